Background: an optimization exercise with open tools, aiming at small area, a short achievable clock period and few clock cycles per item. Do not read the settings as production practice.
At most, simulation tests tie the RTL to the original design; equivalence was not proved.
Order is by start time. A run may have started before the one above it ended, and the first run may already hold edits.
The series may have gaps, and a smaller design here may also do less where the tests do not look.
Only the layout flow was run in run 24; the RTL was not checked for function there.
No driver is modelled on the clock port, so clock power and skew are understated where the tree is cut down; a real chip needs a root buffer or a tree.
No activity file was given, so power comes from the tool's default toggle rates.

File: flow/config.mk
export PLATFORM = sky130hd
export DESIGN_NAME = topModule
export DESIGN_NICKNAME = topModule
export VERILOG_FILES = /design/flow/design.v
export SDC_FILE = /design/flow/constraint.sdc
export NUM_CORES = 4
export LEC_CHECK = 0
export CAP_MARGIN = 20
export CORE_MARGIN = 2
export CORE_UTILIZATION = 40
export SLEW_MARGIN = 20
File: flow/constraint.sdc
create_clock -name core_clock -period 10.0 [get_ports {clock}]
set_input_delay 2.0000 -clock core_clock [delete_from_list [all_inputs] [get_ports {clock}]]
set_output_delay 2.0000 -clock core_clock [all_outputs]
set_load 0.01 [all_outputs]
File: flow/design.v
`timescale 1ns / 1ps
module sqrt(
    input clock,
    input reset,
    input start_in,
    input wire [7:0] input_x,
    output reg done,
    output reg [7:0] output_x
);
localparam IDLE = 1'b0;
localparam WORK = 1'b1;
reg [7:0] x_buffer;
reg [7:0] m;
reg [7:0] b;
reg [7:0] y_buffer;
reg state;
always @(posedge clock) begin
    if (reset) begin
        state <= IDLE;
        x_buffer <= 0;
        m <= 1 << 6;
        y_buffer <= 0;
        done <= 0;
    end else begin
    case (state)
        IDLE: begin
            done <= 0;
            if (start_in) begin
                state <= WORK;
                x_buffer <= input_x;
                m <= 1 << 6;
                output_x <= 0;
                y_buffer <= 0;
            end
        end
        WORK: begin
            if (m != 0) begin
            b = y_buffer | m;
            y_buffer = y_buffer >> 1;
            if (x_buffer >= b) begin
                x_buffer = x_buffer - b;
                y_buffer = y_buffer | m;
            end
            m = m >> 2;
            end else begin
                state <= IDLE;
                output_x <= y_buffer;
                done <=1;
            end
        end
    endcase
    end
end
endmodule
`timescale 1ns / 1ps
module topModule(
    input clock,
    input reset,
    input start,
    input [7:0] input_a,
    input [7:0] input_b,
    output done,
    output [7:0] result
);
wire sqrt1_done;
wire [7:0] sqrt1_result;
wire [7:0] sqrt_plus_result;
wire sqrt_plus_done;
reg [7:0] input_a_reg;
always @(posedge clock) begin
    if (start) begin
        input_a_reg <= input_a;
    end
end 
sqrt sqrt1(
    .clock(clock),
    .reset(reset),
    .start_in(start),
    .input_x(input_b),
    .done(sqrt1_done),
    .output_x(sqrt1_result)
);
assign sqrt_plus_result = sqrt1_result+input_a_reg;
sqrt sqrt2(
    .clock(clock),
    .reset(reset),
    .start_in(sqrt1_done),
    .input_x(sqrt_plus_result),
    .done(done),
    .output_x(result)
);
endmodule
File: flow/run.sh
#!/bin/bash
# synth_recipe.tcl (not shown) runs the flow's synth.tcl, then flattens the netlist and writes it again
# the make line also repeats each setting of config.mk as NAME=value (left out here)
make -C /OpenROAD-flow-scripts/flow DESIGN_CONFIG=/design/flow/config.mk WORK_HOME=/design/flow/orfs CLKGATE_MAP_FILE= SYNTH_SCRIPT=/design/flow/synth_recipe.tcl finish
==> qor.yml, run 1 <==
sta:
  finalHoldViolCount: 0
  finalSetupTns_ps: 0
  finalCriticalPeriod_ps: 3810
  worst_slack_ps: 6190
  setup-violations-final: 0
  maxSlewViolCount: 0
  clock_skew_ps: 7.36
  rsz0062_at_grt: "false"
  timing.slew.headroom_pct: 50.8
  period_share_pct: 38.1
  whs_ps: 477
  fmax_ghz: 0.262
  tightest_slew_ps: 736
setup_path:
  endpoint_kind: "flop"
  critPathKind: "primary input to flop"
  crit_buf_inv: 1
  cpLargestDelayFamily: "simple AND/OR/NAND/NOR gates"
  path_cells: "clkdlybuf4s50_1 -> nor2b_1 -> or2_1 -> nor2_1 -> a311oi_2"
  critical_path_peak_fanout: 16
  arrival_ps: 4060
  critPathMaxStageDelay_ps: 830
  slowest_stage: "clkdlybuf4s50_1"
  start_kind: "primary input"
  required_ps: 10250
routing:
  first_pass_iters: 5
  routed_wl_mm: 7.32
  drt.antenna.violating_nets: 0
  remaining_drc_errors: 0
  drt-initial-drc-count: 109
  wl_per_cell_um: 13.8
  viasPerCell: 5.32
  vias: 2831
cells_and_area:
  layout.nets: 462
  drive_gt1_share_pct: 7.55
  finalCoreUtilization_pct: 47.1
  multi_input_area_um2: 1920
  seqCellArea_um2: 1500
  fillers: 818
  area.growth.synth_to_final_pct: 14.2
  n_antenna_cell: 0
  postLayoutCellArea_um2: 4110
  stdcell_count: 532
synthesis:
  seq_area_frac_synth_pct: 41.8
  synth_area_leaders: "dfxtp_1 23%, edfxtp_1 18%, ha_1 7.3%"
  yosysMostFrequentCell: "nor2_1"
  synth.avg_cell_area_um2: 9.06
  synth_top_area_share_pct: 23.4
  synth_seq_cells: 64
  synth_area_um2: 3600
  synth_cell_types: 59
  synth_common_cells: "50 x nor2_1, 42 x dfxtp_1, 36 x a21oi_1"
  synth_edf_count: 22
  async_flop_share_pct: 0
  yosysWarnings: 2
  synthFlopType: "dfxtp_1"
  synthCells: 397
  synth_top_area_cell: "dfxtp_1"
run:
  maxCapViolCount: 0
placed_design:
  gp_congestion: 0.795
  placed_area_um2: 3920
  io_buffers: 26
  dp_hpwl_mm: 5.27
  placed_cells: 516
  place_ws_ps: 5830
cts:
  clock_latency_ps: 330
  cts-root-buf: "clkbuf_8"
  cts_hold_buf: 0
  cts_max_path_buffers: 2
  ctsResizeCount: 0
  cts_setup_buffers: 0
  htreeDepth: 3
  clock-sinks: 64
  numCtsBuffers: 9
  tritoncts: "done"
  clkTransAtPathRegs_ps: 70
grt:
  antenna_found_initial: 0
  grt_start_max_net_pins: 41
  grtUsageMet3_pct: 3.83
  grtUsageMet2_pct: 27.8
  grt.busiest_layer: "met2"
  gr-usage-all-layers_pct: 16.5
  grt_overflow_total: 0
  grt_pass1_wl_mm: 13.1
  use_met1_pct: 21.2
  grt_pass1_vias: 2825
floorplan:
  core_um2: 8720
  die_width_um: 98.8
  ioPinCount: 28
  initial_core_util_pct: 41.2
  num_rows: 34
  dieArea_um2: 9760
  dieHeight_um: 98.8
power_and_ir_drop:
  p_leak_nw: 1.49
  max-vdd-ir-drop_uv: 85.8
  total_power_uw: 618
  cellPowerDensity_nw_per_um2: 150
run_status:
  status: "no timing/DRC/antenna violations"
worst_hold_path:
  worst_hold_path_type: "flop to flop"
[report_power, final]
group / internal, mW / switching (mW) / leakage [nW]
Clock: 0.121 / 0.0943 / 0.0978
Combinational: 0.0491 / 0.0643 / 0.836
Sequential: 0.280 / 0.00967 / 0.551
[layer usage]
layer  routed length [um]  part of all wire [%]
met5                    0                     0
met4                   80                   1.1
met3                  193                   2.6
met1                 3430                    47
met2                 3610                    49
[worst register-to-register path: cells and delay by family (launching register included)]
kind            cells  cell delay [ps]
compound gates      2              490
flops               1              800
buf+inv             1              690
simple gates        3             1120
[path summary, 6_finish.rpt]
check                          from           endpoint  slack (ps)  cells after the start
hold reg to reg   sqrt1.x_buffer[7]  sqrt1.x_buffer[7]         480                      2
hold / removal    sqrt1.x_buffer[7]  sqrt1.x_buffer[7]         480                      2
setup reg to reg        sqrt1.state  sqrt1.x_buffer[2]        6830                      6
setup / recovery              start  sqrt1.x_buffer[2]        6190                      5
[cell usage in the layout (no fill, tap or decap), types with 3 or more instances in the layout]
cell type / Yosys / final
nand2b_1: 10 / 10
a31oi_1: 5 / 5
clkdlybuf4s50_1: 0 / 26
inv_1: 22 / 22
nor3b_1: 6 / 6
mux2i_1: 4 / 4
a311oi_1: 3 / 3
ha_1: 21 / 21
a21oi_1: 36 / 36
clkbuf_8: 0 / 10
a211oi_1: 9 / 9
o211ai_1: 3 / 3
dfxtp_1: 42 / 42
nand2_1: 29 / 29
fa_1: 3 / 3
nand3b_1: 4 / 4
o21a_1: 4 / 4
o21ai_0: 15 / 15
nand3_1: 16 / 16
nor2_1: 50 / 50
xnor2_1: 3 / 3
edfxtp_1: 22 / 22
and2_1: 13 / 13
a211oi_2: 5 / 5
nor3_1: 8 / 8
a21o_1: 3 / 3
nor2b_1: 7 / 7
[area by class of cell]
type / instances / area share [%]
clock buffer: 12 / 3.53
clock inverter: 4 / 1.07
inverter: 23 / 2.10
multi-input combinational: 293 / 46.8
sequential: 64 / 36.6
tap: 108 / 3.29
timing repair buffer: 28 / 6.70
[kinds of logic after synthesis]
kind of cell,after synthesis,synth area share (%)
other,1,0.104
adder cells (fa/ha/maj),24,8.98
multiplexers,6,1.74
buffers and inverters,40,4.84
AO/OA/AOI/OAI,102,19.3
XOR/XNOR,5,1.22
flip-flops,64,41.8
AND/OR/NAND/NOR,155,22.1
Testbench counts, summed over its fixed seeds: cycles 144,000, items 12,000.
==> run 2, diff against run 1 <==
==> flow/design.v (replaced) <==
`timescale 1ns / 1ps
module blk_sqrt (
    input wire [7:0] x,
    output wire [3:0] y
);
  wire new_n13, new_n14, new_n15, new_n17, new_n18, new_n19, new_n20,
    new_n21, new_n22, new_n23, new_n24, new_n25, new_n26, new_n27, new_n28,
    new_n29, new_n30, new_n31, new_n32, new_n33, new_n34, new_n35, new_n36,
    new_n37, new_n38, new_n39, new_n41, new_n42, new_n43, new_n44, new_n45,
    new_n47;
  assign new_n13 = ~x[0]  & ~x[1] ;
  assign new_n14 = ~x[2]  & new_n13;
  assign new_n15 = ~x[3]  & new_n14;
  assign y[3]  = x[6]  | x[7] ;
  assign new_n17 = ~x[2]  & ~x[3] ;
  assign new_n18 = ~x[4]  & new_n17;
  assign new_n19 = ~y[3]  & new_n18;
  assign new_n20 = x[3]  & ~new_n14;
  assign new_n21 = x[6]  & x[7] ;
  assign new_n22 = ~new_n20 & ~new_n21;
  assign new_n23 = ~new_n19 & new_n22;
  assign new_n24 = ~new_n15 & ~new_n23;
  assign new_n25 = x[4]  & y[3] ;
  assign new_n26 = x[5]  & ~x[7] ;
  assign new_n27 = ~x[5]  & x[7] ;
  assign new_n28 = ~new_n26 & ~new_n27;
  assign new_n29 = ~new_n25 & ~new_n28;
  assign new_n30 = new_n25 & new_n28;
  assign new_n31 = ~new_n29 & ~new_n30;
  assign new_n32 = ~new_n24 & new_n31;
  assign new_n33 = x[4]  & ~new_n15;
  assign new_n34 = ~x[7]  & ~new_n33;
  assign new_n35 = ~new_n27 & ~new_n34;
  assign new_n36 = ~x[4]  & ~x[5] ;
  assign new_n37 = ~x[6]  & new_n36;
  assign new_n38 = ~new_n18 & ~new_n37;
  assign new_n39 = ~new_n35 & new_n38;
  assign y[0]  = ~new_n32 & ~new_n39;
  assign new_n41 = ~new_n26 & ~new_n37;
  assign new_n42 = ~x[7]  & new_n18;
  assign new_n43 = ~new_n41 & ~new_n42;
  assign new_n44 = ~x[5]  & new_n18;
  assign new_n45 = new_n21 & ~new_n44;
  assign y[1]  = new_n43 | new_n45;
  assign new_n47 = ~x[6]  & ~new_n36;
  assign y[2]  = new_n21 | new_n47;
endmodule
`timescale 1ns / 1ps
module topModule(
    input clock,
    input reset,
    input start,
    input [7:0] input_a,
    input [7:0] input_b,
    output reg done,
    output [7:0] result
);
wire [3:0] r;
wire [4:0] lo;
wire [3:0] hi_inc;
wire [3:0] y;
reg  [7:0] sum_reg;
blk_sqrt u_sqrt1(.x(input_b), .y(r));
assign lo = {1'b0, input_a[3:0]} + {1'b0, r};
assign hi_inc = input_a[7:4] + 4'd1;
always @(posedge clock) begin
    done <= start & ~reset;
    sum_reg <= {lo[4] ? hi_inc : input_a[7:4], lo[3:0]};
end
blk_sqrt u_sqrt2(.x(sum_reg), .y(y));
assign result = {4'd0, y};
endmodule
==> flow/flow/run.sh (new file) <==
#!/bin/bash
# The standard layout with these changes:
#  - synthesis maps the logic with our own ABC script (flow/abc.script, area-oriented
#    mapping) instead of ORFS's, and leaves adders to ABC rather than mapping them to
#    full/half-adder cells first (MY_NO_FA). my_synth.tcl is synth_recipe.tcl with an abc
#    wrapper that swaps the script, so the rest of the synthesis (registers and their
#    names) is unchanged;
#  - the port buffers are sky130_fd_sc_hd__buf_1 instead of the slow clkdlybuf4s50_1 that
#    OpenROAD picks by default.
set -euo pipefail
here=$(pwd)
export MY_ABC_SCRIPT=$here/flow/abc.script
export MY_NO_FA=1
bash standard.sh finish \
  "SYNTH_SCRIPT=$here/flow/my_synth.tcl" \
  "BUFFER_PORTS_ARGS=-buffer_cell sky130_fd_sc_hd__buf_1" > standard.log 2>&1
==> flow/flow/abc.script (new file) <==
strash
dc2
dch -f
map -a
topo
==> flow/flow/my_synth.tcl (new file) <==
proc synth {args} { yosys synth -nofsm -noshare {*}$args }
# Technology mapping with our own ABC script and delay target (MY_ABC_SCRIPT, MY_ABC_D)
# instead of ORFS's; everything else in ORFS's synthesis is unchanged.
proc abc {args} {
  if {[info exists ::env(MY_ABC_SCRIPT)]} {
    set i [lsearch -exact $args -script]
    if {$i >= 0} { lset args [expr {$i + 1}] $::env(MY_ABC_SCRIPT) }
  }
  if {[info exists ::env(MY_ABC_D)]} {
    set i [lsearch -exact $args -D]
    if {$i >= 0} { lset args [expr {$i + 1}] $::env(MY_ABC_D) }
  }
  yosys abc {*}$args
}
# MY_NO_FA: leave adders to ABC instead of mapping them to full/half-adder cells first
if {[info exists ::env(MY_NO_FA)] && $::env(MY_NO_FA)} { set ::env(ADDER_MAP_FILE) "" }
source $::env(SCRIPTS_DIR)/synth.tcl
# left out here: clear keep_hierarchy, flatten, clean up, hide names made inside functions, write 1_2_yosys.v
==> flow/standard.sh (new file) <==
#!/bin/bash
# synth_recipe.tcl (not shown) runs the flow's synth.tcl, then flattens the netlist and writes it again
# the make line also repeats each setting of config.mk as NAME=value (left out here)
make -C /OpenROAD-flow-scripts/flow DESIGN_CONFIG=/design/flow/config.mk WORK_HOME=/design/flow/orfs CLKGATE_MAP_FILE= SYNTH_SCRIPT=/design/flow/synth_recipe.tcl "${@:-finish}"
--- a/flow/config.mk
+++ b/flow/config.mk
@@ -5,7 +5,9 @@
 export SDC_FILE = /design/flow/constraint.sdc
 export NUM_CORES = 4
 export LEC_CHECK = 0
+export ABC_AREA = 1
 export CAP_MARGIN = 20
 export CORE_MARGIN = 2
 export CORE_UTILIZATION = 40
+export CTS_BUF_LIST = sky130_fd_sc_hd__clkbuf_2
 export SLEW_MARGIN = 20
removed: flow/run.sh
==> qor.yml, run 2 <==
cts:
  cts_max_path_buffers: 2  # unchanged
  clkTransAtPathRegs_ps: 80  # about the same
  clock-sinks: 9  # -86%
  cts-root-buf: "clkbuf_2"
  cts_setup_buffers: 0  # unchanged
  numCtsBuffers: 3  # -6
  ctsResizeCount: 0  # unchanged
  cts_hold_buf: 0  # unchanged
  htreeDepth: 1  # -2
  tritoncts: "done"
setup_path:
  cp_common_cell: "nor2_1"
  endpoint_kind: "flop"
  required_ps: 10120  # -130 ps
  critical_path_peak_fanout: 5  # -11
  start_kind: "primary input"
  critPathMaxStageDelay_ps: 210  # -620 ps
  critPathKind: "primary input to flop"
  path_cells: "buf_1 -> clkinv_1 -> nor2_1 -> nor2_1 -> xor2_1 -> a32oi_1 -> nand2_1 -> nor2_1 -> a21oi_1 -> nor2_1 -> a21oi_1 -> nand2_1 -> and3_2 -> and3_2 -> xor2_1"
  slowest_stage: "and3_2"
  arrival_ps: 4040  # -20 ps
synthesis:
  yosysWarnings: 1  # -1
  yosysMostFrequentCell: "nor2_1"
  synth_common_cells: "21 x nor2_1, 11 x clkinv_1, 11 x nand2_1"
  synthCells: 94  # -76%
  async_flop_share_pct: 0  # unchanged
  synth_seq_cells: 9  # -86%
  synth_top_area_cell: "dfxtp_1"
  seq_area_frac_synth_pct: 29.1  # -13 points
  synth_edf_count: 0  # -100%
  synthFlopType: "dfxtp_1"
  synth_area_um2: 619  # -83%
  synth.avg_cell_area_um2: 6.59  # -27%
  synth_top_area_share_pct: 29.1  # +5.7 points
  synth_cell_types: 19  # -68%
  synth_area_leaders: "dfxtp_1 29%, nor2_1 13%, xor2_1 11%"
run_status:
  status: "no timing/DRC/antenna violations"
routing:
  remaining_drc_errors: 0  # unchanged
  wl_per_cell_um: 7.84  # -43%
  viasPerCell: 4.74  # -11%
  drt-initial-drc-count: 3  # -97%
  first_pass_iters: 2  # -3
  vias: 645  # -77%
  routed_wl_mm: 1.07  # -85%
  drt.antenna.violating_nets: 0  # unchanged
grt:
  grt_pass1_wl_mm: 1.81  # -86%
  gr-usage-all-layers_pct: 12.6  # -3.9 points
  grtUsageMet3_pct: 1.25  # -2.6 points
  grtUsageMet2_pct: 25.7  # -2.1 points
  grt_overflow_total: 0  # unchanged
  grt_pass1_vias: 533  # -81%
  antenna_found_initial: 0  # unchanged
  use_met1_pct: 11.7  # -9.5 points
  grt.busiest_layer: "met2"
  grt_start_max_net_pins: 7  # -83%
cells_and_area:
  fillers: 168  # -79%
  layout.nets: 140  # -70%
  drive_gt1_share_pct: 5.83  # -1.7 points
  stdcell_count: 136  # -74%
  largest_reg_flops: 8
  area.growth.synth_to_final_pct: 17.4
  n_antenna_cell: 0  # unchanged
  postLayoutCellArea_um2: 727  # -82%
  most-common-layout-cells: "23 x buf_1, 21 x nor2_1, 11 x clkinv_1, 11 x nand2_1, 9 x dfxtp_1"
  final_common_cell: "buf_1"
floorplan:
  ioPinCount: 28  # unchanged
  num_rows: 14  # -59%
  initial_core_util_pct: 42.1  # +0.86 points
  die_width_um: 43.4  # -56%
  core_um2: 1470  # -83%
  dieHeight_um: 43.4  # -56%
  dieArea_um2: 1880  # -81%
placed_design:
  placed_area_um2: 707  # -82%
  dp_hpwl_um: 963  # -82%
  placed_cells: 132  # -74%
  gp_congestion: 0.845  # +6.4%
  io_buffers: 23  # -12%
worst_hold_path:
  worst_hold_path_type: "primary input to flop"
run:
  maxCapViolCount: 0  # unchanged
sta:
  finalCriticalPeriod_ps: 3920  # +106 ps
  fmax_ghz: 0.255  # -2.7%
  maxSlewViolCount: 0  # unchanged
  finalHoldViolCount: 0  # unchanged
  setup-violations-final: 0  # unchanged
  finalSetupTns_ps: 0  # unchanged
  rsz0062_at_grt: "false"
  period_share_pct: 39.2  # +1.1 points
power_and_ir_drop:
  max-vdd-ir-drop_uv: 41.4  # -52%
  p_leak_nw: 0.297  # -80%
  total_power_uw: 100  # -84%
  cellPowerDensity_nw_per_um2: 138  # -8.5%
run 2: cell count changes in the layout (fill, tap and decap cells not counted), sizes merged, moves of 11 or more:
cell / delta
nor2: -30
buf: +21
a211oi: -14
nand2: -18
nand2b: -11
nand3: -15
edfxtp: -22
and2: -13
clkdlybuf4s50: -26
a21oi: -31
ha: -21
dfxtp: -33
inv: -22
run 2: path summary, 6_finish.rpt:
path | from | endpoint | slack, ps | cells after the start
worst max-delay path | input_b[7] | sum_reg[7] | 6080 | 15
worst min-delay path | reset | done | 1910 | 2
run 2: worst max-delay path, delay by kind of cell:
kind,cells,cell delay (ps)
simple gates,8,960
compound gates,3,460
buf+inv,2,340
xor+xnor,2,260
run 2: power breakdown:
group	leakage (nW)	switching, mW	internal, mW	total, mW
clock	0.0166	0.0106	0.0106	0.0213
sequential	0.0758	0.00412	0.0418	0.0459
combinational	0.205	0.0186	0.0142	0.0329
run 2: cells by family (layout without fill, tap and decap cells):
family | Yosys count | in the layout | synth area share [%]
buffers and inverters | 15 | 38 | 11.5
and+or+nand+nor | 41 | 41 | 27.9
xor gates and xnor gates | 10 | 10 | 14.1
DFF | 9 | 9 | 29.1
other | 1 | 4 | 0.605
AOI/OAI and AO/OA | 18 | 18 | 16.8
run 2: layer usage:
layer | routed length (um) | vias up
li1 | - | 355
met3 | 51 | 0
met1 | 416 | 271
met2 | 598 | 19
met4 | 0 | 0
met5 | 0 | -
run 2: area by class of cell:
| type | instances | area (um^2) | share of cell area (%) |
|---|---|---|---|
| Timing Repair Buffer | 23 | 86.3 | 11.9 |
| Multi-Input combinational cell | 73 | 379 | 52.2 |
| Inverter | 11 | 41.3 | 5.68 |
| Clock buffer | 4 | 20.0 | 2.75 |
| Tap cell | 16 | 20.0 | 2.75 |
| Sequential cell | 9 | 180 | 24.8 |
run 2: through the flow:
step | hold WS (ps) | worst slack (ps) | utilization [%]
3_5_place_dp | 2150 | 5840 | 48.0
6_report | 1910 | 6080 | 49.4
4_1_cts | 1890 | 6090 | 49.4
3_3_place_gp | 2150 | 5900 | 48.0
5_1_grt | 1880 | 5890 | 49.4
2_1_floorplan | 2070 | 6200 | -
Testbench counts for the RTL of run 2, summed over its fixed seeds: cycles 12,000, items 12,000.
==> run 3, diff against run 2 <==
==> flow/flow/abc.script (replaced) <==
strash
dch -f
map -a
strash
dch -f
map -a
topo
==> qor.yml, run 3 <==
run_status:
  status: "no timing/DRC/antenna violations"
cts:
  cts_max_path_buffers: 2  # unchanged
  numCtsBuffers: 3  # unchanged
  clkTransAtPathRegs_ps: 80  # about the same
  tritoncts: "done"
  cts_hold_buf: 0  # unchanged
  ctsResizeCount: 0  # unchanged
  cts-root-buf: "clkbuf_2"
  clock-sinks: 9  # unchanged
  htreeDepth: 1  # unchanged
  cts_setup_buffers: 0  # unchanged
routing:
  drt-initial-drc-count: 11  # +8
  routed_wl_mm: 1.12  # +5.1%
  wl_met2_um: 599  # +0.17%
  wl_met1_um: 446  # +7.2%
  drt.antenna.violating_nets: 0  # unchanged
  remaining_drc_errors: 0  # unchanged
  viasPerCell: 4.81  # +1.3%
  first_pass_iters: 4  # +2
  highest_layer: "met4"
  wl_per_cell_um: 7.78  # -0.77%
  vias: 692  # +7.3%
  met3_length_um: 57  # +12%
sta:
  rsz0062_at_grt: "false"
  finalSetupTns_ps: 0  # unchanged
  maxSlewViolCount: 0  # unchanged
  fmax_ghz: 0.270  # +5.9%
  finalCriticalPeriod_ps: 3700  # -217 ps
  setup-violations-final: 0  # unchanged
  finalHoldViolCount: 0  # unchanged
  period_share_pct: 37.0  # -2.2 points
synthesis:
  synth_compound_area_share_pct: 17.2  # +0.48 points
  synth_cell_types: 22  # +3
  yosysWarnings: 1  # unchanged
  synth_seq_cells: 9  # unchanged
  async_flop_share_pct: 0  # unchanged
  synth.avg_cell_area_um2: 6.33  # -3.9%
  synth_top_family_by_area: "simple AND/OR/NAND/NOR gates"
  synthSimpleGateAreaFrac_pct: 31.4  # +3.5 points
  seq_area_frac_synth_pct: 27.9  # -1.2 points
  synth_area_leaders: "dfxtp_1 28%, nor2_1 12%, clkinv_1 8.7%"
  yosysMostFrequentCell: "nor2_1"
  synthFlopType: "dfxtp_1"
  synth_common_cells: "20 x nor2_1, 15 x clkinv_1, 14 x nand2_1"
  synthMuxAreaShare_pct: 0  # unchanged
  synthCells: 102  # +8.5%
  synth_fa_ha_area_share_pct: 0  # unchanged
  synth-xor-area-share_pct: 9.50  # -4.6 points
  synth_edf_count: 0  # unchanged
  synth_top_area_cell: "dfxtp_1"
  synth_area_um2: 646  # +4.2%
  synth_top_area_share_pct: 27.9  # -1.2 points
setup_path:
  endpoint_kind: "flop"
  cpLargestDelayFamily: "simple AND/OR/NAND/NOR gates"
  cp_common_cell: "nand2_1"
  start_kind: "primary input"
  arrival_ps: 3820  # -220 ps
  crit_buf_inv: 1  # -1
  slowest_stage: "nor3_1"
  path_cells: "buf_1 -> nor3_1 -> nand2_1 -> o211ai_1 -> nand2_1 -> nand2_1 -> and3_2 -> nand2_1 -> a21oi_1 -> nand3_1 -> nand2_1 -> nand4_1 -> xnor2_1"
  critPathMaxStageDelay_ps: 380  # +170 ps
  critical_path_peak_fanout: 4  # -1
  required_ps: 10120  # about the same
  critPathKind: "primary input to flop"
cells_and_area:
  finalCoreUtilization_pct: 50.0  # +0.60 points
  n_antenna_cell: 0  # unchanged
  largest_reg_flops: 8  # unchanged
  fillers: 183  # +8.9%
  final_common_cell: "buf_1"
  layout.nets: 148  # +5.7%
  postLayoutCellArea_um2: 753  # +3.6%
  most-common-layout-cells: "23 x buf_1, 20 x nor2_1, 15 x clkinv_1"
  area.growth.synth_to_final_pct: 16.7
  drive_gt1_share_pct: 5.47  # -0.36 points
floorplan:
  dieArea_um2: 1950  # +3.8%
  initial_core_util_pct: 42.9  # +0.77 points
  core_um2: 1510  # +2.4%
  die_width_um: 44.2  # +1.9%
  dieHeight_um: 44.2  # +1.9%
  num_rows: 14  # unchanged
  ioPinCount: 28  # unchanged
run:
  maxCapViolCount: 0  # unchanged
worst_hold_path:
  worst_hold_path_type: "primary input to flop"
power_and_ir_drop:
  p_leak_nw: 0.300  # +1.1%
  max-vdd-ir-drop_uv: 41.4  # about the same
  total_power_uw: 99.6  # -0.46%
  cellPowerDensity_nw_per_um2: 132  # -3.9%
placed_design:
  io_buffers: 23  # unchanged
  dp_hpwl_mm: 1.02  # +6.3%
  gp_congestion: 0.767  # -9.2%
  placed_area_um2: 733  # +3.7%
grt:
  antenna_found_initial: 0  # unchanged
  grt_overflow_total: 0  # unchanged
  grt_pass1_wl_mm: 2.13  # +18%
  grt_start_max_net_pins: 7  # unchanged
  grt_pass1_vias: 592  # +11%
  gr-usage-all-layers_pct: 14.3  # +1.7 points
[run 3: cell types whose count changed in the layout (fill, tap and decap cells not counted), sizes merged, moves of 2 or more]
cell and change:
o21ai -3, o21a +2, nor3 +2, nand2 +3, clkinv +4, o22ai -2
a21oi +3, xor2 -4
[run 3: per-layer routing]
metal / global-route usage [%] / up-vias
li1: - / 378
met3: 2.45 / 2
met5: 0 / -
met1: 15.0 / 292
met4: 5.45 / 0
met2: 27.6 / 20
[run 3: stage by stage]
stage                     cells  hold WS [ps]  setup slack, ps
after floorplan             105          2070             6370
after global placement      140          2150             6090
after detailed placement    140          2160             6060
after CTS                   144          1910             6300
after global routing        144          1920             5960
final                       144          1920             6300
[run 3: cell type report]
cell class | count | area (um^2) | area share (%)
well taps | 16 | 20.0 | 2.66
clock buffers | 4 | 20.0 | 2.66
repair buffers | 23 | 86.3 | 11.5
multi-input cells | 77 | 390 | 51.8
flip-flops and latches | 9 | 180 | 23.9
inverters | 15 | 56.3 | 7.48
[run 3: kinds of logic after synthesis]
group | Yosys count
simple gates | 47
compound gates | 19
buf+inv | 19
flops | 9
xor+xnor | 7
other cells | 1
[run 3: final timing paths]
kind	start	to	slack, ps	depth (start not counted)
worst min-delay path	reset	done	1920	2
worst max-delay path	input_b[2]	sum_reg[7]	6300	13
[run 3: report_power, final]
part	switching [mW]	leakage [nW]	internal [mW]
clock	0.0106	0.0166	0.0107
sequential	0.00372	0.0758	0.0412
combinational	0.0192	0.208	0.0142
==> run 4, diff against run 3 <==
--- a/flow/config.mk
+++ b/flow/config.mk
@@ -7,7 +7,7 @@
 export LEC_CHECK = 0
 export ABC_AREA = 1
 export CAP_MARGIN = 20
-export CORE_MARGIN = 2
-export CORE_UTILIZATION = 40
+export CORE_AREA = 2 2 60 60
 export CTS_BUF_LIST = sky130_fd_sc_hd__clkbuf_2
+export DIE_AREA = 0 0 62 62
 export SLEW_MARGIN = 20
==> qor.yml, run 4 <==
synthesis:
  yosysWarnings: 1  # unchanged
  synth_compound_area_share_pct: 17.2  # unchanged
  synth_common_cells: "20 x nor2_1, 15 x clkinv_1, 14 x nand2_1"
  synth_top_area_cell: "dfxtp_1"
  synth_top_family_by_area: "simple AND/OR/NAND/NOR gates"
  seq_area_frac_synth_pct: 27.9  # unchanged
  synth_area_leaders: "dfxtp_1 28%, nor2_1 12%, clkinv_1 8.7%"
  synth_top_area_share_pct: 27.9  # unchanged
  synth.avg_cell_area_um2: 6.33  # unchanged
  synth_area_um2: 646  # unchanged
  synth_fa_ha_area_share_pct: 0  # unchanged
  synth-xor-area-share_pct: 9.50  # unchanged
  synthMuxAreaShare_pct: 0  # unchanged
  synthCells: 102  # unchanged
  synthFlopType: "dfxtp_1"
  synth_cell_types: 22  # unchanged
  synthSimpleGateAreaFrac_pct: 31.4  # unchanged
  synth_edf_count: 0  # unchanged
  synth_seq_cells: 9  # unchanged
  async_flop_share_pct: 0  # unchanged
  yosysMostFrequentCell: "nor2_1"
worst_hold_path:
  hold_depth: 2  # unchanged
  worst_hold_path_type: "primary input to flop"
setup_path:
  critPathLaunch: "input_b[2]"
  required_ps: 10130  # about the same
  cp_common_cell: "nand2_1"
  cpLargestDelayFamily: "simple AND/OR/NAND/NOR gates"
  slowest_stage: "nor3_1"
  crit_buf_inv: 1  # unchanged
  arrival_ps: 3830  # about the same
  critical_path_peak_fanout: 4  # unchanged
  critPathKind: "primary input to flop"
  endpoint: "sum_reg[7]"
  path_depth: 13  # unchanged
  endpoint_kind: "flop"
  path_cells: "buf_1 -> nor3_1 -> nand2_1 -> o211ai_1 -> nand2_1 -> nand2_1 -> and3_2 -> nand2_1 -> a21oi_1 -> nand3_1 -> nand2_1 -> nand4_1 -> xnor2_1"
  start_kind: "primary input"
  critPathMaxStageDelay_ps: 370  # about the same
sta:
  fmax_ghz: 0.270  # about the same
  finalSetupTns_ps: 0  # unchanged
  setup-violations-final: 0  # unchanged
  finalCriticalPeriod_ps: 3700  # +2.79 ps
  maxSlewViolCount: 0  # unchanged
  finalHoldViolCount: 0  # unchanged
  period_share_pct: 37.0  # about the same
  rsz0062_at_grt: "false"
power_and_ir_drop:
  cellPowerDensity_nw_per_um2: 127  # -4.0%
  seqPwrFrac_pct: 44.7  # -0.4 points
  switchingPower_uw: 34.3  # +2.2%
  pwr-share-comb_pct: 33.7  # +0.2 points
  p_clk_share_pct: 21.6  # +0.2 points
  p_leak_nw: 0.300  # unchanged
  swShare_pct: 34.2  # +0.50 points
  intPower_uw: 66.0  # about the same
  max-vdd-ir-drop_uv: 24.8  # -40%
  total_power_uw: 100  # +0.74%
cts:
  tritoncts: "done"
  ctsResizeCount: 0  # unchanged
  clock-sinks: 9  # unchanged
  clkTransAtPathRegs_ps: 80  # about the same
  cts_max_path_buffers: 2  # unchanged
  numCtsBuffers: 3  # unchanged
  cts_setup_buffers: 0  # unchanged
  htreeDepth: 1  # unchanged
  cts-root-buf: "clkbuf_2"
  cts_hold_buf: 0  # unchanged
floorplan:
  ioPinCount: 28  # unchanged
  initial_core_util_pct: 19.7  # -23 points
  num_rows: 21  # +7
  dieArea_um2: 3840  # +97%
  die_width_um: 62  # +40%
  dieHeight_um: 62  # +40%
  core_um2: 3280  # +120%
routing:
  remaining_drc_errors: 0  # unchanged
  drt.antenna.violating_nets: 0  # unchanged
  drt-initial-drc-count: 18  # +7
  vias: 649  # -6.2%
  first_pass_iters: 4  # unchanged
  routed_wl_mm: 1.19  # +5.8%
  wl_per_cell_um: 6.81  # -12%
  viasPerCell: 3.73  # -22%
placed_design:
  gp_congestion: 0.823  # +7.2%
  io_buffers: 23  # unchanged
  placed_cells: 170  # +21%
  dp_hpwl_mm: 1.03  # +0.79%
cells_and_area:
  most-common-layout-cells: "23 x buf_1, 20 x nor2_1, 15 x clkinv_1"
  largest_reg_flops: 8  # unchanged
  stdcell_count: 174  # +21%
  layout.nets: 148  # unchanged
  n_antenna_cell: 0  # unchanged
  drive_gt1_share_pct: 5.47  # unchanged
  area.growth.synth_to_final_pct: 22.5
  final_common_cell: "buf_1"
grt:
  grt_pass1_wl_mm: 1.89  # -11%
  grt_overflow_total: 0  # unchanged
  grt_start_max_net_pins: 7  # unchanged
  grt_pass1_vias: 502  # -15%
  gr-usage-all-layers_pct: 6.57  # -7.7 points
  antenna_found_initial: 0  # unchanged
run_status:
  status: "no timing/DRC/antenna violations"
run:
  maxCapViolCount: 0  # unchanged
-- run 4: cell counts in the layout (fill, tap and decap cells not counted) --
No cell type changed its count.
-- run 4: routing by layer --
layer,routed length [um],up-vias,track usage (%),part of all wire [%]
li1,-,377,-,-
met1,587,254,8.71,50
met2,529,18,9.97,45
met3,68,0,1.24,5.7
met4,0,0,3.65,0
met5,0,-,0,0
-- run 4: area by class of cell --
cell class	count	area [um^2]
multi-input cells	77	390
flip-flops and latches	9	180
repair buffers	23	86.3
inverters	15	56.3
fillers	379	2490
clock buffers	4	20.0
well taps	46	57.6
-- run 4: cells by family after synthesis --
logic type                count (synthesis)
xor gates and xnor gates                  7
other                                     1
and+or+nand+nor                          47
AOI/OAI and AO/OA                        19
buffers and inverters                    19
DFF                                       9
-- run 4: worst min-delay path by stage --
stage	start	end	slack (ps)
2_1_floorplan	reset	done	2070
3_3_place_gp	reset	done	2150
3_5_place_dp	reset	done	2150
4_1_cts	reset	done	1890
5_1_grt	reset	done	1900
6_report	reset	done	1910
-- run 4: power by group through the flow --
| stage | registers (mW) | logic [mW] | clock network (mW) |
|---|---|---|---|
| 2_1_floorplan | 0.0451 | 0.0258 | 0 |
| 3_3_place_gp | 0.0458 | 0.0336 | 0 |
| 3_5_place_dp | 0.0458 | 0.0340 | 0 |
| 4_1_cts | 0.0449 | 0.0341 | 0.0230 |
| 5_1_grt | 0.0454 | 0.0391 | 0.0247 |
| 6_report | 0.0448 | 0.0338 | 0.0217 |
-- run 4: per-stage QoR --
step                worst slack, ps  area (um^2)  util, %  hold WS [ps]
floorplan                      6370          657        -          2070
global placement               6100          771     23.5          2150
detailed placement             6050          771     23.5          2150
CTS                            6310          791     24.1          1890
global route                   6030          791     24.1          1900
finish                         6300          791     24.1          1910
==> run 5, diff against run 4 <==
--- a/flow/config.mk
+++ b/flow/config.mk
@@ -7,7 +7,7 @@
 export LEC_CHECK = 0
 export ABC_AREA = 1
 export CAP_MARGIN = 20
-export CORE_AREA = 2 2 60 60
+export CORE_AREA = 2 2 68 68
 export CTS_BUF_LIST = sky130_fd_sc_hd__clkbuf_2
-export DIE_AREA = 0 0 62 62
+export DIE_AREA = 0 0 70 70
 export SLEW_MARGIN = 20
==> qor.yml, run 5 <==
cts:
  cts-root-buf: "clkbuf_2"
  ctsResizeCount: 0  # unchanged
  clkTransAtPathRegs_ps: 80  # about the same
  clock-sinks: 9  # unchanged
  numCtsBuffers: 3  # unchanged
  htreeDepth: 1  # unchanged
  cts_setup_buffers: 0  # unchanged
  cts_hold_buf: 0  # unchanged
  tritoncts: "done"
  cts_max_path_buffers: 2  # unchanged
power_and_ir_drop:
  cellPowerDensity_nw_per_um2: 126  # -0.82%
  total_power_uw: 100  # +0.12%
  max-vdd-ir-drop_uv: 25.3  # +2.0%
  p_leak_nw: 0.300  # unchanged
synthesis:
  seq_area_frac_synth_pct: 27.9  # unchanged
  synth-xor-area-share_pct: 9.50  # unchanged
  synth_cell_types: 22  # unchanged
  synthFlopType: "dfxtp_1"
  synth_seq_cells: 9  # unchanged
  synth_common_cells: "20 x nor2_1, 15 x clkinv_1, 14 x nand2_1"
  async_flop_share_pct: 0  # unchanged
  synthSimpleGateAreaFrac_pct: 31.4  # unchanged
  synth_edf_count: 0  # unchanged
  synth_fa_ha_area_share_pct: 0  # unchanged
  synthMuxAreaShare_pct: 0  # unchanged
  synth.avg_cell_area_um2: 6.33  # unchanged
  synth_top_area_share_pct: 27.9  # unchanged
  yosysWarnings: 1  # unchanged
  synth_top_area_cell: "dfxtp_1"
  yosysMostFrequentCell: "nor2_1"
  synth_compound_area_share_pct: 17.2  # unchanged
  synthCells: 102  # unchanged
  synth_top_family_by_area: "simple AND/OR/NAND/NOR gates"
  synth_area_leaders: "dfxtp_1 28%, nor2_1 12%, clkinv_1 8.7%"
  synth_area_um2: 646  # unchanged
routing:
  viasPerCell: 3.72  # -0.21%
  drt.antenna.violating_nets: 0  # unchanged
  first_pass_iters: 4  # unchanged
  remaining_drc_errors: 0  # unchanged
  wl_per_cell_um: 7.25  # +6.5%
  drt-initial-drc-count: 14  # -4
  vias: 670  # +3.2%
  routed_wl_mm: 1.31  # +10%
setup_path:
  critical_path_peak_fanout: 4  # unchanged
  critPathKind: "primary input to flop"
  required_ps: 10130  # about the same
  arrival_ps: 3790  # -40 ps
  start_kind: "primary input"
  endpoint_kind: "flop"
placed_design:
  placed_area_um2: 778  # +0.97%
  io_buffers: 23  # unchanged
  gp_congestion: 0.824  # +0.18%
  dp_hpwl_mm: 1.16  # +12%
floorplan:
  ioPinCount: 28  # unchanged
  core_um2: 4260  # +30%
  dieArea_um2: 4900  # +27%
  die_width_um: 70  # +13%
  num_rows: 24  # +14%
  dieHeight_um: 70  # +13%
  initial_core_util_pct: 15.1  # -4.5 points
sta:
  finalCriticalPeriod_ps: 3660  # -44.2 ps
  setup-violations-final: 0  # unchanged
  maxSlewViolCount: 0  # unchanged
  finalSetupTns_ps: 0  # unchanged
  fmax_ghz: 0.273  # +1.2%
  finalHoldViolCount: 0  # unchanged
  rsz0062_at_grt: "false"
  period_share_pct: 36.6  # -0.44 points
grt:
  grt_pass1_vias: 545  # +8.6%
  antenna_found_initial: 0  # unchanged
  grt_start_max_net_pins: 7  # unchanged
  gr-usage-all-layers_pct: 5.39  # -1.2 points
  grt_overflow_total: 0  # unchanged
  grt_pass1_wl_mm: 2.16  # +14%
cells_and_area:
  postLayoutCellArea_um2: 798  # +0.95%
  most-common-layout-cells: "23 x buf_1, 20 x nor2_1, 15 x clkinv_1"
  area.growth.synth_to_final_pct: 23.6
  layout.nets: 148  # unchanged
  drive_gt1_share_pct: 5.47  # unchanged
  n_antenna_cell: 0  # unchanged
  largest_reg_flops: 8  # unchanged
  final_common_cell: "buf_1"
worst_hold_path:
  worst_hold_path_type: "primary input to flop"
run:
  maxCapViolCount: 0  # unchanged
run_status:
  status: "no timing/DRC/antenna violations"
-- run 5: cells by family after synthesis --
| group | Yosys count |
|---|---|
| and+or+nand+nor | 47 |
| AOI/OAI and AO/OA | 19 |
| xor gates and xnor gates | 7 |
| DFF | 9 |
| buffers and inverters | 19 |
| other | 1 |
-- run 5: routing by layer --
metal | GRT usage, % | routed length (um)
met1 | 7.09 | 614
met2 | 8.04 | 632
met3 | 0.289 | 58
met4 | 4.49 | 0
met5 | 0 | 0
-- run 5: path summary, 6_finish.rpt --
kind,start,to,slack [ps],depth (start not counted)
hold / removal,reset,done,1910,2
setup / recovery,input_b[2],sum_reg[7],6340,13
-- run 5: critical path: stages --
cell,delay [ps]
buf_1,90
nor3_1,370
nand2_1,90
o211ai_1,90
nand2_1,70
nand2_1,70
and3_2,190
nand2_1,60
a21oi_1,230
nand3_1,100
nand2_1,140
nand4_1,140
xnor2_1,150
-- run 5: power by group --
part | internal [mW] | switching (mW)
combinational | 0.0142 | 0.0195
sequential | 0.0412 | 0.00377
clock | 0.0106 | 0.0111
total | 0.0660 | 0.0344
-- run 5: area by class of cell --
type / count / area [um^2]
fillers: 510 / 3470
multi-input cells: 77 / 390
inverters: 15 / 56.3
clock buffers: 4 / 20.0
flip-flops and latches: 9 / 180
well taps: 52 / 65.1
repair buffers: 23 / 86.3
-- run 5: per-stage QoR --
step           utilization (%)  std cells  setup WS (ps)  hold slack (ps)
2_1_floorplan                -        105           6370             2070
3_3_place_gp              18.3        176           6100             2150
3_5_place_dp              18.3        176           6050             2160
4_1_cts                   18.7        180           6330             1890
5_1_grt                   18.7        180           6040             1900
6_report                  18.7        180           6340             1910
==> run 6, diff against run 5 <==
--- a/flow/flow/run.sh
+++ b/flow/flow/run.sh
@@ -13,4 +13,5 @@
 export MY_NO_FA=1
 bash standard.sh finish \
   "SYNTH_SCRIPT=$here/flow/my_synth.tcl" \
-  "BUFFER_PORTS_ARGS=-buffer_cell sky130_fd_sc_hd__buf_1" > standard.log 2>&1
+  "BUFFER_PORTS_ARGS=-buffer_cell sky130_fd_sc_hd__buf_1" \
+  "SETUP_SLACK_MARGIN=6.5" > standard.log 2>&1
==> qor.yml, run 6 <==
sta:
  setup-violations-final: 0  # unchanged
  period_share_pct: 34.3  # -2.3 points
  finalSetupTns_ps: 0  # unchanged
  finalCriticalPeriod_ps: 3430  # -226 ps
  maxSlewViolCount: 0  # unchanged
  finalHoldViolCount: 0  # unchanged
  rsz0062_at_grt: "true"
  fmax_ghz: 0.291  # +6.6%
grt:
  grt_start_max_net_pins: 7  # unchanged
  grt_overflow_total: 0  # unchanged
  grt_pass1_wl_mm: 2.16  # unchanged
  antenna_found_initial: 0  # unchanged
  grt_pass1_vias: 570  # +4.6%
  gr-usage-all-layers_pct: 5.45  # +0.057 points
routing:
  vias: 720  # +7.5%
  drt.antenna.violating_nets: 0  # unchanged
  wl_per_cell_um: 8.01  # +10%
  remaining_drc_errors: 0  # unchanged
  first_pass_iters: 4  # unchanged
  viasPerCell: 3.91  # +5.1%
  drt-initial-drc-count: 13  # -1
  routed_wl_mm: 1.47  # +13%
synthesis:
  synth.avg_cell_area_um2: 6.33  # unchanged
  synth_top_area_share_pct: 27.9  # unchanged
  async_flop_share_pct: 0  # unchanged
  synthFlopType: "dfxtp_1"
  seq_area_frac_synth_pct: 27.9  # unchanged
  yosysMostFrequentCell: "nor2_1"
  synth_area_um2: 646  # unchanged
  synth_cell_types: 22  # unchanged
  synth_top_area_cell: "dfxtp_1"
  yosysWarnings: 1  # unchanged
  synth_seq_cells: 9  # unchanged
  synth_common_cells: "20 x nor2_1, 15 x clkinv_1, 14 x nand2_1"
  synthCells: 102  # unchanged
  synth_edf_count: 0  # unchanged
  synth_area_leaders: "dfxtp_1 28%, nor2_1 12%, clkinv_1 8.7%"
worst_hold_path:
  worst_hold_path_type: "primary input to flop"
  whs_endpoint: "done"
  worstHoldStart: "reset"
  hold_depth: 2  # unchanged
cts:
  tritoncts: "done"
  cts_hold_buf: 0  # unchanged
  cts-root-buf: "clkbuf_2"
  numCtsBuffers: 3  # unchanged
  clock-sinks: 9  # unchanged
  cts_max_path_buffers: 2  # unchanged
  htreeDepth: 1  # unchanged
  clkTransAtPathRegs_ps: 80  # about the same
placed_design:
  io_buffers: 23  # unchanged
  gp_congestion: 0.804  # -2.5%
  placed_area_um2: 790  # +1.4%
  dp_hpwl_mm: 1.10  # -5.0%
  placed_cells: 176  # unchanged
run:
  maxCapViolCount: 0  # unchanged
cells_and_area:
  area.growth.synth_to_final_pct: 45.2
  most-common-layout-cells: "17 x nor2_1, 17 x buf_1, 12 x nand2_1"
  postLayoutCellArea_um2: 937  # +17%
  drive_gt1_share_pct: 27.3  # +22 points
  layout.nets: 152  # +2.7%
  n_antenna_cell: 0  # unchanged
  fillers: 493  # -3.3%
  largest_reg_flops: 8  # unchanged
  stdcell_count: 184  # +2.2%
  finalCoreUtilization_pct: 22.0  # +3.3 points
floorplan:
  dieArea_um2: 4900  # unchanged
  ioPinCount: 28  # unchanged
  dieHeight_um: 70  # unchanged
  core_um2: 4260  # unchanged
  num_rows: 24  # unchanged
  die_width_um: 70  # unchanged
  initial_core_util_pct: 15.1  # unchanged
power_and_ir_drop:
  max-vdd-ir-drop_uv: 28.5  # +13%
  p_leak_nw: 0.368  # +23%
  p_clk_share_pct: 19.3  # -2.3 points
  total_power_uw: 113  # +13%
  intPower_uw: 72.5  # +9.9%
  pwr-share-comb_pct: 39.0  # +5.4 points
  switchingPower_uw: 40.7  # +18%
  seqPwrFrac_pct: 41.6  # -3.2 points
  cellPowerDensity_nw_per_um2: 121  # -3.9%
  swShare_pct: 35.9  # +1.7 points
run_status:
  status: "no timing/DRC/antenna violations"
setup_path:
  arrival_ps: 1430  # -2360 ps
  start_kind: "flop"
  endpoint_kind: "output pin"
  required_ps: 8000  # -2130 ps
  critPathKind: "flop to output pin"
  critical_path_peak_fanout: 3  # -1
run 6: cell types whose count changed in the layout (fill, tap and decap cells not counted), sizes merged:
cell,before,now
clkinv,15,12
inv,0,3
clkbuf,4,6
buf,23,25
run 6: worst max path at each step:
stage / from / end / slack, ps
6_report: sum_reg[4] / result[0] / 6570
3_5_place_dp: input_b[7] / sum_reg[7] / 6160
4_1_cts: sum_reg[2] / result[0] / 6510
2_1_floorplan: input_b[2] / sum_reg[7] / 6500
5_1_grt: sum_reg[4] / result[0] / 6460
3_3_place_gp: input_b[7] / sum_reg[7] / 6190
run 6: timing repair:
action,4_1_cts,5_1_grt
buffers inserted,3,1
setup endpoints to repair,4,4
pin swaps,2,9
resized for setup,6,29
endpoints found under the hold margin,0,0
run 6: cell families (layout without fill, tap and decap cells):
group | after synthesis | count (layout) | share of synthesized area (%)
compound gates | 19 | 19 | 17.2
xor+xnor | 7 | 7 | 9.50
buf+inv | 19 | 46 | 13.4
flops | 9 | 9 | 27.9
other cells | 1 | 4 | 0.581
simple gates | 47 | 47 | 31.4
run 6: stage by stage:
| step | worst slack [ps] | hold WS (ps) |
|---|---|---|
| final | 6570 | 1910 |
| after global routing | 6460 | 1880 |
| after CTS | 6510 | 1890 |
| after detailed placement | 6160 | 2160 |
| after global placement | 6190 | 2160 |
| after floorplan | 6500 | 2070 |
run 6: cell type report:
cell class	count	area [um^2]	area share, %
multi-input cells	77	472	50.3
flip-flops and latches	9	184	19.6
repair buffers	27	136	14.6
well taps	52	65.1	6.94
inverters	15	60.1	6.41
clock buffers	4	20.0	2.14
run 6: power groups by stage:
stage | combinational [mW] | clock [mW] | sequential (mW)
floorplan | 0.0264 | 0 | 0.0451
global placement | 0.0342 | 0 | 0.0458
detailed placement | 0.0345 | 0 | 0.0459
CTS | 0.0377 | 0.0236 | 0.0452
global route | 0.0493 | 0.0258 | 0.0477
finish | 0.0442 | 0.0219 | 0.0471
run 6: critical path: stages (launching register included):
cell and delay, ps:
dfxtp_2 340, buf_4 140, nor3_1 310, nor2_1 90, a22oi_2 180, buf_2 150
run 6: metal layers:
layer	track usage, %	share of wire (%)	vias up
li1	-	-	384
met1	6.56	41	311
met2	8.15	50	23
met3	1.30	7.2	2
met4	4.49	2.0	0
met5	0	0	-
==> run 7, diff against run 6 <==
--- a/flow/flow/run.sh
+++ b/flow/flow/run.sh
@@ -14,4 +14,4 @@
 bash standard.sh finish \
   "SYNTH_SCRIPT=$here/flow/my_synth.tcl" \
   "BUFFER_PORTS_ARGS=-buffer_cell sky130_fd_sc_hd__buf_1" \
-  "SETUP_SLACK_MARGIN=6.5" > standard.log 2>&1
+  "SETUP_SLACK_MARGIN=6.9" > standard.log 2>&1
==> qor.yml, run 7 <==
cells_and_area:
  most-common-layout-cells: "16 x nor2_1, 15 x buf_1, 11 x nand2_1, 11 x buf_4, 9 x clkinv_1"
  fillers: 491  # -0.41%
  drive_gt1_share_pct: 39.6  # +12 points
  layout.nets: 159  # +4.6%
  postLayoutCellArea_um2: 1100  # +17%
  area.growth.synth_to_final_pct: 70.2
  final_common_cell: "nor2_1"
  largest_reg_flops: 8  # unchanged
  n_antenna_cell: 0  # unchanged
routing:
  remaining_drc_errors: 0  # unchanged
  drt.antenna.violating_nets: 0  # unchanged
  vias: 747  # +3.8%
  viasPerCell: 3.91  # about the same
  routed_wl_mm: 1.55  # +4.9%
  wl_per_cell_um: 8.09  # +1.0%
  drt-initial-drc-count: 7  # -6
  first_pass_iters: 4  # unchanged
synthesis:
  synth_common_cells: "20 x nor2_1, 15 x clkinv_1, 14 x nand2_1"
  synth_area_um2: 646  # unchanged
  seq_area_frac_synth_pct: 27.9  # unchanged
  synth_top_area_share_pct: 27.9  # unchanged
  synth_top_area_cell: "dfxtp_1"
  synth_cell_types: 22  # unchanged
  synthCells: 102  # unchanged
  synth_area_leaders: "dfxtp_1 28%, nor2_1 12%, clkinv_1 8.7%"
  synth_seq_cells: 9  # unchanged
  yosysMostFrequentCell: "nor2_1"
  yosysWarnings: 1  # unchanged
  async_flop_share_pct: 0  # unchanged
  synthFlopType: "dfxtp_1"
  synth_edf_count: 0  # unchanged
  synth.avg_cell_area_um2: 6.33  # unchanged
grt:
  grt_pass1_wl_mm: 2.53  # +17%
  gr-usage-all-layers_pct: 6.44  # +0.99 points
  grt_overflow_total: 0  # unchanged
  grt_start_max_net_pins: 7  # unchanged
  grt_pass1_vias: 688  # +21%
  antenna_found_initial: 0  # unchanged
cts:
  cts_max_path_buffers: 2  # unchanged
  cts_hold_buf: 0  # unchanged
  clkTransAtPathRegs_ps: 80  # about the same
  htreeDepth: 1  # unchanged
  tritoncts: "done"
  numCtsBuffers: 3  # unchanged
  clock-sinks: 9  # unchanged
  cts-root-buf: "clkbuf_2"
floorplan:
  num_rows: 24  # unchanged
  core_um2: 4260  # unchanged
  initial_core_util_pct: 15.1  # unchanged
  dieHeight_um: 70  # unchanged
  dieArea_um2: 4900  # unchanged
  die_width_um: 70  # unchanged
  ioPinCount: 28  # unchanged
setup_path:
  slowest_stage: "dfxtp_4"
  path_cells: "nor3_4 -> inv_2 -> nor2_1 -> nor2_1 -> o21a_1 -> a22oi_2 -> buf_2"
  required_ps: 8000  # about the same
  critPathKind: "flop to output pin"
  endpoint_kind: "output pin"
  critical_path_peak_fanout: 3  # unchanged
  critPathMaxStageDelay_ps: 360  # +20 ps
  cp_common_cell: "nor2_1"
  start_kind: "flop"
  arrival_ps: 1370  # -60 ps
placed_design:
  io_buffers: 23  # unchanged
  gp_congestion: 0.828  # +2.9%
  placed_area_um2: 835  # +5.7%
  dp_hpwl_mm: 1.19  # +8.5%
sta:
  rsz0062_at_grt: "true"
  finalSetupTns_ps: 0  # unchanged
  finalCriticalPeriod_ps: 3370  # -60.4 ps
  setup-violations-final: 0  # unchanged
  maxSlewViolCount: 0  # unchanged
  finalHoldViolCount: 0  # unchanged
  period_share_pct: 33.7  # -0.60 points
  fmax_ghz: 0.296  # +1.8%
power_and_ir_drop:
  p_leak_nw: 0.433  # +18%
  max-vdd-ir-drop_uv: 26.1  # -8.6%
  cellPowerDensity_nw_per_um2: 113  # -6.2%
run_status:
  status: "no timing/DRC/antenna violations"
run:
  maxCapViolCount: 0  # unchanged
worst_hold_path:
  worst_hold_path_type: "primary input to flop"
## run 7: final cells by class
| type | instances | area [um^2] | share of cell area (%) |
|---|---|---|---|
| inverter | 15 | 66.3 | 6.04 |
| timing repair buffer | 34 | 214 | 19.5 |
| sequential | 9 | 191 | 17.4 |
| clock buffer | 4 | 20.0 | 1.82 |
| tap | 52 | 65.1 | 5.92 |
| multi-input combinational | 77 | 542 | 49.3 |
## run 7: what timing repair did
| action | CTS | global route |
|---|---|---|
| pin swaps | 13 | 8 |
| resized for setup | 34 | 18 |
| buffers inserted | 7 | 4 |
| endpoints found under the setup margin | 10 | 10 |
## run 7: metrics by stage
stage | total power [mW] | util [%] | cells | setup WS, ps | hold slack [ps]
finish | 0.125 | 25.8 | 191 | 6630 | 1910
global route | 0.134 | 25.8 | 191 | 6500 | 1900
CTS | 0.117 | 23.7 | 187 | 6550 | 1900
detailed placement | 0.0849 | 19.6 | 176 | 6220 | 2170
global placement | 0.0844 | 19.6 | 176 | 6270 | 2170
floorplan | 0.0754 | - | 105 | 6580 | 2070
## run 7: final timing paths
check,startpoint,end,slack (ps),cells past startpoint
setup / recovery,sum_reg[2],result[0],6630,7
hold / removal,reset,done,1910,2
## run 7: power by group
part / internal [mW] / switching (mW) / leakage (nW)
clock: 0.0106 / 0.0113 / 0.0166
combinational: 0.0270 / 0.0277 / 0.340
sequential: 0.0420 / 0.00604 / 0.0764
total: 0.0796 / 0.0450 / 0.433
## run 7: cell families (layout without fill, tap and decap cells)
group | after synthesis | count (layout) | share of synthesized area [%]
buf+inv | 19 | 53 | 13.4
other cells | 1 | 4 | 0.581
flops | 9 | 9 | 27.9
xor+xnor | 7 | 7 | 9.50
simple gates | 47 | 47 | 31.4
compound gates | 19 | 19 | 17.2
## run 7: per-layer routing
metal / GRT usage, % / up-vias / share of wire [%]
li1: - / 401 / -
met5: 0 / - / 0
met4: 5.13 / 0 / 3.2
met2: 11.1 / 23 / 52
met1: 7.01 / 318 / 41
met3: 0.866 / 5 / 3.9
## run 7: worst max-delay path, delay by kind of cell, from the launching register on
| kind | cells | cell delay, ps |
|---|---|---|
| compound gates | 2 | 270 |
| flops | 1 | 360 |
| simple gates | 3 | 300 |
| buf+inv | 2 | 200 |
==> run 8, diff against run 7 <==
--- a/flow/flow/run.sh
+++ b/flow/flow/run.sh
@@ -14,4 +14,4 @@
 bash standard.sh finish \
   "SYNTH_SCRIPT=$here/flow/my_synth.tcl" \
   "BUFFER_PORTS_ARGS=-buffer_cell sky130_fd_sc_hd__buf_1" \
-  "SETUP_SLACK_MARGIN=6.9" > standard.log 2>&1
+  "CTS_ARGS=-repair_clock_nets -buf_list sky130_fd_sc_hd__clkbuf_2 -dont_use_dummy_load" > standard.log 2>&1
==> qor.yml, run 8 <==
cells_and_area:
  final_common_cell: "buf_1"
  layout.nets: 148  # -6.9%
  stdcell_count: 179  # -6.3%
  largest_reg_flops: 8  # unchanged
  fillers: 509  # +3.7%
  multi_input_area_um2: 390  # -28%
  n_antenna_cell: 0  # unchanged
  area.growth.synth_to_final_pct: 22.9
  postLayoutCellArea_um2: 793  # -28%
  drive_gt1_share_pct: 4.72  # -35 points
  seqCellArea_um2: 180  # -5.9%
  most-common-layout-cells: "23 x buf_1, 20 x nor2_1, 15 x clkinv_1"
floorplan:
  core_um2: 4260  # unchanged
  dieHeight_um: 70  # unchanged
  num_rows: 24  # unchanged
  die_width_um: 70  # unchanged
  dieArea_um2: 4900  # unchanged
  initial_core_util_pct: 15.1  # unchanged
  ioPinCount: 28  # unchanged
synthesis:
  synth_area_leaders: "dfxtp_1 28%, nor2_1 12%, clkinv_1 8.7%"
  synth_edf_count: 0  # unchanged
  synth_top_area_share_pct: 27.9  # unchanged
  synth_top_area_cell: "dfxtp_1"
  synthFlopType: "dfxtp_1"
  synth_common_cells: "20 x nor2_1, 15 x clkinv_1, 14 x nand2_1"
  seq_area_frac_synth_pct: 27.9  # unchanged
  synth.avg_cell_area_um2: 6.33  # unchanged
  async_flop_share_pct: 0  # unchanged
  yosysWarnings: 1  # unchanged
  synthCells: 102  # unchanged
  synth_area_um2: 646  # unchanged
  synth_seq_cells: 9  # unchanged
  synth_cell_types: 22  # unchanged
  yosysMostFrequentCell: "nor2_1"
cts:
  cts_hold_buf: 0  # unchanged
  ctsResizeCount: 0  # -100%
  cts_max_path_buffers: 2  # unchanged
  numCtsBuffers: 3  # unchanged
  tritoncts: "done"
  clock-sinks: 9  # unchanged
  htreeDepth: 1  # unchanged
  cts_setup_buffers: 0  # -7
  clkTransAtPathRegs_ps: 80  # about the same
  cts-root-buf: "clkbuf_2"
power_and_ir_drop:
  p_clk_share_pct: 18.9  # +1.3 points
  intPower_uw: 63.6  # -20%
  swShare_pct: 34.5  # -1.6 points
  max-vdd-ir-drop_uv: 25.2  # -3.2%
  p_leak_nw: 0.296  # -32%
  pwr-share-comb_pct: 34.8  # -9.1 points
  seqPwrFrac_pct: 46.3  # +7.8 points
  cellPowerDensity_nw_per_um2: 122  # +7.9%
  switchingPower_uw: 33.5  # -25%
routing:
  routed_wl_mm: 1.30  # -16%
  drt.antenna.violating_nets: 0  # unchanged
  remaining_drc_errors: 0  # unchanged
  drt-initial-drc-count: 15  # +8
  wl_per_cell_um: 7.27  # -10%
  viasPerCell: 3.73  # -4.6%
  vias: 668  # -11%
  first_pass_iters: 4  # unchanged
worst_hold_path:
  worst_hold_path_type: "primary input to flop"
grt:
  grt_pass1_wl_mm: 2.15  # -15%
  grt_start_max_net_pins: 7  # unchanged
  grtUsageMet3_pct: 0.289  # -0.58 points
  grtUsageMet2_pct: 7.94  # -3.2 points
  use_met1_pct: 7.09  # +0.081 points
  grt_pass1_vias: 543  # -21%
  grt_overflow_total: 0  # unchanged
  gr-usage-all-layers_pct: 5.36  # -1.1 points
  antenna_found_initial: 0  # unchanged
  grt.busiest_layer: "met2"
setup_path:
  critical_path_peak_fanout: 4  # +1
  critPathKind: "primary input to flop"
  start_kind: "primary input"
  required_ps: 10130  # +2130 ps
  endpoint_kind: "flop"
  arrival_ps: 3790  # +2420 ps
sta:
  rsz0062_at_grt: "false"
  maxSlewViolCount: 0  # unchanged
  finalSetupTns_ps: 0  # unchanged
  finalCriticalPeriod_ps: 3660  # +286 ps
  period_share_pct: 36.6  # +2.9 points
  setup-violations-final: 0  # unchanged
  fmax_ghz: 0.273  # -7.8%
  finalHoldViolCount: 0  # unchanged
run_status:
  status: "no timing/DRC/antenna violations"
placed_design:
  placed_area_um2: 778  # -6.7%
  placed_cells: 176  # unchanged
  gp_congestion: 0.824  # -0.40%
  dp_hpwl_mm: 1.16  # -2.9%
  io_buffers: 23  # unchanged
run:
  maxCapViolCount: 0  # unchanged
[run 8: cell types whose count changed in the layout (fill, tap and decap cells not counted), sizes merged]
cell	delta
clkinv	+1
inv	-1
buf	-10
clkbuf	-2
[run 8: worst max-delay path: stages]
cell	delay, ps
buf_1	90
nor3_1	370
nand2_1	90
o211ai_1	90
nand2_1	70
nand2_1	70
and3_2	190
nand2_1	60
a21oi_1	230
nand3_1	100
nand2_1	140
nand4_1	140
xnor2_1	150
[run 8: power by group through the flow]
stage / registers [mW] / logic, mW / clock network, mW
2_1_floorplan: 0.0451 / 0.0258 / 0
4_1_cts: 0.0450 / 0.0341 / 0.0198
3_5_place_dp: 0.0459 / 0.0340 / 0
5_1_grt: 0.0455 / 0.0387 / 0.0202
6_report: 0.0450 / 0.0338 / 0.0184
3_3_place_gp: 0.0458 / 0.0335 / 0
[run 8: path summary, 6_finish.rpt]
check / start / to / cells past startpoint
min: reset / done / 2
max: input_b[2] / sum_reg[7] / 13
[run 8: cells by family after synthesis]
group           after synthesis  synth area share, %
buf+inv                      19                 13.4
other cells                   1                0.581
xor+xnor                      7                 9.50
compound gates               19                 17.2
simple gates                 47                 31.4
flops                         9                 27.9
[run 8: through the flow]
stage | power (mW) | util [%] | hold slack (ps) | worst slack (ps)
after floorplan | 0.0710 | - | 2070 | 6370
after global placement | 0.0793 | 18.3 | 2150 | 6100
after detailed placement | 0.0799 | 18.3 | 2160 | 6050
after CTS | 0.0989 | 18.6 | 1890 | 6330
after global routing | 0.104 | 18.6 | 1900 | 6040
final | 0.0971 | 18.6 | 1910 | 6340
[run 8: routing by layer]
| layer | up-vias | part of all wire, % |
|---|---|---|
| met5 | - | 0 |
| met4 | 0 | 0 |
| met3 | 0 | 4.5 |
| met2 | 16 | 48 |
| met1 | 274 | 47 |
| li1 | 378 | - |
[run 8: layout make-up]
type                            count  area share [%]
Clock buffer                        3            1.89
Inverter                           15            7.10
Timing Repair Buffer               23            10.9
Sequential cell                     9            22.7
Tap cell                           52            8.20
Multi-Input combinational cell     77            49.2
==> run 9, diff against run 8 <==
--- a/flow/flow/run.sh
+++ b/flow/flow/run.sh
@@ -14,4 +14,4 @@
 bash standard.sh finish \
   "SYNTH_SCRIPT=$here/flow/my_synth.tcl" \
   "BUFFER_PORTS_ARGS=-buffer_cell sky130_fd_sc_hd__buf_1" \
-  "CTS_ARGS=-repair_clock_nets -buf_list sky130_fd_sc_hd__clkbuf_2 -dont_use_dummy_load" > standard.log 2>&1
+  "CTS_ARGS=-sink_clustering_enable -sink_clustering_size 20 -sink_clustering_max_diameter 200 -repair_clock_nets -buf_list sky130_fd_sc_hd__clkbuf_2 -dont_use_dummy_load" > standard.log 2>&1
==> qor.yml, run 9 <==
grt:
  grtUsageMet2_pct: 7.94  # unchanged
  grt_pass1_vias: 543  # unchanged
  grt_start_max_net_pins: 7  # unchanged
  antenna_found_initial: 0  # unchanged
  gr-usage-all-layers_pct: 5.36  # unchanged
  grtUsageMet3_pct: 0.289  # unchanged
  use_met1_pct: 7.09  # unchanged
  grt_overflow_total: 0  # unchanged
  grt.busiest_layer: "met2"
  grt_pass1_wl_mm: 2.15  # unchanged
routing:
  wl_per_cell_um: 7.27  # unchanged
  viasPerCell: 3.73  # unchanged
  remaining_drc_errors: 0  # unchanged
  vias: 668  # unchanged
  routed_wl_mm: 1.30  # unchanged
  first_pass_iters: 4  # unchanged
  drt-initial-drc-count: 15  # unchanged
  drt.antenna.violating_nets: 0  # unchanged
floorplan:
  initial_core_util_pct: 15.1  # unchanged
  ioPinCount: 28  # unchanged
  die_width_um: 70  # unchanged
  num_rows: 24  # unchanged
  core_um2: 4260  # unchanged
  dieHeight_um: 70  # unchanged
  dieArea_um2: 4900  # unchanged
placed_design:
  gp_congestion: 0.824  # unchanged
  place_ws_ps: 6050  # unchanged
  io_buffers: 23  # unchanged
  dp_hpwl_mm: 1.16  # unchanged
setup_path:
  required_ps: 10130  # about the same
  start_kind: "primary input"
  critical_path_peak_fanout: 4  # unchanged
  arrival_ps: 3790  # about the same
  critPathKind: "primary input to flop"
  endpoint_kind: "flop"
cts:
  tritoncts: "done"
  cts_setup_buffers: 0  # unchanged
  clkTransAtPathRegs_ps: 80  # about the same
  ctsResizeCount: 0  # unchanged
  cts-root-buf: "clkbuf_2"
  numCtsBuffers: 3  # unchanged
  htreeDepth: 1  # unchanged
  cts_hold_buf: 0  # unchanged
  cts_max_path_buffers: 2  # unchanged
  clock-sinks: 9  # unchanged
synthesis:
  synth_top_area_cell: "dfxtp_1"
  synth_top_family_by_area: "simple AND/OR/NAND/NOR gates"
  synthSimpleGateAreaFrac_pct: 31.4  # unchanged
  synthCells: 102  # unchanged
  synth_fa_ha_area_share_pct: 0  # unchanged
  synth_common_cells: "20 x nor2_1, 15 x clkinv_1, 14 x nand2_1"
  synth_seq_cells: 9  # unchanged
  synth_cell_types: 22  # unchanged
  synth-xor-area-share_pct: 9.50  # unchanged
  synth.avg_cell_area_um2: 6.33  # unchanged
  synth_area_leaders: "dfxtp_1 28%, nor2_1 12%, clkinv_1 8.7%"
  synth_compound_area_share_pct: 17.2  # unchanged
  synth_edf_count: 0  # unchanged
  synth_top_area_share_pct: 27.9  # unchanged
  synth_area_um2: 646  # unchanged
  yosysWarnings: 1  # unchanged
  synthFlopType: "dfxtp_1"
  synthMuxAreaShare_pct: 0  # unchanged
  async_flop_share_pct: 0  # unchanged
  yosysMostFrequentCell: "nor2_1"
  seq_area_frac_synth_pct: 27.9  # unchanged
sta:
  finalCriticalPeriod_ps: 3660  # unchanged
  finalHoldViolCount: 0  # unchanged
  fmax_ghz: 0.273  # unchanged
  maxSlewViolCount: 0  # unchanged
  rsz0062_at_grt: "false"
  setup-violations-final: 0  # unchanged
  worst_slack_ps: 6340  # unchanged
  period_share_pct: 36.6  # unchanged
  finalSetupTns_ps: 0  # unchanged
cells_and_area:
  drive_gt1_share_pct: 4.72  # unchanged
  area.growth.synth_to_final_pct: 22.9  # unchanged
  layout.nets: 148  # unchanged
  final_common_cell: "buf_1"
  n_antenna_cell: 0  # unchanged
  most-common-layout-cells: "23 x buf_1, 20 x nor2_1, 15 x clkinv_1"
  largest_reg_flops: 8  # unchanged
power_and_ir_drop:
  max-vdd-ir-drop_uv: 25.2  # unchanged
  total_power_uw: 97.1  # unchanged
  cellPowerDensity_nw_per_um2: 122  # unchanged
  p_leak_nw: 0.296  # unchanged
run_status:
  status: "no timing/DRC/antenna violations"
run:
  maxCapViolCount: 0  # unchanged
worst_hold_path:
  worst_hold_path_type: "primary input to flop"
-- run 9: cell counts in the layout (fill, tap and decap cells not counted) --
No cell type changed its count.
-- run 9: metal layers --
layer / share of wire, % / up-vias
met5: 0 / -
met4: 0 / 0
met3: 4.5 / 0
met2: 48 / 16
met1: 47 / 274
li1: - / 378
-- run 9: report_power, final --
group / switching, mW / internal [mW] / leakage, nW
registers: 0.00377 / 0.0412 / 0.0758
logic: 0.0195 / 0.0142 / 0.208
clock network: 0.0102 / 0.00816 / 0.0125
total: 0.0335 / 0.0636 / 0.296
-- run 9: stage by stage --
step / cells / instance area, um^2 / utilization, % / hold slack (ps)
floorplan: 105 / 657 / - / 2070
global placement: 176 / 778 / 18.3 / 2150
detailed placement: 176 / 778 / 18.3 / 2160
CTS: 179 / 793 / 18.6 / 1890
global route: 179 / 793 / 18.6 / 1900
finish: 179 / 793 / 18.6 / 1910
-- run 9: cells by family after synthesis --
| group | count (synthesis) |
|---|---|
| XOR/XNOR | 7 |
| buffers and inverters | 19 |
| AND/OR/NAND/NOR | 47 |
| other | 1 |
| AO/OA/AOI/OAI | 19 |
| flip-flops | 9 |
-- run 9: final cells by class --
class,count,area [um^2]
Fill cell,509,3470
Multi-Input combinational cell,77,390
Sequential cell,9,180
Timing Repair Buffer,23,86.3
Tap cell,52,65.1
Inverter,15,56.3
Clock buffer,3,15.0
-- run 9: final timing paths --
check | endpoint | from | depth (start not counted) | slack, ps
hold / removal | done | reset | 2 | 1910
setup / recovery | sum_reg[7] | input_b[2] | 13 | 6340
-- run 9: worst max-delay path, cell delays in order --
cell	delay, ps
buf_1	90
nor3_1	370
nand2_1	90
o211ai_1	90
nand2_1	70
nand2_1	70
and3_2	190
nand2_1	60
a21oi_1	230
nand3_1	100
nand2_1	140
nand4_1	140
xnor2_1	150
==> run 10, diff against run 9 <==
--- a/flow/flow/run.sh
+++ b/flow/flow/run.sh
@@ -14,4 +14,5 @@
 bash standard.sh finish \
   "SYNTH_SCRIPT=$here/flow/my_synth.tcl" \
   "BUFFER_PORTS_ARGS=-buffer_cell sky130_fd_sc_hd__buf_1" \
-  "CTS_ARGS=-sink_clustering_enable -sink_clustering_size 20 -sink_clustering_max_diameter 200 -repair_clock_nets -buf_list sky130_fd_sc_hd__clkbuf_2 -dont_use_dummy_load" > standard.log 2>&1
+  "SKIP_REPAIR_TIE_FANOUT=1" \
+  "CTS_ARGS=-repair_clock_nets -buf_list sky130_fd_sc_hd__clkbuf_2 -dont_use_dummy_load" > standard.log 2>&1
==> qor.yml, run 10 <==
grt:
  grt_pass1_wl_mm: 2.13  # -0.61%
  grt_pass1_vias: 522  # -3.9%
  grt_overflow_total: 0  # unchanged
  gr-usage-all-layers_pct: 5.18  # -0.18 points
  grt_start_max_net_pins: 7  # unchanged
  antenna_found_initial: 0  # unchanged
placed_design:
  dp_hpwl_mm: 1.15  # -0.82%
  placed_area_um2: 767  # -1.4%
  io_buffers: 23  # unchanged
  place_ws_ps: 6030  # -12.8 ps
  gp_congestion: 0.891  # +8.1%
synthesis:
  synth_area_leaders: "dfxtp_1 28%, nor2_1 12%, clkinv_1 8.7%"
  synth_top_area_cell: "dfxtp_1"
  synth_common_cells: "20 x nor2_1, 15 x clkinv_1, 14 x nand2_1"
  synth_top_area_share_pct: 27.9  # unchanged
  synth.avg_cell_area_um2: 6.33  # unchanged
  async_flop_share_pct: 0  # unchanged
  synth_seq_cells: 9  # unchanged
  yosysMostFrequentCell: "nor2_1"
  synth_area_um2: 646  # unchanged
  synthFlopType: "dfxtp_1"
  yosysWarnings: 1  # unchanged
  synthCells: 102  # unchanged
  synth_cell_types: 22  # unchanged
  synth_edf_count: 0  # unchanged
  seq_area_frac_synth_pct: 27.9  # unchanged
cells_and_area:
  drive_gt1_share_pct: 4.84  # +0.11 points
  multi_input_area_um2: 379  # -2.9%
  fillers: 485  # -4.7%
  largest_reg_flops: 8  # unchanged
  final_common_cell: "buf_1"
  seqCellArea_um2: 180  # unchanged
  area.growth.synth_to_final_pct: 21.1
  most-common-layout-cells: "23 x buf_1, 20 x nor2_1, 15 x clkinv_1"
  n_antenna_cell: 0  # unchanged
  postLayoutCellArea_um2: 782  # -1.4%
  layout.nets: 145  # -2.0%
sta:
  setup-violations-final: 0  # unchanged
  maxSlewViolCount: 0  # unchanged
  rsz0062_at_grt: "false"
  finalSetupTns_ps: 0  # unchanged
  period_share_pct: 37.1  # +0.49 points
  whs_ps: 1940  # +29.7 ps
  finalCriticalPeriod_ps: 3710  # +49.5 ps
  worst_slack_ps: 6290  # -49.5 ps
  finalHoldViolCount: 0  # unchanged
  fmax_ghz: 0.270  # -1.3%
cts:
  clock-sinks: 9  # unchanged
  cts-root-buf: "clkbuf_2"
  cts_hold_buf: 0  # unchanged
  clkTransAtPathRegs_ps: 60  # -20 ps
  cts_setup_buffers: 0  # unchanged
  numCtsBuffers: 3  # unchanged
  htreeDepth: 1  # unchanged
  ctsResizeCount: 0  # unchanged
  cts_max_path_buffers: 2  # unchanged
  tritoncts: "done"
setup_path:
  endpoint_kind: "flop"
  start_kind: "primary input"
  arrival_ps: 3810  # +20 ps
  required_ps: 10100  # -30 ps
  critical_path_peak_fanout: 5  # +1
  critPathKind: "primary input to flop"
floorplan:
  core_um2: 4260  # unchanged
  initial_core_util_pct: 15.1  # unchanged
  num_rows: 24  # unchanged
  dieHeight_um: 70  # unchanged
  dieArea_um2: 4900  # unchanged
  ioPinCount: 28  # unchanged
  die_width_um: 70  # unchanged
routing:
  routed_wl_mm: 1.29  # -1.2%
  met3_length_um: 52  # -10%
  drt-initial-drc-count: 20  # +5
  wl_met2_um: 621  # -1.3%
  vias: 645  # -3.4%
  wl_per_cell_um: 7.31  # +0.53%
  remaining_drc_errors: 0  # unchanged
  viasPerCell: 3.66  # -1.8%
  first_pass_iters: 2  # -2
  highest_layer: "met3"
  wl_met1_um: 614  # +0.16%
  drt.antenna.violating_nets: 0  # unchanged
run_status:
  status: "no timing/DRC/antenna violations"
run:
  maxCapViolCount: 0  # unchanged
power_and_ir_drop:
  p_leak_nw: 0.287  # -3.3%
  cellPowerDensity_nw_per_um2: 123  # +0.62%
  max-vdd-ir-drop_uv: 25.0  # -1.1%
worst_hold_path:
  worst_hold_path_type: "primary input to flop"
==> run 10: cell type report <==
type,count,area share [%]
multi-input cells,74,48.5
well taps,52,8.32
inverters,15,7.20
flip-flops and latches,9,23.0
clock buffers,3,1.92
repair buffers,23,11.0
==> run 10: worst max-delay path, stage by stage <==
cell and delay [ps]:
buf_1 180, clkinv_1 170, nor2_1 170, nor2_1 70, xor2_1 130, nand2_1 70
and3_2 180, nand2_1 60, a21oi_1 240, nand3_1 110, nand2_1 140, nand4_1 140
xnor2_1 150
==> run 10: stage by stage <==
step                util, %  instances  power, mW
CTS                    18.3        176     0.0976
floorplan                 -        102     0.0710
finish                 18.3        176     0.0963
detailed placement     18.0        173     0.0798
global placement       18.0        173     0.0795
global route           18.3        176      0.105
==> run 10: report_power, final <==
group	internal [mW]	switching, mW
sequential	0.0412	0.00374
clock	0.00818	0.00935
combinational	0.0142	0.0196
==> run 10: path summary, 6_finish.rpt <==
kind,startpoint,endpoint,slack (ps),cells past startpoint
worst max-delay path,input_b[7],sum_reg[7],6290,13
worst min-delay path,reset,done,1940,2
==> run 10: cell families (layout without fill, tap and decap cells) <==
| kind of cell | Yosys count | count (layout) | share of synthesized area (%) |
|---|---|---|---|
| simple gates | 47 | 47 | 31.4 |
| xor+xnor | 7 | 7 | 9.50 |
| compound gates | 19 | 19 | 17.2 |
| buf+inv | 19 | 41 | 13.4 |
| flops | 9 | 9 | 27.9 |
| other cells | 1 | 1 | 0.581 |
==> run 10: per-layer routing <==
layer / up-vias / GRT usage (%)
met5: - / 0
li1: 371 / -
met2: 11 / 8.25
met4: 0 / 3.21
met1: 263 / 6.83
met3: 0 / 0.289
==> run 11, diff against run 10 <==
==> flow/flow/run.sh (replaced) <==
#!/bin/bash
# The standard layout with these changes:
#  - synthesis maps the logic with our own ABC script (flow/abc.script, area-oriented
#    mapping) instead of ORFS's, and leaves adders to ABC rather than mapping them to
#    full/half-adder cells first (MY_NO_FA). my_synth.tcl is synth_recipe.tcl with an abc
#    wrapper that swaps the script, so the rest of the synthesis (registers and their
#    names) is unchanged;
#  - the port buffers are sky130_fd_sc_hd__buf_1 instead of the slow clkdlybuf4s50_1 that
#    OpenROAD picks by default;
#  - the constant outputs share one tie cell, and the clock tree is a single buffer:
#    after CTS, flow/one_clkbuf.tcl connects all clock sinks to the root buffer and
#    removes the leaf buffers and the dummy load.
set -euo pipefail
here=$(pwd)
export MY_ABC_SCRIPT=$here/flow/abc.script
export MY_NO_FA=1
args=("SYNTH_SCRIPT=$here/flow/my_synth.tcl"
      "BUFFER_PORTS_ARGS=-buffer_cell sky130_fd_sc_hd__buf_1"
      "SKIP_REPAIR_TIE_FANOUT=1")
bash standard.sh cts "${args[@]}" > standard_cts.log 2>&1
ROOT_CLKBUF=sky130_fd_sc_hd__clkbuf_4 CTS_ODB=$here/orfs/results/sky130hd/topModule/base/4_cts.odb \
  openroad -no_init -exit $here/flow/one_clkbuf.tcl > one_clkbuf.log 2>&1
bash standard.sh finish "${args[@]}" > standard.log 2>&1
==> flow/flow/one_clkbuf.tcl (new file) <==
# After CTS: drive every clock sink from the root clock buffer and remove the leaf buffers
# that TritonCTS put between them (one buffer is enough for this handful of flip-flops).
# The root buffer becomes ROOT_CLKBUF.
read_db $::env(CTS_ODB)
set block [ord::get_db_block]
set root ""
foreach inst [$block getInsts] {
  if {[string match "clkbuf_0_*" [$inst getName]]} { set root $inst }
}
if {$root eq ""} { puts "no root clock buffer"; exit 1 }
set rootnet [[$root findITerm X] getNet]
set removed 0
foreach inst [$block getInsts] {
  if {[string match "clkbuf_1_*" [$inst getName]] || [string match "clkload*" [$inst getName]]} {
    set in [[$inst findITerm A] getNet]
    if {$in ne $rootnet} { puts "unexpected clock tree shape at [$inst getName]"; exit 1 }
    set xt [$inst findITerm X]
    set outnet [$xt getNet]
    if {$outnet ne "NULL"} {
      foreach it [$outnet getITerms] {
        if {[$it getInst] ne $inst} { $it disconnect; $it connect $rootnet }
      }
    }
    [$inst findITerm A] disconnect
    if {$outnet ne "NULL"} { $xt disconnect; odb::dbNet_destroy $outnet }
    odb::dbInst_destroy $inst
    incr removed
  }
}
# one buffer now drives every sink: make it strong enough for the flip-flops' clock slew
$root swapMaster [[ord::get_db] findMaster $::env(ROOT_CLKBUF)]
detailed_placement
check_placement -verbose
puts "removed $removed clock buffers; root [$root getName] drives [llength [$rootnet getITerms]] pins"
write_db $::env(CTS_ODB)
==> qor.yml, run 11 <==
run_status:
  status: "no timing/DRC/antenna violations"
sta:
  maxSlewViolCount: 0  # unchanged
  setup-violations-final: 0  # unchanged
  finalHoldViolCount: 0  # unchanged
  period_share_pct: 37.7  # +0.60 points
  rsz0062_at_grt: "false"
  finalCriticalPeriod_ps: 3770  # +60.5 ps
  finalSetupTns_ps: 0  # unchanged
  fmax_ghz: 0.265  # -1.6%
  whs_ps: 2000  # +63.7 ps
placed_design:
  dp_hpwl_mm: 1.15  # unchanged
  placed_cells: 173  # unchanged
  io_buffers: 23  # unchanged
  gp_congestion: 0.891  # unchanged
run:
  maxCapViolCount: 0  # unchanged
cells_and_area:
  n_antenna_cell: 0  # unchanged
  most-common-layout-cells: "23 x buf_1, 20 x nor2_1, 15 x clkinv_1"
  stdcell_count: 174  # -1.1%
  layout.nets: 143  # -1.4%
  fillers: 482  # -0.62%
  drive_gt1_share_pct: 3.28  # -1.6 points
  final_common_cell: "buf_1"
  finalCoreUtilization_pct: 18.2  # -0.18 points
  seqCellArea_um2: 180  # unchanged
  area.growth.synth_to_final_pct: 20.0
  multi_input_area_um2: 379  # unchanged
  largest_reg_flops: 8  # unchanged
grt:
  grt_overflow_total: 0  # unchanged
  grt_pass1_wl_mm: 2.13  # -0.33%
  grt_pass1_vias: 511  # -2.1%
  antenna_found_initial: 0  # unchanged
  gr-usage-all-layers_pct: 5.39  # +0.21 points
  grt_start_max_net_pins: 10  # +3
synthesis:
  synth_seq_cells: 9  # unchanged
  yosysWarnings: 1  # unchanged
  synth_top_area_share_pct: 27.9  # unchanged
  seq_area_frac_synth_pct: 27.9  # unchanged
  synth_edf_count: 0  # unchanged
  synthFlopType: "dfxtp_1"
  async_flop_share_pct: 0  # unchanged
  synth_common_cells: "20 x nor2_1, 15 x clkinv_1, 14 x nand2_1"
  synthCells: 102  # unchanged
  synth_area_leaders: "dfxtp_1 28%, nor2_1 12%, clkinv_1 8.7%"
  synth_top_area_cell: "dfxtp_1"
  synth_cell_types: 22  # unchanged
  synth.avg_cell_area_um2: 6.33  # unchanged
  synth_area_um2: 646  # unchanged
  yosysMostFrequentCell: "nor2_1"
routing:
  viasPerCell: 3.71  # +1.1%
  remaining_drc_errors: 0  # unchanged
  vias: 645  # unchanged
  wl_per_cell_um: 7.39  # +0.99%
  drt-initial-drc-count: 19  # -5.0%
  first_pass_iters: 4  # +2
  drt.antenna.violating_nets: 0  # unchanged
  routed_wl_mm: 1.29  # -0.16%
power_and_ir_drop:
  p_leak_nw: 0.279  # -2.7%
  cellPowerDensity_nw_per_um2: 117  # -4.8%
  max-vdd-ir-drop_uv: 25.0  # +0.15%
floorplan:
  ioPinCount: 28  # unchanged
  num_rows: 24  # unchanged
  dieHeight_um: 70  # unchanged
  die_width_um: 70  # unchanged
  dieArea_um2: 4900  # unchanged
  initial_core_util_pct: 15.1  # unchanged
  core_um2: 4260  # unchanged
worst_hold_path:
  worst_hold_path_type: "primary input to flop"
setup_path:
  arrival_ps: 3810  # about the same
  critical_path_peak_fanout: 5  # unchanged
  critPathKind: "primary input to flop"
  path_cells: "buf_1 -> clkinv_1 -> nor2_1 -> nor2_1 -> xor2_1 -> nand2_1 -> and3_2 -> nand2_1 -> a21oi_1 -> nand3_1 -> nand2_1 -> nand4_1 -> xnor2_1"
  critPathMaxStageDelay_ps: 230  # about the same
  cp_common_cell: "nand2_1"
  endpoint_kind: "flop"
  start_kind: "primary input"
  required_ps: 10040  # -60 ps
  slowest_stage: "a21oi_1"
  crit_buf_inv: 2  # unchanged
  cpLargestDelayFamily: "simple AND/OR/NAND/NOR gates"
cts:
  clock-sinks: 9  # unchanged
  cts_setup_buffers: 0  # unchanged
  cts_hold_buf: 0  # unchanged
  ctsResizeCount: 0  # unchanged
  clkTransAtPathRegs_ps: 80  # +20 ps
-- run 11: metal layers --
metal	vias up	routed length (um)	share of wire, %	global-route usage, %
met5	-	0	0	0
met4	0	0	0	1.92
met3	0	52	4.0	0.289
met2	11	615	48	9.42
met1	266	618	48	7.01
li1	368	-	-	-
-- run 11: logic make-up (layout without fill, tap and decap cells) --
logic type / Yosys count / count (layout) / synth area share (%)
DFF: 9 / 9 / 27.9
buffers and inverters: 19 / 39 / 13.4
xor gates and xnor gates: 7 / 7 / 9.50
other: 1 / 1 / 0.581
AOI/OAI and AO/OA: 19 / 19 / 17.2
and+or+nand+nor: 47 / 47 / 31.4
-- run 11: final cells by class --
type	instances	area share (%)
sequential	9	23.3
multi-input combinational	74	48.9
inverter	15	7.27
clock buffer	1	0.969
tap	52	8.40
timing repair buffer	23	11.1
-- run 11: power breakdown --
group / total, mW / internal, mW / switching, mW
logic: 0.0339 / 0.0142 / 0.0197
clock network: 0.0120 / 0.00477 / 0.00722
registers: 0.0449 / 0.0412 / 0.00375
-- run 11: final timing paths --
path / slack [ps] / depth (start not counted) / start / to
max: 6230 / 13 / input_b[7] / sum_reg[7]
min: 2000 / 2 / reset / done
-- run 11: metrics by stage --
stage | setup slack [ps] | power (mW) | area (um^2)
after floorplan | 6370 | 0.0710 | 646
final | 6230 | 0.0908 | 774
after global routing | 5940 | 0.0983 | 774
after global placement | 6090 | 0.0795 | 767
after detailed placement | 6030 | 0.0798 | 767
after CTS | 6280 | 0.101 | 787
==> run 12, diff against run 11 <==
==> flow/design.v (replaced) <==
`timescale 1ns / 1ps
module blk_sum (
    input wire [7:0] a,
    input wire [7:0] b,
    output wire [7:0] s
);
  wire new_n25, new_n26, new_n27, new_n28, new_n29, new_n30, new_n31,
    new_n32, new_n33, new_n34, new_n35, new_n36, new_n37, new_n38, new_n39,
    new_n40, new_n41, new_n42, new_n43, new_n44, new_n45, new_n46, new_n47,
    new_n48, new_n49, new_n50, new_n51, new_n52, new_n53, new_n54, new_n56,
    new_n57, new_n58, new_n59, new_n60, new_n61, new_n62, new_n63, new_n64,
    new_n65, new_n66, new_n68, new_n69, new_n70, new_n71, new_n72, new_n73,
    new_n74, new_n76, new_n77, new_n78, new_n79, new_n80, new_n81, new_n82,
    new_n84, new_n85, new_n86, new_n88, new_n89, new_n91, new_n92, new_n94,
    new_n95;
  assign new_n25 = ~b[0]  & ~b[1] ;
  assign new_n26 = ~b[2]  & new_n25;
  assign new_n27 = b[3]  & ~new_n26;
  assign new_n28 = ~b[2]  & ~b[3] ;
  assign new_n29 = ~b[4]  & new_n28;
  assign new_n30 = ~b[6]  & ~b[7] ;
  assign new_n31 = ~new_n29 & new_n30;
  assign new_n32 = ~b[5]  & ~new_n31;
  assign new_n33 = b[6]  & ~b[7] ;
  assign new_n34 = ~b[4]  & ~b[6] ;
  assign new_n35 = b[5]  & ~new_n34;
  assign new_n36 = ~new_n33 & new_n35;
  assign new_n37 = ~new_n32 & ~new_n36;
  assign new_n38 = b[4]  & b[7] ;
  assign new_n39 = new_n25 & new_n28;
  assign new_n40 = ~new_n38 & new_n39;
  assign new_n41 = ~new_n37 & ~new_n40;
  assign new_n42 = ~new_n27 & ~new_n41;
  assign new_n43 = ~b[5]  & new_n34;
  assign new_n44 = b[5]  & b[7] ;
  assign new_n45 = b[4]  & ~b[7] ;
  assign new_n46 = ~new_n44 & ~new_n45;
  assign new_n47 = ~new_n43 & new_n46;
  assign new_n48 = ~new_n42 & ~new_n47;
  assign new_n49 = ~b[5]  & ~b[7] ;
  assign new_n50 = ~new_n44 & ~new_n49;
  assign new_n51 = new_n29 & new_n50;
  assign new_n52 = ~new_n48 & ~new_n51;
  assign new_n53 = a[0]  & ~new_n52;
  assign new_n54 = ~a[0]  & new_n52;
  assign s[0]  = ~new_n53 & ~new_n54;
  assign new_n56 = ~b[6]  & b[7] ;
  assign new_n57 = ~new_n49 & ~new_n56;
  assign new_n58 = ~new_n43 & ~new_n57;
  assign new_n59 = new_n29 & ~new_n56;
  assign new_n60 = ~new_n36 & new_n59;
  assign new_n61 = ~new_n58 & ~new_n60;
  assign new_n62 = a[1]  & new_n61;
  assign new_n63 = ~a[1]  & ~new_n61;
  assign new_n64 = ~new_n62 & ~new_n63;
  assign new_n65 = ~new_n53 & new_n64;
  assign new_n66 = new_n53 & ~new_n64;
  assign s[1]  = new_n65 | new_n66;
  assign new_n68 = ~new_n33 & ~new_n43;
  assign new_n69 = a[2]  & new_n68;
  assign new_n70 = ~a[2]  & ~new_n68;
  assign new_n71 = ~new_n69 & ~new_n70;
  assign new_n72 = ~new_n63 & ~new_n65;
  assign new_n73 = ~new_n71 & new_n72;
  assign new_n74 = new_n71 & ~new_n72;
  assign s[2]  = new_n73 | new_n74;
  assign new_n76 = ~new_n69 & ~new_n72;
  assign new_n77 = ~new_n70 & ~new_n76;
  assign new_n78 = ~a[3]  & new_n30;
  assign new_n79 = a[3]  & ~new_n30;
  assign new_n80 = ~new_n78 & ~new_n79;
  assign new_n81 = new_n77 & new_n80;
  assign new_n82 = ~new_n77 & ~new_n80;
  assign s[3]  = ~new_n81 & ~new_n82;
  assign new_n84 = ~new_n79 & ~new_n81;
  assign new_n85 = a[4]  & ~new_n84;
  assign new_n86 = ~a[4]  & new_n84;
  assign s[4]  = ~new_n85 & ~new_n86;
  assign new_n88 = a[5]  & new_n85;
  assign new_n89 = ~a[5]  & ~new_n85;
  assign s[5]  = ~new_n88 & ~new_n89;
  assign new_n91 = a[6]  & new_n88;
  assign new_n92 = ~a[6]  & ~new_n88;
  assign s[6]  = ~new_n91 & ~new_n92;
  assign new_n94 = ~a[7]  & ~new_n91;
  assign new_n95 = a[7]  & new_n91;
  assign s[7]  = ~new_n94 & ~new_n95;
endmodule
module blk_sqrt (
    input wire [7:0] x,
    output wire [3:0] y
);
  wire new_n13, new_n14, new_n15, new_n16, new_n17, new_n18, new_n19,
    new_n20, new_n21, new_n22, new_n23, new_n24, new_n25, new_n26, new_n27,
    new_n28, new_n29, new_n30, new_n31, new_n32, new_n34, new_n35, new_n36,
    new_n37, new_n38, new_n39, new_n41, new_n42, new_n43, new_n44, new_n45;
  assign new_n13 = ~x[0]  & ~x[1] ;
  assign new_n14 = ~x[2]  & new_n13;
  assign new_n15 = ~x[3]  & ~x[7] ;
  assign new_n16 = ~x[2]  & ~x[4] ;
  assign new_n17 = ~x[3]  & new_n16;
  assign new_n18 = ~new_n15 & ~new_n17;
  assign new_n19 = new_n14 & ~new_n18;
  assign new_n20 = x[3]  & ~new_n14;
  assign new_n21 = x[6]  & ~x[7] ;
  assign new_n22 = ~x[4]  & ~x[6] ;
  assign new_n23 = ~new_n21 & ~new_n22;
  assign new_n24 = x[5]  & ~new_n23;
  assign new_n25 = ~new_n20 & new_n24;
  assign new_n26 = ~x[4]  & ~x[7] ;
  assign new_n27 = ~x[5]  & new_n23;
  assign new_n28 = ~new_n26 & ~new_n27;
  assign new_n29 = ~new_n25 & new_n28;
  assign new_n30 = ~new_n19 & new_n29;
  assign new_n31 = ~x[5]  & ~x[7] ;
  assign new_n32 = ~x[3]  & ~new_n31;
  assign y[3]  = x[6]  | x[7] ;
  assign new_n34 = ~new_n14 & ~y[3] ;
  assign new_n35 = ~new_n32 & ~new_n34;
  assign new_n36 = x[5]  & ~new_n15;
  assign new_n37 = ~x[3]  & ~new_n16;
  assign new_n38 = ~new_n36 & ~new_n37;
  assign new_n39 = ~new_n35 & new_n38;
  assign y[0]  = new_n30 | new_n39;
  assign new_n41 = ~x[5]  & new_n22;
  assign new_n42 = ~x[6]  & x[7] ;
  assign new_n43 = ~new_n31 & ~new_n42;
  assign new_n44 = ~new_n41 & ~new_n43;
  assign new_n45 = new_n17 & ~new_n28;
  assign y[1]  = ~new_n44 & ~new_n45;
  assign y[2]  = ~new_n21 & ~new_n41;
endmodule
`timescale 1ns / 1ps
module topModule(
    input clock,
    input reset,
    input start,
    input [7:0] input_a,
    input [7:0] input_b,
    output reg done,
    output [7:0] result
);
wire [7:0] s;
wire [3:0] y;
reg  [7:0] sum_reg;
blk_sum u_sum(.a(input_a), .b(input_b), .s(s));
always @(posedge clock) begin
    done <= start & ~reset;
    sum_reg <= s;
end
blk_sqrt u_sqrt(.x(sum_reg), .y(y));
assign result = {4'd0, y};
endmodule
==> qor.yml, run 12 <==
routing:
  routed_wl_mm: 1.33  # +3.7%
  wl_per_cell_um: 8.23  # +11%
  drt-initial-drc-count: 38  # +19
  vias: 639  # -0.93%
  viasPerCell: 3.94  # +6.4%
  remaining_drc_errors: 0  # unchanged
  drt.antenna.violating_nets: 0  # unchanged
  first_pass_iters: 4  # unchanged
floorplan:
  initial_core_util_pct: 14.3  # -0.88 points
  dieHeight_um: 70  # unchanged
  dieArea_um2: 4900  # unchanged
  die_width_um: 70  # unchanged
  ioPinCount: 28  # unchanged
  core_um2: 4260  # unchanged
  num_rows: 24  # unchanged
synthesis:
  synth_area_leaders: "dfxtp_1 30%, nand2_1 9.9%, o21ai_0 7.4%"
  yosysMostFrequentCell: "nand2_1"
  synth_common_cells: "16 x nand2_1, 11 x clkinv_1, 10 x nor2_1"
  synth_area_um2: 608  # -5.8%
  synthCells: 90  # -12%
  synth_top_area_cell: "dfxtp_1"
  synth_top_area_share_pct: 29.6  # +1.7 points
  synthFlopType: "dfxtp_1"
  synth.avg_cell_area_um2: 6.76  # +6.7%
  yosysWarnings: 1  # unchanged
  async_flop_share_pct: 0  # unchanged
  synth_seq_cells: 9  # unchanged
  synth_cell_types: 22  # unchanged
  synth_edf_count: 0  # unchanged
  seq_area_frac_synth_pct: 29.6  # +1.7 points
setup_path:
  critPathMaxStageDelay_ps: 280  # +50 ps
  cp_common_cell: "nand2_1"
  arrival_ps: 4010  # +200 ps
  required_ps: 10080  # +40 ps
  path_cells: "buf_1 -> nor2_1 -> clkinv_1 -> o21ai_0 -> o221ai_1 -> a22oi_1 -> nor2_1 -> o21ai_0 -> nand2_1 -> nand3_1 -> nand2_1 -> and3_2 -> nand2_1 -> xnor2_1"
  start_kind: "primary input"
  critical_path_peak_fanout: 6  # +1
  endpoint_kind: "flop"
  critPathKind: "primary input to flop"
  slowest_stage: "o21ai_0"
power_and_ir_drop:
  cellPowerDensity_nw_per_um2: 123  # +5.2%
  max-vdd-ir-drop_uv: 32.7  # +31%
  p_leak_nw: 0.280  # +0.61%
placed_design:
  placed_area_um2: 729  # -4.9%
  dp_hpwl_mm: 1.21  # +5.9%
  gp_congestion: 0.792  # -11%
  io_buffers: 23  # unchanged
cells_and_area:
  most-common-layout-cells: "23 x buf_1, 16 x nand2_1, 11 x clkinv_1"
  drive_gt1_share_pct: 2.73  # -0.55 points
  fillers: 518  # +7.5%
  area.growth.synth_to_final_pct: 21.2
  largest_reg_flops: 8  # unchanged
  n_antenna_cell: 0  # unchanged
  postLayoutCellArea_um2: 737  # -4.8%
  final_common_cell: "buf_1"
  layout.nets: 131  # -8.4%
cts:
  cts_setup_buffers: 0  # unchanged
  clkTransAtPathRegs_ps: 80  # about the same
  ctsResizeCount: 0  # unchanged
  cts_hold_buf: 0  # unchanged
  clock-sinks: 9  # unchanged
sta:
  finalSetupTns_ps: 0  # unchanged
  rsz0062_at_grt: "false"
  finalCriticalPeriod_ps: 3930  # +158 ps
  period_share_pct: 39.3  # +1.6 points
  maxSlewViolCount: 0  # unchanged
  whs_ps: 2000  # -2.53 ps
  setup-violations-final: 0  # unchanged
  finalHoldViolCount: 0  # unchanged
  fmax_ghz: 0.255  # -4.0%
grt:
  grt_overflow_total: 0  # unchanged
  grt_pass1_vias: 553  # +8.2%
  gr-usage-all-layers_pct: 5.42  # +0.032 points
  grt_pass1_wl_mm: 2.06  # -2.9%
  antenna_found_initial: 0  # unchanged
  grt_start_max_net_pins: 10  # unchanged
worst_hold_path:
  worst_hold_path_type: "primary input to flop"
run_status:
  status: "no timing/DRC/antenna violations"
run:
  maxCapViolCount: 0  # unchanged
## run 12: critical path, delay by kind of cell
| kind | cells | cell delay [ps] |
|---|---|---|
| buffers and inverters | 2 | 240 |
| AND/OR/NAND/NOR | 7 | 870 |
| AO/OA/AOI/OAI | 4 | 790 |
| XOR/XNOR | 1 | 110 |
## run 12: through the flow
stage	instances	total power [mW]	worst slack [ps]	utilization (%)
4_1_cts	165	0.101	6150	17.6
2_1_floorplan	90	0.0699	6290	-
3_5_place_dp	161	0.0795	5910	17.1
3_3_place_gp	161	0.0789	5930	17.1
6_report	162	0.0909	6070	17.3
5_1_grt	162	0.0979	5880	17.3
## run 12: layout make-up
cell class                 count  area (um^2)  share of cell area [%]
clock buffer                   1         7.51                    1.02
sequential                     9          180                    24.4
multi-input combinational     66          357                    48.4
tap                           52         65.1                    8.83
timing repair buffer          23         86.3                    11.7
inverter                      11         41.3                    5.60
## run 12: where the power goes
part	total [mW]	internal, mW	switching [mW]
logic	0.0329	0.0133	0.0195
registers	0.0456	0.0416	0.00400
clock network	0.0124	0.00478	0.00767
## run 12: kinds of logic (layout without fill, tap and decap cells)
group | after synthesis | in the layout | synth area share [%]
AO/OA/AOI/OAI | 23 | 23 | 23.5
XOR/XNOR | 8 | 8 | 11.5
buffers and inverters | 15 | 35 | 11.7
flip-flops | 9 | 9 | 29.6
other | 1 | 1 | 0.617
AND/OR/NAND/NOR | 34 | 34 | 23.0
## run 12: path summary, 6_finish.rpt
check	start	to	slack, ps	depth (start not counted)
worst min-delay path	reset	done	2000	2
worst max-delay path	input_b[7]	sum_reg[7]	6070	14
## run 12: per-layer routing
layer	GRT usage, %	share of wire [%]	up-vias
met5	0	0	-
met3	0.577	5.4	2
met1	6.13	43	279
met4	2.56	2.0	0
met2	10.1	49	17
li1	-	-	341
Testbench counts for the RTL of run 12, summed over its fixed seeds: cycles 12,000, items 12,000.
==> run 13, diff against run 12 <==
==> flow/flow/run.sh (replaced) <==
#!/bin/bash
# The standard layout with these changes:
#  - synthesis maps the logic with our own ABC script (flow/abc.script, area-oriented
#    mapping) instead of ORFS's, and leaves adders to ABC rather than mapping them to
#    full/half-adder cells first (MY_NO_FA). my_synth.tcl is synth_recipe.tcl with an abc
#    wrapper that swaps the script, so the rest of the synthesis (registers and their
#    names) is unchanged;
#  - the port buffers are sky130_fd_sc_hd__buf_1 instead of the slow clkdlybuf4s50_1 that
#    OpenROAD picks by default;
#  - the constant outputs share one tie cell, and CTS inserts no dummy load.
set -euo pipefail
here=$(pwd)
export MY_ABC_SCRIPT=$here/flow/abc.script
export MY_NO_FA=1
bash standard.sh finish \
  "SYNTH_SCRIPT=$here/flow/my_synth.tcl" \
  "BUFFER_PORTS_ARGS=-buffer_cell sky130_fd_sc_hd__buf_1" \
  "SKIP_REPAIR_TIE_FANOUT=1" \
  "CTS_ARGS=-sink_clustering_enable -repair_clock_nets -buf_list sky130_fd_sc_hd__clkbuf_2 -dont_use_dummy_load" > standard.log 2>&1
removed: flow/flow/one_clkbuf.tcl
==> qor.yml, run 13 <==
run_status:
  status: "no timing/DRC/antenna violations"
cts:
  ctsResizeCount: 0  # unchanged
  cts_setup_buffers: 0  # unchanged
  clock-sinks: 9  # unchanged
  cts_hold_buf: 0  # unchanged
  htreeDepth: 1
  clkTransAtPathRegs_ps: 80  # about the same
  numCtsBuffers: 3
  tritoncts: "done"
  cts-root-buf: "clkbuf_2"
  cts_max_path_buffers: 2
cells_and_area:
  final_common_cell: "buf_1"
  area.growth.synth_to_final_pct: 22.4
  layout.nets: 133  # +1.5%
  largest_reg_flops: 8  # unchanged
  n_antenna_cell: 0  # unchanged
  most-common-layout-cells: "23 x buf_1, 16 x nand2_1, 11 x clkinv_1"
  drive_gt1_share_pct: 4.46  # +1.7 points
floorplan:
  die_width_um: 70  # unchanged
  ioPinCount: 28  # unchanged
  initial_core_util_pct: 14.3  # unchanged
  dieHeight_um: 70  # unchanged
  core_um2: 4260  # unchanged
  dieArea_um2: 4900  # unchanged
  num_rows: 24  # unchanged
grt:
  grt_start_max_net_pins: 7  # -3
  grt_overflow_total: 0  # unchanged
  grt_pass1_wl_mm: 2.10  # +1.6%
  grt_pass1_vias: 577  # +4.3%
  antenna_found_initial: 0  # unchanged
  gr-usage-all-layers_pct: 5.33  # -0.090 points
routing:
  first_pass_iters: 4  # unchanged
  remaining_drc_errors: 0  # unchanged
  drt.antenna.violating_nets: 0  # unchanged
  viasPerCell: 3.91  # -0.76%
  wl_per_cell_um: 8.22  # -0.11%
  vias: 642  # +0.47%
  routed_wl_mm: 1.35  # +1.1%
  drt-initial-drc-count: 27  # -29%
synthesis:
  synth_edf_count: 0  # unchanged
  synth_common_cells: "16 x nand2_1, 11 x clkinv_1, 10 x nor2_1"
  seq_area_frac_synth_pct: 29.6  # unchanged
  synth_top_area_share_pct: 29.6  # unchanged
  synthCells: 90  # unchanged
  yosysWarnings: 1  # unchanged
  synth_area_leaders: "dfxtp_1 30%, nand2_1 9.9%, o21ai_0 7.4%"
  synth_area_um2: 608  # unchanged
  yosysMostFrequentCell: "nand2_1"
  synth_cell_types: 22  # unchanged
  synth_seq_cells: 9  # unchanged
  synth.avg_cell_area_um2: 6.76  # unchanged
  synth_top_area_cell: "dfxtp_1"
  async_flop_share_pct: 0  # unchanged
  synthFlopType: "dfxtp_1"
setup_path:
  required_ps: 10150  # +70 ps
  endpoint_kind: "flop"
  start_kind: "primary input"
  critical_path_peak_fanout: 6  # unchanged
  arrival_ps: 4010  # about the same
  critPathKind: "primary input to flop"
  critPathLaunch: "input_b[7]"
sta:
  finalHoldViolCount: 0  # unchanged
  setup-violations-final: 0  # unchanged
  fmax_ghz: 0.259  # +1.8%
  period_share_pct: 38.6  # -0.69 points
  whs_ps: 1920  # -74.7 ps
  rsz0062_at_grt: "false"
  finalCriticalPeriod_ps: 3860  # -69.0 ps
  finalSetupTns_ps: 0  # unchanged
  maxSlewViolCount: 0  # unchanged
power_and_ir_drop:
  pwr-share-comb_pct: 33.9  # -2.3 points
  cellPowerDensity_nw_per_um2: 130  # +5.3%
  p_leak_nw: 0.288  # +2.8%
  switchingPower_uw: 33.6  # +7.7%
  seqPwrFrac_pct: 47.1  # -3.0 points
  p_clk_share_pct: 18.9  # +5.2 points
  intPower_uw: 63.1  # +5.7%
  max-vdd-ir-drop_uv: 27.5  # -16%
  swShare_pct: 34.7  # +0.41 points
worst_hold_path:
  worst_hold_path_type: "primary input to flop"
  worstHoldStart: "reset"
run:
  maxCapViolCount: 0  # unchanged
placed_design:
  gp_congestion: 0.792  # unchanged
  dp_hpwl_mm: 1.21  # unchanged
  io_buffers: 23  # unchanged
==> run 13: changes by cell type in the layout (fill, tap and decap cells not counted), sizes merged <==
cell,previous run,this run
clkbuf,1,3
==> run 13: cells by family (layout without fill, tap and decap cells) <==
logic type / after synthesis / in the layout / share of synthesized area (%)
buffers and inverters: 15 / 37 / 11.7
AND/OR/NAND/NOR: 34 / 34 / 23.0
flip-flops: 9 / 9 / 29.6
XOR/XNOR: 8 / 8 / 11.5
AO/OA/AOI/OAI: 23 / 23 / 23.5
other: 1 / 1 / 0.617
==> run 13: critical path, stage by stage <==
cell	delay, ps
buf_1	140
nor2_1	210
clkinv_1	100
o21ai_0	150
o221ai_1	120
a22oi_1	240
nor2_1	100
o21ai_0	270
nand2_1	120
nand3_1	80
nand2_1	80
and3_2	200
nand2_1	70
xnor2_1	110
==> run 13: metrics by stage <==
| stage | instances | cell area, um^2 | utilization (%) | worst slack (ps) | power (mW) |
|---|---|---|---|---|---|
| after floorplan | 90 | 608 | - | 6290 | 0.0699 |
| after global placement | 161 | 729 | 17.1 | 5930 | 0.0789 |
| after detailed placement | 161 | 729 | 17.1 | 5910 | 0.0795 |
| after CTS | 164 | 744 | 17.5 | 6150 | 0.0982 |
| after global routing | 164 | 744 | 17.5 | 5970 | 0.105 |
| final | 164 | 744 | 17.5 | 6140 | 0.0967 |
==> run 13: cell type report <==
class | count | area, um^2
tap | 52 | 65.1
clock buffer | 3 | 15.0
sequential | 9 | 180
fill | 517 | 3520
inverter | 11 | 41.3
multi-input combinational | 66 | 357
timing repair buffer | 23 | 86.3
==> run 13: final timing paths <==
kind	to	slack [ps]	cells past startpoint
max	sum_reg[7]	6140	14
min	done	1920	2
==> run 13: metal layers <==
layer  global-route usage [%]  wire length [um]  vias up
met3                     1.01                71        2
li1                         -                 -      345
met2                     9.21               664       17
met5                        0                 0        -
met1                     5.52               585      278
met4                     4.49                27        0
==> run 13: power groups by stage <==
| stage | Sequential (mW) | Combinational [mW] | Clock, mW |
|---|---|---|---|
| 4_1_cts | 0.0456 | 0.0331 | 0.0194 |
| 3_5_place_dp | 0.0464 | 0.0330 | 0 |
| 5_1_grt | 0.0463 | 0.0373 | 0.0209 |
| 3_3_place_gp | 0.0463 | 0.0327 | 0 |
| 6_report | 0.0456 | 0.0328 | 0.0183 |
| 2_1_floorplan | 0.0455 | 0.0244 | 0 |
==> run 14, diff against run 13 <==
==> flow/flow/abc.script (replaced) <==
strash
dch -f
map -a
strash
dch -f
map -D 1200
topo
==> qor.yml, run 14 <==
routing:
  drt-initial-drc-count: 33  # +22%
  drt.antenna.violating_nets: 0  # unchanged
  remaining_drc_errors: 0  # unchanged
  vias: 675  # +5.1%
  first_pass_iters: 2  # -2
  wl_per_cell_um: 7.14  # -13%
  viasPerCell: 3.90  # -0.33%
  routed_wl_mm: 1.24  # -8.4%
sta:
  worst_slack_ps: 6390  # +253 ps
  fmax_ghz: 0.277  # +7.0%
  finalHoldViolCount: 0  # unchanged
  finalCriticalPeriod_ps: 3610  # -253 ps
  maxSlewViolCount: 0  # unchanged
  period_share_pct: 36.1  # -2.5 points
  rsz0062_at_grt: "false"
  whs_ps: 1920  # +0.160 ps
  setup-violations-final: 0  # unchanged
  finalSetupTns_ps: 0  # unchanged
grt:
  grt_overflow_total: 0  # unchanged
  grt_pass1_wl_mm: 2.13  # +1.3%
  gr-usage-all-layers_pct: 5.19  # -0.15 points
  antenna_found_initial: 0  # unchanged
  grt_pass1_vias: 615  # +6.6%
  grt_start_max_net_pins: 7  # unchanged
synthesis:
  async_flop_share_pct: 0  # unchanged
  seq_area_frac_synth_pct: 28.2  # -1.4 points
  synth_top_area_share_pct: 28.2  # -1.4 points
  yosysMostFrequentCell: "nand2_1"
  synth_area_um2: 639  # +5.1%
  synthFlopType: "dfxtp_1"
  synth_top_area_cell: "dfxtp_1"
  synth_edf_count: 0  # unchanged
  synth_common_cells: "19 x nand2_1, 14 x clkinv_1, 12 x nor2_1"
  synth_cell_types: 23  # +4.5%
  synth_seq_cells: 9  # unchanged
  synth.avg_cell_area_um2: 6.46  # -4.4%
  synth_area_leaders: "dfxtp_1 28%, nand2_1 11%, clkinv_1 8.2%"
  yosysWarnings: 1  # unchanged
  synthCells: 99  # +10%
placed_design:
  place_ws_ps: 6140  # +234 ps
  io_buffers: 23  # unchanged
  gp_congestion: 0.759  # -4.2%
  placed_area_um2: 761  # +4.3%
  dp_hpwl_mm: 1.16  # -4.4%
  placed_cells: 170  # +5.6%
floorplan:
  dieArea_um2: 4900  # unchanged
  initial_core_util_pct: 15.0  # +0.73 points
  num_rows: 24  # unchanged
  ioPinCount: 28  # unchanged
  core_um2: 4260  # unchanged
  dieHeight_um: 70  # unchanged
  die_width_um: 70  # unchanged
cells_and_area:
  multi_input_area_um2: 377  # +5.6%
  most-common-layout-cells: "23 x buf_1, 19 x nand2_1, 14 x clkinv_1"
  stdcell_count: 173  # +5.5%
  final_common_cell: "buf_1"
  drive_gt1_share_pct: 3.31  # -1.2 points
  n_antenna_cell: 0  # unchanged
  layout.nets: 142  # +6.8%
  fillers: 507  # -1.9%
  finalCoreUtilization_pct: 18.2  # +0.73 points
  postLayoutCellArea_um2: 776  # +4.2%
  area.growth.synth_to_final_pct: 21.3
  seqCellArea_um2: 180  # unchanged
  largest_reg_flops: 8  # unchanged
run:
  maxCapViolCount: 0  # unchanged
setup_path:
  critPathMaxStageDelay_ps: 270  # about the same
  critPathKind: "primary input to flop"
  critical_path_peak_fanout: 5  # -1
  arrival_ps: 3770  # -240 ps
  critPathLaunch: "input_b[7]"
  cp_common_cell: "nand2_1"
  start_kind: "primary input"
  slowest_stage: "a21oi_1"
  endpoint_kind: "flop"
  path_cells: "buf_1 -> clkinv_1 -> nand2_1 -> nand2_1 -> o221ai_1 -> a22oi_1 -> nor2_1 -> o21ai_0 -> nand2_1 -> nand3_1 -> a21oi_1 -> nand4_1 -> nand2_1"
  required_ps: 10170  # +20 ps
cts:
  clock-sinks: 9  # unchanged
  cts_hold_buf: 0  # unchanged
  ctsResizeCount: 0  # unchanged
  numCtsBuffers: 3  # unchanged
  cts-root-buf: "clkbuf_2"
  cts_max_path_buffers: 2  # unchanged
  htreeDepth: 1  # unchanged
  tritoncts: "done"
  clkTransAtPathRegs_ps: 70  # about the same
  cts_setup_buffers: 0  # unchanged
power_and_ir_drop:
  total_power_uw: 94.6  # -2.2%
  p_leak_nw: 0.299  # +3.8%
  max-vdd-ir-drop_uv: 30.3  # +10%
  cellPowerDensity_nw_per_um2: 122  # -6.1%
worst_hold_path:
  worst_hold_path_type: "primary input to flop"
  whs_endpoint: "done"
  hold_depth: 2  # unchanged
  worstHoldStart: "reset"
run_status:
  status: "no timing/DRC/antenna violations"
==> run 14: cell types whose count changed after synthesis <==
cell and change:
and3_2 -1, a211oi_1 +1, o211ai_1 +1, clkinv_1 +3, nor2_1 +2, xor2_1 -1
nand4_1 +2, xnor2_1 -2, nand3b_1 +1, nand2_1 +3
==> run 14: worst max path at each step <==
stage | to | slack, ps | depth (start not counted)
2_1_floorplan | sum_reg[5] | 6520 | 12
3_3_place_gp | sum_reg[7] | 6180 | 13
3_5_place_dp | sum_reg[7] | 6140 | 13
4_1_cts | sum_reg[7] | 6380 | 13
5_1_grt | sum_reg[7] | 6020 | 13
6_report | sum_reg[7] | 6390 | 13
==> run 14: final cells by class <==
| cell class | count | share of cell area [%] |
|---|---|---|
| well taps | 52 | 8.39 |
| inverters | 14 | 6.77 |
| flip-flops and latches | 9 | 23.2 |
| clock buffers | 3 | 1.94 |
| repair buffers | 23 | 11.1 |
| multi-input cells | 72 | 48.5 |
==> run 14: kinds of logic after synthesis <==
family,after synthesis,synth area share [%]
xor gates and xnor gates,5,6.85
DFF,9,28.2
other,1,0.587
buffers and inverters,18,12.9
AOI/OAI and AO/OA,25,24.7
and+or+nand+nor,41,26.8
==> run 14: report_power, final <==
group          switching, mW  internal (mW)
Clock                0.00967        0.00818
Sequential           0.00366         0.0413
Combinational         0.0191         0.0127
Total                 0.0324         0.0622
==> run 14: metal layers <==
metal	up-vias	wire [um]	GRT usage [%]
li1	380	-	-
met4	0	21	4.49
met2	10	629	9.31
met3	2	64	1.01
met5	-	0	0
met1	283	519	5.00
==> run 14: worst max-delay path, delay by kind of cell <==
kind	cells	cell delay [ps]
compound gates	4	690
simple gates	7	800
buf+inv	2	300
==> run 15, diff against run 14 <==
==> flow/flow/abc.script (replaced) <==
strash
dch -f
map -a
strash
dch -f
map -D 1650
topo
==> qor.yml, run 15 <==
run_status:
  status: "no timing/DRC/antenna violations"
floorplan:
  num_rows: 24  # unchanged
  dieHeight_um: 70  # unchanged
  ioPinCount: 28  # unchanged
  die_width_um: 70  # unchanged
  dieArea_um2: 4900  # unchanged
  core_um2: 4260  # unchanged
  initial_core_util_pct: 14.3  # -0.70 points
cells_and_area:
  n_antenna_cell: 0  # unchanged
  final_common_cell: "buf_1"
  drive_gt1_share_pct: 4.46  # +1.2 points
  most-common-layout-cells: "23 x buf_1, 16 x nand2_1, 12 x clkinv_1"
  layout.nets: 133  # -6.3%
  area.growth.synth_to_final_pct: 22.4
  largest_reg_flops: 8  # unchanged
  finalCoreUtilization_pct: 17.5  # -0.70 points
cts:
  htreeDepth: 1  # unchanged
  cts_max_path_buffers: 2  # unchanged
  numCtsBuffers: 3  # unchanged
  cts_hold_buf: 0  # unchanged
  tritoncts: "done"
  ctsResizeCount: 0  # unchanged
  clkTransAtPathRegs_ps: 70  # about the same
  clock-sinks: 9  # unchanged
  cts-root-buf: "clkbuf_2"
  cts_setup_buffers: 0  # unchanged
setup_path:
  start_kind: "primary input"
  path_cells: "buf_1 -> clkinv_1 -> nand2_1 -> o21ai_0 -> o211ai_1 -> a22oi_1 -> nor2_1 -> o21ai_0 -> nand2_1 -> nand3_1 -> nand2_1 -> and3_2 -> xor2_1"
  path_depth: 13  # unchanged
  critPathMaxStageDelay_ps: 260  # about the same
  endpoint: "sum_reg[6]"
  critical_path_peak_fanout: 5  # unchanged
  cp_common_cell: "nand2_1"
  slowest_stage: "o21ai_0"
  crit_buf_inv: 2  # unchanged
  critPathKind: "primary input to flop"
  required_ps: 10110  # -60 ps
  cpLargestDelayFamily: "compound AO/OA/AOI/OAI gates"
  endpoint_kind: "flop"
  critPathLaunch: "input_b[7]"
  arrival_ps: 3840  # +70 ps
sta:
  maxSlewViolCount: 0  # unchanged
  fmax_ghz: 0.269  # -3.1%
  worst_slack_ps: 6280  # -117 ps
  setup-violations-final: 0  # unchanged
  rsz0062_at_grt: "false"
  finalHoldViolCount: 0  # unchanged
  period_share_pct: 37.2  # +1.2 points
  whs_ps: 1930  # +3.44 ps
  finalSetupTns_ps: 0  # unchanged
  finalCriticalPeriod_ps: 3720  # +117 ps
power_and_ir_drop:
  total_power_uw: 96.1  # +1.6%
  max-vdd-ir-drop_uv: 24.7  # -18%
  cellPowerDensity_nw_per_um2: 129  # +5.7%
  p_leak_nw: 0.287  # -4.0%
synthesis:
  synth_area_um2: 609  # -4.7%
  synth_edf_count: 0  # unchanged
  synth_top_family_by_area: "compound AO/OA/AOI/OAI gates"
  async_flop_share_pct: 0  # unchanged
  synthMuxAreaShare_pct: 0  # unchanged
  synth_cell_types: 21  # -8.7%
  yosysMostFrequentCell: "nand2_1"
  synth_seq_cells: 9  # unchanged
  synth_top_area_share_pct: 29.6  # +1.4 points
  synthFlopType: "dfxtp_1"
  synth.avg_cell_area_um2: 6.77  # +4.8%
  synth_common_cells: "16 x nand2_1, 12 x clkinv_1, 9 x dfxtp_1, 9 x nor2_1, 9 x o21ai_0"
  synthSimpleGateAreaFrac_pct: 21.6  # -5.2 points
  synthCells: 90  # -9.1%
  synth-xor-area-share_pct: 11.5  # +4.6 points
  yosysWarnings: 1  # unchanged
  synth_area_leaders: "dfxtp_1 30%, nand2_1 9.9%, o21ai_0 7.4%"
  synth_top_area_cell: "dfxtp_1"
  seq_area_frac_synth_pct: 29.6  # +1.4 points
  synth_fa_ha_area_share_pct: 0  # unchanged
  synth_compound_area_share_pct: 24.4  # -0.22 points
placed_design:
  gp_congestion: 0.693  # -8.7%
  io_buffers: 23  # unchanged
  place_ws_ps: 6020  # -126 ps
  dp_hpwl_mm: 1.13  # -3.0%
grt:
  grt_start_max_net_pins: 7  # unchanged
  grt_pass1_vias: 607  # -1.3%
  gr-usage-all-layers_pct: 5.45  # +0.27 points
  grt_overflow_total: 0  # unchanged
  grt_pass1_wl_mm: 2.25  # +5.8%
  antenna_found_initial: 0  # unchanged
routing:
  vias: 612  # -9.3%
  routed_wl_mm: 1.25  # +0.89%
  viasPerCell: 3.73  # -4.4%
  wl_per_cell_um: 7.60  # +6.4%
  drt-initial-drc-count: 33  # unchanged
  remaining_drc_errors: 0  # unchanged
  first_pass_iters: 2  # unchanged
  drt.antenna.violating_nets: 0  # unchanged
run:
  maxCapViolCount: 0  # unchanged
worst_hold_path:
  worst_hold_path_type: "primary input to flop"
==> run 15: cell types whose count changed in the layout (fill, tap and decap cells not counted), moves of 2 or more <==
cell      before  now
nand4_1        2    0
clkinv_1      14   12
nand2_1       19   16
nor2_1        12    9
xor2_1         3    5
==> run 15: power breakdown <==
group	switching, mW	total (mW)	internal (mW)
sequential	0.00393	0.0455	0.0416
combinational	0.0191	0.0324	0.0132
clock	0.0100	0.0182	0.00818
==> run 15: logic make-up (layout without fill, tap and decap cells) <==
kind of cell	after synthesis	count (layout)
AND/OR/NAND/NOR	32	32
other	1	1
XOR/XNOR	8	8
flip-flops	9	9
AO/OA/AOI/OAI	24	24
buffers and inverters	16	38
==> run 15: worst min path at each step <==
stage	end	start	depth (start not counted)
finish	done	reset	2
detailed placement	done	reset	2
global route	done	reset	2
global placement	done	reset	2
floorplan	done	reset	1
CTS	done	reset	2
==> run 15: stage by stage <==
stage | instance area [um^2] | instances
2_1_floorplan | 609 | 90
3_3_place_gp | 731 | 161
3_5_place_dp | 731 | 161
4_1_cts | 746 | 164
5_1_grt | 746 | 164
6_report | 746 | 164
==> run 15: metal layers <==
layer,track usage (%),part of all wire [%]
met1,6.04,44
met2,10.2,53
met3,0.289,3.5
met4,3.21,0
met5,0,0
==> run 15: layout make-up <==
| class | instances | area (um^2) |
|---|---|---|
| Timing Repair Buffer | 23 | 86.3 |
| Clock buffer | 3 | 15.0 |
| Tap cell | 52 | 65.1 |
| Sequential cell | 9 | 180 |
| Multi-Input combinational cell | 65 | 354 |
| Inverter | 12 | 45.0 |
| Fill cell | 512 | 3520 |
==> run 16, diff against run 15 <==
==> flow/flow/abc.script (replaced) <==
strash
dch -f
map -a
strash
dch -f
map -D 1400
topo
==> qor.yml, run 16 <==
run_status:
  status: "no timing/DRC/antenna violations"
cells_and_area:
  area.growth.synth_to_final_pct: 22.2
  drive_gt1_share_pct: 5.26  # +0.80 points
  most-common-layout-cells: "23 x buf_1, 15 x nand2_1, 14 x nor2_1"
  fillers: 504  # -1.6%
  largest_reg_flops: 8  # unchanged
  final_common_cell: "buf_1"
  layout.nets: 135  # +1.5%
  n_antenna_cell: 0  # unchanged
  stdcell_count: 166  # +1.2%
  finalCoreUtilization_pct: 17.6  # +0.12 points
  postLayoutCellArea_um2: 751  # +0.67%
synthesis:
  synth_common_cells: "15 x nand2_1, 14 x nor2_1, 11 x clkinv_1"
  synth_edf_count: 0  # unchanged
  synth_area_um2: 614  # +0.82%
  synthCells: 92  # +2.2%
  synth_cell_types: 23  # +9.5%
  synth_seq_cells: 9  # unchanged
  synth_top_area_cell: "dfxtp_1"
  async_flop_share_pct: 0  # unchanged
  synth_top_area_share_pct: 29.3  # -0.24 points
  yosysWarnings: 1  # unchanged
  seq_area_frac_synth_pct: 29.3  # -0.24 points
  synth.avg_cell_area_um2: 6.68  # -1.4%
  synthFlopType: "dfxtp_1"
  yosysMostFrequentCell: "nand2_1"
  synth_area_leaders: "dfxtp_1 29%, nand2_1 9.2%, nor2_1 8.6%"
setup_path:
  slowest_stage: "a21boi_0"
  critPathKind: "primary input to flop"
  critical_path_peak_fanout: 5  # unchanged
  cp_common_cell: "nand2_1"
  start_kind: "primary input"
  endpoint_kind: "flop"
  critPathMaxStageDelay_ps: 280  # +20 ps
  required_ps: 10160  # +50 ps
  arrival_ps: 3970  # +130 ps
  path_cells: "buf_1 -> clkinv_1 -> nand2_1 -> nand2_1 -> o221ai_1 -> a22oi_1 -> nor2_1 -> o21ai_0 -> nand2_1 -> nand3_1 -> a21boi_0 -> and3_2 -> xor2_1"
sta:
  period_share_pct: 38.1  # +0.88 points
  finalHoldViolCount: 0  # unchanged
  rsz0062_at_grt: "false"
  fmax_ghz: 0.262  # -2.3%
  finalCriticalPeriod_ps: 3810  # +87.7 ps
  whs_ps: 1920  # -0.900 ps
  finalSetupTns_ps: 0  # unchanged
  setup-violations-final: 0  # unchanged
  worst_slack_ps: 6190  # -87.7 ps
  maxSlewViolCount: 0  # unchanged
cts:
  numCtsBuffers: 3  # unchanged
  cts_max_path_buffers: 2  # unchanged
  cts_hold_buf: 0  # unchanged
  ctsResizeCount: 0  # unchanged
  tritoncts: "done"
  htreeDepth: 1  # unchanged
  clock-sinks: 9  # unchanged
  cts-root-buf: "clkbuf_2"
  clkTransAtPathRegs_ps: 70  # about the same
  cts_setup_buffers: 0  # unchanged
floorplan:
  ioPinCount: 28  # unchanged
  core_um2: 4260  # unchanged
  die_width_um: 70  # unchanged
  dieArea_um2: 4900  # unchanged
  initial_core_util_pct: 14.4  # +0.12 points
  num_rows: 24  # unchanged
  dieHeight_um: 70  # unchanged
power_and_ir_drop:
  total_power_uw: 94.1  # -2.1%
  max-vdd-ir-drop_uv: 25.0  # +1.1%
  p_leak_nw: 0.295  # +2.6%
  cellPowerDensity_nw_per_um2: 125  # -2.8%
routing:
  drt-initial-drc-count: 13  # -61%
  wl_per_cell_um: 7.90  # +4.0%
  viasPerCell: 3.78  # +1.4%
  vias: 628  # +2.6%
  routed_wl_mm: 1.31  # +5.3%
  remaining_drc_errors: 0  # unchanged
  first_pass_iters: 2  # unchanged
  drt.antenna.violating_nets: 0  # unchanged
worst_hold_path:
  worst_hold_path_type: "primary input to flop"
  whs_endpoint: "done"
  hold_depth: 2  # unchanged
  worstHoldStart: "reset"
placed_design:
  placed_cells: 163  # +1.2%
  placed_area_um2: 736  # +0.68%
  place_ws_ps: 5930  # -90.6 ps
  io_buffers: 23  # unchanged
  gp_congestion: 0.715  # +3.1%
  dp_hpwl_mm: 1.17  # +4.3%
grt:
  grt.busiest_layer: "met2"
  antenna_found_initial: 0  # unchanged
  grt_pass1_wl_mm: 2.15  # -4.3%
  gr-usage-all-layers_pct: 5.55  # +0.095 points
  grtUsageMet3_pct: 1.30  # +1.0 points
  grt_start_max_net_pins: 7  # unchanged
  grt_pass1_vias: 582  # -4.1%
  grt_overflow_total: 0  # unchanged
  grtUsageMet2_pct: 8.89  # -1.3 points
  use_met1_pct: 5.97  # -0.072 points
run:
  maxCapViolCount: 0  # unchanged
run 16: cells by family after synthesis:
family          share of synthesized area (%)
flops                                    29.3
simple gates                             25.0
other cells                             0.610
compound gates                           24.8
buf+inv                                  11.6
xor+xnor                                 8.55
run 16: power by group:
group / internal (mW) / switching (mW)
registers: 0.0413 / 0.00365
logic: 0.0127 / 0.0183
clock network: 0.00818 / 0.00992
run 16: worst max-delay path by stage:
stage                    start         end  slack [ps]
floorplan           input_b[7]  sum_reg[7]        6340
global placement    input_b[7]  sum_reg[7]        5980
detailed placement  input_b[7]  sum_reg[7]        5930
CTS                 input_b[7]  sum_reg[7]        6180
global route        input_b[7]  sum_reg[7]        5830
finish              input_b[7]  sum_reg[7]        6190
run 16: area by class of cell:
type / instances / area [um^2] / share of cell area, %
Multi-Input combinational cell: 68 / 363 / 48.3
Inverter: 11 / 41.3 / 5.50
Timing Repair Buffer: 23 / 86.3 / 11.5
Tap cell: 52 / 65.1 / 8.67
Sequential cell: 9 / 180 / 24.0
Clock buffer: 3 / 15.0 / 2.00
run 16: per-layer routing:
metal	routed length [um]	part of all wire [%]
met5	0	0
met4	34	2.6
met3	56	4.3
met2	659	50
met1	563	43
run 16: worst max-delay path, delay by kind of cell:
kind | cells | cell delay, ps
xor+xnor | 1 | 130
simple gates | 6 | 830
compound gates | 4 | 700
buf+inv | 2 | 320
==> run 17, diff against run 16 <==
==> flow/flow/abc.script (replaced) <==
strash
dch -f
map -a
strash
dch -f
map -D 1800
topo
==> qor.yml, run 17 <==
grt:
  antenna_found_initial: 0  # unchanged
  grt_pass1_wl_mm: 2.14  # -0.60%
  gr-usage-all-layers_pct: 5.48  # -0.070 points
  grt_overflow_total: 0  # unchanged
  grt_start_max_net_pins: 7  # unchanged
  grt_pass1_vias: 547  # -6.0%
synthesis:
  synthFlopType: "dfxtp_1"
  synthCells: 89  # -3.3%
  synth_top_area_share_pct: 29.6  # +0.24 points
  synth_area_um2: 609  # -0.81%
  synth_area_leaders: "dfxtp_1 30%, nand2_1 9.9%, clkinv_1 6.8%"
  yosysWarnings: 1  # unchanged
  synth_seq_cells: 9  # unchanged
  synth.avg_cell_area_um2: 6.85  # +2.5%
  async_flop_share_pct: 0  # unchanged
  synth_top_area_cell: "dfxtp_1"
  synth_cell_types: 23  # unchanged
  synth_edf_count: 0  # unchanged
  seq_area_frac_synth_pct: 29.6  # +0.24 points
  synth_common_cells: "16 x nand2_1, 11 x clkinv_1, 10 x nor2_1"
  yosysMostFrequentCell: "nand2_1"
power_and_ir_drop:
  swShare_pct: 34.8  # +0.90 points
  p_leak_nw: 0.286  # -3.1%
  intPower_uw: 63.3  # +1.7%
  p_clk_share_pct: 19.0  # -0.2 points
  cellPowerDensity_nw_per_um2: 130  # +3.8%
  switchingPower_uw: 33.7  # +5.9%
  pwr-share-comb_pct: 34.1  # +1.2 points
  seqPwrFrac_pct: 46.8  # -1.0 points
  max-vdd-ir-drop_uv: 36.3  # +45%
floorplan:
  dieArea_um2: 4900  # unchanged
  dieHeight_um: 70  # unchanged
  ioPinCount: 28  # unchanged
  initial_core_util_pct: 14.3  # -0.12 points
  num_rows: 24  # unchanged
  core_um2: 4260  # unchanged
  die_width_um: 70  # unchanged
routing:
  viasPerCell: 3.80  # +0.54%
  routed_wl_mm: 1.35  # +2.7%
  remaining_drc_errors: 0  # unchanged
  drt-initial-drc-count: 33  # +20
  wl_per_cell_um: 8.26  # +4.6%
  drt.antenna.violating_nets: 0  # unchanged
  first_pass_iters: 4  # +2
  vias: 620  # -1.3%
cts:
  tritoncts: "done"
  clkTransAtPathRegs_ps: 80  # about the same
  cts_max_path_buffers: 2  # unchanged
  cts_setup_buffers: 0  # unchanged
  htreeDepth: 1  # unchanged
  clock-sinks: 9  # unchanged
  cts-root-buf: "clkbuf_2"
  cts_hold_buf: 0  # unchanged
  numCtsBuffers: 3  # unchanged
  ctsResizeCount: 0  # unchanged
sta:
  maxSlewViolCount: 0  # unchanged
  rsz0062_at_grt: "false"
  period_share_pct: 38.2  # +0.12 points
  setup-violations-final: 0  # unchanged
  finalCriticalPeriod_ps: 3820  # +11.6 ps
  whs_ps: 1910  # -13.1 ps
  fmax_ghz: 0.262  # -0.30%
  finalSetupTns_ps: 0  # unchanged
  finalHoldViolCount: 0  # unchanged
worst_hold_path:
  whs_endpoint: "done"
  hold_depth: 2  # unchanged
  worst_hold_path_type: "primary input to flop"
  worstHoldStart: "reset"
placed_design:
  gp_congestion: 0.770  # +7.8%
  io_buffers: 23  # unchanged
  placed_cells: 160  # -1.8%
  dp_hpwl_mm: 1.19  # +1.2%
cells_and_area:
  final_common_cell: "buf_1"
  most-common-layout-cells: "23 x buf_1, 16 x nand2_1, 11 x clkinv_1"
  n_antenna_cell: 0  # unchanged
  layout.nets: 132  # -2.2%
  stdcell_count: 163  # -1.8%
  fillers: 495  # -1.8%
  drive_gt1_share_pct: 4.50  # -0.76 points
  largest_reg_flops: 8  # unchanged
  area.growth.synth_to_final_pct: 22.4
setup_path:
  critPathLaunch: "input_b[7]"
  start_kind: "primary input"
  critPathKind: "primary input to flop"
  arrival_ps: 3930  # -40 ps
  critical_path_peak_fanout: 6  # +1
  required_ps: 10110  # -50 ps
  endpoint_kind: "flop"
run:
  maxCapViolCount: 0  # unchanged
run_status:
  status: "no timing/DRC/antenna violations"
run 17: cell families after synthesis:
logic type      after synthesis  share of synthesized area (%)
simple gates                 33                           22.2
compound gates               23                           24.4
buf+inv                      15                           11.7
flops                         9                           29.6
xor+xnor                      8                           11.5
other cells                   1                          0.615
run 17: stage by stage:
stage	utilization (%)	cell area, um^2	setup slack [ps]	power [mW]
after detailed placement	17.1	731	5920	0.0796
after global routing	17.5	746	5860	0.107
after floorplan	-	609	6320	0.0701
after global placement	17.1	731	6020	0.0793
after CTS	17.5	746	6170	0.0988
final	17.5	746	6180	0.0970
run 17: area by class of cell:
cell class,count,area [um^2],area share [%]
clock buffer,3,15.0,2.01
multi-input combinational,65,358,48.0
inverter,11,41.3,5.54
sequential,9,180,24.2
tap,52,65.1,8.72
timing repair buffer,23,86.3,11.6
run 17: worst max-delay path by stage:
stage	endpoint	cells after the start
2_1_floorplan	sum_reg[6]	12
3_3_place_gp	sum_reg[6]	13
3_5_place_dp	sum_reg[6]	13
4_1_cts	sum_reg[6]	13
5_1_grt	sum_reg[7]	14
6_report	sum_reg[6]	13
run 17: power by group through the flow:
stage	clock [mW]	combinational, mW	sequential, mW
3_5_place_dp	0	0.0334	0.0462
5_1_grt	0.0228	0.0379	0.0461
2_1_floorplan	0	0.0246	0.0455
4_1_cts	0.0200	0.0334	0.0454
3_3_place_gp	0	0.0330	0.0463
6_report	0.0185	0.0331	0.0454
run 17: layer usage:
layer / wire (um) / global-route usage, % / vias to the layer above
met3: 72 / 1.15 / 2
met1: 656 / 6.81 / 253
met4: 30 / 3.85 / 0
met5: 0 / 0 / -
met2: 588 / 8.36 / 22
li1: - / - / 343
run 17: worst max-delay path, cell delays in order:
cell and delay [ps]:
buf_1 140, nor2_1 200, clkinv_1 110, o21ai_0 160, o211ai_1 100, a22oi_1 240
nor2_1 100, o21ai_0 260, nand2_1 110, nand3_1 80, nand2_1 90, and3_2 210
xor2_1 140
==> run 18, diff against run 17 <==
==> flow/flow/abc.script (replaced) <==
strash
dch -f
map -a
strash
dch -f
map -D 1500
topo
==> qor.yml, run 18 <==
run_status:
  status: "no timing/DRC/antenna violations"
synthesis:
  async_flop_share_pct: 0  # unchanged
  synth_cell_types: 21  # -8.7%
  yosysMostFrequentCell: "nand2_1"
  synth.avg_cell_area_um2: 6.71  # -2.0%
  synth_common_cells: "15 x nand2_1, 12 x clkinv_1, 11 x nor2_1"
  seq_area_frac_synth_pct: 29.5  # -0.061 points
  synthCells: 91  # +2.2%
  synthFlopType: "dfxtp_1"
  synth_top_area_share_pct: 29.5  # -0.061 points
  synth_area_um2: 611  # +0.21%
  synth_area_leaders: "dfxtp_1 30%, nand2_1 9.2%, o21ai_0 7.4%"
  yosysWarnings: 1  # unchanged
  synth_seq_cells: 9  # unchanged
  synth_edf_count: 0  # unchanged
  synth_top_area_cell: "dfxtp_1"
floorplan:
  ioPinCount: 28  # unchanged
  num_rows: 24  # unchanged
  initial_core_util_pct: 14.3  # +0.029 points
  die_width_um: 70  # unchanged
  dieHeight_um: 70  # unchanged
  core_um2: 4260  # unchanged
  dieArea_um2: 4900  # unchanged
placed_design:
  place_ws_ps: 6070  # +151 ps
  io_buffers: 23  # unchanged
  gp_congestion: 0.774  # +0.43%
  placed_cells: 162  # +1.3%
  placed_area_um2: 732  # +0.17%
  dp_hpwl_mm: 1.09  # -8.1%
cts:
  tritoncts: "done"
  cts_hold_buf: 0  # unchanged
  numCtsBuffers: 3  # unchanged
  cts_setup_buffers: 0  # unchanged
  cts-root-buf: "clkbuf_2"
  ctsResizeCount: 0  # unchanged
  clock-sinks: 9  # unchanged
  cts_max_path_buffers: 2  # unchanged
  htreeDepth: 1  # unchanged
  clkTransAtPathRegs_ps: 70  # about the same
grt:
  gr-usage-all-layers_pct: 5.39  # -0.087 points
  use_met1_pct: 6.04  # -0.78 points
  grtUsageMet2_pct: 9.84  # +1.5 points
  grt_overflow_total: 0  # unchanged
  grt.busiest_layer: "met2"
  antenna_found_initial: 0  # unchanged
  grtUsageMet3_pct: 0.433  # -0.72 points
  grt_pass1_wl_mm: 2.24  # +4.8%
  grt_pass1_vias: 588  # +7.5%
  grt_start_max_net_pins: 7  # unchanged
cells_and_area:
  final_common_cell: "buf_1"
  layout.nets: 134  # +1.5%
  largest_reg_flops: 8  # unchanged
  n_antenna_cell: 0  # unchanged
  stdcell_count: 165  # +1.2%
  finalCoreUtilization_pct: 17.5  # +0.029 points
  most-common-layout-cells: "23 x buf_1, 15 x nand2_1, 12 x clkinv_1"
  postLayoutCellArea_um2: 747  # +0.17%
  area.growth.synth_to_final_pct: 22.3  # about the same
  drive_gt1_share_pct: 4.42  # -0.080 points
setup_path:
  start_kind: "primary input"
  endpoint_kind: "flop"
  required_ps: 10150  # +40 ps
  critPathKind: "primary input to flop"
  critical_path_peak_fanout: 3  # -3
  arrival_ps: 3830  # -100 ps
power_and_ir_drop:
  switchingPower_uw: 33.1  # -1.8%
  total_power_uw: 96.2  # -0.85%
  cellPowerDensity_nw_per_um2: 129  # -1.0%
  p_leak_nw: 0.288  # +0.66%
  p_clk_share_pct: 19.0  # about the same
  seqPwrFrac_pct: 47.3  # +0.5 points
  max-vdd-ir-drop_uv: 21.0  # -42%
  pwr-share-comb_pct: 33.7  # -0.4 points
  intPower_uw: 63.1  # -0.37%
  swShare_pct: 34.4  # -0.32 points
sta:
  whs_ps: 1920  # +10.4 ps
  worst_slack_ps: 6330  # +150 ps
  rsz0062_at_grt: "false"
  maxSlewViolCount: 0  # unchanged
  finalCriticalPeriod_ps: 3670  # -150 ps
  setup-violations-final: 0  # unchanged
  period_share_pct: 36.7  # -1.5 points
  finalSetupTns_ps: 0  # unchanged
  fmax_ghz: 0.272  # +4.1%
  finalHoldViolCount: 0  # unchanged
routing:
  first_pass_iters: 4  # unchanged
  viasPerCell: 3.70  # -2.6%
  vias: 611  # -1.5%
  remaining_drc_errors: 0  # unchanged
  routed_wl_mm: 1.21  # -10%
  drt.antenna.violating_nets: 0  # unchanged
  drt-initial-drc-count: 23  # -30%
  wl_per_cell_um: 7.35  # -11%
worst_hold_path:
  worstHoldStart: "reset"
  whs_endpoint: "done"
  worst_hold_path_type: "primary input to flop"
  hold_depth: 2  # unchanged
run:
  maxCapViolCount: 0  # unchanged
==> run 18: cell types whose count changed in the layout (fill, tap and decap cells not counted) <==
cell      change
o21ai_0       +2
a32o_1        -1
clkinv_1      +1
nand2_1       -1
nor2_1        +1
nor3_1        +1
o21a_1        -1
xnor2_1       -1
xor2_1        +1
==> run 18: cell families (layout without fill, tap and decap cells) <==
logic type / Yosys count / count (layout) / synth area share [%]
AND/OR/NAND/NOR: 34 / 34 / 23.0
XOR/XNOR: 8 / 8 / 11.5
flip-flops: 9 / 9 / 29.5
buffers and inverters: 16 / 38 / 12.3
AO/OA/AOI/OAI: 23 / 23 / 23.2
other: 1 / 1 / 0.614
==> run 18: worst max-delay path, stage by stage <==
cell	delay, ps
buf_1	120
clkinv_1	110
nor2_1	140
nor3_1	70
nor2_1	80
nand2_1	50
a22oi_1	220
nor2_1	100
o21ai_0	260
nand2_1	110
nand3_1	80
nand2_1	90
and3_2	210
nand2_1	70
xnor2_1	110
==> run 18: worst max-delay path by stage <==
stage                           from  depth (start not counted)          to
after detailed placement  input_b[6]                         15  sum_reg[7]
final                     input_b[6]                         15  sum_reg[7]
after global routing      input_b[6]                         15  sum_reg[7]
after CTS                 input_b[6]                         15  sum_reg[7]
after global placement    input_b[3]                         11  sum_reg[6]
after floorplan           input_b[1]                         12  sum_reg[6]
==> run 18: power by group through the flow <==
stage | registers, mW | clock network, mW | logic [mW]
2_1_floorplan | 0.0455 | 0 | 0.0245
5_1_grt | 0.0465 | 0.0212 | 0.0383
3_3_place_gp | 0.0463 | 0 | 0.0325
4_1_cts | 0.0455 | 0.0189 | 0.0330
6_report | 0.0455 | 0.0182 | 0.0324
3_5_place_dp | 0.0464 | 0 | 0.0329
==> run 18: final cells by class <==
cell class / instances / area [um^2]
timing repair buffer: 23 / 86.3
clock buffer: 3 / 15.0
inverter: 12 / 45.0
sequential: 9 / 180
tap: 52 / 65.1
fill: 506 / 3520
multi-input combinational: 66 / 355
==> run 18: routing by layer <==
metal	routed length, um	part of all wire, %
met1	502	41
met2	656	54
met3	54	4.5
met4	0	0
met5	0	0
==> run 19, diff against run 18 <==
--- a/flow/flow/run.sh
+++ b/flow/flow/run.sh
@@ -16,4 +16,5 @@
   "SYNTH_SCRIPT=$here/flow/my_synth.tcl" \
   "BUFFER_PORTS_ARGS=-buffer_cell sky130_fd_sc_hd__buf_1" \
   "SKIP_REPAIR_TIE_FANOUT=1" \
+  "SETUP_SLACK_MARGIN=6.35" \
   "CTS_ARGS=-sink_clustering_enable -repair_clock_nets -buf_list sky130_fd_sc_hd__clkbuf_2 -dont_use_dummy_load" > standard.log 2>&1
==> qor.yml, run 19 <==
synthesis:
  synth_edf_count: 0  # unchanged
  seq_area_frac_synth_pct: 29.5  # unchanged
  synth_common_cells: "15 x nand2_1, 12 x clkinv_1, 11 x nor2_1"
  synth_area_um2: 611  # unchanged
  yosysWarnings: 1  # unchanged
  synth_top_area_share_pct: 29.5  # unchanged
  synth_area_leaders: "dfxtp_1 30%, nand2_1 9.2%, o21ai_0 7.4%"
  synthFlopType: "dfxtp_1"
  synth_cell_types: 21  # unchanged
  synth.avg_cell_area_um2: 6.71  # unchanged
  async_flop_share_pct: 0  # unchanged
  yosysMostFrequentCell: "nand2_1"
  synth_seq_cells: 9  # unchanged
  synthCells: 91  # unchanged
  synth_top_area_cell: "dfxtp_1"
grt:
  grt_pass1_vias: 588  # unchanged
  gr-usage-all-layers_pct: 5.39  # unchanged
  grt_overflow_total: 0  # unchanged
  antenna_found_initial: 0  # unchanged
  grt_start_max_net_pins: 7  # unchanged
  grt_pass1_wl_mm: 2.24  # unchanged
floorplan:
  die_width_um: 70  # unchanged
  dieArea_um2: 4900  # unchanged
  core_um2: 4260  # unchanged
  ioPinCount: 28  # unchanged
  initial_core_util_pct: 14.3  # unchanged
  dieHeight_um: 70  # unchanged
  num_rows: 24  # unchanged
cells_and_area:
  area.growth.synth_to_final_pct: 30.5
  most-common-layout-cells: "22 x buf_1, 14 x nand2_1, 10 x clkinv_1"
  final_common_cell: "buf_1"
  postLayoutCellArea_um2: 797  # +6.7%
  n_antenna_cell: 0  # unchanged
  layout.nets: 135  # +0.75%
  largest_reg_flops: 8  # unchanged
  drive_gt1_share_pct: 17.5  # +13 points
routing:
  viasPerCell: 3.72  # +0.37%
  wl_per_cell_um: 7.58  # +3.3%
  drt.antenna.violating_nets: 0  # unchanged
  highest_layer: "met3"
  remaining_drc_errors: 0  # unchanged
  wl_met1_um: 530  # +5.6%
  met3_length_um: 54  # unchanged
  vias: 617  # +0.98%
  wl_met2_um: 674  # +2.7%
  routed_wl_mm: 1.26  # +3.9%
  first_pass_iters: 4  # unchanged
  drt-initial-drc-count: 21  # -8.7%
setup_path:
  start_kind: "flop"
  cpLargestDelayFamily: "flip-flops"
  critPathMaxStageDelay_ps: 380  # +120 ps
  required_ps: 8000  # -2150 ps
  path_cells: "clkinv_1 -> nor2_1 -> a21oi_1 -> o211a_1 -> o31ai_1 -> buf_1"
  slowest_stage: "dfxtp_1"
  arrival_ps: 1460  # -2370 ps
  crit_buf_inv: 2  # unchanged
  critical_path_peak_fanout: 5  # +2
  endpoint_kind: "output pin"
  critPathKind: "flop to output pin"
run_status:
  status: "no timing/DRC/antenna violations"
cts:
  htreeDepth: 1  # unchanged
  clock-sinks: 9  # unchanged
  cts-root-buf: "clkbuf_2"
  clkTransAtPathRegs_ps: 70  # about the same
  tritoncts: "done"
  cts_hold_buf: 0  # unchanged
  cts_max_path_buffers: 2  # unchanged
  numCtsBuffers: 3  # unchanged
sta:
  finalSetupTns_ps: 0  # unchanged
  rsz0062_at_grt: "false"
  setup-violations-final: 0  # unchanged
  finalHoldViolCount: 0  # unchanged
  whs_ps: 1920  # unchanged
  maxSlewViolCount: 0  # unchanged
  finalCriticalPeriod_ps: 3460  # -210 ps
  worst_slack_ps: 6540  # +210 ps
  period_share_pct: 34.6  # -2.1 points
  fmax_ghz: 0.289  # +6.1%
power_and_ir_drop:
  max-vdd-ir-drop_uv: 21.0  # +0.15%
  p_leak_nw: 0.306  # +6.4%
  cellPowerDensity_nw_per_um2: 124  # -3.7%
worst_hold_path:
  worst_hold_path_type: "primary input to flop"
placed_design:
  gp_congestion: 0.774  # unchanged
  io_buffers: 23  # unchanged
  placed_area_um2: 732  # unchanged
  place_ws_ps: 6070  # unchanged
  dp_hpwl_mm: 1.09  # unchanged
run:
  maxCapViolCount: 0  # unchanged
run 19: cell counts after synthesis:
Identical to the previous run, type by type.
run 19: worst paths after layout:
kind	from	end	slack [ps]	cells after the start
max	sum_reg[7]	result[0]	6540	6
min	reset	done	1920	2
run 19: stage by stage:
stage | util, % | power (mW) | instances
final | 18.7 | 0.0989 | 166
after CTS | 17.5 | 0.0975 | 165
after global routing | 18.7 | 0.109 | 166
after detailed placement | 17.2 | 0.0793 | 162
after floorplan | - | 0.0701 | 91
after global placement | 17.2 | 0.0787 | 162
run 19: cells by family (layout without fill, tap and decap cells):
family	count (synthesis)	in the layout	synth area share, %
AND/OR/NAND/NOR	34	34	23.0
flip-flops	9	9	29.5
buffers and inverters	16	39	12.3
XOR/XNOR	8	8	11.5
AO/OA/AOI/OAI	23	23	23.2
other	1	1	0.614
run 19: where the power goes:
group          switching, mW  internal (mW)  total (mW)
clock                 0.0101        0.00818      0.0182
sequential           0.00392         0.0416      0.0455
combinational         0.0207         0.0144      0.0351
total                 0.0347         0.0642      0.0989
run 19: what timing repair did:
| item | 4_1_cts | 5_1_grt |
|---|---|---|
| setup endpoints to repair | 2 | 3 |
| pin swaps | 0 | 2 |
| buffers inserted | 0 | 1 |
| resized for setup | 1 | 15 |
run 19: metal layers:
layer / GRT usage (%) / vias to the layer above
li1: - / 344
met1: 6.04 / 261
met2: 9.84 / 12
met3: 0.433 / 0
met4: 3.21 / 0
met5: 0 / -
run 19: area by class of cell:
class / instances / area, um^2
fill: 500 / 3470
multi-input combinational: 66 / 397
sequential: 9 / 180
timing repair buffer: 24 / 95.1
tap: 52 / 65.1
inverter: 12 / 45.0
clock buffer: 3 / 15.0
==> run 20, diff against run 19 <==
--- a/flow/flow/run.sh
+++ b/flow/flow/run.sh
@@ -16,5 +16,5 @@
   "SYNTH_SCRIPT=$here/flow/my_synth.tcl" \
   "BUFFER_PORTS_ARGS=-buffer_cell sky130_fd_sc_hd__buf_1" \
   "SKIP_REPAIR_TIE_FANOUT=1" \
-  "SETUP_SLACK_MARGIN=6.35" \
+  "SETUP_SLACK_MARGIN=6.45" \
   "CTS_ARGS=-sink_clustering_enable -repair_clock_nets -buf_list sky130_fd_sc_hd__clkbuf_2 -dont_use_dummy_load" > standard.log 2>&1
==> qor.yml, run 20 <==
run_status:
  status: "no timing/DRC/antenna violations"
cts:
  htreeDepth: 1  # unchanged
  cts_hold_buf: 0  # unchanged
  numCtsBuffers: 3  # unchanged
  clkTransAtPathRegs_ps: 60  # about the same
  cts_max_path_buffers: 2  # unchanged
  cts-root-buf: "clkbuf_2"
  clock-sinks: 9  # unchanged
  tritoncts: "done"
sta:
  fmax_ghz: 0.291  # +0.83%
  finalSetupTns_ps: 0  # unchanged
  setup-violations-final: 0  # unchanged
  finalCriticalPeriod_ps: 3430  # -28.4 ps
  maxSlewViolCount: 0  # unchanged
  worst_slack_ps: 6570  # +28.4 ps
  period_share_pct: 34.3  # -0.28 points
  rsz0062_at_grt: "true"
  whs_ps: 1920  # +2.85 ps
  finalHoldViolCount: 0  # unchanged
routing:
  drt-initial-drc-count: 1  # -95%
  vias: 646  # +4.7%
  drt.antenna.violating_nets: 0  # unchanged
  routed_wl_mm: 1.30  # +3.3%
  viasPerCell: 3.85  # +3.5%
  wl_per_cell_um: 7.74  # +2.0%
  first_pass_iters: 3  # -1
  remaining_drc_errors: 0  # unchanged
floorplan:
  core_um2: 4260  # unchanged
  die_width_um: 70  # unchanged
  dieArea_um2: 4900  # unchanged
  num_rows: 24  # unchanged
  dieHeight_um: 70  # unchanged
  ioPinCount: 28  # unchanged
  initial_core_util_pct: 14.3  # unchanged
cells_and_area:
  final_common_cell: "buf_1"
  drive_gt1_share_pct: 20.7  # +3.1 points
  n_antenna_cell: 0  # unchanged
  layout.nets: 137  # +1.5%
  finalCoreUtilization_pct: 19.0  # +0.32 points
  postLayoutCellArea_um2: 811  # +1.7%
  largest_reg_flops: 8  # unchanged
  most-common-layout-cells: "20 x buf_1, 13 x nand2_1, 9 x clkinv_1, 9 x dfxtp_1, 8 x nor2_1"
  area.growth.synth_to_final_pct: 32.8
  stdcell_count: 168  # +1.2%
power_and_ir_drop:
  cellPowerDensity_nw_per_um2: 124  # +0.32%
  total_power_uw: 101  # +2.0%
  max-vdd-ir-drop_uv: 22.7  # +8.0%
  swShare_pct: 35.0  # -0.084 points
  intPower_uw: 65.6  # +2.2%
  seqPwrFrac_pct: 45.1  # -0.9 points
  p_clk_share_pct: 18.4  # about the same
  pwr-share-comb_pct: 36.5  # +1.0 points
  switchingPower_uw: 35.3  # +1.8%
  p_leak_nw: 0.323  # +5.5%
synthesis:
  synth_area_um2: 611  # unchanged
  synth_edf_count: 0  # unchanged
  synth.avg_cell_area_um2: 6.71  # unchanged
  synth_area_leaders: "dfxtp_1 30%, nand2_1 9.2%, o21ai_0 7.4%"
  yosysMostFrequentCell: "nand2_1"
  synthFlopType: "dfxtp_1"
  yosysWarnings: 1  # unchanged
  synth_seq_cells: 9  # unchanged
  synthCells: 91  # unchanged
  seq_area_frac_synth_pct: 29.5  # unchanged
  async_flop_share_pct: 0  # unchanged
  synth_top_area_share_pct: 29.5  # unchanged
  synth_cell_types: 21  # unchanged
  synth_top_area_cell: "dfxtp_1"
  synth_common_cells: "15 x nand2_1, 12 x clkinv_1, 11 x nor2_1"
grt:
  grt_overflow_total: 0  # unchanged
  grt_pass1_wl_mm: 2.07  # -7.7%
  gr-usage-all-layers_pct: 5.06  # -0.33 points
  antenna_found_initial: 0  # unchanged
  grt_pass1_vias: 555  # -5.6%
  grt_start_max_net_pins: 7  # unchanged
setup_path:
  critPathKind: "flop to output pin"
  arrival_ps: 1430  # -30 ps
  critical_path_peak_fanout: 5  # unchanged
  required_ps: 8000  # about the same
  endpoint_kind: "output pin"
  start_kind: "flop"
placed_design:
  placed_cells: 162  # unchanged
  dp_hpwl_mm: 1.10  # +0.57%
  gp_congestion: 0.795  # +2.8%
  place_ws_ps: 6110  # +40.6 ps
  placed_area_um2: 732  # unchanged
  io_buffers: 23  # unchanged
run:
  maxCapViolCount: 0  # unchanged
worst_hold_path:
  worst_hold_path_type: "primary input to flop"
## run 20: worst max-delay path, stage by stage, from the launching register on
cell and delay [ps]:
dfxtp_1 340, inv_2 90, nor2_1 50, a21oi_1 150, o22ai_1 110, o31ai_1 280, clkbuf_2 180
## run 20: cell type report
| cell class | count | area, um^2 |
|---|---|---|
| multi-input combinational | 66 | 393 |
| inverter | 12 | 45.0 |
| timing repair buffer | 26 | 113 |
| tap | 52 | 65.1 |
| fill | 502 | 3450 |
| clock buffer | 3 | 15.0 |
| sequential | 9 | 180 |
## run 20: kinds of logic after synthesis
kind of cell              share of synthesized area [%]
buffers and inverters                              12.3
other                                             0.614
xor gates and xnor gates                           11.5
and+or+nand+nor                                    23.0
AOI/OAI and AO/OA                                  23.2
DFF                                                29.5
## run 20: layer usage
metal	vias up	track usage [%]	share of wire, %
met4	0	2.56	1.3
met1	285	5.26	41
met3	2	0.577	3.1
met2	9	9.84	55
li1	350	-	-
met5	-	0	0
## run 20: worst paths after layout
check                      start         to  depth (start not counted)  slack [ps]
worst max-delay path  sum_reg[7]  result[0]                          6        6570
worst min-delay path       reset       done                          2        1920
## run 20: power groups by stage
stage	Clock, mW	Sequential [mW]	Combinational (mW)
floorplan	0	0.0455	0.0246
global placement	0	0.0463	0.0327
detailed placement	0	0.0463	0.0330
CTS	0.0191	0.0455	0.0345
global route	0.0193	0.0461	0.0415
finish	0.0186	0.0455	0.0369
## run 20: what timing repair did
| action | 4_1_cts | 5_1_grt |
|---|---|---|
| setup endpoints to repair | 2 | 4 |
| resized for setup | 4 | 15 |
| gates cloned | 0 | 0 |
| pin swaps | 1 | 6 |
| buffers inserted | 1 | 2 |
==> run 21, diff against run 20 <==
==> flow/design.v (replaced) <==
`timescale 1ns / 1ps
module blk_sum (
    input wire [7:0] a,
    input wire [7:0] b,
    output wire [7:0] s
);
  wire new_n25, new_n26, new_n27, new_n28, new_n29, new_n30, new_n31,
    new_n32, new_n33, new_n34, new_n35, new_n36, new_n37, new_n38, new_n39,
    new_n40, new_n41, new_n42, new_n43, new_n44, new_n45, new_n46, new_n47,
    new_n48, new_n49, new_n50, new_n51, new_n52, new_n53, new_n54, new_n55,
    new_n56, new_n58, new_n59, new_n60, new_n61, new_n62, new_n63, new_n64,
    new_n65, new_n67, new_n68, new_n69, new_n70, new_n71, new_n72, new_n73,
    new_n74, new_n76, new_n77, new_n78, new_n79, new_n80, new_n81, new_n82,
    new_n84, new_n85, new_n86, new_n88, new_n89, new_n91, new_n92, new_n94,
    new_n95;
  assign new_n25 = b[4]  & b[5] ;
  assign new_n26 = b[6]  & ~new_n25;
  assign new_n27 = ~b[6]  & new_n25;
  assign new_n28 = ~new_n26 & ~new_n27;
  assign new_n29 = b[3]  & ~new_n28;
  assign new_n30 = ~b[0]  & ~b[1] ;
  assign new_n31 = ~b[2]  & new_n30;
  assign new_n32 = ~new_n29 & new_n31;
  assign new_n33 = b[5]  & b[7] ;
  assign new_n34 = ~b[5]  & ~b[6] ;
  assign new_n35 = ~b[4]  & ~new_n34;
  assign new_n36 = ~b[7]  & ~new_n35;
  assign new_n37 = ~new_n33 & ~new_n36;
  assign new_n38 = ~b[2]  & ~b[4] ;
  assign new_n39 = new_n34 & new_n38;
  assign new_n40 = ~b[3]  & ~new_n39;
  assign new_n41 = new_n28 & new_n40;
  assign new_n42 = ~new_n37 & ~new_n41;
  assign new_n43 = ~new_n32 & new_n42;
  assign new_n44 = ~b[5]  & ~b[7] ;
  assign new_n45 = ~b[3]  & ~new_n33;
  assign new_n46 = ~b[6]  & b[7] ;
  assign new_n47 = new_n38 & ~new_n46;
  assign new_n48 = new_n45 & new_n47;
  assign new_n49 = ~new_n44 & new_n48;
  assign new_n50 = ~b[4]  & new_n34;
  assign new_n51 = ~new_n25 & ~new_n50;
  assign new_n52 = b[7]  & ~new_n51;
  assign new_n53 = ~new_n49 & ~new_n52;
  assign new_n54 = ~new_n43 & new_n53;
  assign new_n55 = a[0]  & ~new_n54;
  assign new_n56 = ~a[0]  & new_n54;
  assign s[0]  = ~new_n55 & ~new_n56;
  assign new_n58 = ~new_n44 & ~new_n46;
  assign new_n59 = ~new_n50 & ~new_n58;
  assign new_n60 = ~new_n48 & ~new_n59;
  assign new_n61 = a[1]  & new_n60;
  assign new_n62 = ~a[1]  & ~new_n60;
  assign new_n63 = ~new_n61 & ~new_n62;
  assign new_n64 = new_n55 & ~new_n63;
  assign new_n65 = ~new_n55 & new_n63;
  assign s[1]  = new_n64 | new_n65;
  assign new_n67 = b[6]  & ~b[7] ;
  assign new_n68 = ~new_n50 & ~new_n67;
  assign new_n69 = a[2]  & new_n68;
  assign new_n70 = ~a[2]  & ~new_n68;
  assign new_n71 = ~new_n69 & ~new_n70;
  assign new_n72 = ~new_n62 & ~new_n65;
  assign new_n73 = ~new_n71 & ~new_n72;
  assign new_n74 = new_n71 & new_n72;
  assign s[2]  = ~new_n73 & ~new_n74;
  assign new_n76 = ~b[6]  & ~b[7] ;
  assign new_n77 = a[3]  & ~new_n76;
  assign new_n78 = ~a[3]  & new_n76;
  assign new_n79 = ~new_n77 & ~new_n78;
  assign new_n80 = ~new_n69 & ~new_n74;
  assign new_n81 = new_n79 & new_n80;
  assign new_n82 = ~new_n79 & ~new_n80;
  assign s[3]  = new_n81 | new_n82;
  assign new_n84 = ~new_n78 & ~new_n81;
  assign new_n85 = a[4]  & new_n84;
  assign new_n86 = ~a[4]  & ~new_n84;
  assign s[4]  = ~new_n85 & ~new_n86;
  assign new_n88 = a[5]  & new_n85;
  assign new_n89 = ~a[5]  & ~new_n85;
  assign s[5]  = ~new_n88 & ~new_n89;
  assign new_n91 = a[6]  & new_n88;
  assign new_n92 = ~a[6]  & ~new_n88;
  assign s[6]  = ~new_n91 & ~new_n92;
  assign new_n94 = ~a[7]  & ~new_n91;
  assign new_n95 = a[7]  & new_n91;
  assign s[7]  = ~new_n94 & ~new_n95;
endmodule
module blk_sqrt (
    input wire [7:0] x,
    output wire [3:0] y
);
  wire new_n13, new_n14, new_n15, new_n16, new_n17, new_n18, new_n19,
    new_n20, new_n21, new_n22, new_n23, new_n24, new_n25, new_n26, new_n27,
    new_n28, new_n29, new_n30, new_n31, new_n32, new_n34, new_n35, new_n36,
    new_n37, new_n38, new_n39, new_n41, new_n42, new_n43, new_n44, new_n45;
  assign new_n13 = ~x[0]  & ~x[1] ;
  assign new_n14 = ~x[2]  & new_n13;
  assign new_n15 = ~x[3]  & ~x[7] ;
  assign new_n16 = ~x[2]  & ~x[4] ;
  assign new_n17 = ~x[3]  & new_n16;
  assign new_n18 = ~new_n15 & ~new_n17;
  assign new_n19 = new_n14 & ~new_n18;
  assign new_n20 = x[3]  & ~new_n14;
  assign new_n21 = x[6]  & ~x[7] ;
  assign new_n22 = ~x[4]  & ~x[6] ;
  assign new_n23 = ~new_n21 & ~new_n22;
  assign new_n24 = x[5]  & ~new_n23;
  assign new_n25 = ~new_n20 & new_n24;
  assign new_n26 = ~x[4]  & ~x[7] ;
  assign new_n27 = ~x[5]  & new_n23;
  assign new_n28 = ~new_n26 & ~new_n27;
  assign new_n29 = ~new_n25 & new_n28;
  assign new_n30 = ~new_n19 & new_n29;
  assign new_n31 = ~x[5]  & ~x[7] ;
  assign new_n32 = ~x[3]  & ~new_n31;
  assign y[3]  = x[6]  | x[7] ;
  assign new_n34 = ~new_n14 & ~y[3] ;
  assign new_n35 = ~new_n32 & ~new_n34;
  assign new_n36 = x[5]  & ~new_n15;
  assign new_n37 = ~x[3]  & ~new_n16;
  assign new_n38 = ~new_n36 & ~new_n37;
  assign new_n39 = ~new_n35 & new_n38;
  assign y[0]  = new_n30 | new_n39;
  assign new_n41 = ~x[5]  & new_n22;
  assign new_n42 = ~x[6]  & x[7] ;
  assign new_n43 = ~new_n31 & ~new_n42;
  assign new_n44 = ~new_n41 & ~new_n43;
  assign new_n45 = new_n17 & ~new_n28;
  assign y[1]  = ~new_n44 & ~new_n45;
  assign y[2]  = ~new_n21 & ~new_n41;
endmodule
`timescale 1ns / 1ps
module topModule(
    input clock,
    input reset,
    input start,
    input [7:0] input_a,
    input [7:0] input_b,
    output reg done,
    output [7:0] result
);
wire [7:0] s;
wire [3:0] y;
reg  [7:0] sum_reg;
blk_sum u_sum(.a(input_a), .b(input_b), .s(s));
always @(posedge clock) begin
    done <= start & ~reset;
    sum_reg <= s;
end
blk_sqrt u_sqrt(.x(sum_reg), .y(y));
assign result = {4'd0, y};
endmodule
--- a/flow/flow/run.sh
+++ b/flow/flow/run.sh
@@ -16,5 +16,4 @@
   "SYNTH_SCRIPT=$here/flow/my_synth.tcl" \
   "BUFFER_PORTS_ARGS=-buffer_cell sky130_fd_sc_hd__buf_1" \
   "SKIP_REPAIR_TIE_FANOUT=1" \
-  "SETUP_SLACK_MARGIN=6.45" \
   "CTS_ARGS=-sink_clustering_enable -repair_clock_nets -buf_list sky130_fd_sc_hd__clkbuf_2 -dont_use_dummy_load" > standard.log 2>&1
==> flow/flow/abc.script (replaced) <==
strash
dch -f
map -a
strash
dch -f
map -D 1300
topo
==> qor.yml, run 21 <==
cells_and_area:
  finalCoreUtilization_pct: 17.7  # -1.3 points
  largest_reg_flops: 8  # unchanged
  postLayoutCellArea_um2: 753  # -7.1%
  drive_gt1_share_pct: 4.39  # -16 points
  final_common_cell: "buf_1"
  layout.nets: 135  # -1.5%
  stdcell_count: 166  # -1.2%
  n_antenna_cell: 0  # unchanged
  most-common-layout-cells: "23 x buf_1, 14 x nor2_1, 12 x nand2_1"
  area.growth.synth_to_final_pct: 22.1
power_and_ir_drop:
  total_power_uw: 96.8  # -4.0%
  p_leak_nw: 0.279  # -14%
  cellPowerDensity_nw_per_um2: 129  # +3.3%
  max-vdd-ir-drop_uv: 27.8  # +22%
floorplan:
  dieHeight_um: 70  # unchanged
  num_rows: 24  # unchanged
  initial_core_util_pct: 14.5  # +0.15 points
  die_width_um: 70  # unchanged
  ioPinCount: 28  # unchanged
  core_um2: 4260  # unchanged
  dieArea_um2: 4900  # unchanged
synthesis:
  synth_top_area_cell: "dfxtp_1"
  synth_edf_count: 0  # unchanged
  synth_cell_types: 24  # +14%
  yosysMostFrequentCell: "nor2_1"
  synthFlopType: "dfxtp_1"
  synth_area_um2: 617  # +1.0%
  seq_area_frac_synth_pct: 29.2  # -0.30 points
  synth_area_leaders: "dfxtp_1 29%, nor2_1 8.5%, nand2_1 7.3%"
  synth_common_cells: "14 x nor2_1, 12 x nand2_1, 11 x clkinv_1"
  yosysWarnings: 1  # unchanged
  synthCells: 92  # +1.1%
  async_flop_share_pct: 0  # unchanged
  synth_top_area_share_pct: 29.2  # -0.30 points
  synth.avg_cell_area_um2: 6.70  # about the same
  synth_seq_cells: 9  # unchanged
setup_path:
  required_ps: 10120  # +2120 ps
  crit_buf_inv: 2  # unchanged
  path_cells: "buf_1 -> clkinv_1 -> o2111ai_1 -> o21ai_0 -> xor2_1 -> nand2_1 -> nand3_1 -> nand3_1 -> and3_2 -> a21oi_1 -> nor2_1"
  cpLargestDelayFamily: "simple AND/OR/NAND/NOR gates"
  critical_path_peak_fanout: 5  # unchanged
  cp_common_cell: "nand3_1"
  slowest_stage: "o2111ai_1"
  critPathMaxStageDelay_ps: 270  # -70 ps
  critPathKind: "primary input to flop"
  endpoint_kind: "flop"
  arrival_ps: 3740  # +2310 ps
  start_kind: "primary input"
grt:
  grt_start_max_net_pins: 8  # +1
  gr-usage-all-layers_pct: 5.39  # +0.33 points
  grt_pass1_wl_mm: 2.19  # +6.0%
  grt_pass1_vias: 575  # +3.6%
  antenna_found_initial: 0  # unchanged
  grt_overflow_total: 0  # unchanged
cts:
  ctsResizeCount: 0  # -4
  tritoncts: "done"
  clock-sinks: 9  # unchanged
  cts_setup_buffers: 0  # -1
  numCtsBuffers: 3  # unchanged
  clkTransAtPathRegs_ps: 70  # about the same
  htreeDepth: 1  # unchanged
  cts-root-buf: "clkbuf_2"
  cts_hold_buf: 0  # unchanged
  cts_max_path_buffers: 2  # unchanged
placed_design:
  placed_area_um2: 738  # +0.85%
  dp_hpwl_mm: 1.10  # +0.77%
  place_ws_ps: 6180  # +67.3 ps
  placed_cells: 163  # +0.62%
  gp_congestion: 0.762  # -4.1%
  io_buffers: 23  # unchanged
sta:
  maxSlewViolCount: 0  # unchanged
  worst_slack_ps: 6380  # -183 ps
  finalHoldViolCount: 0  # unchanged
  whs_ps: 1920  # -0.210 ps
  finalSetupTns_ps: 0  # unchanged
  rsz0062_at_grt: "false"
  finalCriticalPeriod_ps: 3620  # +183 ps
  period_share_pct: 36.2  # +1.8 points
  setup-violations-final: 0  # unchanged
  fmax_ghz: 0.277  # -5.1%
routing:
  drt.antenna.violating_nets: 0  # unchanged
  routed_wl_mm: 1.24  # -4.4%
  vias: 649  # +0.46%
  wl_per_cell_um: 7.49  # -3.2%
  first_pass_iters: 4  # +1
  viasPerCell: 3.91  # +1.7%
  remaining_drc_errors: 0  # unchanged
  drt-initial-drc-count: 19  # +18
run:
  maxCapViolCount: 0  # unchanged
worst_hold_path:
  worst_hold_path_type: "primary input to flop"
run_status:
  status: "no timing/DRC/antenna violations"
-- run 21: kinds of logic (layout without fill, tap and decap cells) --
group	Yosys count	in the layout	share of synthesized area, %
flops	9	9	29.2
simple gates	34	34	22.9
compound gates	26	26	25.8
buf+inv	15	37	11.6
other cells	1	1	0.608
xor+xnor	7	7	9.94
-- run 21: final timing paths --
path  startpoint  cells after the start  slack [ps]         end
max   input_b[7]                     11        6380  sum_reg[6]
min        reset                      2        1920        done
-- run 21: final cells by class --
cell class              count  area (um^2)
clock buffers               3         15.0
repair buffers             23         86.3
flip-flops and latches      9          180
inverters                  11         41.3
multi-input cells          68          365
fillers                   504         3510
well taps                  52         65.1
-- run 21: metal layers --
layer  vias up  share of wire, %  global-route usage (%)
met5         -                 0                       0
met4         0               2.6                    3.85
met3         4               6.4                    1.01
met2        21                46                    8.78
met1       267                45                    6.31
li1        357                 -                       -
-- run 21: power by group --
part | internal, mW | switching [mW] | total, mW
Clock | 0.00818 | 0.0103 | 0.0184
Sequential | 0.0416 | 0.00376 | 0.0454
Combinational | 0.0134 | 0.0196 | 0.0330
Testbench counts for the RTL of run 21, summed over its fixed seeds: cycles 12,000, items 12,000.
==> run 22, diff against run 21 <==
==> flow/flow/abc.script (replaced) <==
strash
dch -f
map -a
strash
dch -f
map -D 1400
topo
==> qor.yml, run 22 <==
run_status:
  status: "no timing/DRC/antenna violations"
cts:
  tritoncts: "done"
  clkTransAtPathRegs_ps: 70  # about the same
  cts_max_path_buffers: 2  # unchanged
  cts-root-buf: "clkbuf_2"
  clock-sinks: 9  # unchanged
  cts_setup_buffers: 0  # unchanged
  ctsResizeCount: 0  # unchanged
  numCtsBuffers: 3  # unchanged
  htreeDepth: 1  # unchanged
  cts_hold_buf: 0  # unchanged
synthesis:
  synth_edf_count: 0  # unchanged
  synth_fa_ha_area_share_pct: 0  # unchanged
  synth_top_area_share_pct: 28.9  # -0.29 points
  synth_seq_cells: 9  # unchanged
  synth_area_um2: 623  # +1.0%
  synth_top_family_by_area: "simple AND/OR/NAND/NOR gates"
  synth_compound_area_share_pct: 23.7  # -2.1 points
  synth-xor-area-share_pct: 9.84  # -0.10 points
  synth_top_area_cell: "dfxtp_1"
  synth.avg_cell_area_um2: 6.56  # -2.2%
  synthSimpleGateAreaFrac_pct: 24.9  # +2.0 points
  synth_common_cells: "14 x nand2_1, 14 x nor2_1, 12 x clkinv_1"
  async_flop_share_pct: 0  # unchanged
  synth_area_leaders: "dfxtp_1 29%, nand2_1 8.4%, nor2_1 8.4%"
  synthFlopType: "dfxtp_1"
  synthCells: 95  # +3.3%
  yosysWarnings: 1  # unchanged
  synth_cell_types: 20  # -17%
  synthMuxAreaShare_pct: 0  # unchanged
  seq_area_frac_synth_pct: 28.9  # -0.29 points
setup_path:
  slowest_stage: "o211ai_1"
  path_cells: "buf_1 -> clkinv_1 -> o211ai_1 -> nor2_1 -> nor2_1 -> nand2_1 -> nand2_1 -> nand3_1 -> nand3_1 -> nand3_1 -> nand3_1 -> clkinv_1 -> nand2_1 -> xor2_1"
  start_kind: "primary input"
  critical_path_peak_fanout: 6  # +1
  cp_common_cell: "nand3_1"
  cpLargestDelayFamily: "simple AND/OR/NAND/NOR gates"
  required_ps: 10150  # +30 ps
  crit_buf_inv: 3  # +1
  endpoint_kind: "flop"
  arrival_ps: 3720  # -20 ps
  critPathMaxStageDelay_ps: 290  # +20 ps
  critPathKind: "primary input to flop"
routing:
  viasPerCell: 3.88  # -0.87%
  remaining_drc_errors: 0  # unchanged
  drt-initial-drc-count: 12  # -7
  first_pass_iters: 4  # unchanged
  vias: 655  # +0.92%
  routed_wl_mm: 1.28  # +3.3%
  drt.antenna.violating_nets: 0  # unchanged
  wl_per_cell_um: 7.60  # +1.5%
floorplan:
  dieHeight_um: 70  # unchanged
  num_rows: 24  # unchanged
  die_width_um: 70  # unchanged
  core_um2: 4260  # unchanged
  initial_core_util_pct: 14.6  # +0.15 points
  dieArea_um2: 4900  # unchanged
  ioPinCount: 28  # unchanged
grt:
  grt_pass1_wl_mm: 2.33  # +6.0%
  grt_start_max_net_pins: 7  # -1
  gr-usage-all-layers_pct: 5.61  # +0.21 points
  grt_pass1_vias: 613  # +6.6%
  antenna_found_initial: 0  # unchanged
  grt_overflow_total: 0  # unchanged
placed_design:
  dp_hpwl_mm: 1.14  # +3.3%
  io_buffers: 23  # unchanged
  gp_congestion: 0.847  # +11%
power_and_ir_drop:
  cellPowerDensity_nw_per_um2: 129  # +0.22%
  max-vdd-ir-drop_uv: 20.8  # -25%
  p_leak_nw: 0.286  # +2.6%
  total_power_uw: 97.8  # +1.1%
worst_hold_path:
  worst_hold_path_type: "primary input to flop"
cells_and_area:
  final_common_cell: "buf_1"
  fillers: 504  # unchanged
  layout.nets: 138  # +2.2%
  seqCellArea_um2: 180  # unchanged
  n_antenna_cell: 0  # unchanged
  area.growth.synth_to_final_pct: 21.9
  multi_input_area_um2: 368  # +0.69%
  largest_reg_flops: 8  # unchanged
  drive_gt1_share_pct: 4.27  # -0.11 points
  most-common-layout-cells: "23 x buf_1, 14 x nor2_1, 14 x nand2_1"
sta:
  maxSlewViolCount: 0  # unchanged
  setup-violations-final: 0  # unchanged
  finalCriticalPeriod_ps: 3570  # -50.9 ps
  finalSetupTns_ps: 0  # unchanged
  finalHoldViolCount: 0  # unchanged
  rsz0062_at_grt: "false"
  period_share_pct: 35.7  # -0.51 points
  fmax_ghz: 0.280  # +1.4%
run:
  maxCapViolCount: 0  # unchanged
[run 22: power breakdown]
group / total (mW) / internal, mW / leakage, nW / switching, mW
combinational: 0.0344 / 0.0138 / 0.198 / 0.0206
clock: 0.0180 / 0.00818 / 0.0125 / 0.00986
sequential: 0.0454 / 0.0414 / 0.0758 / 0.00398
[run 22: kinds of logic after synthesis]
logic type / after synthesis
buffers and inverters: 16
AOI/OAI and AO/OA: 24
and+or+nand+nor: 38
other: 1
xor gates and xnor gates: 7
DFF: 9
[run 22: area by class of cell]
type                    count  share of cell area (%)
clock buffers               3                    1.98
inverters                  12                    5.93
multi-input cells          70                    48.4
flip-flops and latches      9                    23.7
well taps                  52                    8.57
repair buffers             23                    11.4
[run 22: worst paths after layout]
path	from	endpoint	slack (ps)	cells after the start
max	input_b[7]	sum_reg[6]	6430	14
min	reset	done	1920	2
[run 22: metrics by stage]
| step | instance area [um^2] | utilization (%) | hold WS (ps) | instances | worst slack (ps) |
|---|---|---|---|---|---|
| after detailed placement | 744 | 17.5 | 2150 | 166 | 6180 |
| after floorplan | 623 | - | 2070 | 95 | 6630 |
| final | 759 | 17.8 | 1920 | 169 | 6430 |
| after global routing | 759 | 17.8 | 1910 | 169 | 6160 |
| after CTS | 759 | 17.8 | 1900 | 169 | 6430 |
| after global placement | 744 | 17.5 | 2150 | 166 | 6190 |
[run 22: layer usage]
| layer | part of all wire, % | GRT usage (%) |
|---|---|---|
| met1 | 45 | 6.49 |
| met2 | 49 | 9.63 |
| met3 | 5.0 | 1.01 |
| met4 | 1.1 | 3.21 |
| met5 | 0 | 0 |
==> run 23, diff against run 22 <==
==> flow/design.v (replaced) <==
`timescale 1ns / 1ps
module blk_sum (
    input wire [7:0] a,
    input wire [7:0] b,
    output wire [7:0] s
);
  wire new_n25, new_n26, new_n27, new_n28, new_n29, new_n30, new_n31,
    new_n32, new_n33, new_n34, new_n35, new_n36, new_n37, new_n38, new_n39,
    new_n40, new_n41, new_n42, new_n43, new_n44, new_n45, new_n46, new_n47,
    new_n48, new_n49, new_n50, new_n51, new_n52, new_n53, new_n55, new_n56,
    new_n57, new_n58, new_n59, new_n60, new_n61, new_n62, new_n63, new_n64,
    new_n65, new_n67, new_n68, new_n69, new_n70, new_n71, new_n72, new_n73,
    new_n74, new_n76, new_n77, new_n78, new_n79, new_n80, new_n81, new_n82,
    new_n84, new_n85, new_n86, new_n88, new_n89, new_n91, new_n92, new_n94,
    new_n95;
  assign new_n25 = ~b[0]  & ~b[1] ;
  assign new_n26 = ~b[2]  & new_n25;
  assign new_n27 = ~b[4]  & ~b[5] ;
  assign new_n28 = ~b[2]  & new_n27;
  assign new_n29 = ~b[3]  & ~new_n28;
  assign new_n30 = ~new_n26 & ~new_n29;
  assign new_n31 = ~b[3]  & new_n26;
  assign new_n32 = b[6]  & ~new_n31;
  assign new_n33 = ~b[5]  & ~b[7] ;
  assign new_n34 = b[5]  & b[7] ;
  assign new_n35 = ~b[4]  & new_n34;
  assign new_n36 = ~new_n33 & ~new_n35;
  assign new_n37 = ~new_n32 & ~new_n36;
  assign new_n38 = ~new_n30 & new_n37;
  assign new_n39 = b[5]  & b[6] ;
  assign new_n40 = ~new_n30 & new_n39;
  assign new_n41 = b[4]  & ~b[7] ;
  assign new_n42 = ~new_n31 & new_n41;
  assign new_n43 = ~new_n40 & new_n42;
  assign new_n44 = ~b[2]  & ~b[3] ;
  assign new_n45 = ~b[4]  & new_n44;
  assign new_n46 = ~new_n33 & new_n45;
  assign new_n47 = ~b[6]  & new_n27;
  assign new_n48 = ~new_n34 & ~new_n47;
  assign new_n49 = ~new_n46 & new_n48;
  assign new_n50 = ~new_n43 & new_n49;
  assign new_n51 = ~new_n38 & ~new_n50;
  assign new_n52 = ~a[0]  & ~new_n51;
  assign new_n53 = a[0]  & new_n51;
  assign s[0]  = ~new_n52 & ~new_n53;
  assign new_n55 = ~b[6]  & b[7] ;
  assign new_n56 = ~new_n33 & ~new_n55;
  assign new_n57 = ~new_n47 & ~new_n56;
  assign new_n58 = ~new_n34 & ~new_n55;
  assign new_n59 = new_n45 & new_n58;
  assign new_n60 = ~new_n57 & ~new_n59;
  assign new_n61 = ~a[1]  & ~new_n60;
  assign new_n62 = a[1]  & new_n60;
  assign new_n63 = ~new_n61 & ~new_n62;
  assign new_n64 = new_n53 & ~new_n63;
  assign new_n65 = ~new_n53 & new_n63;
  assign s[1]  = new_n64 | new_n65;
  assign new_n67 = b[6]  & ~b[7] ;
  assign new_n68 = ~new_n47 & ~new_n67;
  assign new_n69 = ~a[2]  & ~new_n68;
  assign new_n70 = a[2]  & new_n68;
  assign new_n71 = ~new_n69 & ~new_n70;
  assign new_n72 = ~new_n61 & ~new_n65;
  assign new_n73 = new_n71 & ~new_n72;
  assign new_n74 = ~new_n71 & new_n72;
  assign s[2]  = new_n73 | new_n74;
  assign new_n76 = ~b[6]  & ~b[7] ;
  assign new_n77 = a[3]  & ~new_n76;
  assign new_n78 = ~a[3]  & new_n76;
  assign new_n79 = ~new_n77 & ~new_n78;
  assign new_n80 = ~new_n69 & ~new_n73;
  assign new_n81 = ~new_n79 & ~new_n80;
  assign new_n82 = new_n79 & new_n80;
  assign s[3]  = ~new_n81 & ~new_n82;
  assign new_n84 = ~new_n77 & ~new_n82;
  assign new_n85 = a[4]  & ~new_n84;
  assign new_n86 = ~a[4]  & new_n84;
  assign s[4]  = ~new_n85 & ~new_n86;
  assign new_n88 = ~a[5]  & ~new_n85;
  assign new_n89 = a[5]  & new_n85;
  assign s[5]  = ~new_n88 & ~new_n89;
  assign new_n91 = ~a[6]  & ~new_n89;
  assign new_n92 = a[6]  & new_n89;
  assign s[6]  = ~new_n91 & ~new_n92;
  assign new_n94 = a[7]  & ~new_n92;
  assign new_n95 = ~a[7]  & new_n92;
  assign s[7]  = new_n94 | new_n95;
endmodule
module blk_sqrt (
    input wire [7:0] x,
    output wire [3:0] y
);
  wire new_n13, new_n14, new_n15, new_n16, new_n17, new_n18, new_n19,
    new_n20, new_n21, new_n22, new_n23, new_n24, new_n25, new_n26, new_n27,
    new_n28, new_n29, new_n30, new_n31, new_n32, new_n34, new_n35, new_n36,
    new_n37, new_n38, new_n39, new_n41, new_n42, new_n43, new_n44, new_n45;
  assign new_n13 = ~x[0]  & ~x[1] ;
  assign new_n14 = ~x[2]  & new_n13;
  assign new_n15 = ~x[3]  & ~x[7] ;
  assign new_n16 = ~x[2]  & ~x[4] ;
  assign new_n17 = ~x[3]  & new_n16;
  assign new_n18 = ~new_n15 & ~new_n17;
  assign new_n19 = new_n14 & ~new_n18;
  assign new_n20 = x[3]  & ~new_n14;
  assign new_n21 = x[6]  & ~x[7] ;
  assign new_n22 = ~x[4]  & ~x[6] ;
  assign new_n23 = ~new_n21 & ~new_n22;
  assign new_n24 = x[5]  & ~new_n23;
  assign new_n25 = ~new_n20 & new_n24;
  assign new_n26 = ~x[4]  & ~x[7] ;
  assign new_n27 = ~x[5]  & new_n23;
  assign new_n28 = ~new_n26 & ~new_n27;
  assign new_n29 = ~new_n25 & new_n28;
  assign new_n30 = ~new_n19 & new_n29;
  assign new_n31 = ~x[5]  & ~x[7] ;
  assign new_n32 = ~x[3]  & ~new_n31;
  assign y[3]  = x[6]  | x[7] ;
  assign new_n34 = ~new_n14 & ~y[3] ;
  assign new_n35 = ~new_n32 & ~new_n34;
  assign new_n36 = x[5]  & ~new_n15;
  assign new_n37 = ~x[3]  & ~new_n16;
  assign new_n38 = ~new_n36 & ~new_n37;
  assign new_n39 = ~new_n35 & new_n38;
  assign y[0]  = new_n30 | new_n39;
  assign new_n41 = ~x[5]  & new_n22;
  assign new_n42 = ~x[6]  & x[7] ;
  assign new_n43 = ~new_n31 & ~new_n42;
  assign new_n44 = ~new_n41 & ~new_n43;
  assign new_n45 = new_n17 & ~new_n28;
  assign y[1]  = ~new_n44 & ~new_n45;
  assign y[2]  = ~new_n21 & ~new_n41;
endmodule
`timescale 1ns / 1ps
module topModule(
    input clock,
    input reset,
    input start,
    input [7:0] input_a,
    input [7:0] input_b,
    output reg done,
    output [7:0] result
);
wire [7:0] s;
wire [3:0] y;
reg  [7:0] sum_reg;
blk_sum u_sum(.a(input_a), .b(input_b), .s(s));
always @(posedge clock) begin
    done <= start & ~reset;
    sum_reg <= s;
end
blk_sqrt u_sqrt(.x(sum_reg), .y(y));
assign result = {4'd0, y};
endmodule
==> flow/flow/abc.script (replaced) <==
strash
dch -f
map -a
strash
dch -f
map -D 1500
topo
==> qor.yml, run 23 <==
setup_path:
  required_ps: 10120  # -30 ps
  critical_path_peak_fanout: 3  # -3
  arrival_ps: 3690  # -30 ps
  crit_buf_inv: 1  # -2
  critPathMaxStageDelay_ps: 310  # +20 ps
  start_kind: "primary input"
  slowest_stage: "nor3_1"
  path_depth: 14  # unchanged
  critPathKind: "primary input to flop"
  cpLargestDelayFamily: "simple AND/OR/NAND/NOR gates"
  endpoint_kind: "flop"
  path_cells: "buf_1 -> nor3_1 -> o21bai_1 -> nand3_1 -> a31o_2 -> nand3_1 -> nand2_1 -> nand2_1 -> nand3_1 -> nand3_1 -> nand2_1 -> nand2_1 -> nor2_1 -> xor2_1"
routing:
  drt-initial-drc-count: 29  # +17
  remaining_drc_errors: 0  # unchanged
  wl_per_cell_um: 7.13  # -6.1%
  routed_wl_mm: 1.22  # -5.0%
  drt.antenna.violating_nets: 0  # unchanged
  viasPerCell: 3.77  # -2.7%
  vias: 645  # -1.5%
  first_pass_iters: 2  # -2
cells_and_area:
  n_antenna_cell: 0  # unchanged
  layout.nets: 140  # +1.4%
  largest_reg_flops: 8  # unchanged
  most-common-layout-cells: "23 x buf_1, 20 x nand2_1, 12 x nor2_1"
  finalCoreUtilization_pct: 17.8  # -0.029 points
  area.growth.synth_to_final_pct: 21.9  # about the same
  final_common_cell: "buf_1"
  fillers: 499  # -0.99%
  stdcell_count: 171  # +1.2%
  multi_input_area_um2: 370  # +0.68%
  seqCellArea_um2: 180  # unchanged
  drive_gt1_share_pct: 5.04  # +0.77 points
worst_hold_path:
  worst_hold_path_type: "primary input to flop"
  hold_depth: 2  # unchanged
floorplan:
  dieHeight_um: 70  # unchanged
  initial_core_util_pct: 14.6  # -0.029 points
  die_width_um: 70  # unchanged
  ioPinCount: 28  # unchanged
  core_um2: 4260  # unchanged
  dieArea_um2: 4900  # unchanged
  num_rows: 24  # unchanged
run:
  maxCapViolCount: 0  # unchanged
grt:
  gr-usage-all-layers_pct: 4.86  # -0.75 points
  grt_overflow_total: 0  # unchanged
  grt_start_max_net_pins: 8  # +1
  antenna_found_initial: 0  # unchanged
  grt_pass1_wl_mm: 1.92  # -18%
  grt_pass1_vias: 517  # -16%
placed_design:
  placed_cells: 168  # +1.2%
  io_buffers: 23  # unchanged
  gp_congestion: 0.713  # -16%
  dp_hpwl_mm: 1.14  # -0.46%
run_status:
  status: "no timing/DRC/antenna violations"
cts:
  cts_hold_buf: 0  # unchanged
  cts-root-buf: "clkbuf_2"
  cts_setup_buffers: 0  # unchanged
  cts_max_path_buffers: 2  # unchanged
  htreeDepth: 1  # unchanged
  clkTransAtPathRegs_ps: 80  # about the same
  clock-sinks: 9  # unchanged
  tritoncts: "done"
  numCtsBuffers: 3  # unchanged
  ctsResizeCount: 0  # unchanged
power_and_ir_drop:
  max-vdd-ir-drop_uv: 26.1  # +25%
  cellPowerDensity_nw_per_um2: 128  # -0.97%
  p_leak_nw: 0.298  # +4.1%
  total_power_uw: 96.7  # -1.1%
sta:
  fmax_ghz: 0.280  # about the same
  period_share_pct: 35.7  # about the same
  finalCriticalPeriod_ps: 3570  # +2.79 ps
  finalHoldViolCount: 0  # unchanged
  whs_ps: 1900  # -16.5 ps
  rsz0062_at_grt: "false"
  maxSlewViolCount: 0  # unchanged
  setup-violations-final: 0  # unchanged
  finalSetupTns_ps: 0  # unchanged
synthesis:
  yosysMostFrequentCell: "nand2_1"
  synth_top_area_cell: "dfxtp_1"
  synth_edf_count: 0  # unchanged
  synth_seq_cells: 9  # unchanged
  synth_cell_types: 21  # +5.0%
  synth_area_leaders: "dfxtp_1 29%, nand2_1 12%, nor2_1 7.2%"
  async_flop_share_pct: 0  # unchanged
  synthFlopType: "dfxtp_1"
  synth_common_cells: "20 x nand2_1, 12 x nor2_1, 11 x clkinv_1"
  synth_area_um2: 622  # -0.20%
  synth_top_area_share_pct: 29.0  # +0.058 points
  yosysWarnings: 1  # unchanged
  seq_area_frac_synth_pct: 29.0  # +0.058 points
  synth.avg_cell_area_um2: 6.41  # -2.3%
  synthCells: 97  # +2.1%
## run 23: per-stage QoR
stage / setup WS [ps] / area, um^2
after CTS: 6410 / 758
final: 6430 / 758
after global routing: 6190 / 758
after floorplan: 6450 / 622
after detailed placement: 6150 / 743
after global placement: 6150 / 743
## run 23: per-layer routing
| metal | track usage [%] | wire length, um |
|---|---|---|
| met1 | 4.83 | 487 |
| met2 | 8.78 | 639 |
| met3 | 0.866 | 63 |
| met4 | 3.85 | 30 |
| met5 | 0 | 0 |
## run 23: cell families (layout without fill, tap and decap cells)
| group | count (synthesis) | count (layout) | synth area share [%] |
|---|---|---|---|
| flip-flops | 9 | 9 | 29.0 |
| buffers and inverters | 15 | 37 | 11.5 |
| AO/OA/AOI/OAI | 19 | 19 | 18.7 |
| other | 1 | 1 | 0.603 |
| AND/OR/NAND/NOR | 47 | 47 | 31.8 |
| XOR/XNOR | 6 | 6 | 8.45 |
## run 23: area by class of cell
| cell class | instances | share of cell area, % |
|---|---|---|
| repair buffers | 23 | 11.4 |
| well taps | 52 | 8.58 |
| multi-input cells | 73 | 48.8 |
| clock buffers | 3 | 1.98 |
| flip-flops and latches | 9 | 23.8 |
| inverters | 11 | 5.45 |
## run 23: power by group
| part | internal, mW | leakage (nW) | switching, mW |
|---|---|---|---|
| registers | 0.0415 | 0.0758 | 0.00376 |
| clock network | 0.00816 | 0.0125 | 0.00980 |
| logic | 0.0138 | 0.210 | 0.0197 |
| total | 0.0634 | 0.298 | 0.0333 |
## run 23: path summary, 6_finish.rpt
path | from | end | slack (ps)
worst min-delay path | reset | done | 1900
worst max-delay path | input_b[1] | sum_reg[6] | 6430
Testbench counts for the RTL of run 23, summed over its fixed seeds: cycles 12,000, items 12,000.
==> run 24, diff against run 23 <==
==> flow/design.v (replaced) <==
`timescale 1ns / 1ps
module blk_sum (
    input wire [7:0] a,
    input wire [7:0] b,
    output wire [7:0] s
);
  wire new_n25, new_n26, new_n27, new_n28, new_n29, new_n30, new_n31,
    new_n32, new_n33, new_n34, new_n35, new_n36, new_n37, new_n38, new_n39,
    new_n40, new_n41, new_n42, new_n43, new_n44, new_n45, new_n46, new_n47,
    new_n48, new_n49, new_n50, new_n51, new_n52, new_n53, new_n54, new_n55,
    new_n56, new_n58, new_n59, new_n60, new_n61, new_n62, new_n63, new_n64,
    new_n65, new_n66, new_n67, new_n68, new_n70, new_n71, new_n72, new_n73,
    new_n74, new_n75, new_n76, new_n78, new_n79, new_n80, new_n81, new_n82,
    new_n83, new_n85, new_n86, new_n87, new_n89, new_n90, new_n92, new_n93,
    new_n95, new_n96;
  assign new_n25 = ~b[0]  & ~b[1] ;
  assign new_n26 = ~b[2]  & new_n25;
  assign new_n27 = b[3]  & ~new_n26;
  assign new_n28 = ~b[3]  & new_n26;
  assign new_n29 = b[6]  & ~new_n28;
  assign new_n30 = b[5]  & b[7] ;
  assign new_n31 = ~b[4]  & new_n30;
  assign new_n32 = ~new_n29 & new_n31;
  assign new_n33 = ~b[5]  & ~b[7] ;
  assign new_n34 = new_n28 & new_n33;
  assign new_n35 = b[6]  & ~b[7] ;
  assign new_n36 = b[5]  & ~new_n35;
  assign new_n37 = ~b[2]  & ~b[3] ;
  assign new_n38 = ~b[4]  & new_n37;
  assign new_n39 = ~b[6]  & ~b[7] ;
  assign new_n40 = ~b[5]  & ~new_n39;
  assign new_n41 = ~new_n38 & ~new_n40;
  assign new_n42 = ~new_n36 & new_n41;
  assign new_n43 = ~new_n34 & ~new_n42;
  assign new_n44 = ~new_n32 & new_n43;
  assign new_n45 = ~new_n27 & ~new_n44;
  assign new_n46 = b[4]  & ~b[7] ;
  assign new_n47 = ~new_n28 & new_n46;
  assign new_n48 = ~new_n33 & new_n38;
  assign new_n49 = ~b[4]  & ~b[5] ;
  assign new_n50 = ~b[6]  & new_n49;
  assign new_n51 = ~new_n30 & ~new_n50;
  assign new_n52 = ~new_n48 & new_n51;
  assign new_n53 = ~new_n47 & new_n52;
  assign new_n54 = ~new_n45 & ~new_n53;
  assign new_n55 = ~a[0]  & ~new_n54;
  assign new_n56 = a[0]  & new_n54;
  assign s[0]  = ~new_n55 & ~new_n56;
  assign new_n58 = ~b[6]  & b[7] ;
  assign new_n59 = ~new_n33 & ~new_n58;
  assign new_n60 = ~new_n50 & ~new_n59;
  assign new_n61 = ~new_n30 & ~new_n58;
  assign new_n62 = new_n38 & new_n61;
  assign new_n63 = ~new_n60 & ~new_n62;
  assign new_n64 = ~a[1]  & ~new_n63;
  assign new_n65 = a[1]  & new_n63;
  assign new_n66 = ~new_n64 & ~new_n65;
  assign new_n67 = ~new_n56 & new_n66;
  assign new_n68 = new_n56 & ~new_n66;
  assign s[1]  = new_n67 | new_n68;
  assign new_n70 = ~new_n64 & ~new_n67;
  assign new_n71 = ~new_n35 & ~new_n50;
  assign new_n72 = ~a[2]  & ~new_n71;
  assign new_n73 = a[2]  & new_n71;
  assign new_n74 = ~new_n72 & ~new_n73;
  assign new_n75 = new_n70 & ~new_n74;
  assign new_n76 = ~new_n70 & new_n74;
  assign s[2]  = new_n75 | new_n76;
  assign new_n78 = ~new_n72 & ~new_n76;
  assign new_n79 = a[3]  & ~new_n39;
  assign new_n80 = ~a[3]  & new_n39;
  assign new_n81 = ~new_n79 & ~new_n80;
  assign new_n82 = ~new_n78 & ~new_n81;
  assign new_n83 = new_n78 & new_n81;
  assign s[3]  = ~new_n82 & ~new_n83;
  assign new_n85 = ~new_n79 & ~new_n83;
  assign new_n86 = a[4]  & ~new_n85;
  assign new_n87 = ~a[4]  & new_n85;
  assign s[4]  = ~new_n86 & ~new_n87;
  assign new_n89 = a[5]  & new_n86;
  assign new_n90 = ~a[5]  & ~new_n86;
  assign s[5]  = ~new_n89 & ~new_n90;
  assign new_n92 = ~a[6]  & ~new_n89;
  assign new_n93 = a[6]  & new_n89;
  assign s[6]  = ~new_n92 & ~new_n93;
  assign new_n95 = a[7]  & ~new_n93;
  assign new_n96 = ~a[7]  & new_n93;
  assign s[7]  = new_n95 | new_n96;
endmodule
module blk_sqrt (
    input wire [7:0] x,
    output wire [3:0] y
);
  wire new_n13, new_n14, new_n15, new_n16, new_n17, new_n18, new_n19,
    new_n20, new_n21, new_n22, new_n23, new_n24, new_n25, new_n26, new_n27,
    new_n28, new_n29, new_n30, new_n31, new_n32, new_n34, new_n35, new_n36,
    new_n37, new_n38, new_n39, new_n41, new_n42, new_n43, new_n44, new_n45;
  assign new_n13 = ~x[0]  & ~x[1] ;
  assign new_n14 = ~x[2]  & new_n13;
  assign new_n15 = ~x[3]  & ~x[7] ;
  assign new_n16 = ~x[2]  & ~x[4] ;
  assign new_n17 = ~x[3]  & new_n16;
  assign new_n18 = ~new_n15 & ~new_n17;
  assign new_n19 = new_n14 & ~new_n18;
  assign new_n20 = x[3]  & ~new_n14;
  assign new_n21 = x[6]  & ~x[7] ;
  assign new_n22 = ~x[4]  & ~x[6] ;
  assign new_n23 = ~new_n21 & ~new_n22;
  assign new_n24 = x[5]  & ~new_n23;
  assign new_n25 = ~new_n20 & new_n24;
  assign new_n26 = ~x[4]  & ~x[7] ;
  assign new_n27 = ~x[5]  & new_n23;
  assign new_n28 = ~new_n26 & ~new_n27;
  assign new_n29 = ~new_n25 & new_n28;
  assign new_n30 = ~new_n19 & new_n29;
  assign new_n31 = ~x[5]  & ~x[7] ;
  assign new_n32 = ~x[3]  & ~new_n31;
  assign y[3]  = x[6]  | x[7] ;
  assign new_n34 = ~new_n14 & ~y[3] ;
  assign new_n35 = ~new_n32 & ~new_n34;
  assign new_n36 = x[5]  & ~new_n15;
  assign new_n37 = ~x[3]  & ~new_n16;
  assign new_n38 = ~new_n36 & ~new_n37;
  assign new_n39 = ~new_n35 & new_n38;
  assign y[0]  = new_n30 | new_n39;
  assign new_n41 = ~x[5]  & new_n22;
  assign new_n42 = ~x[6]  & x[7] ;
  assign new_n43 = ~new_n31 & ~new_n42;
  assign new_n44 = ~new_n41 & ~new_n43;
  assign new_n45 = new_n17 & ~new_n28;
  assign y[1]  = ~new_n44 & ~new_n45;
  assign y[2]  = ~new_n21 & ~new_n41;
endmodule
`timescale 1ns / 1ps
module topModule(
    input clock,
    input reset,
    input start,
    input [7:0] input_a,
    input [7:0] input_b,
    output reg done,
    output [7:0] result
);
wire [7:0] s;
wire [3:0] y;
reg  [7:0] sum_reg;
blk_sum u_sum(.a(input_a), .b(input_b), .s(s));
always @(posedge clock) begin
    done <= start & ~reset;
    sum_reg <= s;
end
blk_sqrt u_sqrt(.x(sum_reg), .y(y));
assign result = {4'd0, y};
endmodule
==> flow/flow/abc.script (replaced) <==
strash
dch -f
map -a
strash
dch -f
map -D 1400
topo
==> qor.yml, run 24 <==
run_status:
  status: "no timing/DRC/antenna violations"
power_and_ir_drop:
  max-vdd-ir-drop_uv: 36.0  # +38%
  p_leak_nw: 0.273  # -8.5%
  total_power_uw: 99.1  # +2.5%
  cellPowerDensity_nw_per_um2: 132  # +3.2%
cells_and_area:
  drive_gt1_share_pct: 3.54  # -1.5 points
  stdcell_count: 165  # -3.5%
  fillers: 515  # +3.2%
  multi_input_area_um2: 365  # -1.4%
  layout.nets: 134  # -4.3%
  most-common-layout-cells: "23 x buf_1, 15 x nand2_1, 11 x clkinv_1, 11 x nor2_1, 9 x dfxtp_1"
  area.growth.synth_to_final_pct: 22.1
  seqCellArea_um2: 180  # unchanged
  largest_reg_flops: 8  # unchanged
  final_common_cell: "buf_1"
  n_antenna_cell: 0  # unchanged
setup_path:
  required_ps: 10150  # +30 ps
  arrival_ps: 3730  # +40 ps
  cpLargestDelayFamily: "simple AND/OR/NAND/NOR gates"
  critPathMaxStageDelay_ps: 280  # -30 ps
  critPathKind: "primary input to flop"
  start_kind: "primary input"
  critical_path_peak_fanout: 8  # +5
  path_cells: "buf_1 -> nor2_1 -> nor2_1 -> o32ai_1 -> o22ai_1 -> and3_2 -> a21oi_1 -> nand2_1 -> nand3_1 -> nand2_1 -> nand3_1 -> xnor2_1"
  slowest_stage: "o32ai_1"
  endpoint_kind: "flop"
  crit_buf_inv: 1  # unchanged
floorplan:
  die_width_um: 70  # unchanged
  dieHeight_um: 70  # unchanged
  num_rows: 24  # unchanged
  initial_core_util_pct: 14.5  # -0.12 points
  ioPinCount: 28  # unchanged
  core_um2: 4260  # unchanged
  dieArea_um2: 4900  # unchanged
grt:
  grt_overflow_total: 0  # unchanged
  grt_start_max_net_pins: 9  # +1
  grt_pass1_wl_mm: 2.25  # +17%
  gr-usage-all-layers_pct: 5.69  # +0.83 points
  antenna_found_initial: 0  # unchanged
  grt_pass1_vias: 610  # +18%
placed_design:
  place_ws_ps: 6180  # +30.6 ps
  dp_hpwl_mm: 1.19  # +4.9%
  placed_cells: 162  # -3.6%
  gp_congestion: 0.661  # -7.3%
  io_buffers: 23  # unchanged
routing:
  drt.antenna.violating_nets: 0  # unchanged
  viasPerCell: 3.81  # +1.1%
  remaining_drc_errors: 0  # unchanged
  routed_wl_mm: 1.29  # +6.1%
  drt-initial-drc-count: 32  # +10%
  first_pass_iters: 4  # +2
  vias: 629  # -2.5%
  wl_per_cell_um: 7.84  # +9.9%
synthesis:
  synth_top_area_share_pct: 29.2  # +0.24 points
  synth_common_cells: "15 x nand2_1, 11 x clkinv_1, 11 x nor2_1"
  synthCells: 91  # -6.2%
  yosysWarnings: 1  # unchanged
  synth_seq_cells: 9  # unchanged
  synth_area_leaders: "dfxtp_1 29%, xnor2_1 9.9%, nand2_1 9.1%"
  synth.avg_cell_area_um2: 6.78  # +5.7%
  synth_area_um2: 617  # -0.80%
  seq_area_frac_synth_pct: 29.2  # +0.24 points
  synthFlopType: "dfxtp_1"
  yosysMostFrequentCell: "nand2_1"
  async_flop_share_pct: 0  # unchanged
  synth_cell_types: 21  # unchanged
  synth_edf_count: 0  # unchanged
  synth_top_area_cell: "dfxtp_1"
cts:
  cts_hold_buf: 0  # unchanged
  cts_setup_buffers: 0  # unchanged
  tritoncts: "done"
  cts_max_path_buffers: 2  # unchanged
  clock-sinks: 9  # unchanged
  numCtsBuffers: 3  # unchanged
  clkTransAtPathRegs_ps: 80  # about the same
  cts-root-buf: "clkbuf_2"
  ctsResizeCount: 0  # unchanged
  htreeDepth: 1  # unchanged
sta:
  period_share_pct: 35.7  # +0.050 points
  maxSlewViolCount: 0  # unchanged
  finalSetupTns_ps: 0  # unchanged
  rsz0062_at_grt: "false"
  worst_slack_ps: 6430  # -4.95 ps
  setup-violations-final: 0  # unchanged
  fmax_ghz: 0.280  # -0.14%
  finalCriticalPeriod_ps: 3570  # +4.95 ps
  finalHoldViolCount: 0  # unchanged
worst_hold_path:
  worstHoldStart: "reset"
  hold_depth: 2  # unchanged
  worst_hold_path_type: "primary input to flop"
  whs_endpoint: "done"
run:
  maxCapViolCount: 0  # unchanged
==> run 24: layer usage <==
metal | GRT usage [%] | wire, um
met5 | 0 | 0
met4 | 4.49 | 34
met3 | 1.44 | 71
met2 | 9.84 | 653
met1 | 5.78 | 535
==> run 24: final cells by class <==
class,instances,share of cell area [%]
multi-input combinational,67,48.5
sequential,9,23.9
timing repair buffer,23,11.5
tap,52,8.64
inverter,11,5.48
clock buffer,3,1.99
==> run 24: worst max path at each step <==
stage,from,end,slack [ps],depth (start not counted)
after floorplan,input_b[1],sum_reg[7],6470,11
after global placement,input_b[6],sum_reg[7],6200,12
after detailed placement,input_b[6],sum_reg[6],6180,12
after CTS,input_b[6],sum_reg[6],6410,12
after global routing,input_b[6],sum_reg[6],6190,12
final,input_b[6],sum_reg[6],6430,12
==> run 24: cell families (layout without fill, tap and decap cells) <==
kind of cell              Yosys count  count (layout)  synth area share [%]
other                               1               1                 0.608
xor gates and xnor gates            9               9                  12.8
AOI/OAI and AO/OA                  21              21                  21.1
buffers and inverters              15              37                  11.6
and+or+nand+nor                    36              36                  24.7
DFF                                 9               9                  29.2
==> run 24: where the power goes <==
group	total (mW)	internal, mW	switching [mW]
Clock	0.0183	0.00818	0.0101
Sequential	0.0461	0.0418	0.00429
Combinational	0.0347	0.0145	0.0202
Total	0.0991	0.0645	0.0347
==> run 24: through the flow <==
| stage | cell area, um^2 | hold WS, ps | util [%] |
|---|---|---|---|
| CTS | 753 | 1900 | 17.7 |
| floorplan | 617 | 2070 | - |
| detailed placement | 738 | 2160 | 17.3 |
| global placement | 738 | 2170 | 17.3 |
| global route | 753 | 1910 | 17.7 |
| finish | 753 | 1910 | 17.7 |
==> run 25, diff against run 24 <==
==> flow/design.v: back to that of run 21 <==
==> flow/flow/abc.script (replaced) <==
strash
dch -f
map -a
strash
dch -f
map -D 1250
topo
==> qor.yml, run 25 <==
run_status:
  status: "no timing/DRC/antenna violations"
sta:
  rsz0062_at_grt: "false"
  fmax_ghz: 0.284  # +1.6%
  finalCriticalPeriod_ps: 3520  # -55.0 ps
  whs_ps: 1930  # +12.7 ps
  maxSlewViolCount: 0  # unchanged
  finalHoldViolCount: 0  # unchanged
  finalSetupTns_ps: 0  # unchanged
  setup-violations-final: 0  # unchanged
  period_share_pct: 35.2  # -0.55 points
setup_path:
  cp_common_cell: "nand3_1"
  path_cells: "buf_1 -> clkinv_1 -> o2111ai_1 -> o21ai_0 -> xor2_1 -> nand2_1 -> nand3_1 -> nand3_1 -> nand3_1 -> clkinv_1 -> nand4_1 -> nand2_1"
  critPathMaxStageDelay_ps: 250  # -30 ps
  start_kind: "primary input"
  critical_path_peak_fanout: 5  # -3
  required_ps: 10110  # -40 ps
  arrival_ps: 3630  # -100 ps
  slowest_stage: "o2111ai_1"
  critPathKind: "primary input to flop"
  endpoint_kind: "flop"
synthesis:
  yosysWarnings: 1  # unchanged
  synth_top_area_share_pct: 29.2  # unchanged
  synth_edf_count: 0  # unchanged
  synthCells: 90  # -1.1%
  synth.avg_cell_area_um2: 6.85  # +1.1%
  async_flop_share_pct: 0  # unchanged
  synth_top_area_cell: "dfxtp_1"
  synth_common_cells: "12 x nand2_1, 11 x clkinv_1, 11 x nor2_1"
  synthFlopType: "dfxtp_1"
  synth_area_leaders: "dfxtp_1 29%, nand2_1 7.3%, xor2_1 7.1%"
  synth_seq_cells: 9  # unchanged
  seq_area_frac_synth_pct: 29.2  # unchanged
  yosysMostFrequentCell: "nand2_1"
  synth_cell_types: 23  # +9.5%
  synth_area_um2: 617  # unchanged
grt:
  grt_pass1_wl_mm: 2.15  # -4.3%
  grt_overflow_total: 0  # unchanged
  grt_pass1_vias: 536  # -12%
  gr-usage-all-layers_pct: 5.24  # -0.45 points
  antenna_found_initial: 0  # unchanged
  grt_start_max_net_pins: 8  # -1
cells_and_area:
  largest_reg_flops: 8  # unchanged
  area.growth.synth_to_final_pct: 22.1  # unchanged
  most-common-layout-cells: "23 x buf_1, 12 x nand2_1, 11 x clkinv_1, 11 x nor2_1, 9 x dfxtp_1"
  finalCoreUtilization_pct: 17.7  # unchanged
  n_antenna_cell: 0  # unchanged
  layout.nets: 133  # -0.75%
  final_common_cell: "buf_1"
  postLayoutCellArea_um2: 753  # unchanged
  drive_gt1_share_pct: 3.57  # +0.032 points
power_and_ir_drop:
  p_leak_nw: 0.275  # +0.72%
  switchingPower_uw: 33.9  # -2.1%
  intPower_uw: 64.5  # about the same
  cellPowerDensity_nw_per_um2: 131  # -0.68%
  swShare_pct: 34.5  # -0.50 points
  pwr-share-comb_pct: 35.3  # +0.3 points
  p_clk_share_pct: 17.9  # -0.6 points
  seqPwrFrac_pct: 46.8  # +0.3 points
  max-vdd-ir-drop_uv: 28.1  # -22%
cts:
  cts_setup_buffers: 0  # unchanged
  tritoncts: "done"
  ctsResizeCount: 0  # unchanged
  numCtsBuffers: 3  # unchanged
  cts_hold_buf: 0  # unchanged
  clkTransAtPathRegs_ps: 60  # -20 ps
  cts-root-buf: "clkbuf_2"
  cts_max_path_buffers: 2  # unchanged
  htreeDepth: 1  # unchanged
  clock-sinks: 9  # unchanged
routing:
  routed_wl_mm: 1.25  # -3.5%
  drt-initial-drc-count: 17  # -47%
  drt.antenna.violating_nets: 0  # unchanged
  viasPerCell: 3.85  # +1.1%
  wl_per_cell_um: 7.62  # -2.9%
  first_pass_iters: 4  # unchanged
  remaining_drc_errors: 0  # unchanged
  vias: 632  # +0.48%
placed_design:
  gp_congestion: 0.766  # +16%
  io_buffers: 23  # unchanged
  dp_hpwl_mm: 1.10  # -8.0%
  placed_area_um2: 738  # unchanged
floorplan:
  dieArea_um2: 4900  # unchanged
  ioPinCount: 28  # unchanged
  initial_core_util_pct: 14.5  # unchanged
  dieHeight_um: 70  # unchanged
  die_width_um: 70  # unchanged
  core_um2: 4260  # unchanged
  num_rows: 24  # unchanged
worst_hold_path:
  whs_endpoint: "done"
  hold_depth: 2  # unchanged
  worstHoldStart: "reset"
  worst_hold_path_type: "primary input to flop"
run:
  maxCapViolCount: 0  # unchanged
## run 25: changes by cell type after synthesis, moves of 2 or more
cell,change
xor2_1,+3
o21ai_0,+2
xnor2_1,-3
nand2_1,-3
## run 25: power groups by stage
stage          logic [mW]  clock network, mW  registers [mW]
2_1_floorplan      0.0263                  0          0.0461
3_3_place_gp       0.0351                  0          0.0469
3_5_place_dp       0.0351                  0          0.0470
4_1_cts            0.0352             0.0188          0.0461
5_1_grt            0.0404             0.0201          0.0467
6_report           0.0347             0.0176          0.0461
## run 25: cell type report
type,instances,area [um^2]
Clock buffer,3,15.0
Inverter,11,41.3
Timing Repair Buffer,23,86.3
Multi-Input combinational cell,66,365
Fill cell,505,3510
Tap cell,52,65.1
Sequential cell,9,180
## run 25: worst max-delay path, delay by kind of cell
kind	cells	cell delay, ps
buf+inv	3	400
xor+xnor	1	220
compound gates	2	430
simple gates	6	580
## run 25: stage by stage
step | total power, mW | instances | setup slack, ps
CTS | 0.100 | 164 | 6480
global placement | 0.0820 | 161 | 6250
detailed placement | 0.0821 | 161 | 6240
floorplan | 0.0724 | 90 | 6620
finish | 0.0985 | 164 | 6480
global route | 0.107 | 164 | 6150
## run 25: how the worst max path moves through the flow
stage	startpoint	to	cells after the start
CTS	input_b[7]	sum_reg[7]	12
detailed placement	input_b[7]	sum_reg[7]	12
floorplan	input_b[5]	sum_reg[7]	10
finish	input_b[7]	sum_reg[7]	12
global route	input_b[7]	sum_reg[7]	13
global placement	input_b[5]	sum_reg[7]	11
## run 25: cells by family (layout without fill, tap and decap cells)
kind of cell              after synthesis  count (layout)  synth area share (%)
DFF                                     9               9                  29.2
buffers and inverters                  15              37                  11.6
and+or+nand+nor                        32              32                  21.7
xor gates and xnor gates                9               9                  12.8
AOI/OAI and AO/OA                      24              24                  24.1
other                                   1               1                 0.608
## run 25: per-layer routing
layer | vias up | track usage [%] | wire length [um]
met2 | 17 | 8.47 | 589
li1 | 346 | - | -
met3 | 0 | 0.433 | 70
met5 | - | 0 | 0
met1 | 269 | 6.49 | 589
met4 | 0 | 3.85 | 0
Testbench counts for the RTL of run 25, summed over its fixed seeds: cycles 12,000, items 12,000.

[separate check: timing with driven ports]
Ports are ideal in the flow. The routed layouts listed here were re-timed in OpenROAD. Step 1: set_driving_cell puts a clkbuf_16 on clock and a buf_2 on each other input, an assumption about the parent block. Step 2 times the ports against the registers' clock, not the clock port: input delays grow and output delays shrink by t, the midpoint of the rising clock arrivals with the driver on. a / b / c = ideal ports / drivers / drivers and shift; a / b = the first two.
run | t (ns) | setup WS [ns] | worst data-port slew with drivers (ns)
run 1 | 0.358 | 6.187 / 6.193 / 5.835 | 0.03
run 2 | 0.242 | 6.081 / 6.074 / 5.832 | 0.03
run 3 | 0.237 | 6.298 / 6.297 / 6.059 | 0.03
run 4 | 0.247 | 6.295 / 6.292 / 6.045 | 0.03
run 5 | 0.249 | 6.339 / 6.337 / 6.088 | 0.03
run 6 | 0.253 | 6.565 / 6.543 / 6.335 | 0.04
run 7 | 0.253 | 6.626 / 6.606 / 6.364 | 0.05
run 8 | 0.243 | 6.339 / 6.337 / 6.094 | 0.03
run 9 | 0.243 | 6.339 / 6.337 / 6.094 | 0.03
run 10 | 0.230 | 6.290 / 6.274 / 6.045 | 0.04
run 11 | 0.161 | 6.229 / 6.214 / 6.053 | 0.04
run 12 | 0.166 | 6.071 / 6.071 / 5.905 | 0.04
run 13 | 0.239 | 6.140 / 6.140 / 5.901 | 0.03
run 14 | 0.235 | 6.394 / 6.390 / 6.155 | 0.03
run 15 | 0.237 | 6.277 / 6.273 / 6.036 | 0.03
run 16 | 0.241 | 6.189 / 6.189 / 5.948 | 0.03
run 17 | 0.242 | 6.178 / 6.179 / 5.937 | 0.04
run 18 | 0.239 | 6.328 / 6.321 / 6.082 | 0.03
run 19 | 0.239 | 6.538 / 6.522 / 6.333 | 0.03
run 20 | 0.245 | 6.566 / 6.551 / 6.337 | 0.03
run 21 | 0.243 | 6.383 / 6.372 / 6.128 | 0.04
run 22 | 0.236 | 6.434 / 6.422 / 6.185 | 0.03
run 23 | 0.239 | 6.432 / 6.428 / 6.189 | 0.04
run 24 | 0.243 | 6.427 / 6.424 / 6.181 | 0.04
run 25 | 0.234 | 6.482 / 6.475 / 6.241 | 0.04
After both steps setup and hold are still met in every run listed. For run 1, which loses most, drivers alone change the setup slack by +0.006 ns; drivers and shift together by -0.352 ns.
